Source: an optimization exercise on an open RTL-to-GDS flow (aim: small area and a short achievable clock period). Production flows keep margins and buffers that such runs may drop. Where RTL was checked, it was by simulation tests only, not by an equivalence proof against the original. Runs are listed by start time; runs that overlapped did not see each other's results, and the first one shown may already differ from the original design. Some runs may be left out. An edit can pass the tests and still lose a function that they never use. The RTL of runs 6 to 11 was laid out without a check of its function. Power figures rest on the tool's default switching activity, not on a simulated workload.

==> flow/design.v <==
module dff(d,clk,q);
    input d,clk;
    output q;
    reg q;
    always @ (posedge clk)
    begin
    q<=d;
    end
endmodule 
module pipo(d, clk, q);
input [7:0]d;
input clk;
output [7:0]q;
    dff uua(d[7], clk, q[7]);
    dff uub(d[6], clk, q[6]);
    dff uuc(d[5], clk, q[5]);
    dff uud(d[4], clk, q[4]);
    dff uue(d[3], clk, q[3]);
    dff uuf(d[2], clk, q[2]);
    dff uug(d[1], clk, q[1]);
    dff uuh(d[0], clk, q[0]);
endmodule
module regfile(clk, en_write, en_read, reg_write_addr,  reg_read_addr1, reg_read_addr2, reg_write_data, reg_read_data1, reg_read_data2 );
input clk;
input en_write;
input en_read;
input [3:0] reg_write_addr;
input [3:0] reg_read_addr1;
input [3:0] reg_read_addr2;
input [7:0] reg_write_data;
reg [7:0] Registers[15:0];
reg [7:0] out_val1;
reg [7:0] out_val2;
output [7:0] reg_read_data1;
output [7:0] reg_read_data2;
	always @(posedge clk)
	begin
      		if (en_write)
       		begin
			Registers[reg_write_addr] <= reg_write_data;
       		end
	end
   	always @(negedge clk)
	begin
		if(en_read)
		begin
		out_val1 <= Registers[reg_read_addr1];
		out_val2 <= Registers[reg_read_addr2];
		end
	end   
assign reg_read_data1 = en_write ? 8'b0 : out_val1;
assign reg_read_data2 = en_write ? 8'b0 : out_val2;
endmodule
module SIMD_CU(d,d1,d2,en_write, 
		en_read, reg_write_addr1,
		reg_write_addr2,reg_write_addr3, 
		reg_read_addr1,reg_read_addr2,reg_read_addr3,reg_read_addr4,reg_read_addr5, reg_read_addr6,  
		clk, 
		reg_read_data1, reg_read_data2, reg_read_data3, reg_read_data4,reg_read_data5,reg_read_data6);
	input clk,en_write, en_read;
	input [3:0] reg_write_addr1;
	input [3:0] reg_write_addr2;
	input [3:0] reg_write_addr3;
	input [3:0] reg_read_addr1;
	input [3:0] reg_read_addr2;
	input [3:0] reg_read_addr3;
	input [3:0] reg_read_addr4;
	input [3:0] reg_read_addr5;
	input [3:0] reg_read_addr6;
	input [7:0] d,d1,d2;
	wire [7:0] q,q1,q2;
	output[7:0] reg_read_data1;
	output[7:0] reg_read_data2;
	output[7:0] reg_read_data3;
	output[7:0] reg_read_data4;
	output[7:0] reg_read_data5;
	output[7:0] reg_read_data6;
	pipo p1(d, clk, q);
	pipo p2(d1, clk, q1);
	pipo p3(d2, clk, q2);
	regfile PEM1(clk, en_write, en_read, reg_write_addr1,  reg_read_addr1, reg_read_addr2, q, reg_read_data1, reg_read_data2 );
	regfile PEM2(clk, en_write, en_read, reg_write_addr2,  reg_read_addr3, reg_read_addr4, q1, reg_read_data3, reg_read_data4 );
	regfile PEM3(clk, en_write, en_read, reg_write_addr3,  reg_read_addr5, reg_read_addr6, q2, reg_read_data5, reg_read_data6 );
endmodule
==> flow/run.sh <==
#!/bin/bash
# synth_recipe.tcl (not shown) runs the flow's synth.tcl, then flattens the netlist and writes it again
# the make line also repeats each setting of config.mk as NAME=value (left out here)
make -C /OpenROAD-flow-scripts/flow DESIGN_CONFIG=/design/flow/config.mk WORK_HOME=/design/flow/orfs CLKGATE_MAP_FILE= SYNTH_SCRIPT=/design/flow/synth_recipe.tcl finish
==> flow/config.mk <==
export PLATFORM = sky130hd
export DESIGN_NAME = SIMD_CU
export DESIGN_NICKNAME = SIMD_CU
export VERILOG_FILES = /design/flow/design.v
export SDC_FILE = /design/flow/constraint.sdc
export NUM_CORES = 4
export LEC_CHECK = 0
export CAP_MARGIN = 20
export CORE_MARGIN = 2
export CORE_UTILIZATION = 40
export SETUP_SLACK_MARGIN = 1.5
export SLEW_MARGIN = 20
==> flow/constraint.sdc <==
create_clock -name core_clock -period 5.2 [get_ports {clk}]
set_input_delay 1.0400 -clock core_clock [delete_from_list [all_inputs] [get_ports {clk}]]
set_output_delay 1.0400 -clock core_clock [all_outputs]
set_load 0.01 [all_outputs]
==> flow_summary.yaml, run 1 <==
drt:
  via_per_inst: 5.56
  detail_route.first_pass.iterations: 5
  wire_per_inst_um: 26.1
  drt-total-wl_um: 52600
  detail_route.iter0.violations: 1050
  drc: 0
  antenna_violating_nets_post_route: 0
  vias: 11224
critical_path:
  critical-path-max-stage-delay_ps: 390
  worstSetupPathType: "reg -> out"
  cp_num_cells: 2
  cp_max_fo: 1
  worst_path_max_delay_cell: "sky130_fd_sc_hd__edfxtp_1"
  crit_path_cell_trace: "nor2b_4 -> buf_6"
  worstSetupEndpointType: "primary output"
  regToRegEndpoint: "PEM3.out_val1[0]"
  worstPathArrival_ps: 3970
  timing.critical_path.required_ps: 4160
  setup.reg_to_reg.worst_slack_ps: 1010
  critical_path.endpoint: "reg_read_data5[7]"
  critPathTopFamily: "flip-flops"
  reg2reg_from: "PEM3.Registers[2][0]"
  cp.buffers_inverters: 1
  startpoint_type: "flip-flop"
  worst-r2r-cell-count: 4
  timing.critical_path.from: "PEM3.out_val1[7]"
clocking:
  cts_hold_repair.buffers: 0
  clkSlewWorstSetupHoldPaths_ps: 60
  clk_path_buf_depth: 3
  tritoncts: "done"
  tritoncts_num_sinks: 456
  clk-insertion-delay-late_ps: 620
  cts-buffers-inserted: 49
  h-tree-depth: 2
  root_buffer_selected_by_cts: "sky130_fd_sc_hd__clkbuf_16"
final_layout:
  post-route-cell-area_sq_um: 26500
  mostFrequentLayoutCells: "sky130_fd_sc_hd__edfxtp_1, sky130_fd_sc_hd__mux4_2, sky130_fd_sc_hd__buf_4"
  layout.core_utilization: 0.528
  syn2layout_area_growth_pct: 30.0
  most_common_library_cell_in_the_layout_ignoring_fill_and_taps: "sky130_fd_sc_hd__edfxtp_1"
  finalNetCount: 1367
  ant_cells: 0
  num-fill-cells: 3892
  fraction_of_final_layout_cells_with_drive_strength_greater_than_1: 0.486
run_status:
  run_status: "finished clean"
synthesis:
  synth_cell_type_count: 25
  synth_area_leaders: "sky130_fd_sc_hd__edfxtp_1, sky130_fd_sc_hd__mux4_2, sky130_fd_sc_hd__mux4_1, sky130_fd_sc_hd__a22oi_1, sky130_fd_sc_hd__dfxtp_1"
  mappedNetlistArea_sq_um: 20400
  postSynthAreaPerCell_sq_um: 20.1
  ys.warnings.count: 2
  post_synth_inst_count: 1011
  yosys_register_bits: 456
  synthDominantAreaCellType: "sky130_fd_sc_hd__edfxtp_1"
  yosysSeqAreaShare: 0.661
  mappedNetlistNets: 1074
  synth.top_cell.area_share: 0.637
sta:
  setup_total_negative_slack_ps: 0
  skew_ps: 49.6
  worst_slew_slack_as_a_fraction_of_its_limit: 0.190
  postLayoutSetupSlackWorst_ps: 194
  finalMaxSlewViolations: 0
  hold_viol_final: 0
  setup_repair_after_global_routing_missed_its_margin: "true"
  setup_viol: 0
  worst_slew_pin_slew_ps: 1210
global_routing:
  tot_gr_track_use: 0.204
  first_global_vias: 11969
  grt_max_degree: 46
  grt_antenna_before_repair: 0
  first_pass_grt_wire_length_um: 78400
  grt_overflow: 0
placed_design:
  io_buffer_count: 110
  pre_cts_slack_ps: -277
  gp_routability_congestion: 0.842
  detailed_place.area_sq_um: 22900
  detailedPlacementHpwl_um: 33300
die:
  die_w_um: 230
  vertical_extent_of_the_die_um: 230
  ios: 111
  std_cell_rows: 82
  fp.dieArea_sq_um: 52700
  start_util: 0.406
  placeableCoreArea_sq_um: 50200
pwr:
  leakage_nw: 9.14
  max-vdd-ir-drop_uv: 218
  pwr_density_cell_nw_per_um2: 323
worst_hold_path:
  hp-class: "reg -> reg"
run:
  drv_cap: 0
-- worst min path at each step --
| stage | start | end | slack, ps | cells past startpoint |
|---|---|---|---|---|
| global route | p3.uua.q | PEM3.Registers[12][7] | 750 | 0 |
| finish | p3.uua.q | PEM3.Registers[8][7] | 700 | 0 |
| floorplan | p1.uuh.q | PEM1.Registers[0][0] | 580 | 0 |
| CTS | p2.uua.q | PEM2.Registers[8][7] | 700 | 0 |
| detailed placement | p2.uua.q | PEM2.Registers[5][7] | 700 | 0 |
| global placement | p3.uua.q | PEM3.Registers[5][7] | 670 | 0 |
-- Yosys cell counts --
master and number:
sky130_fd_sc_hd__buf_6 18, sky130_fd_sc_hd__mux4_1 78, sky130_fd_sc_hd__mux4_4 6, sky130_fd_sc_hd__nor2b_1 54
sky130_fd_sc_hd__mux4_2 108, sky130_fd_sc_hd__inv_1 1, sky130_fd_sc_hd__nor2_1 29, sky130_fd_sc_hd__a22oi_1 96
sky130_fd_sc_hd__or3b_2 1, sky130_fd_sc_hd__dfxtp_1 24, sky130_fd_sc_hd__nor4b_1 2, sky130_fd_sc_hd__nand3_1 3
sky130_fd_sc_hd__edfxtp_1 432, sky130_fd_sc_hd__buf_4 6, sky130_fd_sc_hd__nand2_1 56, sky130_fd_sc_hd__nor4_1 4
sky130_fd_sc_hd__nand3b_1 4, sky130_fd_sc_hd__buf_2 15, sky130_fd_sc_hd__clkdlybuf4s25_2 18, sky130_fd_sc_hd__nor3_1 20
sky130_fd_sc_hd__and2_1 6, sky130_fd_sc_hd__buf_1 3, sky130_fd_sc_hd__clkbuf_1 13, sky130_fd_sc_hd__nand2b_1 8
sky130_fd_sc_hd__and2b_1 6
-- worst reg2reg max path: cells and delay by family (launching register included) --
kind	cells	cell delay [ps]
AOI/OAI and AO/OA	1	170
buffers and inverters	1	140
and+or+nand+nor	1	40
DFF	1	400
muxes	1	610
-- report_power, final --
part	leakage, nW	internal (mW)	total (mW)	switching (mW)
Sequential	4.15	4.09	4.15	0.0612
Combinational	3.95	0.471	0.857	0.386
Clock	1.04	2.04	3.56	1.52
Total	9.14	6.59	8.56	1.97
-- registers in the layout (all words and copies together), names as in the netlist, 8 cells and up --
signal / count
PEM2.out_val2: 8
PEM2.out_val1: 8
PEM1.out_val1: 8
PEM3.out_val2: 8
PEM2.Registers: 128
PEM3.out_val1: 8
PEM3.Registers: 128
PEM1.out_val2: 8
PEM1.Registers: 128
-- cell type report --
class                           instances  area (sq um)  share of cell area
Multi-Input combinational cell        481          7000               0.264
Tap cell                              672           841              0.0318
Sequential cell                       456         13500               0.508
Clock inverter                         69           327              0.0123
Timing Repair Buffer                  268          3420               0.129
Clock buffer                           71          1430              0.0541
-- routing by layer --
| metal | share of wire | GRT usage | vias to the layer above |
|---|---|---|---|
| li1 | - | - | 4873 |
| met1 | 0.39 | 0.256 | 5865 |
| met2 | 0.51 | 0.353 | 360 |
| met3 | 0.053 | 0.0295 | 126 |
| met4 | 0.041 | 0.0903 | 0 |
| met5 | 0 | 0 | - |
-- per-stage QoR --
stage	instances	power (mW)	hold WS (ps)
5_1_grt	2017	8.84	750
2_1_floorplan	1011	4.67	580
3_3_place_gp	1812	4.95	669
6_report	2017	8.56	699
4_1_cts	2007	8.61	701
3_5_place_dp	1812	4.96	696
-- repair_timing --
item / in CTS / in global routing
setup buffers: 37 / 10
setup endpoints to repair: 144 / 96
pin swaps: 27 / 20
gates cloned: 19 / 0
resized for setup: 459 / 30
-- kinds of logic (layout without fill, tap and decap cells) --
family | after synthesis | after routing | share of synthesized area
buffers and inverters | 74 | 408 | 0.0278
AOI/OAI and AO/OA | 96 | 96 | 0.0354
muxes | 192 | 192 | 0.228
and+or+nand+nor | 193 | 193 | 0.0484
DFF | 456 | 456 | 0.661
==> run 2: changes to the inputs <==
--- a/flow/design.v
+++ b/flow/design.v
@@ -6,21 +6,15 @@
     begin
     q<=d;
     end
-endmodule 
+endmodule
 module pipo(d, clk, q);
-input [7:0]d;
+input [7:0] d;
 input clk;
-output [7:0]q;
-    dff uua(d[7], clk, q[7]);
-    dff uub(d[6], clk, q[6]);
-    dff uuc(d[5], clk, q[5]);
-    dff uud(d[4], clk, q[4]);
-    dff uue(d[3], clk, q[3]);
-    dff uuf(d[2], clk, q[2]);
-    dff uug(d[1], clk, q[1]);
-    dff uuh(d[0], clk, q[0]);
+output reg [7:0] q;
+always @(posedge clk) q <= d;
 endmodule
-module regfile(clk, en_write, en_read, reg_write_addr,  reg_read_addr1, reg_read_addr2, reg_write_data, reg_read_data1, reg_read_data2 );
+module regfile(clk, en_write, en_read, reg_write_addr, reg_read_addr1, reg_read_addr2,
+               reg_write_data, reg_read_data1, reg_read_data2);
 input clk;
 input en_write;
 input en_read;
@@ -28,28 +22,36 @@
 input [3:0] reg_read_addr1;
 input [3:0] reg_read_addr2;
 input [7:0] reg_write_data;
-reg [7:0] Registers[15:0];
-reg [7:0] out_val1;
-reg [7:0] out_val2;
 output [7:0] reg_read_data1;
 output [7:0] reg_read_data2;
-	always @(posedge clk)
-	begin
-      		if (en_write)
-       		begin
-			Registers[reg_write_addr] <= reg_write_data;
-       		end
-	end
-   	always @(negedge clk)
-	begin
-		if(en_read)
-		begin
-		out_val1 <= Registers[reg_read_addr1];
-		out_val2 <= Registers[reg_read_addr2];
-		end
-	end   
-assign reg_read_data1 = en_write ? 8'b0 : out_val1;
-assign reg_read_data2 = en_write ? 8'b0 : out_val2;
+reg [7:0] Registers [0:15];
+reg [7:0] hold1, hold2;
+genvar i;
+generate
+  for (i = 0; i < 16; i = i + 1) begin : row
+    always @(posedge clk)
+      if (en_write && reg_write_addr == i)
+        Registers[i] <= reg_write_data;
+  end
+endgenerate
+wire [15:0] sel1 = {16{en_read}} & (16'b1 << reg_read_addr1);
+wire [15:0] sel2 = {16{en_read}} & (16'b1 << reg_read_addr2);
+reg [7:0] r1, r2;
+integer k;
+always @* begin
+  r1 = {8{~en_read}} & hold1;
+  r2 = {8{~en_read}} & hold2;
+  for (k = 0; k < 16; k = k + 1) begin
+    r1 = r1 | ({8{sel1[k]}} & Registers[k]);
+    r2 = r2 | ({8{sel2[k]}} & Registers[k]);
+  end
+end
+always @(posedge clk) begin
+  hold1 <= r1;
+  hold2 <= r2;
+end
+assign reg_read_data1 = {8{~en_write}} & r1;
+assign reg_read_data2 = {8{~en_write}} & r2;
 endmodule
 module SIMD_CU(d,d1,d2,en_write, 
 		en_read, reg_write_addr1,
==> run 2 against run 1 <==
Clock skew is 20 ps lower. Power is 6.3% higher. Critical path depth is 8 higher. Combinational power is 31% higher. Flip-flop and latch count stayed put. Non-clock buffer count is 182 higher.
==> flow_summary.yaml, run 2 <==
run_status:
  run_status: "finished clean"
synthesis:
  mappedNetlistArea_sq_um: 21100
  post_synth_inst_count: 1720
  synth-adder-area-share: 0
  synth_enable_flop_cells: 384
  synthDominantAreaCellType: "sky130_fd_sc_hd__edfxtp_1"
  ys.warnings.count: 3
  postSynthAreaPerCell_sq_um: 12.3
  yosysSeqAreaShare: 0.615
  ys_top_cells_by_count: "sky130_fd_sc_hd__edfxtp_1, sky130_fd_sc_hd__nand3_1, sky130_fd_sc_hd__nand2_1, sky130_fd_sc_hd__nor2_1, sky130_fd_sc_hd__dfxtp_1"
  synth_simple_gate_area_frac: 0.183
  synth_area_leaders: "sky130_fd_sc_hd__edfxtp_1, sky130_fd_sc_hd__dfxtp_1, sky130_fd_sc_hd__nand3_1, sky130_fd_sc_hd__mux2i_1, sky130_fd_sc_hd__nand4_1"
  yosys_register_bits: 456
  synth_compound_area_frac: 0.128
  synthFlopType: "sky130_fd_sc_hd__edfxtp_1"
  synth.top_cell.area_share: 0.547
  post_synthesis_xor_xnor_area_fraction: 0
  mappedNetlistNets: 1783
  post_synth_mux_area_share: 0.0442
  synth_top_family_by_area: "simple AND/OR/NAND/NOR gates"
  most_common_cell_in_the_netlist: "sky130_fd_sc_hd__edfxtp_1"
  ys_async_sr_fraction: 0
  synth_cell_type_count: 74
final_layout:
  num-fill-cells: 4368
  multi_input_area_sq_um: 8870
  ant_cells: 0
  layout.core_utilization: 0.552
  layout.area.seq_sq_um: 13000
  syn2layout_area_growth_pct: 37.0
  finalNetCount: 2150
  mostFrequentLayoutCells: "sky130_fd_sc_hd__edfxtp_1, sky130_fd_sc_hd__buf_4, sky130_fd_sc_hd__nand3_1"
  most_common_library_cell_in_the_layout_ignoring_fill_and_taps: "sky130_fd_sc_hd__edfxtp_1"
  reg_top3: "PEM1.Registers (128), PEM2.Registers (128), PEM3.Registers (128)"
  fraction_of_final_layout_cells_with_drive_strength_greater_than_1: 0.364
  post-route-cell-area_sq_um: 28900
sta:
  worst_slew_pin_slew_ps: 1040
  period_share: 0.744
  skew_ps: 29.7
  setup_total_negative_slack_ps: 0
  finalMaxSlewViolations: 0
  min_period_ps: 3870
  setup_viol: 0
  worst_slew_slack_as_a_fraction_of_its_limit: 0.306
  hold_viol_final: 0
  setup_repair_after_global_routing_missed_its_margin: "true"
  max_freq_mhz: 258
drt:
  detail_route.iter0.violations: 2578
  drt-total-wl_um: 90600
  vias: 18849
  drc: 0
  antenna_violating_nets_post_route: 0
  wire_per_inst_um: 32.2
  via_per_inst: 6.69
  detail_route.first_pass.iterations: 6
pwr:
  power_switching_share: 0.244
  max-vdd-ir-drop_uv: 267
  combinationalPowerShare: 0.123
  power_report.internal_total_mw: 6.88
  power.total_mw: 9.10
  seq_power_share: 0.451
  power.share.clock: 0.426
  pwr_density_cell_nw_per_um2: 315
  net-switching-power_mw: 2.22
  leakage_nw: 10.5
run:
  drv_cap: 0
clocking:
  clk-insertion-delay-late_ps: 610
  tritoncts_num_sinks: 456
  tritoncts: "done"
  root_buffer_selected_by_cts: "sky130_fd_sc_hd__clkbuf_16"
  cts-buffers-inserted: 52
  clk_path_buf_depth: 3
  clkSlewWorstSetupHoldPaths_ps: 60
  h-tree-depth: 2
  cts_hold_repair.buffers: 0
critical_path:
  startpoint_type: "primary input"
  crit_path_cell_trace: "buf_16 -> buf_16 -> buf_8 -> and3b_2 -> buf_6 -> nand3_2 -> nand2_2 -> or4_4 -> and2_4 -> buf_6"
  cp.buffers_inverters: 5
  worstSetupEndpointType: "primary output"
  cp_max_fo: 8
  worstSetupPathType: "in -> out"
  worstPathArrival_ps: 2830
  timing.critical_path.required_ps: 4160
  cp_num_cells: 10
  critical-path-max-stage-delay_ps: 540
  worst_path_max_delay_cell: "sky130_fd_sc_hd__or4_4"
  worst-r2r-cell-count: 4
  critPathTopFamily: "simple AND/OR/NAND/NOR gates"
die:
  vertical_extent_of_the_die_um: 234
  fp.dieArea_sq_um: 54600
  start_util: 0.403
  die_w_um: 234
  ios: 111
  std_cell_rows: 84
  placeableCoreArea_sq_um: 52300
placed_design:
  detailed_place.area_sq_um: 24100
  detailedPlacementHpwl_um: 57600
  io_buffer_count: 110
  gp_routability_congestion: 1.01
global_routing:
  grt_antenna_before_repair: 2
  first_global_vias: 18294
  first_pass_grt_wire_length_um: 128000
  grt_max_degree: 46
  grt_overflow: 0
  tot_gr_track_use: 0.328
worst_hold_path:
  hold-path-cell-count: 2
  hp-class: "reg -> reg"
## run 2: cell count changes after synthesis, moves of 48 or more
cell                       change
sky130_fd_sc_hd__and3_1       +49
sky130_fd_sc_hd__clkbuf_1     +56
sky130_fd_sc_hd__dfxtp_1      +48
sky130_fd_sc_hd__edfxtp_1     -48
sky130_fd_sc_hd__mux4_1       -78
sky130_fd_sc_hd__mux4_2      -104
sky130_fd_sc_hd__nand3_1     +199
sky130_fd_sc_hd__nand4_1      +66
## run 2: worst paths after layout
kind,end,from,slack [ps]
worst max-delay path,reg_read_data5[7],en_read,1330
worst min-delay path,PEM3.hold1[5],PEM3.hold1[5],470
worst max register to register,PEM2.hold2[1],PEM2.Registers[1][1],3430
worst min register to register,PEM3.hold1[5],PEM3.hold1[5],470
## run 2: worst reg2reg max path, stage by stage (launching register included)
cell	delay, ps
sky130_fd_sc_hd__edfxtp_1	440
sky130_fd_sc_hd__mux4_2	490
sky130_fd_sc_hd__and2_0	210
sky130_fd_sc_hd__a2111oi_4	360
sky130_fd_sc_hd__nand4_1	130
## run 2: metal layers
| metal | global-route usage | wire length (um) |
|---|---|---|
| met2 | 0.478 | 38800 |
| met4 | 0.153 | 4910 |
| met3 | 0.0919 | 11500 |
| met5 | 0 | 13 |
| met1 | 0.451 | 35400 |
## run 2: kinds of logic (layout without fill, tap and decap cells)
| logic type | after synthesis | count (layout) |
|---|---|---|
| muxes | 84 | 84 |
| and+or+nand+nor | 692 | 692 |
| AOI/OAI and AO/OA | 343 | 343 |
| buffers and inverters | 145 | 554 |
| DFF | 456 | 456 |
## run 2: through the flow
| stage | worst slack, ps | hold slack (ps) | std cells |
|---|---|---|---|
| 2_1_floorplan | 1550 | 436 | 1720 |
| 3_3_place_gp | 119 | 445 | 2585 |
| 3_5_place_dp | 128 | 452 | 2585 |
| 4_1_cts | 1350 | 471 | 2792 |
| 5_1_grt | 1300 | 486 | 2817 |
| 6_report | 1330 | 468 | 2817 |
## run 2: area by class of cell
| type | instances | area share |
|---|---|---|
| Sequential cell | 456 | 0.449 |
| Multi-Input combinational cell | 1119 | 0.307 |
| Timing Repair Buffer | 450 | 0.151 |
| Clock buffer | 62 | 0.0478 |
| Tap cell | 688 | 0.0298 |
| Clock inverter | 34 | 0.0141 |
| Inverter | 8 | 0.00126 |
## run 2: power groups by stage
stage	logic [mW]	registers [mW]	clock network, mW
2_1_floorplan	0.417	4.16	0
3_3_place_gp	0.828	4.18	0
3_5_place_dp	0.831	4.18	0
4_1_cts	1.02	4.11	3.91
5_1_grt	1.15	4.12	4.06
6_report	1.12	4.11	3.88
## run 2: timing repair
item	in CTS	in global routing
gates resized for setup	635	122
pin swaps	93	57
buffers inserted	93	23
gates cloned	18	2
endpoints found under the setup margin	48	46
==> run 3: changes to the inputs <==
--- a/flow/design.v
+++ b/flow/design.v
@@ -26,32 +26,102 @@
 output [7:0] reg_read_data2;
 reg [7:0] Registers [0:15];
 reg [7:0] hold1, hold2;
+wire [15:0] wsel, nwsel;
+wdec wd (.en(en_write), .a(reg_write_addr), .sel(wsel), .nsel(nwsel));
 genvar i;
 generate
   for (i = 0; i < 16; i = i + 1) begin : row
+    wire [7:0] nxt;
+    genvar b;
+    for (b = 0; b < 8; b = b + 1) begin : wb
+      wbit w (.q(Registers[i][b]), .d(reg_write_data[b]), .s(wsel[i]), .ns(nwsel[i]), .nxt(nxt[b]));
+    end
     always @(posedge clk)
-      if (en_write && reg_write_addr == i)
-        Registers[i] <= reg_write_data;
+      Registers[i] <= nxt;
   end
 endgenerate
-wire [15:0] sel1 = {16{en_read}} & (16'b1 << reg_read_addr1);
-wire [15:0] sel2 = {16{en_read}} & (16'b1 << reg_read_addr2);
-reg [7:0] r1, r2;
-integer k;
-always @* begin
-  r1 = {8{~en_read}} & hold1;
-  r2 = {8{~en_read}} & hold2;
-  for (k = 0; k < 16; k = k + 1) begin
-    r1 = r1 | ({8{sel1[k]}} & Registers[k]);
-    r2 = r2 | ({8{sel2[k]}} & Registers[k]);
+wire [15:0] sel1, sel2;
+wire selh1, selh2;
+rdec rd1 (.en(en_read), .a(reg_read_addr1), .sel(sel1), .selh(selh1));
+rdec rd2 (.en(en_read), .a(reg_read_addr2), .sel(sel2), .selh(selh2));
+wire [7:0] r1, r2;
+generate
+  for (i = 0; i < 8; i = i + 1) begin : rb
+    wire [15:0] col;
+    genvar j;
+    for (j = 0; j < 16; j = j + 1) begin : c
+      assign col[j] = Registers[j][i];
+    end
+    rsel rs1 (.sel(sel1), .selh(selh1), .m(col), .h(hold1[i]), .we(en_write), .r(r1[i]), .o(reg_read_data1[i]));
+    rsel rs2 (.sel(sel2), .selh(selh2), .m(col), .h(hold2[i]), .we(en_write), .r(r2[i]), .o(reg_read_data2[i]));
   end
-end
+endgenerate
 always @(posedge clk) begin
   hold1 <= r1;
   hold2 <= r2;
 end
-assign reg_read_data1 = {8{~en_write}} & r1;
-assign reg_read_data2 = {8{~en_write}} & r2;
+endmodule
+module wdec(en, a, sel, nsel);
+input en;
+input [3:0] a;
+output [15:0] sel, nsel;
+assign sel = {16{en}} & (16'b1 << a);
+assign nsel = ~sel;
+endmodule
+module wbit(q, d, s, ns, nxt);
+input q, d, s, ns;
+output nxt;
+assign nxt = (ns & q) | (s & d);
+endmodule
+module rdec(en, a, sel, selh);
+input en;
+input [3:0] a;
+output [15:0] sel;
+output selh;
+assign sel = {16{en}} & (16'b1 << a);
+assign selh = ~en;
+endmodule
+module rsel(sel, selh, m, h, we, r, o);
+input [15:0] sel, m;
+input selh, h, we;
+output r, o;
+wire [5:0] x;
+aoi222 g0 (sel[0],  m[0],  sel[1],  m[1],  sel[2],  m[2],  x[0]);
+aoi222 g1 (sel[3],  m[3],  sel[4],  m[4],  sel[5],  m[5],  x[1]);
+aoi222 g2 (sel[6],  m[6],  sel[7],  m[7],  sel[8],  m[8],  x[2]);
+aoi222 g3 (sel[9],  m[9],  sel[10], m[10], sel[11], m[11], x[3]);
+aoi222 g4 (sel[12], m[12], sel[13], m[13], sel[14], m[14], x[4]);
+aoi22  g5 (sel[15], m[15], selh,    h,                     x[5]);
+wire n0, n1;
+and3g  g6 (x[0], x[1], x[2], n0);
+and3g  g7 (x[3], x[4], x[5], n1);
+nand2g g8 (n0, n1, r);
+aoi21  g9 (n0, n1, we, o);
+endmodule
+module aoi222(a1, a2, b1, b2, c1, c2, y);
+input a1, a2, b1, b2, c1, c2;
+output y;
+assign y = ~((a1 & a2) | (b1 & b2) | (c1 & c2));
+endmodule
+module aoi22(a1, a2, b1, b2, y);
+input a1, a2, b1, b2;
+output y;
+assign y = ~((a1 & a2) | (b1 & b2));
+endmodule
+module aoi21(a1, a2, b1, y);
+input a1, a2, b1;
+output y;
+assign y = ~((a1 & a2) | b1);
+endmodule
+module and3g(a, b, c, y);
+input a, b, c;
+output y;
+assign y = a & b & c;
+endmodule
+module nand2g(a, b, y);
+input a, b;
+output y;
+assign y = ~(a & b);
 endmodule
 module SIMD_CU(d,d1,d2,en_write, 
 		en_read, reg_write_addr1,
--- a/flow/config.mk
+++ b/flow/config.mk
@@ -10,3 +10,4 @@
 export CORE_UTILIZATION = 40
 export SETUP_SLACK_MARGIN = 1.5
 export SLEW_MARGIN = 20
+export SYNTH_HIERARCHICAL = 1
==> run 3 against run 2 <==
First-iteration DRC count increased by 25%. Largest power group unchanged. Design area decreased by 20%. Count of clock-buffer cells in the layout increased by 4. Final cell count down 10%.
==> flow_summary.yaml, run 3 <==
drt:
  antenna_violating_nets_post_route: 0
  drt-total-wl_um: 68400
  detail_route.iter0.violations: 3231
  wire_per_inst_um: 27.0
  detail_route.first_pass.iterations: 12
  vias: 17404
  drc: 0
  via_per_inst: 6.89
pwr:
  leakage_nw: 8.62
  max-vdd-ir-drop_uv: 270
  pwr_density_cell_nw_per_um2: 440
  power.total_mw: 10.2
synthesis:
  mappedNetlistArea_sq_um: 18200
  ys.warnings.count: 10
  post_synthesis_xor_xnor_area_fraction: 0
  mappedNetlistNets: 1671
  synth_cell_type_count: 21
  ys_top_cells_by_count: "sky130_fd_sc_hd__dfxtp_1, sky130_fd_sc_hd__a22o_1, sky130_fd_sc_hd__a222oi_1, sky130_fd_sc_hd__nor2_1, sky130_fd_sc_hd__and3_1"
  yosys_register_bits: 456
  most_common_cell_in_the_netlist: "sky130_fd_sc_hd__dfxtp_1"
  post_synth_mux_area_share: 0
  post_synth_inst_count: 1608
  synth_area_leaders: "sky130_fd_sc_hd__dfxtp_1, sky130_fd_sc_hd__a22o_1, sky130_fd_sc_hd__a222oi_1, sky130_fd_sc_hd__a22oi_2, sky130_fd_sc_hd__and3_1"
  synth.top_cell.area_share: 0.502
  synth_top_family_by_area: "compound AO/OA/AOI/OAI gates"
  synth-adder-area-share: 0
  synth_compound_area_frac: 0.373
  synth_simple_gate_area_frac: 0.121
  ys_async_sr_fraction: 0
  synth_enable_flop_cells: 0
  yosysSeqAreaShare: 0.502
  synthDominantAreaCellType: "sky130_fd_sc_hd__dfxtp_1"
  postSynthAreaPerCell_sq_um: 11.3
  synthFlopType: "sky130_fd_sc_hd__dfxtp_1"
global_routing:
  first_pass_grt_wire_length_um: 103000
  grt_max_degree: 44
  tot_gr_track_use: 0.282
  grt_antenna_before_repair: 2
  first_global_vias: 16285
  grt_overflow: 0
run:
  drv_cap: 0
clocking:
  tritoncts: "done"
  h-tree-depth: 2
  clkSlewWorstSetupHoldPaths_ps: 60
  cts-buffers-inserted: 50
  cts_hold_repair.buffers: 0
  root_buffer_selected_by_cts: "sky130_fd_sc_hd__clkbuf_16"
  clk-insertion-delay-late_ps: 590
  clk_path_buf_depth: 3
  tritoncts_num_sinks: 456
final_layout:
  finalNetCount: 1948
  mostFrequentLayoutCells: "sky130_fd_sc_hd__dfxtp_1, sky130_fd_sc_hd__a22o_1, sky130_fd_sc_hd__a222oi_1"
  num-fill-cells: 4068
  multi_input_area_sq_um: 9540
  fraction_of_final_layout_cells_with_drive_strength_greater_than_1: 0.261
  syn2layout_area_growth_pct: 27.7
  layout.area.seq_sq_um: 9130
  reg_top3: "PEM1.Registers (128), PEM2.Registers (128), PEM3.Registers (128)"
  most_common_library_cell_in_the_layout_ignoring_fill_and_taps: "sky130_fd_sc_hd__dfxtp_1"
die:
  std_cell_rows: 78
  placeableCoreArea_sq_um: 45100
  ios: 111
  fp.dieArea_sq_um: 47100
  vertical_extent_of_the_die_um: 217
  die_w_um: 217
  start_util: 0.403
worst_hold_path:
  hp-class: "reg -> reg"
  min_delay_worst_endpoint: "PEM1.Registers[4][4]"
  timing.hold.worst.start: "PEM1.Registers[4][4]"
  hold-path-cell-count: 1
critical_path:
  setup.reg_to_reg.worst_slack_ps: 3740
  reg2reg_from: "PEM3.Registers[3][7]"
  worst-r2r-cell-count: 3
  regToRegEndpoint: "PEM3.hold1[7]"
  timing.critical_path.required_ps: 4160
  timing.critical_path.from: "en_read"
  worstSetupPathType: "in -> out"
  startpoint_type: "primary input"
  worstSetupEndpointType: "primary output"
  cp_max_fo: 6
  worstPathArrival_ps: 3020
placed_design:
  gp_routability_congestion: 0.950
  detailedPlacementHpwl_um: 47600
  io_buffer_count: 110
sta:
  worst_slew_slack_as_a_fraction_of_its_limit: 0.320
  hold_viol_final: 0
  max_freq_mhz: 246
  setup_viol: 0
  worst_slew_pin_slew_ps: 1020
  skew_ps: 21.9
  period_share: 0.781
  min_period_ps: 4060
  setup_repair_after_global_routing_missed_its_margin: "true"
  finalMaxSlewViolations: 0
  setup_total_negative_slack_ps: 0
run_status:
  run_status: "finished clean"
## run 3: repair_timing
action                                  CTS  global route
resized for setup                       402            49
pin swaps                               175            84
cloned                                    1             0
buffers inserted                         46            14
endpoints found under the setup margin   48            48
## run 3: worst max path at each step
stage | endpoint | slack (ps) | cells after the start
CTS | reg_read_data3[3] | 1200 | 10
global route | reg_read_data4[7] | 1140 | 11
detailed placement | reg_read_data5[1] | 280 | 8
floorplan | reg_read_data1[0] | 1880 | 5
global placement | reg_read_data5[4] | 290 | 8
finish | reg_read_data3[3] | 1140 | 10
## run 3: kinds of logic after synthesis
logic type      count (synthesis)
compound gates                720
buf+inv                        12
flops                         456
simple gates                  420
## run 3: layer usage
layer / vias to the layer above / part of all wire / GRT usage
met1: 8653 / 0.42 / 0.396
met4: 2 / 0.038 / 0.0979
met5: - / 0.00016 / 0
li1: 7545 / - / -
met2: 1034 / 0.45 / 0.436
met3: 170 / 0.092 / 0.0499
## run 3: layout make-up
type                       count  share of cell area
antenna                        1            0.000108
clock buffer                  66              0.0623
clock inverter                27              0.0155
inverter                       6            0.000970
multi-input combinational   1140               0.411
sequential                   456               0.393
tap                          600              0.0323
timing repair buffer         231              0.0845
## run 3: stage by stage
stage / worst slack, ps / utilization / cells / instance area [sq um] / hold slack, ps
final: 1140 / 0.515 / 2527 / 23200 / 507
after global routing: 1140 / 0.515 / 2526 / 23200 / 521
after CTS: 1200 / 0.509 / 2512 / 22900 / 506
after detailed placement: 283 / 0.454 / 2372 / 20500 / 489
after global placement: 289 / 0.454 / 2372 / 20500 / 483
after floorplan: 1880 / - / 1608 / 18200 / 470
## run 3: report_power, final
group | internal [mW] | switching, mW
Clock | 2.36 | 1.50
Sequential | 4.25 | 0.687
Combinational | 0.825 | 0.593
## run 3: Yosys stat by module, one instance, submodules excluded, a selection
| module | flops+latches | times used | cells |
|---|---|---|---|
| aoi222 | 0 | 240 | 1 |
| regfile | 144 | 3 | 144 |
| pipo | 8 | 3 | 8 |
| rdec | 0 | 6 | 24 |
| nand2g | 0 | 48 | 1 |
| aoi22 | 0 | 48 | 1 |
| wbit | 0 | 384 | 1 |
| aoi21 | 0 | 48 | 1 |
| and3g | 0 | 96 | 1 |
## run 3: critical path, stage by stage
cell	delay, ps
sky130_fd_sc_hd__buf_12	120
sky130_fd_sc_hd__buf_12	150
sky130_fd_sc_hd__buf_8	120
sky130_fd_sc_hd__or3b_4	290
sky130_fd_sc_hd__nor2_4	40
sky130_fd_sc_hd__buf_6	130
sky130_fd_sc_hd__a222oi_1	560
sky130_fd_sc_hd__and3_4	310
sky130_fd_sc_hd__a21oi_2	70
sky130_fd_sc_hd__buf_2	180
==> run 4: changes to the inputs <==
==> flow/design.v (replaced) <==
module dff(d,clk,q);
    input d,clk;
    output q;
    reg q;
    always @ (posedge clk)
    begin
    q<=d;
    end
endmodule
module pipo(d, clk, q);
input [7:0] d;
input clk;
output reg [7:0] q;
always @(posedge clk) q <= d;
endmodule
module regfile(clk, en_write, en_read, reg_write_addr, reg_read_addr1, reg_read_addr2,
               reg_write_data, reg_read_data1, reg_read_data2);
input clk;
input en_write;
input en_read;
input [3:0] reg_write_addr;
input [3:0] reg_read_addr1;
input [3:0] reg_read_addr2;
input [7:0] reg_write_data;
output [7:0] reg_read_data1;
output [7:0] reg_read_data2;
reg [7:0] Registers [0:15];
reg [7:0] hold1, hold2;
wire [15:0] wsel, nwsel;
wdec wd (.en(en_write), .a(reg_write_addr), .sel(wsel), .nsel(nwsel));
genvar i, j;
generate
  for (i = 0; i < 16; i = i + 1) begin : row
    wire [7:0] nxt;
    for (j = 0; j < 8; j = j + 1) begin : wb
      g_a22o w (.a1(nwsel[i]), .a2(Registers[i][j]), .b1(wsel[i]), .b2(reg_write_data[j]), .y(nxt[j]));
    end
    always @(posedge clk)
      Registers[i] <= nxt;
  end
endgenerate
wire [15:0] sel1, sel2;
wire selh1, selh2;
rdec rd1 (.en(en_read), .a(reg_read_addr1), .sel(sel1), .selh(selh1));
rdec rd2 (.en(en_read), .a(reg_read_addr2), .sel(sel2), .selh(selh2));
wire wen;
g_inv iw (.a(en_write), .y(wen));
wire [7:0] r1, r2;
generate
  for (i = 0; i < 8; i = i + 1) begin : rb
    wire [15:0] col;
    for (j = 0; j < 16; j = j + 1) begin : c
      assign col[j] = Registers[j][i];
    end
    rsel rs1 (.sel(sel1), .selh(selh1), .m(col), .h(hold1[i]), .wen(wen), .r(r1[i]), .o(reg_read_data1[i]));
    rsel rs2 (.sel(sel2), .selh(selh2), .m(col), .h(hold2[i]), .wen(wen), .r(r2[i]), .o(reg_read_data2[i]));
  end
endgenerate
always @(posedge clk) begin
  hold1 <= r1;
  hold2 <= r2;
end
endmodule
module wdec(en, a, sel, nsel);
input en;
input [3:0] a;
output [15:0] sel, nsel;
wire [3:0] lo_n, hi_n;
predec p (.en(en), .a(a), .lo_n(lo_n), .hi_n(hi_n));
genvar k;
generate
  for (k = 0; k < 16; k = k + 1) begin : d
    g_nor2 s (.a(lo_n[k % 4]), .b(hi_n[k / 4]), .y(sel[k]));
    g_or2  n (.a(lo_n[k % 4]), .b(hi_n[k / 4]), .y(nsel[k]));
  end
endgenerate
endmodule
module rdec(en, a, sel, selh);
input en;
input [3:0] a;
output [15:0] sel;
output selh;
wire [3:0] lo_n, hi_n;
predec p (.en(en), .a(a), .lo_n(lo_n), .hi_n(hi_n));
genvar k;
generate
  for (k = 0; k < 16; k = k + 1) begin : d
    g_nor2 s (.a(lo_n[k % 4]), .b(hi_n[k / 4]), .y(sel[k]));
  end
endgenerate
g_inv ih (.a(en), .y(selh));
endmodule
module predec(en, a, lo_n, hi_n);
input en;
input [3:0] a;
output [3:0] lo_n, hi_n;
wire [3:0] an;
g_inv i0 (.a(a[0]), .y(an[0]));
g_inv i1 (.a(a[1]), .y(an[1]));
g_inv i2 (.a(a[2]), .y(an[2]));
g_inv i3 (.a(a[3]), .y(an[3]));
g_nand2 l0 (.a(an[1]), .b(an[0]), .y(lo_n[0]));
g_nand2 l1 (.a(an[1]), .b(a[0]),  .y(lo_n[1]));
g_nand2 l2 (.a(a[1]),  .b(an[0]), .y(lo_n[2]));
g_nand2 l3 (.a(a[1]),  .b(a[0]),  .y(lo_n[3]));
g_nand3 h0 (.a(en), .b(an[3]), .c(an[2]), .y(hi_n[0]));
g_nand3 h1 (.a(en), .b(an[3]), .c(a[2]),  .y(hi_n[1]));
g_nand3 h2 (.a(en), .b(a[3]),  .c(an[2]), .y(hi_n[2]));
g_nand3 h3 (.a(en), .b(a[3]),  .c(a[2]),  .y(hi_n[3]));
endmodule
module rsel(sel, selh, m, h, wen, r, o);
input [15:0] sel, m;
input selh, h, wen;
output r, o;
wire [7:0] x;
genvar k;
generate
  for (k = 0; k < 8; k = k + 1) begin : t
    g_a22oi g (.a1(sel[2*k]), .a2(m[2*k]), .b1(sel[2*k+1]), .b2(m[2*k+1]), .y(x[k]));
  end
endgenerate
wire y0, y1, hp;
g_nand4 n0 (.a(x[0]), .b(x[1]), .c(x[2]), .d(x[3]), .y(y0));
g_nand4 n1 (.a(x[4]), .b(x[5]), .c(x[6]), .d(x[7]), .y(y1));
g_and2  hh (.a(selh), .b(h), .y(hp));
g_or3   rr (.a(y0), .b(y1), .c(hp), .y(r));
g_o31a  oo (.a1(y0), .a2(y1), .a3(hp), .b1(wen), .y(o));
endmodule
module g_inv(a, y);
input a; output y;
assign y = ~a;
endmodule
module g_nand2(a, b, y);
input a, b; output y;
assign y = ~(a & b);
endmodule
module g_nand3(a, b, c, y);
input a, b, c; output y;
assign y = ~(a & b & c);
endmodule
module g_nand4(a, b, c, d, y);
input a, b, c, d; output y;
assign y = ~(a & b & c & d);
endmodule
module g_nor2(a, b, y);
input a, b; output y;
assign y = ~(a | b);
endmodule
module g_or2(a, b, y);
input a, b; output y;
assign y = a | b;
endmodule
module g_or3(a, b, c, y);
input a, b, c; output y;
assign y = a | b | c;
endmodule
module g_and2(a, b, y);
input a, b; output y;
assign y = a & b;
endmodule
module g_a22o(a1, a2, b1, b2, y);
input a1, a2, b1, b2; output y;
assign y = (a1 & a2) | (b1 & b2);
endmodule
module g_a22oi(a1, a2, b1, b2, y);
input a1, a2, b1, b2; output y;
assign y = ~((a1 & a2) | (b1 & b2));
endmodule
module g_o31a(a1, a2, a3, b1, y);
input a1, a2, a3, b1; output y;
assign y = (a1 | a2 | a3) & b1;
endmodule
module SIMD_CU(d,d1,d2,en_write, 
		en_read, reg_write_addr1,
		reg_write_addr2,reg_write_addr3, 
		reg_read_addr1,reg_read_addr2,reg_read_addr3,reg_read_addr4,reg_read_addr5, reg_read_addr6,  
		clk, 
		reg_read_data1, reg_read_data2, reg_read_data3, reg_read_data4,reg_read_data5,reg_read_data6);
	input clk,en_write, en_read;
	input [3:0] reg_write_addr1;
	input [3:0] reg_write_addr2;
	input [3:0] reg_write_addr3;
	input [3:0] reg_read_addr1;
	input [3:0] reg_read_addr2;
	input [3:0] reg_read_addr3;
	input [3:0] reg_read_addr4;
	input [3:0] reg_read_addr5;
	input [3:0] reg_read_addr6;
	input [7:0] d,d1,d2;
	wire [7:0] q,q1,q2;
	output[7:0] reg_read_data1;
	output[7:0] reg_read_data2;
	output[7:0] reg_read_data3;
	output[7:0] reg_read_data4;
	output[7:0] reg_read_data5;
	output[7:0] reg_read_data6;
	pipo p1(d, clk, q);
	pipo p2(d1, clk, q1);
	pipo p3(d2, clk, q2);
	regfile PEM1(clk, en_write, en_read, reg_write_addr1,  reg_read_addr1, reg_read_addr2, q, reg_read_data1, reg_read_data2 );
	regfile PEM2(clk, en_write, en_read, reg_write_addr2,  reg_read_addr3, reg_read_addr4, q1, reg_read_data3, reg_read_data4 );
	regfile PEM3(clk, en_write, en_read, reg_write_addr3,  reg_read_addr5, reg_read_addr6, q2, reg_read_data5, reg_read_data6 );
endmodule
==> run 4 against run 3 <==
Largest cell class unchanged. Sequential share of layout area down 3.8 points. Design area up 11%. Via count grew 1.1%. Clock skew down 13 ps.
==> flow_summary.yaml, run 4 <==
global_routing:
  grt_antenna_before_repair: 4
  grt_max_degree: 17
  first_pass_grt_wire_length_um: 110000
  tot_gr_track_use: 0.274
  grt_overflow: 0
  first_global_vias: 17145
clocking:
  clkSlewWorstSetupHoldPaths_ps: 60
  h-tree-depth: 2
  clk-insertion-delay-late_ps: 590
  clk_path_buf_depth: 3
  cts_hold_repair.buffers: 0
  tritoncts_num_sinks: 456
  cts-buffers-inserted: 50
  tritoncts: "done"
  root_buffer_selected_by_cts: "sky130_fd_sc_hd__clkbuf_16"
critical_path:
  startpoint_type: "primary input"
  timing.critical_path.required_ps: 4160
  critical-path-max-stage-delay_ps: 340
  crit_path_cell_trace: "buf_12 -> buf_16 -> buf_12 -> nand3_4 -> nor2_4 -> buf_12 -> a22oi_2 -> nand4_1 -> o31a_1 -> buf_2"
  worstPathArrival_ps: 2710
  cp_max_fo: 8
  critPathTopFamily: "buffers and inverters"
  cp.buffers_inverters: 5
  worst_path_max_delay_cell: "sky130_fd_sc_hd__o31a_1"
  worstSetupEndpointType: "primary output"
  worstSetupPathType: "in -> out"
  critical_path.most_common_cell: "sky130_fd_sc_hd__buf_12"
pwr:
  leakage_nw: 9.03
  pwr_density_cell_nw_per_um2: 397
  max-vdd-ir-drop_uv: 258
die:
  std_cell_rows: 82
  fp.dieArea_sq_um: 52400
  start_util: 0.404
  placeableCoreArea_sq_um: 50100
  die_w_um: 229
  ios: 111
  vertical_extent_of_the_die_um: 229
placed_design:
  io_buffer_count: 110
  detailedPlacementHpwl_um: 51600
  gp_routability_congestion: 0.963
sta:
  setup_viol: 0
  finalMaxSlewViolations: 0
  min_period_ps: 3750
  setup_total_negative_slack_ps: 0
  skew_ps: 9.21
  worst_slew_slack_as_a_fraction_of_its_limit: 0.235
  period_share: 0.720
  max_freq_mhz: 267
  hold_viol_final: 0
  holdWs_ps: 544
  setup_repair_after_global_routing_missed_its_margin: "true"
  worst_slew_pin_slew_ps: 1150
drt:
  antenna_violating_nets_post_route: 0
  drc: 0
  wire_per_inst_um: 26.9
  via_per_inst: 6.41
  vias: 17599
  detail_route.iter0.violations: 1588
  detail_route.first_pass.iterations: 5
  drt-total-wl_um: 73900
synthesis:
  ys_top_cells_by_count: "sky130_fd_sc_hd__dfxtp_1, sky130_fd_sc_hd__a22o_1, sky130_fd_sc_hd__a22oi_2, sky130_fd_sc_hd__nor2_1, sky130_fd_sc_hd__nand4_1"
  yosys_register_bits: 456
  synth_area_leaders: "sky130_fd_sc_hd__dfxtp_1, sky130_fd_sc_hd__a22oi_2, sky130_fd_sc_hd__a22o_1, sky130_fd_sc_hd__nand4_1, sky130_fd_sc_hd__nor2_1"
  yosysSeqAreaShare: 0.451
  ys_async_sr_fraction: 0
  synth_cell_type_count: 12
  post_synth_inst_count: 1773
  synth_enable_flop_cells: 0
  synth.top_cell.area_share: 0.451
  postSynthAreaPerCell_sq_um: 11.4
  synthDominantAreaCellType: "sky130_fd_sc_hd__dfxtp_1"
  mappedNetlistArea_sq_um: 20200
  ys.warnings.count: 10
  most_common_cell_in_the_netlist: "sky130_fd_sc_hd__dfxtp_1"
  synthFlopType: "sky130_fd_sc_hd__dfxtp_1"
  mappedNetlistNets: 1836
final_layout:
  syn2layout_area_growth_pct: 26.8
  mostFrequentLayoutCells: "sky130_fd_sc_hd__dfxtp_1, sky130_fd_sc_hd__a22oi_2, sky130_fd_sc_hd__a22o_1"
  finalNetCount: 2098
  fraction_of_final_layout_cells_with_drive_strength_greater_than_1: 0.375
  reg_top3: "PEM1.Registers (128), PEM2.Registers (128), PEM3.Registers (128)"
  most_common_library_cell_in_the_layout_ignoring_fill_and_taps: "sky130_fd_sc_hd__dfxtp_1"
worst_hold_path:
  hp-class: "reg -> reg"
run_status:
  run_status: "finished clean"
run:
  drv_cap: 0
[run 4: cell types whose count changed after synthesis, moves of 48 or more]
cell / previous run / this run
sky130_fd_sc_hd__a22oi_2: 48 / 384
sky130_fd_sc_hd__a222oi_1: 240 / 0
sky130_fd_sc_hd__and3_1: 96 / 0
sky130_fd_sc_hd__nand4_1: 0 / 96
sky130_fd_sc_hd__nand2_1: 93 / 36
sky130_fd_sc_hd__a21oi_2: 48 / 0
sky130_fd_sc_hd__and2_1: 0 / 48
sky130_fd_sc_hd__o31a_1: 0 / 48
sky130_fd_sc_hd__or2_1: 0 / 48
sky130_fd_sc_hd__or3_1: 0 / 48
[run 4: timing repair]
| action | in CTS | in global routing |
|---|---|---|
| endpoints found under the setup margin | 48 | 45 |
| pin swaps | 237 | 86 |
| cloned | 3 | 0 |
| buffers inserted | 46 | 15 |
| gates resized for setup | 523 | 44 |
[run 4: worst register-to-register path, cell delays in order, from the launching register on]
cell	delay, ps
sky130_fd_sc_hd__dfxtp_1	350
sky130_fd_sc_hd__a22oi_2	230
sky130_fd_sc_hd__nand4_1	250
sky130_fd_sc_hd__buf_4	210
sky130_fd_sc_hd__or3_1	360
[run 4: layer usage]
metal,GRT usage,wire length [um],share of wire,vias to the layer above
met4,0.121,3520,0.048,6
met3,0.0463,4370,0.059,215
met2,0.446,34300,0.46,720
met5,0,48,0.00065,-
met1,0.357,31700,0.43,8812
li1,-,-,-,7846
[run 4: layout make-up]
cell class / count / area, sq um
Fill cell: 4473 / 24400
Timing Repair Buffer: 210 / 1970
Sequential cell: 456 / 9130
Clock buffer: 72 / 1500
Antenna cell: 1 / 2.50
Inverter: 45 / 180
Clock inverter: 19 / 169
Multi-Input combinational cell: 1272 / 11900
Tap cell: 672 / 841
[run 4: logic make-up (layout without fill, tap and decap cells)]
logic type      count (synthesis)  in the layout  synth area share
compound gates                816            816             0.424
buf+inv                        45            346           0.00834
flops                         456            456             0.451
other cells                     0              1                 0
simple gates                  456            456             0.116
[run 4: path summary, 6_finish.rpt]
| kind | endpoint | slack (ps) | startpoint | cells after the start |
|---|---|---|---|---|
| setup reg to reg | PEM2.hold1[4] | 3680 | PEM2.Registers[10][4] | 4 |
| hold / removal | PEM2.hold2[6] | 540 | PEM2.hold2[6] | 2 |
| setup / recovery | reg_read_data4[2] | 1450 | en_read | 10 |
| hold reg to reg | PEM2.hold2[6] | 540 | PEM2.hold2[6] | 2 |
[run 4: modules after synthesis (local to each module, per instance), excerpt]
| module | cells | times used | area, sq um | flip-flops and latches |
|---|---|---|---|---|
| regfile | 144 | 3 | 2880 | 144 |
| g_inv | 1 | 45 | 3.75 | 0 |
| g_or3 | 1 | 48 | 6.26 | 0 |
| g_nand4 | 1 | 96 | 6.26 | 0 |
| g_a22oi | 1 | 384 | 12.5 | 0 |
| g_nor2 | 1 | 144 | 3.75 | 0 |
| pipo | 8 | 3 | 160 | 8 |
| g_nand2 | 1 | 36 | 3.75 | 0 |
| g_or2 | 1 | 48 | 6.26 | 0 |
[run 4: per-stage QoR]
step,cell area (sq um),cells,power [mW],worst slack [ps],utilization
after global routing,25700,2746,10.6,1410,0.513
after floorplan,20200,1773,5.89,1960,-
after CTS,25500,2731,10.2,1450,0.510
after detailed placement,22500,2591,6.56,243,0.449
after global placement,22500,2591,6.52,263,0.449
final,25700,2747,10.2,1450,0.513
[run 4: where the power goes]
part	switching [mW]	leakage [nW]	internal [mW]
clock	1.50	0.815	2.10
combinational	0.580	4.40	0.851
sequential	0.912	3.81	4.25
total	2.99	9.03	7.20
==> run 5: changes to the inputs <==
==> flow/design.v: back to that of run 3 <==
--- a/flow/config.mk
+++ b/flow/config.mk
@@ -8,6 +8,7 @@
 export CAP_MARGIN = 20
 export CORE_MARGIN = 2
 export CORE_UTILIZATION = 40
+export CTS_BUF_LIST = sky130_fd_sc_hd__clkbuf_4 sky130_fd_sc_hd__clkbuf_8
 export SETUP_SLACK_MARGIN = 1.5
 export SLEW_MARGIN = 20
 export SYNTH_HIERARCHICAL = 1
==> run 5 against run 4 <==
Power is 2.9% lower. First-iteration DRC count is 120% higher. Die area is 10% lower. Largest cell class unchanged. Largest power group unchanged.
==> flow_summary.yaml, run 5 <==
run_status:
  run_status: "finished clean"
drt:
  wire_per_inst_um: 27.1
  antenna_violating_nets_post_route: 0
  drt-total-wl_um: 69600
  drc: 0
  detail_route.first_pass.iterations: 9
  vias: 17631
  via_per_inst: 6.87
  detail_route.iter0.violations: 3523
die:
  std_cell_rows: 78
  die_w_um: 217
  vertical_extent_of_the_die_um: 217
  placeableCoreArea_sq_um: 45100
  start_util: 0.403
  ios: 111
  fp.dieArea_sq_um: 47100
synthesis:
  synth_enable_flop_cells: 0
  mappedNetlistArea_sq_um: 18200
  yosys_register_bits: 456
  post_synth_inst_count: 1608
  yosysSeqAreaShare: 0.502
  synth_area_leaders: "sky130_fd_sc_hd__dfxtp_1, sky130_fd_sc_hd__a22o_1, sky130_fd_sc_hd__a222oi_1, sky130_fd_sc_hd__a22oi_2, sky130_fd_sc_hd__and3_1"
  ys_top_cells_by_count: "sky130_fd_sc_hd__dfxtp_1, sky130_fd_sc_hd__a22o_1, sky130_fd_sc_hd__a222oi_1, sky130_fd_sc_hd__nor2_1, sky130_fd_sc_hd__and3_1"
  most_common_cell_in_the_netlist: "sky130_fd_sc_hd__dfxtp_1"
  synth_cell_type_count: 21
  postSynthAreaPerCell_sq_um: 11.3
  mappedNetlistNets: 1671
  ys_async_sr_fraction: 0
  ys.warnings.count: 10
  synth.top_cell.area_share: 0.502
  synthDominantAreaCellType: "sky130_fd_sc_hd__dfxtp_1"
  synthFlopType: "sky130_fd_sc_hd__dfxtp_1"
final_layout:
  num-fill-cells: 4091
  reg_top3: "PEM1.Registers (128), PEM2.Registers (128), PEM3.Registers (128)"
  layout.core_utilization: 0.513
  mostFrequentLayoutCells: "sky130_fd_sc_hd__dfxtp_1, sky130_fd_sc_hd__a22o_1, sky130_fd_sc_hd__a222oi_1"
  finalNetCount: 1967
  fraction_of_final_layout_cells_with_drive_strength_greater_than_1: 0.286
  most_common_library_cell_in_the_layout_ignoring_fill_and_taps: "sky130_fd_sc_hd__dfxtp_1"
  syn2layout_area_growth_pct: 27.2
global_routing:
  grt_antenna_before_repair: 3
  grt_overflow: 0
  first_global_vias: 16676
  first_pass_grt_wire_length_um: 105000
  tot_gr_track_use: 0.287
  grt_max_degree: 44
clocking:
  clk_path_buf_depth: 3
  cts_hold_repair.buffers: 0
  clkSlewWorstSetupHoldPaths_ps: 60
  tritoncts_num_sinks: 456
  tritoncts: "done"
  h-tree-depth: 3
  clk-insertion-delay-late_ps: 650
  root_buffer_selected_by_cts: "sky130_fd_sc_hd__clkbuf_8"
  cts-buffers-inserted: 79
critical_path:
  worstSetupEndpointType: "primary output"
  setup.reg_to_reg.worst_slack_ps: 3760
  worstSetupPathType: "in -> out"
  startpoint_type: "primary input"
  cp_max_fo: 8
  timing.critical_path.required_ps: 4160
  worstPathArrival_ps: 2950
run:
  drv_cap: 0
sta:
  min_period_ps: 3990
  skew_ps: 23.3
  holdWs_ps: 504
  hold_viol_final: 0
  max_freq_mhz: 250
  postLayoutSetupSlackWorst_ps: 1210
  setup_repair_after_global_routing_missed_its_margin: "true"
  period_share: 0.768
  worst_slew_pin_slew_ps: 1050
  finalMaxSlewViolations: 0
  worst_slew_slack_as_a_fraction_of_its_limit: 0.299
  setup_total_negative_slack_ps: 0
  setup_viol: 0
pwr:
  leakage_nw: 8.63
  power_switching_share: 0.282
  max-vdd-ir-drop_uv: 251
  pwr_density_cell_nw_per_um2: 428
  seq_power_share: 0.500
  power_report.internal_total_mw: 7.10
  power.total_mw: 9.89
  combinationalPowerShare: 0.145
  power.share.clock: 0.356
  net-switching-power_mw: 2.79
placed_design:
  detailedPlacementHpwl_um: 47600
  pre_cts_slack_ps: 283
  io_buffer_count: 110
  gp_routability_congestion: 0.950
worst_hold_path:
  hp-class: "reg -> reg"
-- run 5: worst max-delay path: stages --
cell                       delay (ps)
sky130_fd_sc_hd__buf_12           130
sky130_fd_sc_hd__buf_12           150
sky130_fd_sc_hd__or3b_4           270
sky130_fd_sc_hd__buf_12           120
sky130_fd_sc_hd__nor2_4            40
sky130_fd_sc_hd__buf_6            130
sky130_fd_sc_hd__a222oi_1         530
sky130_fd_sc_hd__and3_4           330
sky130_fd_sc_hd__a21oi_2           60
sky130_fd_sc_hd__buf_2            140
-- run 5: final timing paths --
path | start | to | cells past startpoint
worst min register to register | PEM1.Registers[10][6] | PEM1.Registers[10][6] | 1
worst min-delay path | PEM1.Registers[10][6] | PEM1.Registers[10][6] | 1
worst max-delay path | en_read | reg_read_data4[6] | 10
worst max register to register | PEM2.Registers[9][6] | PEM2.hold1[6] | 4
-- run 5: through the flow --
| stage | instance area, sq um | instances |
|---|---|---|
| 2_1_floorplan | 18200 | 1608 |
| 3_3_place_gp | 20500 | 2372 |
| 3_5_place_dp | 20500 | 2372 |
| 4_1_cts | 22900 | 2553 |
| 5_1_grt | 23100 | 2564 |
| 6_report | 23100 | 2565 |
-- run 5: repair_timing --
item / CTS / global route
pin swaps: 168 / 91
gates cloned: 2 / 1
buffers inserted: 38 / 10
endpoints found under the setup margin: 48 / 48
resized for setup: 441 / 41
-- run 5: cell type report --
type | count | area [sq um] | share of cell area
Inverter | 6 | 22.5 | 0.000974
Antenna cell | 1 | 2.50 | 0.000108
Tap cell | 600 | 751 | 0.0325
Multi-Input combinational cell | 1140 | 9600 | 0.415
Sequential cell | 456 | 9130 | 0.395
Clock buffer | 125 | 1570 | 0.0679
Timing Repair Buffer | 221 | 1900 | 0.0822
Clock inverter | 16 | 143 | 0.00617
-- run 5: per-module statistics from Yosys, one instance, submodules excluded, excerpt --
module | times used | cells | cell area (sq um) | flip-flops and latches
regfile | 3 | 144 | 2880 | 144
wdec | 3 | 48 | 244 | 0
pipo | 3 | 8 | 160 | 8
rdec | 6 | 24 | 124 | 0
aoi22 | 48 | 1 | 12.5 | 0
aoi222 | 240 | 1 | 10.0 | 0
aoi21 | 48 | 1 | 8.76 | 0
wbit | 384 | 1 | 8.76 | 0
and3g | 96 | 1 | 6.26 | 0
nand2g | 48 | 1 | 3.75 | 0
-- run 5: layer usage --
layer	track usage	wire, um	vias up	share of wire
li1	-	-	7594	-
met1	0.394	29400	8745	0.42
met2	0.439	31000	1093	0.45
met3	0.0609	6370	197	0.092
met4	0.117	2790	2	0.040
met5	0	10	-	0.00014
-- run 5: logic make-up (layout without fill, tap and decap cells) --
kind of cell,count (synthesis),after routing,synth area share
and+or+nand+nor,420,420,0.121
other,0,1,0
DFF,456,456,0.502
AOI/OAI and AO/OA,720,720,0.373
buffers and inverters,12,368,0.00289
-- run 5: power by group through the flow --
| stage | Sequential (mW) | Clock, mW | Combinational, mW |
|---|---|---|---|
| floorplan | 4.74 | 0 | 0.953 |
| CTS | 4.91 | 3.56 | 1.39 |
| global placement | 4.95 | 0 | 1.32 |
| detailed placement | 4.97 | 0 | 1.35 |
| global route | 5.01 | 3.73 | 1.53 |
| finish | 4.94 | 3.52 | 1.43 |
==> run 6: changes to the inputs <==
==> flow/design.v (replaced) <==
module dff(d,clk,q);
    input d,clk;
    output q;
    reg q;
    always @ (posedge clk)
    begin
    q<=d;
    end
endmodule
module pipo(d, clk, q);
input [7:0] d;
input clk;
output reg [7:0] q;
always @(posedge clk) q <= d;
endmodule
module regfile(clk, en_write, en_read, reg_write_addr, reg_read_addr1, reg_read_addr2,
               reg_write_data, reg_read_data1, reg_read_data2);
input clk;
input en_write;
input en_read;
input [3:0] reg_write_addr;
input [3:0] reg_read_addr1;
input [3:0] reg_read_addr2;
input [7:0] reg_write_data;
output [7:0] reg_read_data1;
output [7:0] reg_read_data2;
reg [7:0] Registers [0:15];
reg [7:0] hold1_n, hold2_n;    
wire [15:0] wsel, nwsel;
wdec wd (.en(en_write), .a(reg_write_addr), .sel(wsel), .nsel(nwsel));
genvar i, j;
generate
  for (i = 0; i < 16; i = i + 1) begin : row
    wire [7:0] nxt;
    for (j = 0; j < 8; j = j + 1) begin : wb
      g_a22o w (.a1(nwsel[i]), .a2(Registers[i][j]), .b1(wsel[i]), .b2(reg_write_data[j]), .y(nxt[j]));
    end
    always @(posedge clk)
      Registers[i] <= nxt;
  end
endgenerate
wire [15:0] sel1, sel2;
wire selh1, selh2;
rdec rd1 (.en(en_read), .a(reg_read_addr1), .sel(sel1), .selh(selh1));
rdec rd2 (.en(en_read), .a(reg_read_addr2), .sel(sel2), .selh(selh2));
wire [7:0] r1n, r2n;
generate
  for (i = 0; i < 8; i = i + 1) begin : rb
    wire [15:0] col;
    for (j = 0; j < 16; j = j + 1) begin : c
      assign col[j] = Registers[j][i];
    end
    rsel rs1 (.sel(sel1), .selh(selh1), .m(col), .hn(hold1_n[i]), .we(en_write), .rn(r1n[i]), .o(reg_read_data1[i]));
    rsel rs2 (.sel(sel2), .selh(selh2), .m(col), .hn(hold2_n[i]), .we(en_write), .rn(r2n[i]), .o(reg_read_data2[i]));
  end
endgenerate
always @(posedge clk) begin
  hold1_n <= r1n;
  hold2_n <= r2n;
end
endmodule
module wdec(en, a, sel, nsel);
input en;
input [3:0] a;
output [15:0] sel, nsel;
wire [3:0] lo_n, hi_n;
predec p (.en(en), .a(a), .lo_n(lo_n), .hi_n(hi_n));
genvar k;
generate
  for (k = 0; k < 16; k = k + 1) begin : d
    g_nor2 s (.a(lo_n[k % 4]), .b(hi_n[k / 4]), .y(sel[k]));
    g_or2  n (.a(lo_n[k % 4]), .b(hi_n[k / 4]), .y(nsel[k]));
  end
endgenerate
endmodule
module rdec(en, a, sel, selh);
input en;
input [3:0] a;
output [15:0] sel;
output selh;
wire [3:0] lo_n, hi_n;
predec p (.en(en), .a(a), .lo_n(lo_n), .hi_n(hi_n));
genvar k;
generate
  for (k = 0; k < 16; k = k + 1) begin : d
    g_nor2 s (.a(lo_n[k % 4]), .b(hi_n[k / 4]), .y(sel[k]));
  end
endgenerate
g_inv ih (.a(en), .y(selh));
endmodule
module predec(en, a, lo_n, hi_n);
input en;
input [3:0] a;
output [3:0] lo_n, hi_n;
wire [3:0] an;
g_inv i0 (.a(a[0]), .y(an[0]));
g_inv i1 (.a(a[1]), .y(an[1]));
g_inv i2 (.a(a[2]), .y(an[2]));
g_inv i3 (.a(a[3]), .y(an[3]));
g_nand2 l0 (.a(an[1]), .b(an[0]), .y(lo_n[0]));
g_nand2 l1 (.a(an[1]), .b(a[0]),  .y(lo_n[1]));
g_nand2 l2 (.a(a[1]),  .b(an[0]), .y(lo_n[2]));
g_nand2 l3 (.a(a[1]),  .b(a[0]),  .y(lo_n[3]));
g_nand3 h0 (.a(en), .b(an[3]), .c(an[2]), .y(hi_n[0]));
g_nand3 h1 (.a(en), .b(an[3]), .c(a[2]),  .y(hi_n[1]));
g_nand3 h2 (.a(en), .b(a[3]),  .c(an[2]), .y(hi_n[2]));
g_nand3 h3 (.a(en), .b(a[3]),  .c(a[2]),  .y(hi_n[3]));
endmodule
module rsel(sel, selh, m, hn, we, rn, o);
input [15:0] sel, m;
input selh, hn, we;
output rn, o;
wire y0, y1, hp;
g_or8  p0 (.s(sel[7:0]),  .m(m[7:0]),  .y(y0));
g_or8  p1 (.s(sel[15:8]), .m(m[15:8]), .y(y1));
g_and2b hh (.a_n(hn), .b(selh), .y(hp));
g_nor3 rr (.a(y0), .b(y1), .c(hp), .y(rn));
g_nor2 oo (.a(we), .b(rn), .y(o));
endmodule
module g_or8(s, m, y);
input [7:0] s, m;
output y;
assign y = |(s & m);
endmodule
module g_inv(a, y);
input a; output y;
assign y = ~a;
endmodule
module g_nand2(a, b, y);
input a, b; output y;
assign y = ~(a & b);
endmodule
module g_nand3(a, b, c, y);
input a, b, c; output y;
assign y = ~(a & b & c);
endmodule
module g_nand4(a, b, c, d, y);
input a, b, c, d; output y;
assign y = ~(a & b & c & d);
endmodule
module g_nor2(a, b, y);
input a, b; output y;
assign y = ~(a | b);
endmodule
module g_or2(a, b, y);
input a, b; output y;
assign y = a | b;
endmodule
module g_nor3(a, b, c, y);
input a, b, c; output y;
assign y = ~(a | b | c);
endmodule
module g_and2b(a_n, b, y);
input a_n, b; output y;
assign y = ~a_n & b;
endmodule
module g_a22o(a1, a2, b1, b2, y);
input a1, a2, b1, b2; output y;
assign y = (a1 & a2) | (b1 & b2);
endmodule
module g_a22oi(a1, a2, b1, b2, y);
input a1, a2, b1, b2; output y;
assign y = ~((a1 & a2) | (b1 & b2));
endmodule
module SIMD_CU(d,d1,d2,en_write, 
		en_read, reg_write_addr1,
		reg_write_addr2,reg_write_addr3, 
		reg_read_addr1,reg_read_addr2,reg_read_addr3,reg_read_addr4,reg_read_addr5, reg_read_addr6,  
		clk, 
		reg_read_data1, reg_read_data2, reg_read_data3, reg_read_data4,reg_read_data5,reg_read_data6);
	input clk,en_write, en_read;
	input [3:0] reg_write_addr1;
	input [3:0] reg_write_addr2;
	input [3:0] reg_write_addr3;
	input [3:0] reg_read_addr1;
	input [3:0] reg_read_addr2;
	input [3:0] reg_read_addr3;
	input [3:0] reg_read_addr4;
	input [3:0] reg_read_addr5;
	input [3:0] reg_read_addr6;
	input [7:0] d,d1,d2;
	wire [7:0] q,q1,q2;
	output[7:0] reg_read_data1;
	output[7:0] reg_read_data2;
	output[7:0] reg_read_data3;
	output[7:0] reg_read_data4;
	output[7:0] reg_read_data5;
	output[7:0] reg_read_data6;
	pipo p1(d, clk, q);
	pipo p2(d1, clk, q1);
	pipo p3(d2, clk, q2);
	regfile PEM1(clk, en_write, en_read, reg_write_addr1,  reg_read_addr1, reg_read_addr2, q, reg_read_data1, reg_read_data2 );
	regfile PEM2(clk, en_write, en_read, reg_write_addr2,  reg_read_addr3, reg_read_addr4, q1, reg_read_data3, reg_read_data4 );
	regfile PEM3(clk, en_write, en_read, reg_write_addr3,  reg_read_addr5, reg_read_addr6, q2, reg_read_data5, reg_read_data6 );
endmodule
--- a/flow/config.mk
+++ b/flow/config.mk
@@ -8,7 +8,6 @@
 export CAP_MARGIN = 20
 export CORE_MARGIN = 2
 export CORE_UTILIZATION = 40
-export CTS_BUF_LIST = sky130_fd_sc_hd__clkbuf_4 sky130_fd_sc_hd__clkbuf_8
-export SETUP_SLACK_MARGIN = 1.5
+export SETUP_SLACK_MARGIN = 0
 export SLEW_MARGIN = 20
 export SYNTH_HIERARCHICAL = 1
==> run 6 against run 5 <==
Still clean on timing, DRC and antenna. Clock power increased by 4%. Sequential share of layout area increased by 1.7 points. Via count decreased by 5.7%. Worst hold slack improved by 5.4 ps. Routed wire length decreased by 4.3%. Sequential power increased by 2%. Final cell count increased by 0.51%. Register-to-register slack improved by 30 ps. Synthesized area increased by 2.4%. Critical path depth decreased by 1. Die area increased by 2.4%. Critical endpoint is now reg_read_data3[4]. Largest power group unchanged.
==> flow_summary.yaml, run 6 <==
synthesis:
  post_synthesis_xor_xnor_area_fraction: 0
  synthFlopType: "sky130_fd_sc_hd__dfxtp_1"
  mappedNetlistNets: 1833
  synth_compound_area_frac: 0.336
  yosysSeqAreaShare: 0.491
  synth-adder-area-share: 0
  postSynthAreaPerCell_sq_um: 10.5
  post_synth_mux_area_share: 0
  yosys_register_bits: 456
  post_synth_inst_count: 1770
  synth.top_cell.area_share: 0.491
  ys_async_sr_fraction: 0
  synth_area_leaders: "sky130_fd_sc_hd__dfxtp_1, sky130_fd_sc_hd__a22o_1, sky130_fd_sc_hd__a22oi_1, sky130_fd_sc_hd__nor2_1, sky130_fd_sc_hd__nor2b_4"
  synth_enable_flop_cells: 0
  mappedNetlistArea_sq_um: 18600
  most_common_cell_in_the_netlist: "sky130_fd_sc_hd__dfxtp_1"
  ys_top_cells_by_count: "sky130_fd_sc_hd__dfxtp_1, sky130_fd_sc_hd__a22o_1, sky130_fd_sc_hd__a22oi_1, sky130_fd_sc_hd__nor2_1, sky130_fd_sc_hd__nand4_1"
  synth_top_family_by_area: "compound AO/OA/AOI/OAI gates"
  synthDominantAreaCellType: "sky130_fd_sc_hd__dfxtp_1"
  ys.warnings.count: 10
  synth_simple_gate_area_frac: 0.165
  synth_cell_type_count: 11
clocking:
  clkSlewWorstSetupHoldPaths_ps: 60
  tritoncts: "done"
  root_buffer_selected_by_cts: "sky130_fd_sc_hd__clkbuf_16"
  cts-buffers-inserted: 49
  clk-insertion-delay-late_ps: 610
  h-tree-depth: 2
  post_cts_resized: 0
  tritoncts_num_sinks: 456
  cts_hold_repair.buffers: 0
  clk_path_buf_depth: 3
  cts_setup_buffers: 0
sta:
  setup_total_negative_slack_ps: 0
  period_share: 0.923
  setup_viol: 0
  holdWs_ps: 510
  skew_ps: 26.4
  worst_slew_pin_slew_ps: 1150
  finalMaxSlewViolations: 0
  worst_slew_slack_as_a_fraction_of_its_limit: 0.231
  min_period_ps: 4800
  setup_repair_after_global_routing_missed_its_margin: "false"
  hold_viol_final: 0
  max_freq_mhz: 208
drt:
  wire_per_inst_um: 25.8
  via_per_inst: 6.45
  antenna_violating_nets_post_route: 0
  detail_route.iter0.violations: 1787
  drc: 0
  drt-total-wl_um: 66500
  vias: 16626
  detail_route.first_pass.iterations: 8
die:
  placeableCoreArea_sq_um: 46300
  start_util: 0.402
  vertical_extent_of_the_die_um: 220
  fp.dieArea_sq_um: 48300
  std_cell_rows: 79
  die_w_um: 220
  ios: 111
global_routing:
  grt_use_met2: 0.433
  tot_gr_track_use: 0.271
  grt_max_degree: 42
  grt_overflow: 0
  grt_antenna_before_repair: 1
  first_pass_grt_wire_length_um: 99000
  groute.layer.met1.usage: 0.371
  global_route.usage.met3: 0.0431
  top_usage_layer: "met2"
  first_global_vias: 15791
placed_design:
  placedCellCount: 2490
  detailedPlacementHpwl_um: 47700
  gp_routability_congestion: 0.956
  io_buffer_count: 110
critical_path:
  startpoint_type: "primary input"
  worstSetupEndpointType: "primary output"
  cp_max_fo: 30
  worstSetupPathType: "in -> out"
  timing.critical_path.from: "en_read"
  reg2reg_from: "p1.q[0]"
  timing.critical_path.required_ps: 4160
  worstPathArrival_ps: 3760
pwr:
  power.total_mw: 9.97
  leakage_nw: 8.12
  max-vdd-ir-drop_uv: 276
  pwr_density_cell_nw_per_um2: 450
final_layout:
  num-fill-cells: 4272
  reg_top3: "PEM1.Registers (128), PEM2.Registers (128), PEM3.Registers (128)"
  final-instance-count-excl-fill: 2578
  most_common_library_cell_in_the_layout_ignoring_fill_and_taps: "sky130_fd_sc_hd__dfxtp_1"
  syn2layout_area_growth_pct: 19.2
  layout.area.seq_sq_um: 9130
  multi_input_area_sq_um: 9320
  finalNetCount: 1997
  layout.core_utilization: 0.480
  mostFrequentLayoutCells: "sky130_fd_sc_hd__dfxtp_1, sky130_fd_sc_hd__a22oi_1, sky130_fd_sc_hd__a22o_1"
  fraction_of_final_layout_cells_with_drive_strength_greater_than_1: 0.0914
run:
  drv_cap: 0
run_status:
  run_status: "finished clean"
worst_hold_path:
  timing.hold.worst.start: "PEM2.Registers[10][0]"
  hp-class: "reg -> reg"
[run 6: changes by cell type in the layout (fill, tap and decap cells not counted), sizes merged, moves of 42 or more]
cell | before | now
or2 | 0 | 48
buf | 164 | 4
nor2b | 6 | 48
a21oi | 48 | 0
clkdlybuf4s50 | 36 | 109
and3 | 99 | 0
nand4 | 0 | 96
a22oi | 48 | 384
clkbuf | 130 | 68
a222oi | 240 | 0
nand2 | 93 | 36
nor2 | 111 | 192
[run 6: cell families after synthesis]
logic type,count (synthesis)
buffers and inverters,42
flip-flops,456
AO/OA/AOI/OAI,768
AND/OR/NAND/NOR,504
[run 6: final timing paths]
check	to	slack, ps	cells past startpoint
setup / recovery	reg_read_data3[4]	400	9
hold / removal	PEM2.Registers[10][0]	510	1
setup reg to reg	PEM1.Registers[3][0]	3790	1
hold reg to reg	PEM2.Registers[10][0]	510	1
[run 6: area by class of cell]
class                           count  share of cell area
Antenna cell                        1            0.000113
Clock buffer                       68              0.0639
Clock inverter                     19              0.0118
Inverter                           42             0.00711
Multi-Input combinational cell   1272               0.420
Sequential cell                   456               0.412
Tap cell                          607              0.0342
Timing Repair Buffer              113              0.0510
[run 6: power by group]
| group | total (mW) | internal (mW) | leakage [nW] | switching [mW] |
|---|---|---|---|---|
| Sequential | 5.03 | 4.25 | 3.81 | 0.776 |
| Combinational | 1.30 | 0.789 | 3.49 | 0.512 |
| Clock | 3.65 | 2.19 | 0.820 | 1.45 |
[run 6: modules after synthesis, one instance, submodules excluded, excerpt]
module,flip-flops and latches,cells,copies in the design
regfile,144,144,3
pipo,8,8,3
g_or8,0,5,96
g_and2b,0,1,48
g_nor2,0,1,192
g_inv,0,1,42
[run 6: critical path: stages]
cell and delay [ps]:
sky130_fd_sc_hd__clkdlybuf4s50_1 510, sky130_fd_sc_hd__buf_12 220, sky130_fd_sc_hd__nand3_1 190, sky130_fd_sc_hd__nor2_1 480, sky130_fd_sc_hd__a22oi_1 210, sky130_fd_sc_hd__nand4_1 190
sky130_fd_sc_hd__nor3_2 70, sky130_fd_sc_hd__nor2_1 240, sky130_fd_sc_hd__clkdlybuf4s50_1 610
[run 6: per-layer routing]
layer / vias up / share of wire / wire (um)
met1: 8167 / 0.45 / 29700
met3: 157 / 0.064 / 4250
met4: 0 / 0.035 / 2330
met5: - / 0 / 0
met2: 790 / 0.45 / 30200
li1: 7512 / - / -
[run 6: through the flow]
stage	setup WS, ps	instance area (sq um)
floorplan	2130	18600
detailed placement	465	20500
finish	403	22200
CTS	466	22200
global placement	485	20500
global route	251	22200
==> run 7: changes to the inputs <==
--- a/flow/config.mk
+++ b/flow/config.mk
@@ -8,6 +8,6 @@
 export CAP_MARGIN = 20
 export CORE_MARGIN = 2
 export CORE_UTILIZATION = 40
-export SETUP_SLACK_MARGIN = 0
+export SETUP_SLACK_MARGIN = 1
 export SLEW_MARGIN = 20
 export SYNTH_HIERARCHICAL = 1
==> run 7 against run 6 <==
Count of clock-buffer cells in the layout did not move. Highest routed layer unchanged. Synthesized area did not move. Largest cell class unchanged. Final cell count up 0.50%. Sequential power is essentially flat.
==> flow_summary.yaml, run 7 <==
worst_hold_path:
  hold-path-cell-count: 1
  min_delay_worst_endpoint: "PEM2.Registers[10][0]"
  timing.hold.worst.start: "PEM2.Registers[10][0]"
  hp-class: "reg -> reg"
synthesis:
  ys_top_cells_by_count: "sky130_fd_sc_hd__dfxtp_1, sky130_fd_sc_hd__a22o_1, sky130_fd_sc_hd__a22oi_1, sky130_fd_sc_hd__nor2_1, sky130_fd_sc_hd__nand4_1"
  ys.warnings.count: 10
  synthDominantAreaCellType: "sky130_fd_sc_hd__dfxtp_1"
  mappedNetlistArea_sq_um: 18600
  yosysSeqAreaShare: 0.491
  synth.top_cell.area_share: 0.491
  synth_enable_flop_cells: 0
  synth_area_leaders: "sky130_fd_sc_hd__dfxtp_1, sky130_fd_sc_hd__a22o_1, sky130_fd_sc_hd__a22oi_1, sky130_fd_sc_hd__nor2_1, sky130_fd_sc_hd__nor2b_4"
  post_synth_inst_count: 1770
  synthFlopType: "sky130_fd_sc_hd__dfxtp_1"
  most_common_cell_in_the_netlist: "sky130_fd_sc_hd__dfxtp_1"
  postSynthAreaPerCell_sq_um: 10.5
  synth_cell_type_count: 11
  mappedNetlistNets: 1833
  yosys_register_bits: 456
  ys_async_sr_fraction: 0
global_routing:
  tot_gr_track_use: 0.278
  first_global_vias: 16288
  grt_antenna_before_repair: 1
  first_pass_grt_wire_length_um: 102000
  grt_overflow: 0
  grt_max_degree: 42
drt:
  drc: 0
  antenna_violating_nets_post_route: 0
  detail_route.first_pass.iterations: 7
  drt-total-wl_um: 68200
  detail_route.iter0.violations: 1518
  wire_per_inst_um: 26.3
  via_per_inst: 6.48
  vias: 16782
pwr:
  power_report.internal_total_mw: 7.27
  leakage_nw: 8.60
  power_switching_share: 0.280
  combinationalPowerShare: 0.140
  seq_power_share: 0.499
  power.total_mw: 10.1
  max-vdd-ir-drop_uv: 276
  power.share.clock: 0.361
  pwr_density_cell_nw_per_um2: 428
  net-switching-power_mw: 2.83
critical_path:
  regToRegEndpoint: "PEM1.hold1_n[5]"
  worstSetupPathType: "in -> out"
  reg2reg_from: "PEM1.Registers[5][5]"
  worst-r2r-cell-count: 11
  worstSetupEndpointType: "primary output"
  timing.critical_path.required_ps: 4160
  crit_path_cell_trace: "buf_4 -> bufbuf_16 -> nand3_4 -> nor2_4 -> a22oi_1 -> nand4_1 -> nor3_2 -> nor2_1 -> clkdlybuf4s50_1"
  cp_max_fo: 8
  worstPathArrival_ps: 3140
  worst_path_max_delay_cell: "sky130_fd_sc_hd__clkdlybuf4s50_1"
  setup.reg_to_reg.worst_slack_ps: 3170
  timing.critical_path.from: "en_read"
  startpoint_type: "primary input"
  critical-path-max-stage-delay_ps: 520
clocking:
  cts-buffers-inserted: 49
  h-tree-depth: 2
  clkSlewWorstSetupHoldPaths_ps: 60
  tritoncts: "done"
  clk_path_buf_depth: 3
  cts_hold_repair.buffers: 0
  root_buffer_selected_by_cts: "sky130_fd_sc_hd__clkbuf_16"
  tritoncts_num_sinks: 456
  clk-insertion-delay-late_ps: 610
sta:
  period_share: 0.803
  worst_slew_pin_slew_ps: 1130
  holdWs_ps: 511
  min_period_ps: 4180
  max_freq_mhz: 239
  postLayoutSetupSlackWorst_ps: 1020
  setup_viol: 0
  skew_ps: 27.3
  worst_slew_slack_as_a_fraction_of_its_limit: 0.244
  hold_viol_final: 0
  setup_repair_after_global_routing_missed_its_margin: "true"
  setup_total_negative_slack_ps: 0
  finalMaxSlewViolations: 0
final_layout:
  reg_top3: "PEM1.Registers (128), PEM2.Registers (128), PEM3.Registers (128)"
  syn2layout_area_growth_pct: 26.8
  finalNetCount: 2010
  mostFrequentLayoutCells: "sky130_fd_sc_hd__dfxtp_1, sky130_fd_sc_hd__a22o_1, sky130_fd_sc_hd__a22oi_1"
  post-route-cell-area_sq_um: 23600
  most_common_library_cell_in_the_layout_ignoring_fill_and_taps: "sky130_fd_sc_hd__dfxtp_1"
  layout.core_utilization: 0.510
  fraction_of_final_layout_cells_with_drive_strength_greater_than_1: 0.195
  final-instance-count-excl-fill: 2591
placed_design:
  detailed_place.area_sq_um: 20500
  gp_routability_congestion: 0.956
  detailedPlacementHpwl_um: 47700
  pre_cts_slack_ps: 465
  io_buffer_count: 110
  placedCellCount: 2490
die:
  placeableCoreArea_sq_um: 46300
  fp.dieArea_sq_um: 48300
  std_cell_rows: 79
  die_w_um: 220
  vertical_extent_of_the_die_um: 220
  ios: 111
  start_util: 0.402
run_status:
  run_status: "finished clean"
run:
  drv_cap: 0
[run 7: cell families after synthesis]
logic type / count (synthesis) / synth area share
AOI/OAI and AO/OA: 768 / 0.336
and+or+nand+nor: 504 / 0.165
DFF: 456 / 0.491
buffers and inverters: 42 / 0.00847
[run 7: area by class of cell]
class,instances,area (sq um)
antenna,1,2.50
clock buffer,68,1420
clock inverter,19,263
fill,4113,22700
inverter,42,158
multi-input combinational,1272,10600
sequential,456,9130
tap,607,759
timing repair buffer,126,1240
[run 7: worst max-delay path by stage]
stage / cells past startpoint / endpoint
2_1_floorplan: 7 / reg_read_data1[0]
3_3_place_gp: 9 / reg_read_data5[4]
3_5_place_dp: 9 / reg_read_data3[4]
4_1_cts: 9 / reg_read_data6[7]
5_1_grt: 9 / reg_read_data6[2]
6_report: 9 / reg_read_data1[6]
[run 7: per-module statistics from Yosys (local to each module, per instance), a selection]
module,flip-flops and latches,area (sq um),copies in the design,cells inside
g_and2b,0,13.8,48,1
pipo,8,160,3,8
g_a22o,0,8.76,384,1
g_inv,0,3.75,42,1
g_nor3,0,10.0,48,1
g_or8,0,36.3,96,5
g_nand2,0,3.75,36,1
regfile,144,2880,3,144
g_nor2,0,3.75,192,1
g_or2,0,6.26,48,1
g_nand3,0,5.00,36,1
[run 7: power by group through the flow]
stage	registers, mW	clock network, mW	logic [mW]
floorplan	4.77	0	0.934
global placement	5.07	0	1.26
detailed placement	5.07	0	1.29
CTS	5.02	3.69	1.40
global route	5.12	3.84	1.52
finish	5.04	3.65	1.41
[run 7: critical path: cells and delay by family]
| family | cells | cell delay [ps] |
|---|---|---|
| AO/OA/AOI/OAI | 1 | 270 |
| buffers and inverters | 3 | 1000 |
| AND/OR/NAND/NOR | 5 | 790 |
[run 7: metal layers]
metal | track usage | vias to the layer above | share of wire | wire length (um)
met3 | 0.0455 | 175 | 0.063 | 4280
met2 | 0.445 | 776 | 0.46 | 31300
met4 | 0.116 | 0 | 0.042 | 2840
li1 | - | 7556 | - | -
met1 | 0.372 | 8275 | 0.44 | 29800
met5 | 0 | - | 0 | 0
[run 7: repair_timing]
item                                    4_1_cts  5_1_grt
buffers inserted                             11        0
resized for setup                           342       53
pin swaps                                    48       38
gates cloned                                  2        0
endpoints found under the setup margin       48       44
==> run 8: changes to the inputs <==
--- a/flow/config.mk
+++ b/flow/config.mk
@@ -8,6 +8,6 @@
 export CAP_MARGIN = 20
 export CORE_MARGIN = 2
 export CORE_UTILIZATION = 40
-export SETUP_SLACK_MARGIN = 1
+export SETUP_SLACK_MARGIN = 2.5
 export SLEW_MARGIN = 20
 export SYNTH_HIERARCHICAL = 1
==> run 8 against run 7 <==
Flip-flop and latch count unchanged. Via count up 1.3%. Synthesized area unchanged. Combinational power up 7%. Power up 1.9%. Non-clock buffer count up 63. Die area unchanged. Sequential share of layout area down 2.3 points. Clock skew down 15 ps. Register-to-register slack better by 400 ps. Largest cell class unchanged.
==> flow_summary.yaml, run 8 <==
run_status:
  run_status: "finished clean"
final_layout:
  mostFrequentLayoutCells: "sky130_fd_sc_hd__dfxtp_1, sky130_fd_sc_hd__a22o_1, sky130_fd_sc_hd__a22oi_2"
  finalNetCount: 2073
  most_common_library_cell_in_the_layout_ignoring_fill_and_taps: "sky130_fd_sc_hd__dfxtp_1"
  syn2layout_area_growth_pct: 34.7
  fraction_of_final_layout_cells_with_drive_strength_greater_than_1: 0.363
  reg_top3: "PEM1.Registers (128), PEM2.Registers (128), PEM3.Registers (128)"
synthesis:
  synth_area_leaders: "sky130_fd_sc_hd__dfxtp_1, sky130_fd_sc_hd__a22o_1, sky130_fd_sc_hd__a22oi_1, sky130_fd_sc_hd__nor2_1, sky130_fd_sc_hd__nor2b_4"
  ys_top_cells_by_count: "sky130_fd_sc_hd__dfxtp_1, sky130_fd_sc_hd__a22o_1, sky130_fd_sc_hd__a22oi_1, sky130_fd_sc_hd__nor2_1, sky130_fd_sc_hd__nand4_1"
  yosys_register_bits: 456
  yosysSeqAreaShare: 0.491
  postSynthAreaPerCell_sq_um: 10.5
  synth_enable_flop_cells: 0
  mappedNetlistNets: 1833
  post_synth_inst_count: 1770
  synthFlopType: "sky130_fd_sc_hd__dfxtp_1"
  most_common_cell_in_the_netlist: "sky130_fd_sc_hd__dfxtp_1"
  mappedNetlistArea_sq_um: 18600
  synthDominantAreaCellType: "sky130_fd_sc_hd__dfxtp_1"
  ys_async_sr_fraction: 0
  ys.warnings.count: 10
  synth.top_cell.area_share: 0.491
  synth_cell_type_count: 11
sta:
  finalMaxSlewViolations: 0
  max_freq_mhz: 266
  setup_viol: 0
  setup_total_negative_slack_ps: 0
  setup_repair_after_global_routing_missed_its_margin: "true"
  period_share: 0.722
  skew_ps: 12.2
  hold_viol_final: 0
  postLayoutSetupSlackWorst_ps: 1450
  min_period_ps: 3750
  worst_slew_pin_slew_ps: 1060
  worst_slew_slack_as_a_fraction_of_its_limit: 0.289
global_routing:
  tot_gr_track_use: 0.290
  grt_antenna_before_repair: 4
  first_global_vias: 16497
  first_pass_grt_wire_length_um: 106000
  grt_overflow: 0
  grt_max_degree: 61
worst_hold_path:
  timing.hold.worst.start: "PEM1.Registers[14][6]"
  hp-class: "reg -> reg"
  hold-path-cell-count: 1
  min_delay_worst_endpoint: "PEM1.Registers[14][6]"
clocking:
  clkSlewWorstSetupHoldPaths_ps: 60
  root_buffer_selected_by_cts: "sky130_fd_sc_hd__clkbuf_16"
  clk-insertion-delay-late_ps: 600
  h-tree-depth: 2
  tritoncts: "done"
  clk_path_buf_depth: 3
  tritoncts_num_sinks: 456
  cts-buffers-inserted: 49
pwr:
  pwr_density_cell_nw_per_um2: 411
  max-vdd-ir-drop_uv: 281
  leakage_nw: 8.90
  power.total_mw: 10.3
placed_design:
  detailedPlacementHpwl_um: 50200
  gp_routability_congestion: 0.982
  io_buffer_count: 110
  pre_cts_slack_ps: 631
drt:
  wire_per_inst_um: 26.7
  detail_route.first_pass.iterations: 5
  via_per_inst: 6.40
  drc: 0
  detail_route.iter0.violations: 1383
  vias: 16992
  drt-total-wl_um: 71000
  antenna_violating_nets_post_route: 0
die:
  die_w_um: 220
  vertical_extent_of_the_die_um: 220
  fp.dieArea_sq_um: 48300
  ios: 111
  start_util: 0.402
  placeableCoreArea_sq_um: 46300
  std_cell_rows: 79
critical_path:
  timing.critical_path.from: "en_read"
  worstSetupEndpointType: "primary output"
  worst-r2r-cell-count: 8
  cp.buffers_inverters: 4
  regToRegEndpoint: "PEM1.hold1_n[7]"
  worstSetupPathType: "in -> out"
  worstPathArrival_ps: 2710
  critical-path-max-stage-delay_ps: 270
  critPathTopFamily: "simple AND/OR/NAND/NOR gates"
  reg2reg_from: "PEM1.Registers[2][7]"
  setup.reg_to_reg.worst_slack_ps: 3570
  crit_path_cell_trace: "buf_12 -> buf_16 -> buf_8 -> nand3_4 -> nor2_4 -> a22oi_2 -> nand4_1 -> nor3_2 -> nor2_2 -> buf_2"
  startpoint_type: "primary input"
  worst_path_max_delay_cell: "sky130_fd_sc_hd__nor3_2"
  timing.critical_path.required_ps: 4160
  cp_max_fo: 8
run:
  drv_cap: 0
-- run 8: modules after synthesis, one instance, submodules excluded, excerpt --
module,flip-flops and latches,cells inside
g_a22o,0,1
g_and2b,0,1
g_inv,0,1
g_nand2,0,1
g_nand3,0,1
g_nor2,0,1
g_nor3,0,1
g_or2,0,1
g_or8,0,5
pipo,8,8
regfile,144,144
-- run 8: worst max-delay path by stage --
stage,to,slack [ps],cells after the start
2_1_floorplan,reg_read_data1[0],2240,7
3_3_place_gp,reg_read_data5[0],680,9
3_5_place_dp,reg_read_data5[4],630,9
4_1_cts,reg_read_data4[6],1450,10
5_1_grt,reg_read_data4[0],1410,10
6_report,reg_read_data4[6],1450,10
-- run 8: cell type report --
class | instances | area (sq um)
sequential | 456 | 9130
inverter | 42 | 158
multi-input combinational | 1272 | 11700
tap | 607 | 759
fill | 4057 | 21200
timing repair buffer | 189 | 1610
antenna | 2 | 5.00
clock buffer | 70 | 1430
clock inverter | 18 | 254
-- run 8: power by group --
part / switching, mW / total (mW) / internal, mW
clock network: 1.49 / 3.66 / 2.16
logic: 0.640 / 1.51 / 0.874
registers: 0.881 / 5.13 / 4.25
total: 3.01 / 10.3 / 7.29
-- run 8: per-stage QoR --
| step | util | instances | area, sq um | hold WS (ps) |
|---|---|---|---|---|
| 2_1_floorplan | - | 1770 | 19900 | 473 |
| 3_3_place_gp | 0.470 | 2488 | 21700 | 486 |
| 3_5_place_dp | 0.470 | 2488 | 21700 | 492 |
| 4_1_cts | 0.532 | 2639 | 24600 | 507 |
| 5_1_grt | 0.542 | 2654 | 25100 | 530 |
| 6_report | 0.542 | 2656 | 25100 | 513 |
-- run 8: routing by layer --
metal | vias to the layer above | wire length (um) | track usage
met5 | - | 26 | 0
met1 | 8425 | 30000 | 0.375
met4 | 4 | 3310 | 0.127
li1 | 7688 | - | -
met2 | 664 | 33600 | 0.479
met3 | 211 | 4080 | 0.0446
-- run 8: logic make-up (layout without fill, tap and decap cells) --
kind of cell           after synthesis  in the layout  share of synthesized area
AO/OA/AOI/OAI                      768            768                      0.336
buffers and inverters               42            319                    0.00847
other                                0              2                          0
flip-flops                         456            456                      0.491
AND/OR/NAND/NOR                    504            504                      0.165
-- run 8: repair_timing --
item                       CTS  global route
cloned                       2             0
setup endpoints to repair  160            48
buffers inserted            61            15
resized for setup          492            70
pin swaps                  243           179
hold buffers                 0             0
==> run 9: changes to the inputs <==
==> flow/flow/run.sh (new file) <==
#!/bin/bash
# Standard synthesis, then every combinational cell that synthesis gave a
# drive strength above 1 is set back to strength 1 (same function and pins;
# flip-flops are left as they are), then the standard layout from there.
# Each tool's output goes to a log file of its own in this folder.
set -euo pipefail
R=orfs/results/sky130hd/SIMD_CU/base
bash standard.sh synth > synth.log 2>&1
python3 flow/downsize.py "$FLOW_HOME/platforms/sky130hd/lib/sky130_fd_sc_hd__tt_025C_1v80.lib" \
  $R/1_2_yosys.v > downsize.log 2>&1
rm -f $R/1_synth.odb $R/1_synth.sdc
bash standard.sh finish > layout.log 2>&1
==> flow/flow/downsize.py (new file) <==
# Set every combinational cell in a synthesized netlist to drive strength 1.
# usage: downsize.py LIBERTY NETLIST (the netlist is rewritten in place)
import re, sys, collections
lib, net = sys.argv[1], sys.argv[2]
cells = set(re.findall(r'cell\s*\(\s*"?(sky130_fd_sc_hd__\w+?)"?\s*\)', open(lib).read()))
keep = ('df', 'edf', 'sdf', 'dl', 'clk', 'conb', 'tap', 'fill', 'decap')
changed = collections.Counter()
def swap(m):
    name, base, size = m.group(0), m.group(1), m.group(2)
    if base.startswith(keep) or size == '1':
        return name
    new = 'sky130_fd_sc_hd__%s_1' % base
    if new not in cells:
        return name
    changed[name + ' -> ' + new] += 1
    return new
text = open(net).read()
text = re.sub(r'(?<=^  )sky130_fd_sc_hd__(\w+?)_(\d+)(?= )', swap, text, flags=re.M)
open(net, 'w').write(text)
for k, n in sorted(changed.items()):
    print(n, k)
==> flow/standard.sh (new file) <==
#!/bin/bash
# synth_recipe.tcl (not shown) runs the flow's synth.tcl, then flattens the netlist and writes it again
# the make line also repeats each setting of config.mk as NAME=value (left out here)
make -C /OpenROAD-flow-scripts/flow DESIGN_CONFIG=/design/flow/config.mk WORK_HOME=/design/flow/orfs CLKGATE_MAP_FILE= SYNTH_SCRIPT=/design/flow/synth_recipe.tcl "${@:-finish}"
--- a/flow/config.mk
+++ b/flow/config.mk
@@ -8,6 +8,6 @@
 export CAP_MARGIN = 20
 export CORE_MARGIN = 2
 export CORE_UTILIZATION = 40
-export SETUP_SLACK_MARGIN = 2.5
+export SETUP_SLACK_MARGIN = 1.5
 export SLEW_MARGIN = 20
 export SYNTH_HIERARCHICAL = 1
removed: flow/run.sh
==> run 9 against run 8 <==
Routed wire length about the same. First-iteration DRC count up 31%. Via count up 0.34%. Still clean on timing, DRC and antenna. Critical path depth down 1. Largest cell class unchanged. Power down 3.5%.
==> flow_summary.yaml, run 9 <==
worst_hold_path:
  min_delay_worst_endpoint: "PEM2.Registers[5][0]"
  hold-path-cell-count: 1
  timing.hold.worst.start: "PEM2.Registers[5][0]"
  hp-class: "reg -> reg"
global_routing:
  tot_gr_track_use: 0.295
  first_global_vias: 16665
  grt_antenna_before_repair: 7
  first_pass_grt_wire_length_um: 105000
  grt_max_degree: 61
  grt_overflow: 0
die:
  placeableCoreArea_sq_um: 44300
  start_util: 0.406
  vertical_extent_of_the_die_um: 216
  ios: 111
  std_cell_rows: 77
  die_w_um: 216
  fp.dieArea_sq_um: 46700
critical_path:
  timing.critical_path.required_ps: 4160
  worst-r2r-cell-count: 1
  worstSetupPathType: "in -> out"
  regToRegEndpoint: "PEM1.Registers[9][6]"
  cp_max_fo: 8
  worstPathArrival_ps: 2760
  worstSetupEndpointType: "primary output"
  reg2reg_from: "p1.q[6]"
  setup.reg_to_reg.worst_slack_ps: 3790
  startpoint_type: "primary input"
drt:
  drt-total-wl_um: 71000
  via_per_inst: 6.54
  wire_per_inst_um: 27.2
  detail_route.iter0.violations: 1809
  vias: 17050
  antenna_violating_nets_post_route: 0
  detail_route.first_pass.iterations: 7
  drc: 0
final_layout:
  finalNetCount: 2037
  layout.area.seq_sq_um: 9130
  most_common_library_cell_in_the_layout_ignoring_fill_and_taps: "sky130_fd_sc_hd__dfxtp_1"
  reg_top3: "PEM1.Registers (128), PEM2.Registers (128), PEM3.Registers (128)"
  syn2layout_area_growth_pct: 32.3
  multi_input_area_sq_um: 10900
  mostFrequentLayoutCells: "sky130_fd_sc_hd__dfxtp_1, sky130_fd_sc_hd__a22o_1, sky130_fd_sc_hd__a22oi_1"
  fraction_of_final_layout_cells_with_drive_strength_greater_than_1: 0.273
  num-fill-cells: 3964
sta:
  hold_viol_final: 0
  worst_slew_slack_as_a_fraction_of_its_limit: 0.235
  finalMaxSlewViolations: 0
  setup_total_negative_slack_ps: 0
  setup_repair_after_global_routing_missed_its_margin: "true"
  skew_ps: 31.3
  period_share: 0.731
  setup_viol: 0
  min_period_ps: 3800
  worst_slew_pin_slew_ps: 1150
  max_freq_mhz: 263
pwr:
  leakage_nw: 8.36
  max-vdd-ir-drop_uv: 305
  power.total_mw: 9.94
  pwr_density_cell_nw_per_um2: 417
run_status:
  run_status: "finished clean"
placed_design:
  gp_routability_congestion: 1.02
  detailedPlacementHpwl_um: 48100
  io_buffer_count: 110
clocking:
  tritoncts: "done"
  clk_path_buf_depth: 3
  tritoncts_num_sinks: 456
  clkSlewWorstSetupHoldPaths_ps: 60
  root_buffer_selected_by_cts: "sky130_fd_sc_hd__clkbuf_16"
  clk-insertion-delay-late_ps: 620
  h-tree-depth: 2
  cts-buffers-inserted: 47
synthesis:
  mappedNetlistNets: 1833
  postSynthAreaPerCell_sq_um: 10.2
  mappedNetlistArea_sq_um: 18000
  post_synth_inst_count: 1770
  ys.warnings.count: 10
run:
  drv_cap: 0
-- run 9: cell type report --
cell class                 instances  area share
clock inverter                    19     0.00919
timing repair buffer             155      0.0535
inverter                          42     0.00662
clock buffer                      68      0.0573
tap                              592      0.0311
antenna                            5    0.000525
sequential                       456       0.383
multi-input combinational       1272       0.459
-- run 9: power by group --
group,total (mW),switching [mW],internal [mW]
combinational,1.38,0.605,0.780
sequential,5.07,0.824,4.25
clock,3.48,1.50,1.99
total,9.94,2.92,7.01
-- run 9: critical path, stage by stage --
cell and delay [ps]:
sky130_fd_sc_hd__clkdlybuf4s15_2 270, sky130_fd_sc_hd__inv_2 90, sky130_fd_sc_hd__nand2_4 140, sky130_fd_sc_hd__nor2_4 90, sky130_fd_sc_hd__a22oi_1 280, sky130_fd_sc_hd__nand4_1 330, sky130_fd_sc_hd__nor3_2 280, sky130_fd_sc_hd__nor2_1 60
sky130_fd_sc_hd__buf_2 170
-- run 9: through the flow --
stage               setup slack (ps)  hold WS [ps]  cells  area [sq um]  utilization
global placement                 386           487   2474         19900        0.448
finish                          1400           509   2609         23800        0.537
detailed placement               458           494   2474         19900        0.448
floorplan                       2140           473   1770         18000            -
global route                    1400           536   2604         23800        0.537
CTS                             1470           510   2580         23500        0.529
-- run 9: repair_timing --
action / CTS / global route
hold buffers: 0 / 0
gates cloned: 2 / 0
buffers inserted: 17 / 24
gates resized for setup: 673 / 131
pin swaps: 176 / 129
setup endpoints to repair: 48 / 48
-- run 9: how the worst max path moves through the flow --
stage	from	endpoint	slack, ps
2_1_floorplan	reg_read_addr1[2]	reg_read_data1[0]	2140
3_3_place_gp	en_read	reg_read_data5[1]	390
3_5_place_dp	en_read	reg_read_data5[6]	460
4_1_cts	reg_read_addr1[0]	reg_read_data1[2]	1470
5_1_grt	reg_read_addr5[1]	reg_read_data5[1]	1400
6_report	reg_read_addr5[1]	reg_read_data5[1]	1400
-- run 9: metal layers --
| layer | global-route usage | vias to the layer above | part of all wire |
|---|---|---|---|
| met3 | 0.0612 | 251 | 0.083 |
| met5 | 0 | - | 0.00014 |
| met1 | 0.385 | 8271 | 0.42 |
| met4 | 0.157 | 2 | 0.058 |
| met2 | 0.459 | 897 | 0.44 |
| li1 | - | 7629 | - |
==> run 10: changes to the inputs <==
--- a/flow/design.v
+++ b/flow/design.v
@@ -25,7 +25,7 @@
 output [7:0] reg_read_data1;
 output [7:0] reg_read_data2;
 reg [7:0] Registers [0:15];
-reg [7:0] hold1_n, hold2_n;    
+reg [7:0] hold1, hold2;
 wire [15:0] wsel, nwsel;
 wdec wd (.en(en_write), .a(reg_write_addr), .sel(wsel), .nsel(nwsel));
 genvar i, j;
@@ -40,23 +40,24 @@
   end
 endgenerate
 wire [15:0] sel1, sel2;
-wire selh1, selh2;
-rdec rd1 (.en(en_read), .a(reg_read_addr1), .sel(sel1), .selh(selh1));
-rdec rd2 (.en(en_read), .a(reg_read_addr2), .sel(sel2), .selh(selh2));
-wire [7:0] r1n, r2n;
+rdec rd1 (.a(reg_read_addr1), .sel(sel1));
+rdec rd2 (.a(reg_read_addr2), .sel(sel2));
+wire en_read_n;
+g_inv ie (.a(en_read), .y(en_read_n));
+wire [7:0] r1, r2;
 generate
   for (i = 0; i < 8; i = i + 1) begin : rb
     wire [15:0] col;
     for (j = 0; j < 16; j = j + 1) begin : c
       assign col[j] = Registers[j][i];
     end
-    rsel rs1 (.sel(sel1), .selh(selh1), .m(col), .hn(hold1_n[i]), .we(en_write), .rn(r1n[i]), .o(reg_read_data1[i]));
-    rsel rs2 (.sel(sel2), .selh(selh2), .m(col), .hn(hold2_n[i]), .we(en_write), .rn(r2n[i]), .o(reg_read_data2[i]));
+    rsel rs1 (.sel(sel1), .m(col), .en(en_read), .en_n(en_read_n), .h(hold1[i]), .we(en_write), .r(r1[i]), .o(reg_read_data1[i]));
+    rsel rs2 (.sel(sel2), .m(col), .en(en_read), .en_n(en_read_n), .h(hold2[i]), .we(en_write), .r(r2[i]), .o(reg_read_data2[i]));
   end
 endgenerate
 always @(posedge clk) begin
-  hold1_n <= r1n;
-  hold2_n <= r2n;
+  hold1 <= r1;
+  hold2 <= r2;
 end
 endmodule
 module wdec(en, a, sel, nsel);
@@ -64,32 +65,30 @@
 input [3:0] a;
 output [15:0] sel, nsel;
 wire [3:0] lo_n, hi_n;
-predec p (.en(en), .a(a), .lo_n(lo_n), .hi_n(hi_n));
+predec p (.a(a), .lo_n(lo_n), .hi_n(hi_n));
 genvar k;
 generate
   for (k = 0; k < 16; k = k + 1) begin : d
-    g_nor2 s (.a(lo_n[k % 4]), .b(hi_n[k / 4]), .y(sel[k]));
-    g_or2  n (.a(lo_n[k % 4]), .b(hi_n[k / 4]), .y(nsel[k]));
+    wire s;
+    g_nor2 s0 (.a(lo_n[k % 4]), .b(hi_n[k / 4]), .y(s));
+    g_and2 s1 (.a(s), .b(en), .y(sel[k]));
+    g_nand2 n (.a(s), .b(en), .y(nsel[k]));
   end
 endgenerate
 endmodule
-module rdec(en, a, sel, selh);
-input en;
+module rdec(a, sel);
 input [3:0] a;
 output [15:0] sel;
-output selh;
 wire [3:0] lo_n, hi_n;
-predec p (.en(en), .a(a), .lo_n(lo_n), .hi_n(hi_n));
+predec p (.a(a), .lo_n(lo_n), .hi_n(hi_n));
 genvar k;
 generate
   for (k = 0; k < 16; k = k + 1) begin : d
     g_nor2 s (.a(lo_n[k % 4]), .b(hi_n[k / 4]), .y(sel[k]));
   end
 endgenerate
-g_inv ih (.a(en), .y(selh));
 endmodule
-module predec(en, a, lo_n, hi_n);
-input en;
+module predec(a, lo_n, hi_n);
 input [3:0] a;
 output [3:0] lo_n, hi_n;
 wire [3:0] an;
@@ -101,21 +100,21 @@
 g_nand2 l1 (.a(an[1]), .b(a[0]),  .y(lo_n[1]));
 g_nand2 l2 (.a(a[1]),  .b(an[0]), .y(lo_n[2]));
 g_nand2 l3 (.a(a[1]),  .b(a[0]),  .y(lo_n[3]));
-g_nand3 h0 (.a(en), .b(an[3]), .c(an[2]), .y(hi_n[0]));
-g_nand3 h1 (.a(en), .b(an[3]), .c(a[2]),  .y(hi_n[1]));
-g_nand3 h2 (.a(en), .b(a[3]),  .c(an[2]), .y(hi_n[2]));
-g_nand3 h3 (.a(en), .b(a[3]),  .c(a[2]),  .y(hi_n[3]));
+g_nand2 h0 (.a(an[3]), .b(an[2]), .y(hi_n[0]));
+g_nand2 h1 (.a(an[3]), .b(a[2]),  .y(hi_n[1]));
+g_nand2 h2 (.a(a[3]),  .b(an[2]), .y(hi_n[2]));
+g_nand2 h3 (.a(a[3]),  .b(a[2]),  .y(hi_n[3]));
 endmodule
-module rsel(sel, selh, m, hn, we, rn, o);
+module rsel(sel, m, en, en_n, h, we, r, o);
 input [15:0] sel, m;
-input selh, hn, we;
-output rn, o;
-wire y0, y1, hp;
-g_or8  p0 (.s(sel[7:0]),  .m(m[7:0]),  .y(y0));
-g_or8  p1 (.s(sel[15:8]), .m(m[15:8]), .y(y1));
-g_and2b hh (.a_n(hn), .b(selh), .y(hp));
-g_nor3 rr (.a(y0), .b(y1), .c(hp), .y(rn));
-g_nor2 oo (.a(we), .b(rn), .y(o));
+input en, en_n, h, we;
+output r, o;
+wire y0, y1, rn;
+g_or8    p0 (.s(sel[7:0]),  .m(m[7:0]),  .y(y0));
+g_or8    p1 (.s(sel[15:8]), .m(m[15:8]), .y(y1));
+g_a222oi f  (.a1(en), .a2(y0), .b1(en), .b2(y1), .c1(en_n), .c2(h), .y(rn));
+g_nor2   oo (.a(we), .b(rn), .y(o));
+g_inv    ir (.a(rn), .y(r));
 endmodule
 module g_or8(s, m, y);
 input [7:0] s, m;
@@ -130,37 +129,21 @@
 input a, b; output y;
 assign y = ~(a & b);
 endmodule
-module g_nand3(a, b, c, y);
-input a, b, c; output y;
-assign y = ~(a & b & c);
-endmodule
-module g_nand4(a, b, c, d, y);
-input a, b, c, d; output y;
-assign y = ~(a & b & c & d);
+module g_and2(a, b, y);
+input a, b; output y;
+assign y = a & b;
 endmodule
 module g_nor2(a, b, y);
 input a, b; output y;
 assign y = ~(a | b);
 endmodule
-module g_or2(a, b, y);
-input a, b; output y;
-assign y = a | b;
-endmodule
-module g_nor3(a, b, c, y);
-input a, b, c; output y;
-assign y = ~(a | b | c);
-endmodule
-module g_and2b(a_n, b, y);
-input a_n, b; output y;
-assign y = ~a_n & b;
-endmodule
 module g_a22o(a1, a2, b1, b2, y);
 input a1, a2, b1, b2; output y;
 assign y = (a1 & a2) | (b1 & b2);
 endmodule
-module g_a22oi(a1, a2, b1, b2, y);
-input a1, a2, b1, b2; output y;
-assign y = ~((a1 & a2) | (b1 & b2));
+module g_a222oi(a1, a2, b1, b2, c1, c2, y);
+input a1, a2, b1, b2, c1, c2; output y;
+assign y = ~((a1 & a2) | (b1 & b2) | (c1 & c2));
 endmodule
 module SIMD_CU(d,d1,d2,en_write, 
 		en_read, reg_write_addr1,
==> run 10 against run 9 <==
Global-route usage is 0.33 points lower. Setup slack better by 43 ps. Non-clock buffer count is 19 higher. Combinational power is about 20% higher. Die area is 1.3% higher. Power is 4.3% higher. Routed wire length is 0.37% higher. Design area is 1.3% higher. Critical path type unchanged. Critical endpoint is now reg_read_data1[5]. Largest cell class unchanged. Highest routed layer is now met4.
==> flow_summary.yaml, run 10 <==
run_status:
  run_status: "finished clean"
clocking:
  clk-insertion-delay-late_ps: 620
  root_buffer_selected_by_cts: "sky130_fd_sc_hd__clkbuf_16"
  cts_hold_repair.buffers: 0
  cts-buffers-inserted: 49
  clk_path_buf_depth: 3
  clkSlewWorstSetupHoldPaths_ps: 60
  h-tree-depth: 2
  tritoncts: "done"
  tritoncts_num_sinks: 456
worst_hold_path:
  hold-path-cell-count: 2
  timing.hold.worst.start: "PEM2.hold1[6]"
  hp-class: "reg -> reg"
synthesis:
  yosys_register_bits: 456
  post_synth_inst_count: 1815
  ys.warnings.count: 10
  synthDominantAreaCellType: "sky130_fd_sc_hd__dfxtp_1"
  mappedNetlistNets: 1878
  postSynthAreaPerCell_sq_um: 10.1
  synth_area_leaders: "sky130_fd_sc_hd__dfxtp_1, sky130_fd_sc_hd__a22o_1, sky130_fd_sc_hd__a22oi_1, sky130_fd_sc_hd__nor2_1, sky130_fd_sc_hd__nand4_1"
  mappedNetlistArea_sq_um: 18300
  synthFlopType: "sky130_fd_sc_hd__dfxtp_1"
  most_common_cell_in_the_netlist: "sky130_fd_sc_hd__dfxtp_1"
  yosysSeqAreaShare: 0.500
  synth_cell_type_count: 9
  synth_enable_flop_cells: 0
  synth.top_cell.area_share: 0.500
  ys_top_cells_by_count: "sky130_fd_sc_hd__dfxtp_1, sky130_fd_sc_hd__a22o_1, sky130_fd_sc_hd__a22oi_1, sky130_fd_sc_hd__nor2_1, sky130_fd_sc_hd__nand2_1"
  ys_async_sr_fraction: 0
final_layout:
  syn2layout_area_growth_pct: 32.2
  reg_top3: "PEM1.Registers (128), PEM2.Registers (128), PEM3.Registers (128)"
  ant_cells: 0
  fraction_of_final_layout_cells_with_drive_strength_greater_than_1: 0.267
  num-fill-cells: 4012
  finalNetCount: 2103
  post-route-cell-area_sq_um: 24100
  most_common_library_cell_in_the_layout_ignoring_fill_and_taps: "sky130_fd_sc_hd__dfxtp_1"
  mostFrequentLayoutCells: "sky130_fd_sc_hd__dfxtp_1, sky130_fd_sc_hd__a22o_1, sky130_fd_sc_hd__a22oi_1"
critical_path:
  cp_max_fo: 8
  startpoint_type: "primary input"
  timing.critical_path.from: "reg_read_addr1[1]"
  reg2reg_from: "PEM1.Registers[8][2]"
  worstPathArrival_ps: 2720
  setup.reg_to_reg.worst_slack_ps: 2800
  critical_path.endpoint: "reg_read_data1[5]"
  worst-r2r-cell-count: 14
  worstSetupPathType: "in -> out"
  timing.critical_path.required_ps: 4160
  regToRegEndpoint: "PEM1.hold1[2]"
  worstSetupEndpointType: "primary output"
sta:
  max_freq_mhz: 266
  worst_slew_pin_slew_ps: 1120
  postLayoutSetupSlackWorst_ps: 1440
  setup_viol: 0
  skew_ps: 32.9
  worst_slew_slack_as_a_fraction_of_its_limit: 0.250
  finalMaxSlewViolations: 0
  min_period_ps: 3760
  hold_viol_final: 0
  setup_total_negative_slack_ps: 0
  period_share: 0.723
  setup_repair_after_global_routing_missed_its_margin: "true"
placed_design:
  pre_cts_slack_ps: 452
  gp_routability_congestion: 0.993
  detailed_place.area_sq_um: 20100
  io_buffer_count: 110
  detailedPlacementHpwl_um: 48900
global_routing:
  grt_antenna_before_repair: 0
  grt_overflow: 0
  first_global_vias: 16855
  grt_max_degree: 82
  tot_gr_track_use: 0.291
  first_pass_grt_wire_length_um: 106000
die:
  ios: 111
  placeableCoreArea_sq_um: 45200
  start_util: 0.404
  std_cell_rows: 78
  die_w_um: 218
  fp.dieArea_sq_um: 47400
  vertical_extent_of_the_die_um: 218
pwr:
  pwr_density_cell_nw_per_um2: 430
  max-vdd-ir-drop_uv: 254
  leakage_nw: 8.96
  power.total_mw: 10.4
drt:
  via_per_inst: 6.53
  vias: 17497
  drc: 0
  detail_route.first_pass.iterations: 10
  drt-total-wl_um: 71300
  wire_per_inst_um: 26.6
  antenna_violating_nets_post_route: 0
  detail_route.iter0.violations: 2192
run:
  drv_cap: 0
==> run 10: metrics by stage <==
stage                     cells   util  hold slack [ps]
final                      2678  0.534              483
after global routing       2678  0.534              507
after global placement     2529  0.446              459
after CTS                  2666  0.513              484
after floorplan            1815      -              442
after detailed placement   2529  0.446              464
==> run 10: per-module statistics from Yosys (local to each module, per instance), a selection <==
module	cell area (sq um)	times used	flops+latches
g_a222oi	10.0	48	0
g_a22o	8.76	384	0
g_and2	6.26	48	0
g_inv	3.75	87	0
g_nand2	3.75	120	0
g_nor2	3.75	192	0
g_or8	36.3	96	0
pipo	160	3	8
regfile	2880	3	144
==> run 10: report_power, final <==
group          switching (mW)  internal, mW  leakage, nW
clock network            1.50          2.14        0.829
logic                   0.721         0.924         4.32
registers               0.835          4.24         3.81
==> run 10: worst min-delay path by stage <==
stage / end / slack, ps
floorplan: PEM1.hold1[0] / 440
finish: PEM2.hold1[6] / 480
global placement: PEM1.hold2[0] / 460
global route: PEM3.hold1[5] / 510
detailed placement: PEM1.hold1[1] / 460
CTS: PEM1.hold2[0] / 480
==> run 10: final cells by class <==
type | instances | area (sq um) | area share
inverter | 87 | 420 | 0.0174
tap | 600 | 751 | 0.0311
clock buffer | 68 | 1410 | 0.0583
multi-input combinational | 1272 | 10700 | 0.445
clock inverter | 21 | 263 | 0.0109
sequential | 456 | 9130 | 0.378
timing repair buffer | 174 | 1420 | 0.0589
==> run 10: logic make-up (layout without fill, tap and decap cells) <==
logic type / Yosys count / after routing / synth area share
AOI/OAI and AO/OA: 816 / 816 / 0.368
DFF: 456 / 456 / 0.500
and+or+nand+nor: 456 / 456 / 0.114
buffers and inverters: 87 / 350 / 0.0179
==> run 10: worst max-delay path: stages <==
cell                       delay (ps)
sky130_fd_sc_hd__buf_6            120
sky130_fd_sc_hd__inv_4             70
sky130_fd_sc_hd__nand2_8          100
sky130_fd_sc_hd__nor2_4            80
sky130_fd_sc_hd__a22oi_2          220
sky130_fd_sc_hd__nand4_1          200
sky130_fd_sc_hd__a222oi_1         430
sky130_fd_sc_hd__buf_4            200
sky130_fd_sc_hd__nor2_1            50
sky130_fd_sc_hd__buf_2            180
==> run 10: routing by layer <==
layer | up-vias | global-route usage | share of wire
met5 | - | 0 | 0
met4 | 0 | 0.134 | 0.051
met3 | 240 | 0.0431 | 0.067
met2 | 829 | 0.465 | 0.45
met1 | 8572 | 0.389 | 0.43
li1 | 7856 | - | -
==> run 10: timing repair <==
action,4_1_cts,5_1_grt
endpoints found under the setup margin,48,48
setup buffers,48,12
pin swaps,158,116
resized for setup,658,198
==> run 11: changes to the inputs <==
==> flow/flow/run.sh (replaced) <==
#!/bin/bash
# Standard synthesis, then every combinational cell that synthesis gave a
# drive strength above 1 is set back to strength 1 (same function and pins;
# flip-flops are left as they are), then the standard layout from there.
# Clock tree: larger sink clusters and no dummy loads.
# Each tool's output goes to a log file of its own in this folder.
set -euo pipefail
R=orfs/results/sky130hd/SIMD_CU/base
bash standard.sh synth > synth.log 2>&1
python3 flow/downsize.py "$FLOW_HOME/platforms/sky130hd/lib/sky130_fd_sc_hd__tt_025C_1v80.lib" \
  $R/1_2_yosys.v > downsize.log 2>&1
rm -f $R/1_synth.odb $R/1_synth.sdc
bash standard.sh finish \
  CTS_ARGS="-sink_clustering_enable -repair_clock_nets -dont_use_dummy_load -sink_clustering_size 24 -sink_clustering_max_diameter 80" \
  > layout.log 2>&1
==> run 11 against run 10 <==
Global-route usage shrank 0.52 points. Count of clock-buffer cells in the layout is 38 lower. Non-clock buffer count rose by 15.
==> flow_summary.yaml, run 11 <==
synthesis:
  mappedNetlistNets: 1878
  most_common_cell_in_the_netlist: "sky130_fd_sc_hd__dfxtp_1"
  synth_enable_flop_cells: 0
  yosysSeqAreaShare: 0.500
  yosys_register_bits: 456
  synthFlopType: "sky130_fd_sc_hd__dfxtp_1"
  mappedNetlistArea_sq_um: 18300
  ys.warnings.count: 10
  synth.top_cell.area_share: 0.500
  ys_async_sr_fraction: 0
  synthDominantAreaCellType: "sky130_fd_sc_hd__dfxtp_1"
  ys_top_cells_by_count: "sky130_fd_sc_hd__dfxtp_1, sky130_fd_sc_hd__a22o_1, sky130_fd_sc_hd__a22oi_1, sky130_fd_sc_hd__nor2_1, sky130_fd_sc_hd__nand2_1"
  postSynthAreaPerCell_sq_um: 10.1
  synth_cell_type_count: 9
  synth_area_leaders: "sky130_fd_sc_hd__dfxtp_1, sky130_fd_sc_hd__a22o_1, sky130_fd_sc_hd__a22oi_1, sky130_fd_sc_hd__nor2_1, sky130_fd_sc_hd__nand4_1"
  post_synth_inst_count: 1815
run_status:
  run_status: "finished clean"
placed_design:
  detailed_place.area_sq_um: 20100
  gp_routability_congestion: 0.993
  io_buffer_count: 110
  detailedPlacementHpwl_um: 48900
pwr:
  leakage_nw: 8.56
  max-vdd-ir-drop_uv: 277
  pwr_density_cell_nw_per_um2: 384
  power.total_mw: 8.93
sta:
  period_share: 0.716
  setup_repair_after_global_routing_missed_its_margin: "true"
  setup_total_negative_slack_ps: 0
  hold_viol_final: 0
  min_period_ps: 3720
  holdWs_ps: 482
  setup_viol: 0
  finalMaxSlewViolations: 0
  worst_slew_pin_slew_ps: 1140
  skew_ps: 47.8
  max_freq_mhz: 269
  worst_slew_slack_as_a_fraction_of_its_limit: 0.238
drt:
  detail_route.first_pass.iterations: 11
  antenna_violating_nets_post_route: 0
  wire_per_inst_um: 26.7
  drc: 0
  via_per_inst: 6.62
  detail_route.iter0.violations: 2195
  drt-total-wl_um: 70400
  vias: 17448
die:
  vertical_extent_of_the_die_um: 218
  fp.dieArea_sq_um: 47400
  ios: 111
  die_w_um: 218
  std_cell_rows: 78
  placeableCoreArea_sq_um: 45200
  start_util: 0.404
critical_path:
  timing.critical_path.required_ps: 4160
  worst_path_max_delay_cell: "sky130_fd_sc_hd__a222oi_1"
  worstSetupPathType: "in -> out"
  cp.buffers_inverters: 4
  cp_num_cells: 10
  crit_path_cell_trace: "buf_6 -> inv_4 -> nand2_8 -> nor2_4 -> buf_4 -> a22oi_2 -> nand4_1 -> a222oi_1 -> nor2_1 -> buf_2"
  cp_max_fo: 8
  worstSetupEndpointType: "primary output"
  startpoint_type: "primary input"
  worstPathArrival_ps: 2680
  critPathTopFamily: "compound AO/OA/AOI/OAI gates"
  worst-r2r-cell-count: 16
  critical-path-max-stage-delay_ps: 470
clocking:
  clkSlewWorstSetupHoldPaths_ps: 50
  h-tree-depth: 1
  root_buffer_selected_by_cts: "sky130_fd_sc_hd__clkbuf_16"
  tritoncts_num_sinks: 456
  tritoncts: "done"
  cts-buffers-inserted: 30
  cts_hold_repair.buffers: 0
  clk-insertion-delay-late_ps: 610
  clk_path_buf_depth: 3
worst_hold_path:
  hold-path-cell-count: 2
  hp-class: "reg -> reg"
global_routing:
  grt_antenna_before_repair: 0
  grt_max_degree: 82
  tot_gr_track_use: 0.286
  grt_overflow: 0
  first_pass_grt_wire_length_um: 104000
  first_global_vias: 16662
final_layout:
  layout.area.seq_sq_um: 9130
  post-route-cell-area_sq_um: 23200
  syn2layout_area_growth_pct: 27.3
  fraction_of_final_layout_cells_with_drive_strength_greater_than_1: 0.250
  multi_input_area_sq_um: 10600
  num-fill-cells: 4120
  most_common_library_cell_in_the_layout_ignoring_fill_and_taps: "sky130_fd_sc_hd__dfxtp_1"
  finalNetCount: 2099
  ant_cells: 0
  reg_top3: "PEM1.Registers (128), PEM2.Registers (128), PEM3.Registers (128)"
  mostFrequentLayoutCells: "sky130_fd_sc_hd__dfxtp_1, sky130_fd_sc_hd__a22o_1, sky130_fd_sc_hd__a22oi_1"
run:
  drv_cap: 0
## run 11: timing repair
item	in CTS	in global routing
endpoints found under the hold margin	0	0
resized for setup	658	181
pin swaps	156	108
setup endpoints to repair	48	47
setup buffers	61	14
## run 11: where the power goes
group / leakage, nW / switching [mW] / internal (mW)
Combinational: 4.38 / 0.722 / 0.950
Sequential: 3.81 / 0.827 / 4.24
Clock: 0.370 / 1.18 / 1.01
Total: 8.56 / 2.73 / 6.20
## run 11: layer usage
| layer | vias to the layer above | GRT usage | share of wire |
|---|---|---|---|
| li1 | 7809 | - | - |
| met1 | 8571 | 0.384 | 0.42 |
| met2 | 859 | 0.465 | 0.46 |
| met3 | 209 | 0.0378 | 0.070 |
| met4 | 0 | 0.117 | 0.048 |
| met5 | - | 0 | 0 |
## run 11: Yosys stat by module, one instance, submodules excluded, a selection
module | flip-flops and latches | times used | cell area [sq um] | cells
regfile | 144 | 3 | 2880 | 144
pipo | 8 | 3 | 160 | 8
g_or8 | 0 | 96 | 36.3 | 5
g_a222oi | 0 | 48 | 10.0 | 1
g_a22o | 0 | 384 | 8.76 | 1
g_and2 | 0 | 48 | 6.26 | 1
g_inv | 0 | 87 | 3.75 | 1
g_nand2 | 0 | 120 | 3.75 | 1
g_nor2 | 0 | 192 | 3.75 | 1
## run 11: worst reg2reg max path, stage by stage, from the launching register on
cell                       delay, ps
sky130_fd_sc_hd__dfxtp_1         350
sky130_fd_sc_hd__a22oi_2         260
sky130_fd_sc_hd__nand4_1         170
sky130_fd_sc_hd__a222oi_1        470
sky130_fd_sc_hd__buf_4           180
sky130_fd_sc_hd__buf_4            90
sky130_fd_sc_hd__buf_4            90
sky130_fd_sc_hd__buf_4            90
sky130_fd_sc_hd__buf_4            90
sky130_fd_sc_hd__buf_4            90
sky130_fd_sc_hd__buf_4            90
sky130_fd_sc_hd__buf_4            90
sky130_fd_sc_hd__buf_4           100
sky130_fd_sc_hd__buf_4            90
sky130_fd_sc_hd__buf_4            90
sky130_fd_sc_hd__buf_4            90
sky130_fd_sc_hd__inv_1            30
## run 11: worst paths after layout
check        slack (ps)           endpoint                 start
max                1480  reg_read_data2[0]     reg_read_addr2[0]
min                 480      PEM3.hold2[5]         PEM3.hold2[5]
max reg2reg        2680      PEM3.hold1[3]  PEM3.Registers[3][3]
min reg2reg         480      PEM3.hold2[5]         PEM3.hold2[5]
## run 11: cells by family (layout without fill, tap and decap cells)
kind of cell,after synthesis,count (layout),synth area share
buffers and inverters,87,306,0.0179
flip-flops,456,456,0.500
AO/OA/AOI/OAI,816,816,0.368
AND/OR/NAND/NOR,456,456,0.114
## run 11: final cells by class
type,count,area share
inverters,87,0.0180
clock buffers,30,0.0323
flip-flops and latches,456,0.393
multi-input cells,1272,0.458
repair buffers,189,0.0670
well taps,600,0.0323
## run 11: per-stage QoR
| stage | utilization | worst slack, ps | instances |
|---|---|---|---|
| 6_report | 0.514 | 1480 | 2634 |
| 5_1_grt | 0.514 | 1410 | 2634 |
| 3_5_place_dp | 0.446 | 452 | 2529 |
| 4_1_cts | 0.495 | 1490 | 2620 |
| 3_3_place_gp | 0.446 | 411 | 2529 |
| 2_1_floorplan | - | 2110 | 1815 |
==> run 12: changes to the inputs <==
--- a/flow/design.v
+++ b/flow/design.v
@@ -109,12 +109,13 @@
 input [15:0] sel, m;
 input en, en_n, h, we;
 output r, o;
-wire y0, y1, rn;
-g_or8    p0 (.s(sel[7:0]),  .m(m[7:0]),  .y(y0));
-g_or8    p1 (.s(sel[15:8]), .m(m[15:8]), .y(y1));
-g_a222oi f  (.a1(en), .a2(y0), .b1(en), .b2(y1), .c1(en_n), .c2(h), .y(rn));
-g_nor2   oo (.a(we), .b(rn), .y(o));
-g_inv    ir (.a(rn), .y(r));
+wire y0, y1, a, b;
+g_or8   p0 (.s(sel[7:0]),  .m(m[7:0]),  .y(y0));
+g_or8   p1 (.s(sel[15:8]), .m(m[15:8]), .y(y1));
+g_o21ai na (.a1(y0), .a2(y1), .b1(en), .y(a));    
+g_nand2 nb (.a(en_n), .b(h), .y(b));              
+g_a21oi oo (.a1(a), .a2(b), .b1(we), .y(o));
+g_nand2 rr (.a(a), .b(b), .y(r));
 endmodule
 module g_or8(s, m, y);
 input [7:0] s, m;
@@ -141,9 +142,13 @@
 input a1, a2, b1, b2; output y;
 assign y = (a1 & a2) | (b1 & b2);
 endmodule
-module g_a222oi(a1, a2, b1, b2, c1, c2, y);
-input a1, a2, b1, b2, c1, c2; output y;
-assign y = ~((a1 & a2) | (b1 & b2) | (c1 & c2));
+module g_o21ai(a1, a2, b1, y);
+input a1, a2, b1; output y;
+assign y = ~((a1 | a2) & b1);
+endmodule
+module g_a21oi(a1, a2, b1, y);
+input a1, a2, b1; output y;
+assign y = ~((a1 & a2) | b1);
 endmodule
 module SIMD_CU(d,d1,d2,en_write, 
 		en_read, reg_write_addr1,
==> flow/flow/run.sh (replaced) <==
#!/bin/bash
# Standard synthesis, then every combinational cell that synthesis gave a
# drive strength above 1 is set back to strength 1 (same function and pins;
# flip-flops are left as they are), then the standard layout from there.
# Each tool's output goes to a log file of its own in this folder.
set -euo pipefail
R=orfs/results/sky130hd/SIMD_CU/base
bash standard.sh synth > synth.log 2>&1
python3 flow/downsize.py "$FLOW_HOME/platforms/sky130hd/lib/sky130_fd_sc_hd__tt_025C_1v80.lib" \
  $R/1_2_yosys.v > downsize.log 2>&1
rm -f $R/1_synth.odb $R/1_synth.sdc
bash standard.sh finish > layout.log 2>&1
==> run 12 against run 11 <==
Final cell count up 4.0%. Maximum frequency down 3.4%. Count of clock-buffer cells in the layout up 38. Largest power group unchanged. Synthesized cell count up 2.6%. Die area unchanged. Setup slack worse by 130 ps. Synthesized area unchanged. Still clean. Clock skew down 30 ps. First-iteration DRC count down 7.2%. Combinational power down 11%.
==> flow_summary.yaml, run 12 <==
synthesis:
  ys_top_cells_by_count: "sky130_fd_sc_hd__dfxtp_1, sky130_fd_sc_hd__a22o_1, sky130_fd_sc_hd__a22oi_1, sky130_fd_sc_hd__nand2_1, sky130_fd_sc_hd__nor2_1"
  synth_cell_type_count: 10
  yosysSeqAreaShare: 0.495
  yosys_register_bits: 456
  summed_standard_cell_area_reported_by_yosys_sq_um: 18400
  synthDominantAreaCellType: "sky130_fd_sc_hd__dfxtp_1"
  postSynthAreaPerCell_sq_um: 9.80
  ys.warnings.count: 10
  synth_enable_flop_cells: 0
  post_synth_inst_count: 1863
  mappedNetlistArea_sq_um: 18300
  synthFlopType: "sky130_fd_sc_hd__dfxtp_1"
  synth.top_cell.area_share: 0.495
  most_common_cell_in_the_netlist: "sky130_fd_sc_hd__dfxtp_1"
  ys_async_sr_fraction: 0
  mappedNetlistNets: 1926
  synth_area_leaders: "sky130_fd_sc_hd__dfxtp_1, sky130_fd_sc_hd__a22o_1, sky130_fd_sc_hd__a22oi_1, sky130_fd_sc_hd__nand2_1, sky130_fd_sc_hd__nand4_1"
drt:
  wire_per_inst_um: 25.2
  drt-total-wl_um: 68900
  antenna_violating_nets_post_route: 0
  detail_route.first_pass.iterations: 8
  detail_route.iter0.violations: 2036
  drc: 0
  via_per_inst: 6.50
  vias: 17800
sta:
  worst_slew_slack_as_a_fraction_of_its_limit: 0.270
  min_period_ps: 3850
  finalMaxSlewViolations: 0
  skew_ps: 18.0
  worst_slew_pin_slew_ps: 1090
  max_freq_mhz: 260
  hold_viol_final: 0
  setup_total_negative_slack_ps: 0
  setup_repair_after_global_routing_missed_its_margin: "true"
  setup_viol: 0
  holdWs_ps: 435
  period_share: 0.741
pwr:
  pwr_density_cell_nw_per_um2: 422
  leakage_nw: 9.00
  max-vdd-ir-drop_uv: 296
  power.total_mw: 10.0
critical_path:
  worstSetupEndpointType: "primary output"
  regToRegEndpoint: "PEM3.hold1[6]"
  timing.critical_path.from: "reg_read_addr3[1]"
  critical-path-max-stage-delay_ps: 520
  worstPathArrival_ps: 2810
  critical_path.endpoint: "reg_read_data3[3]"
  startpoint_type: "primary input"
  worst_path_max_delay_cell: "sky130_fd_sc_hd__clkdlybuf4s50_1"
  timing.critical_path.required_ps: 4160
  setup.reg_to_reg.worst_slack_ps: 3690
  crit_path_cell_trace: "buf_2 -> inv_2 -> nand2_4 -> nor2_4 -> a22oi_1 -> nand4_1 -> o21ai_2 -> a21oi_2 -> clkdlybuf4s50_1"
  cp_max_fo: 8
  reg2reg_from: "PEM3.Registers[5][6]"
  worst-r2r-cell-count: 6
  worstSetupPathType: "in -> out"
global_routing:
  grt_antenna_before_repair: 0
  grt_max_degree: 47
  global_route.usage.met3: 0.0483
  tot_gr_track_use: 0.282
  first_global_vias: 16754
  first_pass_grt_wire_length_um: 103000
  top_usage_layer: "met2"
  grt_overflow: 0
  groute.layer.met1.usage: 0.398
  grt_use_met2: 0.429
final_layout:
  most_common_library_cell_in_the_layout_ignoring_fill_and_taps: "sky130_fd_sc_hd__dfxtp_1"
  mostFrequentLayoutCells: "sky130_fd_sc_hd__dfxtp_1, sky130_fd_sc_hd__a22o_1, sky130_fd_sc_hd__a22oi_1"
  num-fill-cells: 3999
  ant_cells: 0
  reg_top3: "PEM1.Registers (128), PEM2.Registers (128), PEM3.Registers (128)"
  syn2layout_area_growth_pct: 30.1
  fraction_of_final_layout_cells_with_drive_strength_greater_than_1: 0.235
  final-instance-count-excl-fill: 2740
  finalNetCount: 2166
clocking:
  tritoncts: "done"
  root_buffer_selected_by_cts: "sky130_fd_sc_hd__clkbuf_16"
  cts-buffers-inserted: 49
  h-tree-depth: 2
  tritoncts_num_sinks: 456
  clk_path_buf_depth: 3
  cts_hold_repair.buffers: 0
  clk-insertion-delay-late_ps: 600
  clkSlewWorstSetupHoldPaths_ps: 60
placed_design:
  placedCellCount: 2586
  detailedPlacementHpwl_um: 48000
  io_buffer_count: 110
  gp_routability_congestion: 0.987
worst_hold_path:
  hp-class: "reg -> reg"
die:
  die_w_um: 218
  vertical_extent_of_the_die_um: 218
  std_cell_rows: 78
  placeableCoreArea_sq_um: 45200
  fp.dieArea_sq_um: 47400
  ios: 111
  start_util: 0.404
run_status:
  run_status: "finished clean"
run:
  drv_cap: 0
## run 12: cell count changes after synthesis
| cell | before | now |
|---|---|---|
| sky130_fd_sc_hd__inv_1 | 87 | 39 |
| sky130_fd_sc_hd__nand2_1 | 120 | 216 |
| sky130_fd_sc_hd__a222oi_1 | 48 | 0 |
| sky130_fd_sc_hd__nor2_1 | 192 | 144 |
| sky130_fd_sc_hd__a21oi_2 | 0 | 48 |
| sky130_fd_sc_hd__o21ai_1 | 0 | 48 |
## run 12: final cells by class
class                      instances  area, sq um  area share
tap                              600          751      0.0316
clock inverter                    20          176     0.00743
multi-input combinational       1368        10600       0.444
sequential                       456         9130       0.384
timing repair buffer             189         1530      0.0646
clock buffer                      68         1460      0.0615
inverter                          39          151     0.00637
## run 12: logic make-up after synthesis
group / Yosys count / synth area share
AOI/OAI and AO/OA: 864 / 0.375
buffers and inverters: 39 / 0.00794
and+or+nand+nor: 504 / 0.122
DFF: 456 / 0.495
## run 12: worst min-delay path by stage
| stage | startpoint | to | slack [ps] | depth (start not counted) |
|---|---|---|---|---|
| 6_report | PEM1.hold2[1] | PEM1.hold2[1] | 440 | 2 |
| 2_1_floorplan | PEM1.hold1[0] | PEM1.hold1[0] | 410 | 2 |
| 5_1_grt | PEM3.hold2[3] | PEM3.hold2[3] | 460 | 2 |
| 3_5_place_dp | PEM1.hold2[7] | PEM1.hold2[7] | 420 | 2 |
| 3_3_place_gp | PEM2.hold1[6] | PEM2.hold1[6] | 420 | 2 |
| 4_1_cts | PEM3.hold1[3] | PEM3.hold1[3] | 440 | 2 |
## run 12: modules after synthesis (local to each module, per instance), excerpt
| module | flops+latches | cells | copies in the design |
|---|---|---|---|
| g_a22o | 0 | 1 | 384 |
| pipo | 8 | 8 | 3 |
| regfile | 144 | 144 | 3 |
| g_inv | 0 | 1 | 39 |
| g_a21oi | 0 | 1 | 48 |
| g_and2 | 0 | 1 | 48 |
| g_or8 | 0 | 5 | 96 |
| g_nand2 | 0 | 1 | 216 |
| g_nor2 | 0 | 1 | 144 |
## run 12: repair_timing
item	4_1_cts	5_1_grt
setup endpoints to repair	48	44
gates resized for setup	573	90
pin swaps	127	92
buffers inserted	52	14
## run 12: per-layer routing
| metal | routed length [um] | vias up | part of all wire |
|---|---|---|---|
| met5 | 0 | - | 0 |
| met4 | 2570 | 0 | 0.037 |
| met3 | 5450 | 164 | 0.079 |
| met2 | 30400 | 929 | 0.44 |
| met1 | 30500 | 8718 | 0.44 |
| li1 | - | 7989 | - |
## run 12: worst max-delay path: cells and delay by family
kind                   cells  cell delay, ps
AO/OA/AOI/OAI              3             570
buffers and inverters      3             790
AND/OR/NAND/NOR            3             410
## run 12: through the flow
stage / util / instance area, sq um / setup slack [ps]
after CTS: 0.521 / 23600 / 1320
after global placement: 0.447 / 20200 / 567
after floorplan: - / 18300 / 2120
final: 0.526 / 23800 / 1350
after global routing: 0.526 / 23800 / 1270
after detailed placement: 0.447 / 20200 / 588
## run 12: power breakdown
part	total [mW]	internal [mW]	switching (mW)
combinational	1.48	0.801	0.681
sequential	5.01	4.24	0.766
clock	3.55	2.06	1.49
total	10.0	7.10	2.94
==> run 13: changes to the inputs <==
==> flow/flow/run.sh (replaced) <==
#!/bin/bash
# Standard synthesis, then every combinational cell that synthesis gave a
# drive strength above 1 is set back to strength 1 (same function and pins;
# flip-flops are left as they are), then the standard layout from there.
# Clock tree: larger sink clusters and no dummy loads.
# Port buffers: buf_2 (the resizer sizes them from there).
# Each tool's output goes to a log file of its own in this folder.
set -euo pipefail
R=orfs/results/sky130hd/SIMD_CU/base
bash standard.sh synth > synth.log 2>&1
python3 flow/downsize.py "$FLOW_HOME/platforms/sky130hd/lib/sky130_fd_sc_hd__tt_025C_1v80.lib" \
  $R/1_2_yosys.v > downsize.log 2>&1
rm -f $R/1_synth.odb $R/1_synth.sdc
bash standard.sh finish \
  CTS_ARGS="-sink_clustering_enable -repair_clock_nets -dont_use_dummy_load -sink_clustering_size 24 -sink_clustering_max_diameter 80" \
  BUFFER_PORTS_ARGS="-buffer_cell sky130_fd_sc_hd__buf_2" \
  > layout.log 2>&1
--- a/flow/config.mk
+++ b/flow/config.mk
@@ -8,6 +8,6 @@
 export CAP_MARGIN = 20
 export CORE_MARGIN = 2
 export CORE_UTILIZATION = 40
-export SETUP_SLACK_MARGIN = 1.5
+export SETUP_SLACK_MARGIN = 2.0
 export SLEW_MARGIN = 20
 export SYNTH_HIERARCHICAL = 1
==> run 13 against run 12 <==
Still clean. Power down 13%. Die area did not move. Count of clock-buffer cells in the layout down 40. Clock power is 41% lower. Final cell count shrank 3.9%. Clock skew is 40 ps higher. Flip-flop and latch count did not move. Register-to-register slack improved by 60 ps. Design area fell by 1.1%. Sequential share of layout area is 0.43 points higher. Routed wire length down 0.78%. Sequential power is essentially flat. Largest cell class unchanged. Largest power group unchanged.
==> flow_summary.yaml, run 13 <==
pwr:
  power_switching_share: 0.308
  power_report.internal_total_mw: 6.01
  net-switching-power_mw: 2.68
  power.share.clock: 0.241
  leakage_nw: 8.35
  seq_power_share: 0.581
  pwr_density_cell_nw_per_um2: 370
  combinationalPowerShare: 0.178
  max-vdd-ir-drop_uv: 292
drt:
  drt-total-wl_um: 68400
  antenna_violating_nets_post_route: 0
  detail_route.first_pass.iterations: 5
  via_per_inst: 6.60
  wire_per_inst_um: 26.0
  drc: 0
  vias: 17376
  detail_route.iter0.violations: 1876
synthesis:
  post_synth_inst_count: 1863
  synth_cell_type_count: 10
  yosysSeqAreaShare: 0.495
  yosys_register_bits: 456
  summed_standard_cell_area_reported_by_yosys_sq_um: 18400
  mappedNetlistNets: 1926
  synth_area_leaders: "sky130_fd_sc_hd__dfxtp_1, sky130_fd_sc_hd__a22o_1, sky130_fd_sc_hd__a22oi_1, sky130_fd_sc_hd__nand2_1, sky130_fd_sc_hd__nand4_1"
  most_common_cell_in_the_netlist: "sky130_fd_sc_hd__dfxtp_1"
  postSynthAreaPerCell_sq_um: 9.80
  ys_async_sr_fraction: 0
  synth_enable_flop_cells: 0
  mappedNetlistArea_sq_um: 18300
  ys.warnings.count: 10
  synth.top_cell.area_share: 0.495
  synthFlopType: "sky130_fd_sc_hd__dfxtp_1"
  ys_top_cells_by_count: "sky130_fd_sc_hd__dfxtp_1, sky130_fd_sc_hd__a22o_1, sky130_fd_sc_hd__a22oi_1, sky130_fd_sc_hd__nand2_1, sky130_fd_sc_hd__nor2_1"
  synthDominantAreaCellType: "sky130_fd_sc_hd__dfxtp_1"
die:
  start_util: 0.404
  fp.dieArea_sq_um: 47400
  placeableCoreArea_sq_um: 45200
  std_cell_rows: 78
  ios: 111
  vertical_extent_of_the_die_um: 218
  die_w_um: 218
critical_path:
  worst_path_max_delay_cell: "sky130_fd_sc_hd__o21ai_2"
  cp_max_fo: 7
  critical-path-max-stage-delay_ps: 240
  worstSetupEndpointType: "primary output"
  crit_path_cell_trace: "buf_12 -> inv_8 -> nand2_8 -> nor2_4 -> buf_4 -> a22oi_2 -> nand4_1 -> o21ai_2 -> a21oi_1 -> buf_2"
  critPathTopFamily: "compound AO/OA/AOI/OAI gates"
  worstPathArrival_ps: 2470
  timing.critical_path.required_ps: 4160
  startpoint_type: "primary input"
  cp.buffers_inverters: 4
  worstSetupPathType: "in -> out"
clocking:
  tritoncts: "done"
  clkSlewWorstSetupHoldPaths_ps: 50
  root_buffer_selected_by_cts: "sky130_fd_sc_hd__clkbuf_16"
  clk-insertion-delay-late_ps: 600
  tritoncts_num_sinks: 456
  cts-buffers-inserted: 28
  h-tree-depth: 1
  cts_hold_repair.buffers: 0
  clk_path_buf_depth: 3
sta:
  setup_viol: 0
  holdWs_ps: 437
  finalMaxSlewViolations: 0
  setup_repair_after_global_routing_missed_its_margin: "true"
  worst_slew_slack_as_a_fraction_of_its_limit: 0.298
  max_freq_mhz: 285
  hold_viol_final: 0
  period_share: 0.674
  setup_total_negative_slack_ps: 0
  worst_slew_pin_slew_ps: 1050
  skew_ps: 57.6
  min_period_ps: 3510
final_layout:
  syn2layout_area_growth_pct: 28.7
  ant_cells: 0
  num-fill-cells: 3963
  most_common_library_cell_in_the_layout_ignoring_fill_and_taps: "sky130_fd_sc_hd__dfxtp_1"
  fraction_of_final_layout_cells_with_drive_strength_greater_than_1: 0.274
  layout.area.seq_sq_um: 9130
  reg_top3: "PEM1.Registers (128), PEM2.Registers (128), PEM3.Registers (128)"
  finalNetCount: 2098
  multi_input_area_sq_um: 11400
  mostFrequentLayoutCells: "sky130_fd_sc_hd__dfxtp_1, sky130_fd_sc_hd__a22o_1, sky130_fd_sc_hd__a22oi_1"
global_routing:
  grt_antenna_before_repair: 0
  tot_gr_track_use: 0.278
  grt_max_degree: 84
  grt_overflow: 0
  first_pass_grt_wire_length_um: 102000
  first_global_vias: 16238
run:
  drv_cap: 0
placed_design:
  detailedPlacementHpwl_um: 47900
  gp_routability_congestion: 1.02
  io_buffer_count: 110
run_status:
  run_status: "finished clean"
worst_hold_path:
  hp-class: "reg -> reg"
run 13: worst register-to-register path, cell delays in order, from the launching register on:
cell	delay [ps]
sky130_fd_sc_hd__dfxtp_1	360
sky130_fd_sc_hd__a22oi_2	260
sky130_fd_sc_hd__nand4_1	250
sky130_fd_sc_hd__o21ai_2	230
sky130_fd_sc_hd__buf_4	130
sky130_fd_sc_hd__buf_4	90
sky130_fd_sc_hd__nand2_1	40
run 13: final timing paths:
kind	depth (start not counted)	slack, ps	endpoint	start
worst max-delay path	10	1690	reg_read_data6[6]	reg_read_addr6[1]
worst min-delay path	2	440	PEM1.hold1[4]	PEM1.hold1[4]
worst max register to register	6	3750	PEM1.hold1[6]	PEM1.Registers[2][6]
worst min register to register	2	440	PEM1.hold1[4]	PEM1.hold1[4]
run 13: final cells by class:
type / count / area share
Inverter: 39 / 0.0143
Clock buffer: 28 / 0.0298
Timing Repair Buffer: 142 / 0.0495
Tap cell: 600 / 0.0320
Sequential cell: 456 / 0.389
Multi-Input combinational cell: 1368 / 0.486
run 13: modules after synthesis (local to each module, per instance), a selection:
module,area [sq um],cells,flops+latches,copies in the design
g_and2,6.26,1,0,48
g_or8,36.3,5,0,96
g_nand2,3.75,1,0,216
regfile,2880,144,144,3
g_a22o,8.76,1,0,384
pipo,160,8,8,3
g_o21ai,5.00,1,0,48
run 13: timing repair:
item                                    in CTS  in global routing
pin swaps                                  252                108
buffers inserted                            14                 14
endpoints found under the setup margin      48                 48
resized for setup                          674                 61
run 13: logic make-up after synthesis:
kind of cell / Yosys count / synth area share
DFF: 456 / 0.495
buffers and inverters: 39 / 0.00794
and+or+nand+nor: 504 / 0.122
AOI/OAI and AO/OA: 864 / 0.375
run 13: per-stage QoR:
step	power [mW]	area, sq um	cells	util	setup slack (ps)
floorplan	5.63	18300	1863	-	2120
finish	8.69	23500	2633	0.520	1690
global route	9.03	23500	2633	0.520	1670
global placement	6.21	19600	2577	0.433	1330
CTS	8.61	23100	2619	0.511	1780
detailed placement	6.24	19600	2577	0.433	1330
run 13: power by group through the flow:
| stage | logic [mW] | clock network (mW) | registers [mW] |
|---|---|---|---|
| 2_1_floorplan | 0.923 | 0 | 4.71 |
| 3_3_place_gp | 1.21 | 0 | 5.01 |
| 3_5_place_dp | 1.24 | 0 | 5.00 |
| 4_1_cts | 1.49 | 2.13 | 5.00 |
| 5_1_grt | 1.66 | 2.25 | 5.12 |
| 6_report | 1.55 | 2.10 | 5.04 |
run 13: per-layer routing:
layer  track usage  wire (um)
met2         0.425      30100
met4        0.0916       2570
met3        0.0427       5140
met5             0          0
met1         0.400      30600
==> run 14: changes to the inputs <==
--- a/flow/config.mk
+++ b/flow/config.mk
@@ -8,6 +8,6 @@
 export CAP_MARGIN = 20
 export CORE_MARGIN = 2
 export CORE_UTILIZATION = 40
-export SETUP_SLACK_MARGIN = 2.0
+export SETUP_SLACK_MARGIN = 1.5
 export SLEW_MARGIN = 20
 export SYNTH_HIERARCHICAL = 1
==> run 14 against run 13 <==
Synthesized area is the same. First-iteration DRC count grew 2.1%. Die area did not move. Critical endpoint is now reg_read_data3[2]. Worst hold slack worse by 2.1 ps. Clock skew is 0.70 ps higher. Largest power group unchanged. Power down 3.4%. Flip-flop and latch count did not move. Final cell count is 1.1% lower. Sequential power down 1%.
==> flow_summary.yaml, run 14 <==
run_status:
  run_status: "finished clean"
synthesis:
  post_synth_inst_count: 1863
  synth_cell_type_count: 10
  ys_async_sr_fraction: 0
  synth.top_cell.area_share: 0.495
  ys.warnings.count: 10
  synth_enable_flop_cells: 0
  yosysSeqAreaShare: 0.495
  synthDominantAreaCellType: "sky130_fd_sc_hd__dfxtp_1"
  synthFlopType: "sky130_fd_sc_hd__dfxtp_1"
  most_common_cell_in_the_netlist: "sky130_fd_sc_hd__dfxtp_1"
  summed_standard_cell_area_reported_by_yosys_sq_um: 18400
  postSynthAreaPerCell_sq_um: 9.80
  mappedNetlistNets: 1926
  ys_top_cells_by_count: "sky130_fd_sc_hd__dfxtp_1, sky130_fd_sc_hd__a22o_1, sky130_fd_sc_hd__a22oi_1, sky130_fd_sc_hd__nand2_1, sky130_fd_sc_hd__nor2_1"
  synth_area_leaders: "sky130_fd_sc_hd__dfxtp_1, sky130_fd_sc_hd__a22o_1, sky130_fd_sc_hd__a22oi_1, sky130_fd_sc_hd__nand2_1, sky130_fd_sc_hd__nand4_1"
  mappedNetlistArea_sq_um: 18300
  yosys_register_bits: 456
final_layout:
  finalNetCount: 2070
  post-route-cell-area_sq_um: 21200
  multi_input_area_sq_um: 9860
  ant_cells: 0
  most_common_library_cell_in_the_layout_ignoring_fill_and_taps: "sky130_fd_sc_hd__dfxtp_1"
  reg_top3: "PEM1.Registers (128), PEM2.Registers (128), PEM3.Registers (128)"
  fraction_of_final_layout_cells_with_drive_strength_greater_than_1: 0.158
  layout.area.seq_sq_um: 9130
  syn2layout_area_growth_pct: 16.0
  num-fill-cells: 4253
  mostFrequentLayoutCells: "sky130_fd_sc_hd__dfxtp_1, sky130_fd_sc_hd__a22o_1, sky130_fd_sc_hd__a22oi_1"
global_routing:
  grt_overflow: 0
  grt_max_degree: 84
  grt_antenna_before_repair: 0
  tot_gr_track_use: 0.268
  first_global_vias: 15573
  first_pass_grt_wire_length_um: 98500
die:
  vertical_extent_of_the_die_um: 218
  die_w_um: 218
  ios: 111
  fp.dieArea_sq_um: 47400
  placeableCoreArea_sq_um: 45200
  std_cell_rows: 78
  start_util: 0.404
critical_path:
  critical-path-max-stage-delay_ps: 280
  startpoint_type: "primary input"
  critical_path.most_common_cell: "sky130_fd_sc_hd__buf_2"
  cp_max_fo: 8
  worst_path_max_delay_cell: "sky130_fd_sc_hd__a22oi_1"
  worstPathArrival_ps: 2660
  crit_path_cell_trace: "buf_2 -> inv_1 -> nand2_2 -> nor2_4 -> a22oi_1 -> nand4_1 -> o21ai_1 -> a21oi_1 -> buf_2"
  worstSetupEndpointType: "primary output"
  critPathTopFamily: "compound AO/OA/AOI/OAI gates"
  cp.buffers_inverters: 3
  timing.critical_path.required_ps: 4160
  setup.reg_to_reg.worst_slack_ps: 3800
  worstSetupPathType: "in -> out"
clocking:
  clk-insertion-delay-late_ps: 600
  tritoncts_num_sinks: 456
  cts-buffers-inserted: 28
  root_buffer_selected_by_cts: "sky130_fd_sc_hd__clkbuf_16"
  clkSlewWorstSetupHoldPaths_ps: 50
  clk_path_buf_depth: 3
  tritoncts: "done"
  h-tree-depth: 1
pwr:
  leakage_nw: 7.95
  pwr_density_cell_nw_per_um2: 396
  max-vdd-ir-drop_uv: 292
  power.total_mw: 8.39
sta:
  setup_repair_after_global_routing_missed_its_margin: "true"
  min_period_ps: 3700
  finalMaxSlewViolations: 0
  worst_slew_slack_as_a_fraction_of_its_limit: 0.290
  skew_ps: 58.3
  max_freq_mhz: 270
  setup_viol: 0
  period_share: 0.712
  worst_slew_pin_slew_ps: 1060
  hold_viol_final: 0
  holdWs_ps: 435
  setup_total_negative_slack_ps: 0
placed_design:
  detailed_place.area_sq_um: 19600
  detailedPlacementHpwl_um: 47900
  gp_routability_congestion: 1.02
  io_buffer_count: 110
run:
  drv_cap: 0
drt:
  detail_route.first_pass.iterations: 6
  wire_per_inst_um: 25.5
  vias: 17021
  via_per_inst: 6.53
  drc: 0
  drt-total-wl_um: 66300
  detail_route.iter0.violations: 1916
  antenna_violating_nets_post_route: 0
worst_hold_path:
  hp-class: "reg -> reg"
==> run 14: logic make-up after synthesis <==
group,synth area share
buf+inv,0.00794
simple gates,0.122
compound gates,0.375
flops,0.495
==> run 14: where the power goes <==
part / internal (mW) / switching [mW]
Clock: 0.950 / 1.14
Sequential: 4.23 / 0.732
Combinational: 0.710 / 0.625
==> run 14: final cells by class <==
type / instances / area share
repair buffers: 114 / 0.0277
inverters: 39 / 0.00692
clock buffers: 28 / 0.0331
flip-flops and latches: 456 / 0.431
well taps: 600 / 0.0355
multi-input cells: 1368 / 0.466
==> run 14: metal layers <==
layer  track usage  up-vias  share of wire
li1              -     7732              -
met2         0.405      872           0.43
met4        0.0829        0          0.038
met3        0.0382      144          0.075
met5             0        -              0
met1         0.394     8273           0.45
==> run 14: path summary, 6_finish.rpt <==
path                startpoint                   end  cells past startpoint
min              PEM1.hold1[2]         PEM1.hold1[2]                      2
min reg2reg      PEM1.hold1[2]         PEM1.hold1[2]                      2
max reg2reg            p1.q[3]  PEM1.Registers[5][3]                      1
max          reg_read_addr3[3]     reg_read_data3[2]                      9
==> run 14: through the flow <==
step / util / worst slack, ps / instances
after floorplan: - / 2120 / 1863
after global placement: 0.433 / 1330 / 2577
after detailed placement: 0.433 / 1330 / 2577
after CTS: 0.454 / 1420 / 2605
after global routing: 0.468 / 1420 / 2605
final: 0.468 / 1500 / 2605
==> run 14: per-module statistics from Yosys, one instance, submodules excluded, excerpt <==
module | cells | cell area [sq um] | flops+latches | times used
g_nor2 | 1 | 3.75 | 0 | 144
g_inv | 1 | 3.75 | 0 | 39
g_and2 | 1 | 6.26 | 0 | 48
regfile | 144 | 2880 | 144 | 3
g_a22o | 1 | 8.76 | 0 | 384
g_nand2 | 1 | 3.75 | 0 | 216
g_o21ai | 1 | 5.00 | 0 | 48
g_a21oi | 1 | 8.76 | 0 | 48
g_or8 | 5 | 36.3 | 0 | 96
pipo | 8 | 160 | 8 | 3
==> run 14: tightest hold or removal path, cell delays in order (launching register included) <==
cell and delay (ps):
sky130_fd_sc_hd__dfxtp_1 300, sky130_fd_sc_hd__nand2_1 60, sky130_fd_sc_hd__nand2_1 50
==> run 14: timing repair <==
action	CTS	global route
resized for setup	81	171
buffers inserted	0	0
setup endpoints to repair	48	48
hold buffers	0	0
pin swaps	1	13
==> run 15: changes to the inputs <==
--- a/flow/design.v
+++ b/flow/design.v
@@ -64,15 +64,24 @@
 input en;
 input [3:0] a;
 output [15:0] sel, nsel;
-wire [3:0] lo_n, hi_n;
-predec p (.a(a), .lo_n(lo_n), .hi_n(hi_n));
+wire [3:0] an, lo, hi;
+g_inv i0 (.a(a[0]), .y(an[0]));
+g_inv i1 (.a(a[1]), .y(an[1]));
+g_inv i2 (.a(a[2]), .y(an[2]));
+g_inv i3 (.a(a[3]), .y(an[3]));
+g_nor2 l0 (.a(a[1]),  .b(a[0]),  .y(lo[0]));
+g_nor2 l1 (.a(a[1]),  .b(an[0]), .y(lo[1]));
+g_nor2 l2 (.a(an[1]), .b(a[0]),  .y(lo[2]));
+g_nor2 l3 (.a(an[1]), .b(an[0]), .y(lo[3]));
+g_nor2 h0 (.a(a[3]),  .b(a[2]),  .y(hi[0]));
+g_nor2 h1 (.a(a[3]),  .b(an[2]), .y(hi[1]));
+g_nor2 h2 (.a(an[3]), .b(a[2]),  .y(hi[2]));
+g_nor2 h3 (.a(an[3]), .b(an[2]), .y(hi[3]));
 genvar k;
 generate
   for (k = 0; k < 16; k = k + 1) begin : d
-    wire s;
-    g_nor2 s0 (.a(lo_n[k % 4]), .b(hi_n[k / 4]), .y(s));
-    g_and2 s1 (.a(s), .b(en), .y(sel[k]));
-    g_nand2 n (.a(s), .b(en), .y(nsel[k]));
+    g_nand3 n (.a(en), .b(lo[k % 4]), .c(hi[k / 4]), .y(nsel[k]));
+    g_inv   s (.a(nsel[k]), .y(sel[k]));
   end
 endgenerate
 endmodule
@@ -130,9 +139,9 @@
 input a, b; output y;
 assign y = ~(a & b);
 endmodule
-module g_and2(a, b, y);
-input a, b; output y;
-assign y = a & b;
+module g_nand3(a, b, c, y);
+input a, b, c; output y;
+assign y = ~(a & b & c);
 endmodule
 module g_nor2(a, b, y);
 input a, b; output y;
==> run 15 against run 14 <==
Still clean. Die area shrank 1.3%. Worst hold slack gained 3.5 ps. Flip-flop and latch count stayed put. Sequential share of layout area is 0.79 points higher. Sequential power barely moved. Final cell count is 2.0% lower. Clock skew fell by 8.6 ps. Design area is 1.8% lower. Combinational power about the same. Highest routed layer unchanged.
==> flow_summary.yaml, run 15 <==
die:
  fp.dieArea_sq_um: 46700
  placeableCoreArea_sq_um: 44300
  vertical_extent_of_the_die_um: 216
  start_util: 0.406
  ios: 111
  std_cell_rows: 77
  die_w_um: 216
global_routing:
  first_global_vias: 15864
  grt_antenna_before_repair: 3
  top_usage_layer: "met2"
  global_route.usage.met3: 0.0401
  grt_use_met2: 0.424
  tot_gr_track_use: 0.272
  grt_max_degree: 80
  grt_overflow: 0
  groute.layer.met1.usage: 0.384
  first_pass_grt_wire_length_um: 99100
sta:
  setup_total_negative_slack_ps: 0
  period_share: 0.713
  worst_slew_pin_slew_ps: 1050
  min_period_ps: 3710
  max_freq_mhz: 270
  worst_slew_slack_as_a_fraction_of_its_limit: 0.300
  postLayoutSetupSlackWorst_ps: 1490
  setup_viol: 0
  hold_viol_final: 0
  setup_repair_after_global_routing_missed_its_margin: "true"
  finalMaxSlewViolations: 0
  skew_ps: 49.7
clocking:
  cts_hold_repair.buffers: 0
  tritoncts_num_sinks: 456
  clk-insertion-delay-late_ps: 590
  h-tree-depth: 1
  clkSlewWorstSetupHoldPaths_ps: 60
  clk_path_buf_depth: 3
  root_buffer_selected_by_cts: "sky130_fd_sc_hd__clkbuf_16"
  tritoncts: "done"
  cts-buffers-inserted: 27
final_layout:
  mostFrequentLayoutCells: "sky130_fd_sc_hd__dfxtp_1, sky130_fd_sc_hd__a22o_1, sky130_fd_sc_hd__a22oi_1"
  finalNetCount: 2022
  layout.core_utilization: 0.469
  fraction_of_final_layout_cells_with_drive_strength_greater_than_1: 0.160
  most_common_library_cell_in_the_layout_ignoring_fill_and_taps: "sky130_fd_sc_hd__dfxtp_1"
  reg_top3: "PEM1.Registers (128), PEM2.Registers (128), PEM3.Registers (128)"
  final-instance-count-excl-fill: 2553
  syn2layout_area_growth_pct: 15.4
critical_path:
  worstSetupEndpointType: "primary output"
  timing.critical_path.required_ps: 4160
  regToRegEndpoint: "PEM1.hold1[1]"
  worst-r2r-cell-count: 4
  cp_max_fo: 8
  reg2reg_from: "PEM1.Registers[10][1]"
  timing.critical_path.from: "reg_read_addr1[0]"
  worstPathArrival_ps: 2670
  startpoint_type: "primary input"
  worstSetupPathType: "in -> out"
  setup.reg_to_reg.worst_slack_ps: 3820
  critical_path.endpoint: "reg_read_data1[1]"
drt:
  antenna_violating_nets_post_route: 0
  wire_per_inst_um: 25.7
  detail_route.first_pass.iterations: 6
  via_per_inst: 6.57
  detail_route.iter0.violations: 1978
  drc: 0
  drt-total-wl_um: 65700
  vias: 16767
synthesis:
  mappedNetlistArea_sq_um: 18000
  mappedNetlistNets: 1878
  post_synth_inst_count: 1815
  postSynthAreaPerCell_sq_um: 9.92
  ys.warnings.count: 10
placed_design:
  pre_cts_slack_ps: 1380
  gp_routability_congestion: 1.01
  detailedPlacementHpwl_um: 47500
  io_buffer_count: 110
  placedCellCount: 2519
run:
  drv_cap: 0
pwr:
  pwr_density_cell_nw_per_um2: 401
  max-vdd-ir-drop_uv: 246
  leakage_nw: 8.15
  power.total_mw: 8.34
worst_hold_path:
  hp-class: "reg -> reg"
  timing.hold.worst.start: "PEM3.hold2[2]"
run_status:
  run_status: "finished clean"
-- run 15: cell count changes in the layout (fill, tap and decap cells not counted), moves of 9 or more --
cell                      change
sky130_fd_sc_hd__nor2_2      +18
sky130_fd_sc_hd__nor2_4      -18
sky130_fd_sc_hd__nor2_1      -24
sky130_fd_sc_hd__nand2_1     -61
sky130_fd_sc_hd__and2_1      -48
sky130_fd_sc_hd__nand2_4      -9
sky130_fd_sc_hd__inv_1       +47
sky130_fd_sc_hd__nand3_1     +48
-- run 15: per-stage QoR --
stage	instance area [sq um]	hold WS, ps
after global routing	20800	462
after floorplan	18000	410
final	20800	439
after global placement	19300	418
after detailed placement	19300	424
after CTS	20200	441
-- run 15: routing by layer --
layer	part of all wire	wire (um)
met1	0.44	28900
met2	0.45	29400
met3	0.072	4700
met4	0.040	2630
met5	0	0
-- run 15: worst max-delay path: stages --
cell and delay, ps:
sky130_fd_sc_hd__buf_2 120, sky130_fd_sc_hd__inv_1 70, sky130_fd_sc_hd__nand2_2 170, sky130_fd_sc_hd__nor2_4 90, sky130_fd_sc_hd__a22oi_1 310, sky130_fd_sc_hd__nand4_1 270, sky130_fd_sc_hd__o21ai_2 290, sky130_fd_sc_hd__a21oi_1 110
sky130_fd_sc_hd__buf_2 190
-- run 15: layout make-up --
| cell class | instances | area [sq um] |
|---|---|---|
| fill | 4242 | 23500 |
| multi-input combinational | 1272 | 9300 |
| sequential | 456 | 9130 |
| tap | 592 | 741 |
| clock buffer | 27 | 676 |
| timing repair buffer | 115 | 593 |
| inverter | 87 | 334 |
| antenna | 4 | 10.0 |
-- run 15: worst min path at each step --
stage / endpoint / slack [ps] / depth (start not counted)
after floorplan: PEM1.hold1[0] / 410 / 2
after global placement: PEM1.hold2[1] / 420 / 2
after detailed placement: PEM2.hold2[0] / 420 / 2
after CTS: PEM1.hold2[5] / 440 / 2
after global routing: PEM3.hold1[1] / 460 / 2
final: PEM3.hold2[2] / 440 / 2
-- run 15: report_power, final --
part	internal, mW	switching (mW)
clock network	0.919	1.15
logic	0.705	0.608
registers	4.23	0.718
-- run 15: what timing repair did --
item,4_1_cts,5_1_grt
setup buffers,0,3
endpoints found under the setup margin,44,48
pin swaps,0,13
gates resized for setup,66,156
==> run 16: changes to the inputs <==
--- a/flow/config.mk
+++ b/flow/config.mk
@@ -7,7 +7,7 @@
 export LEC_CHECK = 0
 export CAP_MARGIN = 20
 export CORE_MARGIN = 2
-export CORE_UTILIZATION = 40
+export CORE_UTILIZATION = 60
 export SETUP_SLACK_MARGIN = 1.5
 export SLEW_MARGIN = 20
 export SYNTH_HIERARCHICAL = 1
==> run 16 against run 15 <==
Still clean on timing, DRC and antenna. Routed wire length shrank 3.4%. Register-to-register slack lost 20 ps. Die area shrank 33%. Maximum frequency shrank 0.77%. Non-clock buffer count is the same. Critical path type unchanged. Largest cell class unchanged.
==> flow_summary.yaml, run 16 <==
clocking:
  clkSlewWorstSetupHoldPaths_ps: 60
  h-tree-depth: 1
  cts_hold_repair.buffers: 0
  tritoncts_num_sinks: 456
  tritoncts: "done"
  cts-buffers-inserted: 25
  clk-insertion-delay-late_ps: 580
  root_buffer_selected_by_cts: "sky130_fd_sc_hd__clkbuf_16"
  clk_path_buf_depth: 3
placed_design:
  placedCellCount: 2319
  detailedPlacementHpwl_um: 45300
  io_buffer_count: 110
  detailed_place.area_sq_um: 19100
  gp_routability_congestion: 1.04
critical_path:
  startpoint_type: "primary input"
  setup.reg_to_reg.worst_slack_ps: 3800
  worstSetupEndpointType: "primary output"
  worstSetupPathType: "in -> out"
  worstPathArrival_ps: 2700
  timing.critical_path.required_ps: 4160
  cp_max_fo: 8
sta:
  setup_repair_after_global_routing_missed_its_margin: "true"
  setup_total_negative_slack_ps: 0
  max_freq_mhz: 268
  setup_viol: 0
  worst_slew_pin_slew_ps: 1060
  worst_slew_slack_as_a_fraction_of_its_limit: 0.293
  finalMaxSlewViolations: 0
  min_period_ps: 3740
  period_share: 0.719
  hold_viol_final: 0
  skew_ps: 46.7
global_routing:
  tot_gr_track_use: 0.392
  grt_max_degree: 63
  grt_overflow: 0
  first_global_vias: 15810
  first_pass_grt_wire_length_um: 94600
  grt_antenna_before_repair: 1
final_layout:
  reg_top3: "PEM1.Registers (128), PEM2.Registers (128), PEM3.Registers (128)"
  mostFrequentLayoutCells: "sky130_fd_sc_hd__dfxtp_1, sky130_fd_sc_hd__a22o_1, sky130_fd_sc_hd__a22oi_1"
  final-instance-count-excl-fill: 2345
  syn2layout_area_growth_pct: 13.7
  num-fill-cells: 2307
  most_common_library_cell_in_the_layout_ignoring_fill_and_taps: "sky130_fd_sc_hd__dfxtp_1"
  post-route-cell-area_sq_um: 20500
  fraction_of_final_layout_cells_with_drive_strength_greater_than_1: 0.149
  finalNetCount: 2020
  ant_cells: 0
pwr:
  leakage_nw: 8.13
  power.total_mw: 8.25
  pwr_density_cell_nw_per_um2: 403
  max-vdd-ir-drop_uv: 360
drt:
  detail_route.iter0.violations: 2840
  wire_per_inst_um: 27.1
  antenna_violating_nets_post_route: 0
  vias: 17369
  drc: 0
  detail_route.first_pass.iterations: 7
  drt-total-wl_um: 63500
  via_per_inst: 7.41
synthesis:
  mappedNetlistNets: 1878
  ys.warnings.count: 10
  post_synth_inst_count: 1815
  postSynthAreaPerCell_sq_um: 9.92
  mappedNetlistArea_sq_um: 18000
run_status:
  run_status: "finished clean"
die:
  placeableCoreArea_sq_um: 29600
  ios: 111
  vertical_extent_of_the_die_um: 177
  fp.dieArea_sq_um: 31400
  die_w_um: 177
  std_cell_rows: 63
  start_util: 0.608
run:
  drv_cap: 0
worst_hold_path:
  hp-class: "reg -> reg"
run 16: cell type report:
class                      count  area, sq um  share of cell area
sequential                   456         9130               0.446
multi-input combinational   1272         9320               0.455
clock buffer                  25          626              0.0305
timing repair buffer         115          593              0.0290
inverter                      87          327              0.0159
tap                          390          488              0.0238
run 16: routing by layer:
| metal | vias up | wire length (um) | global-route usage |
|---|---|---|---|
| met2 | 1219 | 27200 | 0.581 |
| met4 | 0 | 2580 | 0.134 |
| met1 | 8379 | 26200 | 0.564 |
| li1 | 7592 | - | - |
| met3 | 179 | 7440 | 0.0840 |
| met5 | - | 0 | 0 |
run 16: report_power, final:
part / total [mW] / switching (mW) / internal, mW
clock: 1.96 / 1.11 / 0.855
combinational: 1.33 / 0.627 / 0.702
sequential: 4.95 / 0.720 / 4.23
total: 8.25 / 2.45 / 5.79
run 16: final timing paths:
check,endpoint,start,cells past startpoint
max,reg_read_data3[7],reg_read_addr3[0],9
min,PEM3.hold1[2],PEM3.hold1[2],2
max reg2reg,PEM2.hold2[7],PEM2.Registers[10][7],4
min reg2reg,PEM3.hold1[2],PEM3.hold1[2],2
run 16: worst max-delay path: stages:
cell and delay, ps:
sky130_fd_sc_hd__buf_2 120, sky130_fd_sc_hd__inv_1 60, sky130_fd_sc_hd__nand2_1 240, sky130_fd_sc_hd__nor2_2 150
sky130_fd_sc_hd__a22oi_1 330, sky130_fd_sc_hd__nand4_1 220, sky130_fd_sc_hd__o21ai_2 260, sky130_fd_sc_hd__a21oi_1 100
sky130_fd_sc_hd__buf_2 180
run 16: timing repair:
item                                    CTS  global route
cloned                                    0             0
setup buffers                             0             1
pin swaps                                 0             2
endpoints found under the setup margin   43            47
hold endpoints to repair                  0             0
resized for setup                        59           164
run 16: stage by stage:
| step | hold WS (ps) | utilization | setup WS, ps |
|---|---|---|---|
| floorplan | 410 | - | 2120 |
| global placement | 418 | 0.644 | 1330 |
| detailed placement | 424 | 0.644 | 1280 |
| CTS | 443 | 0.671 | 1500 |
| global route | 452 | 0.691 | 1460 |
| finish | 441 | 0.691 | 1460 |
==> run 17: changes to the inputs <==
--- a/flow/flow/run.sh
+++ b/flow/flow/run.sh
@@ -12,6 +12,6 @@
   $R/1_2_yosys.v > downsize.log 2>&1
 rm -f $R/1_synth.odb $R/1_synth.sdc
 bash standard.sh finish \
-  CTS_ARGS="-sink_clustering_enable -repair_clock_nets -dont_use_dummy_load -sink_clustering_size 24 -sink_clustering_max_diameter 80" \
+  CTS_ARGS="-sink_clustering_enable -repair_clock_nets -dont_use_dummy_load -sink_clustering_size 16 -sink_clustering_max_diameter 60 -buf_list sky130_fd_sc_hd__clkbuf_8" \
   BUFFER_PORTS_ARGS="-buffer_cell sky130_fd_sc_hd__buf_2" \
   > layout.log 2>&1
--- a/flow/config.mk
+++ b/flow/config.mk
@@ -7,7 +7,7 @@
 export LEC_CHECK = 0
 export CAP_MARGIN = 20
 export CORE_MARGIN = 2
-export CORE_UTILIZATION = 60
-export SETUP_SLACK_MARGIN = 1.5
+export CORE_UTILIZATION = 40
+export SETUP_SLACK_MARGIN = 1.7
 export SLEW_MARGIN = 20
 export SYNTH_HIERARCHICAL = 1
==> run 17 against run 16 <==
Critical path depth did not move. Clock skew rose by 7.0 ps. Utilization fell by 18 points. First-iteration DRC count fell by 39%. Clock power fell by 6%. Via count fell by 1.6%. Largest cell class unchanged.
==> flow_summary.yaml, run 17 <==
placed_design:
  io_buffer_count: 110
  placedCellCount: 2519
  detailedPlacementHpwl_um: 47500
  gp_routability_congestion: 1.01
  detailed_place.area_sq_um: 19300
  pre_cts_slack_ps: 1380
sta:
  postLayoutSetupSlackWorst_ps: 1650
  max_freq_mhz: 282
  min_period_ps: 3550
  skew_ps: 53.8
  worst_slew_slack_as_a_fraction_of_its_limit: 0.278
  setup_total_negative_slack_ps: 0
  period_share: 0.683
  finalMaxSlewViolations: 0
  holdWs_ps: 442
  setup_repair_after_global_routing_missed_its_margin: "true"
  setup_viol: 0
  hold_viol_final: 0
  worst_slew_pin_slew_ps: 1080
final_layout:
  mostFrequentLayoutCells: "sky130_fd_sc_hd__dfxtp_1, sky130_fd_sc_hd__a22o_1, sky130_fd_sc_hd__a22oi_1"
  fraction_of_final_layout_cells_with_drive_strength_greater_than_1: 0.282
  final-instance-count-excl-fill: 2587
  reg_top3: "PEM1.Registers (128), PEM2.Registers (128), PEM3.Registers (128)"
  most_common_library_cell_in_the_layout_ignoring_fill_and_taps: "sky130_fd_sc_hd__dfxtp_1"
  post-route-cell-area_sq_um: 22700
  finalNetCount: 2057
  layout.core_utilization: 0.512
  syn2layout_area_growth_pct: 25.9
synthesis:
  mappedNetlistArea_sq_um: 18000
  ys.warnings.count: 10
  mappedNetlistNets: 1878
  postSynthAreaPerCell_sq_um: 9.92
  post_synth_inst_count: 1815
global_routing:
  first_global_vias: 16430
  first_pass_grt_wire_length_um: 102000
  global_route.usage.met3: 0.0495
  grt_use_met2: 0.436
  grt_max_degree: 80
  grt_antenna_before_repair: 2
  tot_gr_track_use: 0.281
  groute.layer.met1.usage: 0.385
  grt_overflow: 0
  top_usage_layer: "met2"
worst_hold_path:
  hp-class: "reg -> reg"
  min_delay_worst_endpoint: "PEM1.hold1[6]"
  timing.hold.worst.start: "PEM1.hold1[6]"
  hold-path-cell-count: 2
clocking:
  cts_hold_repair.buffers: 0
  clk_path_buf_depth: 3
  clk-insertion-delay-late_ps: 650
  tritoncts: "done"
  root_buffer_selected_by_cts: "sky130_fd_sc_hd__clkbuf_8"
  clkSlewWorstSetupHoldPaths_ps: 90
  h-tree-depth: 2
  tritoncts_num_sinks: 456
  cts-buffers-inserted: 39
critical_path:
  cp_max_fo: 8
  worstSetupEndpointType: "primary output"
  cp.buffers_inverters: 3
  crit_path_cell_trace: "buf_4 -> inv_2 -> nand2_4 -> nor2_4 -> a22oi_1 -> nand4_1 -> o21ai_2 -> a21oi_1 -> buf_2"
  reg2reg_from: "PEM3.Registers[5][3]"
  setup.reg_to_reg.worst_slack_ps: 3750
  worstSetupPathType: "in -> out"
  cp_num_cells: 9
  regToRegEndpoint: "PEM3.hold2[3]"
  worst_path_max_delay_cell: "sky130_fd_sc_hd__a22oi_1"
  critical-path-max-stage-delay_ps: 270
  startpoint_type: "primary input"
  critPathTopFamily: "compound AO/OA/AOI/OAI gates"
  worstPathArrival_ps: 2510
  worst-r2r-cell-count: 5
  timing.critical_path.required_ps: 4160
run:
  drv_cap: 0
die:
  fp.dieArea_sq_um: 46700
  placeableCoreArea_sq_um: 44300
  die_w_um: 216
  std_cell_rows: 77
  ios: 111
  vertical_extent_of_the_die_um: 216
  start_util: 0.406
drt:
  antenna_violating_nets_post_route: 0
  detail_route.first_pass.iterations: 6
  drc: 0
  vias: 17086
  wire_per_inst_um: 26.3
  via_per_inst: 6.60
  detail_route.iter0.violations: 1746
  drt-total-wl_um: 67900
run_status:
  run_status: "finished clean"
pwr:
  combinationalPowerShare: 0.180
  power_switching_share: 0.318
  power_report.internal_total_mw: 5.72
  seq_power_share: 0.601
  pwr_density_cell_nw_per_um2: 369
  leakage_nw: 8.48
  max-vdd-ir-drop_uv: 214
  power.share.clock: 0.219
  power.total_mw: 8.37
  net-switching-power_mw: 2.66
run 17: cell count changes in the layout (fill, tap and decap cells not counted), moves of 21 or more:
cell                        before  now
sky130_fd_sc_hd__buf_2         108   84
sky130_fd_sc_hd__nand2_4         0   21
sky130_fd_sc_hd__o21ai_1        35    2
sky130_fd_sc_hd__nand2_2        37    1
sky130_fd_sc_hd__a22oi_2         6  153
sky130_fd_sc_hd__o21ai_2        13   46
sky130_fd_sc_hd__clkbuf_16      25    0
sky130_fd_sc_hd__a22oi_1       378  231
sky130_fd_sc_hd__nand2_8         0   26
sky130_fd_sc_hd__inv_1          87   60
sky130_fd_sc_hd__nor2_4         70   96
sky130_fd_sc_hd__nor2_2         26    0
sky130_fd_sc_hd__clkbuf_8        0   39
run 17: tightest hold or removal path, cell delays in order (launching register included):
cell	delay, ps
sky130_fd_sc_hd__dfxtp_1	310
sky130_fd_sc_hd__nand2_1	50
sky130_fd_sc_hd__nand2_1	50
run 17: how the worst max path moves through the flow:
| stage | end | startpoint | slack [ps] |
|---|---|---|---|
| 6_report | reg_read_data2[1] | reg_read_addr2[3] | 1650 |
| 5_1_grt | reg_read_data2[1] | reg_read_addr2[3] | 1610 |
| 4_1_cts | reg_read_data2[0] | reg_read_addr2[3] | 1670 |
| 3_5_place_dp | reg_read_data6[5] | reg_read_addr6[1] | 1380 |
| 3_3_place_gp | reg_read_data6[5] | reg_read_addr6[2] | 1370 |
| 2_1_floorplan | reg_read_data1[0] | reg_read_addr1[2] | 2120 |
run 17: power groups by stage:
stage | Combinational (mW) | Clock (mW) | Sequential (mW)
after global routing | 1.62 | 1.98 | 5.12
after detailed placement | 1.23 | 0 | 4.99
after CTS | 1.37 | 1.87 | 4.95
after floorplan | 0.917 | 0 | 4.71
final | 1.51 | 1.84 | 5.03
after global placement | 1.19 | 0 | 4.99
run 17: area by class of cell:
class                           instances  area (sq um)
Multi-Input combinational cell       1272         10900
Inverter                               87           408
Tap cell                              592           741
Fill cell                            4059         21600
Timing Repair Buffer                  138          1010
Antenna cell                            3          7.51
Clock buffer                           39           537
Sequential cell                       456          9130
run 17: timing repair:
item | CTS | global route
endpoints found under the setup margin | 48 | 48
hold endpoints to repair | 0 | 0
resized for setup | 400 | 255
pin swaps | 85 | 175
buffers inserted | 11 | 15
run 17: per-layer routing:
| layer | vias up | wire length (um) |
|---|---|---|
| met5 | - | 0 |
| met3 | 201 | 5400 |
| met1 | 8373 | 28900 |
| met4 | 0 | 3000 |
| li1 | 7659 | - |
| met2 | 853 | 30700 |
==> run 18: changes to the inputs <==
--- a/flow/config.mk
+++ b/flow/config.mk
@@ -8,6 +8,6 @@
 export CAP_MARGIN = 20
 export CORE_MARGIN = 2
 export CORE_UTILIZATION = 40
-export SETUP_SLACK_MARGIN = 1.7
+export SETUP_SLACK_MARGIN = 1.3
 export SLEW_MARGIN = 20
 export SYNTH_HIERARCHICAL = 1
==> run 18 against run 17 <==
Still clean. Clock power barely moved. Combinational power is 17% lower. Setup slack got worse by 290 ps. Die area unchanged. Routed wire length decreased by 3.2%. Critical endpoint is now reg_read_data5[7]. Largest cell class is now flip-flops and latches. Largest power group unchanged.
==> flow_summary.yaml, run 18 <==
worst_hold_path:
  hold-path-cell-count: 2
  min_delay_worst_endpoint: "PEM1.hold1[6]"
  hp-class: "reg -> reg"
  timing.hold.worst.start: "PEM1.hold1[6]"
die:
  vertical_extent_of_the_die_um: 216
  ios: 111
  fp.dieArea_sq_um: 46700
  std_cell_rows: 77
  placeableCoreArea_sq_um: 44300
  start_util: 0.406
  die_w_um: 216
critical_path:
  reg2reg_from: "PEM3.Registers[2][3]"
  cp.buffers_inverters: 3
  critPathTopFamily: "simple AND/OR/NAND/NOR gates"
  timing.critical_path.required_ps: 4160
  worstSetupPathType: "in -> out"
  regToRegEndpoint: "PEM3.hold2[3]"
  critical_path.most_common_cell: "sky130_fd_sc_hd__buf_2"
  critical-path-max-stage-delay_ps: 530
  worstPathArrival_ps: 2810
  startpoint_type: "primary input"
  crit_path_cell_trace: "buf_2 -> inv_1 -> nand2_1 -> nor2_1 -> a22oi_1 -> nand4_1 -> o21ai_1 -> a21oi_1 -> buf_2"
  worst-r2r-cell-count: 4
  setup.reg_to_reg.worst_slack_ps: 3760
  worstSetupEndpointType: "primary output"
  worst_path_max_delay_cell: "sky130_fd_sc_hd__nor2_1"
  cp_max_fo: 8
final_layout:
  most_common_library_cell_in_the_layout_ignoring_fill_and_taps: "sky130_fd_sc_hd__dfxtp_1"
  mostFrequentLayoutCells: "sky130_fd_sc_hd__dfxtp_1, sky130_fd_sc_hd__a22oi_1, sky130_fd_sc_hd__a22o_1"
  multi_input_area_sq_um: 8670
  reg_top3: "PEM1.Registers (128), PEM2.Registers (128), PEM3.Registers (128)"
  syn2layout_area_growth_pct: 10.9
  fraction_of_final_layout_cells_with_drive_strength_greater_than_1: 0.0997
  num-fill-cells: 4318
  layout.area.seq_sq_um: 9130
  final-instance-count-excl-fill: 2561
  finalNetCount: 2031
  layout.core_utilization: 0.451
global_routing:
  grt_antenna_before_repair: 3
  grt_overflow: 0
  tot_gr_track_use: 0.275
  grt_max_degree: 80
  first_pass_grt_wire_length_um: 99400
  first_global_vias: 15972
drt:
  via_per_inst: 6.58
  drc: 0
  antenna_violating_nets_post_route: 0
  drt-total-wl_um: 65700
  detail_route.first_pass.iterations: 8
  wire_per_inst_um: 25.7
  vias: 16839
  detail_route.iter0.violations: 1880
pwr:
  max-vdd-ir-drop_uv: 215
  pwr_density_cell_nw_per_um2: 401
  leakage_nw: 8.04
synthesis:
  postSynthAreaPerCell_sq_um: 9.92
  mappedNetlistArea_sq_um: 18000
  ys.warnings.count: 10
  post_synth_inst_count: 1815
  mappedNetlistNets: 1878
sta:
  finalMaxSlewViolations: 0
  period_share: 0.740
  hold_viol_final: 0
  min_period_ps: 3850
  worst_slew_slack_as_a_fraction_of_its_limit: 0.301
  worst_slew_pin_slew_ps: 1050
  setup_repair_after_global_routing_missed_its_margin: "true"
  postLayoutSetupSlackWorst_ps: 1350
  setup_total_negative_slack_ps: 0
  setup_viol: 0
  max_freq_mhz: 260
  skew_ps: 62.3
  holdWs_ps: 441
placed_design:
  detailedPlacementHpwl_um: 47500
  gp_routability_congestion: 1.01
  pre_cts_slack_ps: 1380
  io_buffer_count: 110
  placedCellCount: 2519
clocking:
  tritoncts: "done"
  tritoncts_num_sinks: 456
  clkSlewWorstSetupHoldPaths_ps: 80
  h-tree-depth: 2
  cts-buffers-inserted: 39
  clk-insertion-delay-late_ps: 660
  root_buffer_selected_by_cts: "sky130_fd_sc_hd__clkbuf_8"
  clk_path_buf_depth: 3
run_status:
  run_status: "finished clean"
run:
  drv_cap: 0
run 18: how the worst max path moves through the flow:
stage	from	end	slack (ps)	depth (start not counted)
2_1_floorplan	reg_read_addr1[2]	reg_read_data1[0]	2120	7
3_3_place_gp	reg_read_addr6[2]	reg_read_data6[5]	1370	9
3_5_place_dp	reg_read_addr6[1]	reg_read_data6[5]	1380	9
4_1_cts	reg_read_addr6[1]	reg_read_data6[5]	1380	9
5_1_grt	reg_read_addr3[2]	reg_read_data3[4]	1280	9
6_report	reg_read_addr5[3]	reg_read_data5[7]	1350	9
run 18: power breakdown:
part	internal, mW	total [mW]	switching, mW
Clock	0.673	1.82	1.15
Combinational	0.682	1.25	0.568
Sequential	4.23	4.94	0.710
run 18: layout make-up:
type	count	share of cell area
inverter	87	0.0163
tap	592	0.0371
sequential	456	0.457
antenna	3	0.000376
timing repair buffer	112	0.0284
clock buffer	39	0.0269
multi-input combinational	1272	0.434
run 18: what timing repair did:
item | 4_1_cts | 5_1_grt
endpoints found under the setup margin | 0 | 34
endpoints found under the hold margin | 0 | 0
setup buffers | 0 | 0
gates resized for setup | 0 | 45
hold buffers | 0 | 0
run 18: metrics by stage:
stage	power, mW	area (sq um)
floorplan	5.63	18000
global placement	6.19	19300
detailed placement	6.21	19300
CTS	8.02	19900
global route	8.37	20000
finish	8.02	20000
run 18: routing by layer:
layer	GRT usage	routed length, um
met5	0	0
met4	0.116	2700
met3	0.0466	5080
met2	0.424	29100
met1	0.381	28800
run 18: tightest hold or removal path, cell delays in order, from the launching register on:
cell and delay [ps]:
sky130_fd_sc_hd__dfxtp_1 310, sky130_fd_sc_hd__nand2_1 50, sky130_fd_sc_hd__nand2_1 50
==> run 19: changes to the inputs <==
--- a/flow/config.mk
+++ b/flow/config.mk
@@ -8,6 +8,6 @@
 export CAP_MARGIN = 20
 export CORE_MARGIN = 2
 export CORE_UTILIZATION = 40
-export SETUP_SLACK_MARGIN = 1.3
+export SETUP_SLACK_MARGIN = 1.5
 export SLEW_MARGIN = 20
 export SYNTH_HIERARCHICAL = 1
==> run 19 against run 18 <==
Synthesized area is the same. Critical endpoint is now reg_read_data6[3]. Final cell count rose by 0.23%. Design area up 3.4%. Largest cell class is now multi-input gates. Synthesized cell count is the same. Utilization increased by 1.5 points. Clock skew decreased by 1.4 ps.
==> flow_summary.yaml, run 19 <==
run_status:
  run_status: "finished clean"
global_routing:
  grt_max_degree: 80
  grt_antenna_before_repair: 3
  first_global_vias: 15999
  grt_overflow: 0
  tot_gr_track_use: 0.275
  first_pass_grt_wire_length_um: 99600
die:
  placeableCoreArea_sq_um: 44300
  start_util: 0.406
  fp.dieArea_sq_um: 46700
  std_cell_rows: 77
  ios: 111
  die_w_um: 216
  vertical_extent_of_the_die_um: 216
final_layout:
  finalNetCount: 2036
  fraction_of_final_layout_cells_with_drive_strength_greater_than_1: 0.166
  reg_top3: "PEM1.Registers (128), PEM2.Registers (128), PEM3.Registers (128)"
  layout.area.seq_sq_um: 9130
  layout.core_utilization: 0.466
  num-fill-cells: 4282
  multi_input_area_sq_um: 9310
  mostFrequentLayoutCells: "sky130_fd_sc_hd__dfxtp_1, sky130_fd_sc_hd__a22o_1, sky130_fd_sc_hd__a22oi_1"
  most_common_library_cell_in_the_layout_ignoring_fill_and_taps: "sky130_fd_sc_hd__dfxtp_1"
  syn2layout_area_growth_pct: 14.7
sta:
  skew_ps: 60.9
  setup_viol: 0
  holdWs_ps: 440
  setup_total_negative_slack_ps: 0
  max_freq_mhz: 268
  hold_viol_final: 0
  period_share: 0.717
  min_period_ps: 3730
  worst_slew_slack_as_a_fraction_of_its_limit: 0.299
  setup_repair_after_global_routing_missed_its_margin: "true"
  worst_slew_pin_slew_ps: 1050
  finalMaxSlewViolations: 0
pwr:
  max-vdd-ir-drop_uv: 208
  pwr_density_cell_nw_per_um2: 391
  leakage_nw: 8.11
critical_path:
  worstPathArrival_ps: 2690
  startpoint_type: "primary input"
  cp_max_fo: 8
  worstSetupPathType: "in -> out"
  timing.critical_path.required_ps: 4160
  worstSetupEndpointType: "primary output"
placed_design:
  io_buffer_count: 110
  detailedPlacementHpwl_um: 47500
  gp_routability_congestion: 1.01
drt:
  vias: 16848
  antenna_violating_nets_post_route: 0
  drt-total-wl_um: 66000
  detail_route.first_pass.iterations: 7
  via_per_inst: 6.56
  detail_route.iter0.violations: 1890
  drc: 0
  wire_per_inst_um: 25.7
synthesis:
  mappedNetlistNets: 1878
  mappedNetlistArea_sq_um: 18000
  postSynthAreaPerCell_sq_um: 9.92
  post_synth_inst_count: 1815
  ys.warnings.count: 10
run:
  drv_cap: 0
clocking:
  tritoncts: "done"
  cts_hold_repair.buffers: 0
  root_buffer_selected_by_cts: "sky130_fd_sc_hd__clkbuf_8"
  clk-insertion-delay-late_ps: 660
  tritoncts_num_sinks: 456
  clkSlewWorstSetupHoldPaths_ps: 80
  cts-buffers-inserted: 39
  clk_path_buf_depth: 3
  h-tree-depth: 2
worst_hold_path:
  hp-class: "reg -> reg"
## run 19: stage by stage
| step | std cells | instance area (sq um) | worst slack [ps] | total power [mW] |
|---|---|---|---|---|
| floorplan | 1815 | 18000 | 2120 | 5.63 |
| CTS | 2558 | 20000 | 1470 | 8.03 |
| finish | 2567 | 20700 | 1470 | 8.09 |
| detailed placement | 2519 | 19300 | 1380 | 6.21 |
| global placement | 2519 | 19300 | 1370 | 6.19 |
| global route | 2564 | 20700 | 1400 | 8.44 |
## run 19: repair_timing
| item | in CTS | in global routing |
|---|---|---|
| buffers inserted | 0 | 5 |
| endpoints found under the hold margin | 0 | 0 |
| setup endpoints to repair | 44 | 48 |
| pin swaps | 0 | 13 |
| gates resized for setup | 61 | 161 |
## run 19: layout make-up
cell class,count,area share
Antenna cell,4,0.000484
Timing Repair Buffer,117,0.0294
Tap cell,592,0.0358
Multi-Input combinational cell,1272,0.450
Inverter,87,0.0162
Sequential cell,456,0.442
Clock buffer,39,0.0260
## run 19: final timing paths
| path | start | to | slack, ps | cells past startpoint |
|---|---|---|---|---|
| hold reg to reg | PEM1.hold1[6] | PEM1.hold1[6] | 440 | 2 |
| setup reg to reg | PEM3.Registers[2][3] | PEM3.hold1[3] | 3720 | 5 |
| hold / removal | PEM1.hold1[6] | PEM1.hold1[6] | 440 | 2 |
| setup / recovery | reg_read_addr6[1] | reg_read_data6[3] | 1470 | 9 |
## run 19: critical path, stage by stage
cell and delay (ps):
sky130_fd_sc_hd__buf_2 100, sky130_fd_sc_hd__inv_1 50, sky130_fd_sc_hd__nand2_1 190, sky130_fd_sc_hd__nor2_2 140, sky130_fd_sc_hd__a22oi_1 300, sky130_fd_sc_hd__nand4_1 230
sky130_fd_sc_hd__o21ai_1 320, sky130_fd_sc_hd__a21oi_1 110, sky130_fd_sc_hd__buf_2 190
## run 19: power breakdown
part	total, mW	leakage, nW	switching [mW]	internal [mW]
logic	1.32	4.01	0.608	0.707
clock network	1.82	0.280	1.15	0.673
registers	4.95	3.81	0.721	4.23
total	8.09	8.11	2.48	5.61
## run 19: routing by layer
| layer | GRT usage | routed length (um) | up-vias | part of all wire |
|---|---|---|---|---|
| met5 | 0 | 0 | - | 0 |
| met4 | 0.114 | 2690 | 0 | 0.041 |
| met3 | 0.0462 | 4690 | 172 | 0.071 |
| met2 | 0.426 | 29500 | 811 | 0.45 |
| met1 | 0.381 | 29100 | 8271 | 0.44 |
| li1 | - | - | 7594 | - |
==> run 20: changes to the inputs <==
--- a/flow/config.mk
+++ b/flow/config.mk
@@ -8,6 +8,7 @@
 export CAP_MARGIN = 20
 export CORE_MARGIN = 2
 export CORE_UTILIZATION = 40
+export PLACE_DENSITY = 0.8
 export SETUP_SLACK_MARGIN = 1.5
 export SLEW_MARGIN = 20
 export SYNTH_HIERARCHICAL = 1
==> run 20 against run 19 <==
Still clean. Design area fell by 0.65%. Setup slack improved by 7.2 ps. Combinational power barely moved. Critical path type unchanged. Largest cell class unchanged. Largest power group unchanged. Highest routed layer unchanged.
==> flow_summary.yaml, run 20 <==
placed_design:
  gp_routability_congestion: 1.03
  io_buffer_count: 110
  detailedPlacementHpwl_um: 44200
  pre_cts_slack_ps: 1330
global_routing:
  tot_gr_track_use: 0.254
  grt_overflow: 0
  first_pass_grt_wire_length_um: 94100
  grt_antenna_before_repair: 0
  first_global_vias: 16073
  grt_max_degree: 50
sta:
  max_freq_mhz: 269
  worst_slew_pin_slew_ps: 1060
  setup_repair_after_global_routing_missed_its_margin: "true"
  worst_slew_slack_as_a_fraction_of_its_limit: 0.295
  hold_viol_final: 0
  skew_ps: 87.4
  period_share: 0.716
  postLayoutSetupSlackWorst_ps: 1480
  setup_viol: 0
  min_period_ps: 3720
  setup_total_negative_slack_ps: 0
  finalMaxSlewViolations: 0
critical_path:
  worstPathArrival_ps: 2680
  critical-path-max-stage-delay_ps: 360
  startpoint_type: "primary input"
  critPathTopFamily: "compound AO/OA/AOI/OAI gates"
  cp.buffers_inverters: 3
  critical_path.most_common_cell: "sky130_fd_sc_hd__buf_2"
  worstSetupEndpointType: "primary output"
  worstSetupPathType: "in -> out"
  timing.critical_path.required_ps: 4160
  cp_max_fo: 8
  worst_path_max_delay_cell: "sky130_fd_sc_hd__a22oi_1"
  crit_path_cell_trace: "buf_2 -> inv_1 -> nand2_1 -> nor2_2 -> a22oi_1 -> nand4_1 -> o21ai_1 -> a21oi_1 -> buf_2"
die:
  placeableCoreArea_sq_um: 44300
  fp.dieArea_sq_um: 46700
  start_util: 0.406
  ios: 111
  std_cell_rows: 77
  die_w_um: 216
  vertical_extent_of_the_die_um: 216
final_layout:
  mostFrequentLayoutCells: "sky130_fd_sc_hd__dfxtp_1, sky130_fd_sc_hd__a22o_1, sky130_fd_sc_hd__a22oi_1"
  most_common_library_cell_in_the_layout_ignoring_fill_and_taps: "sky130_fd_sc_hd__dfxtp_1"
  layout.core_utilization: 0.463
  reg_top3: "PEM1.Registers (128), PEM2.Registers (128), PEM3.Registers (128)"
  syn2layout_area_growth_pct: 14.0
  num-fill-cells: 4174
  fraction_of_final_layout_cells_with_drive_strength_greater_than_1: 0.145
  finalNetCount: 2033
clocking:
  root_buffer_selected_by_cts: "sky130_fd_sc_hd__clkbuf_8"
  tritoncts_num_sinks: 456
  clk_path_buf_depth: 3
  cts-buffers-inserted: 38
  cts_hold_repair.buffers: 0
  clk-insertion-delay-late_ps: 660
  clkSlewWorstSetupHoldPaths_ps: 70
  h-tree-depth: 2
  tritoncts: "done"
worst_hold_path:
  hp-class: "reg -> reg"
pwr:
  leakage_nw: 8.09
  max-vdd-ir-drop_uv: 235
  pwr_density_cell_nw_per_um2: 391
synthesis:
  mappedNetlistArea_sq_um: 18000
  post_synth_inst_count: 1815
  ys.warnings.count: 10
  mappedNetlistNets: 1878
  postSynthAreaPerCell_sq_um: 9.92
run:
  drv_cap: 0
drt:
  drc: 0
  vias: 17258
  drt-total-wl_um: 62200
  via_per_inst: 6.74
  wire_per_inst_um: 24.3
  detail_route.first_pass.iterations: 7
  antenna_violating_nets_post_route: 0
  detail_route.iter0.violations: 2311
run_status:
  run_status: "finished clean"
## run 20: worst min-delay path: stages, from the launching register on
cell and delay, ps:
sky130_fd_sc_hd__dfxtp_1 310, sky130_fd_sc_hd__nand2_1 60, sky130_fd_sc_hd__nand2_1 50
## run 20: cell type report
class | instances | area, sq um | area share
Inverter | 87 | 327 | 0.0159
Timing Repair Buffer | 115 | 618 | 0.0301
Sequential cell | 456 | 9130 | 0.445
Tap cell | 592 | 741 | 0.0361
Antenna cell | 1 | 2.50 | 0.000122
Clock buffer | 38 | 523 | 0.0255
Multi-Input combinational cell | 1272 | 9190 | 0.448
## run 20: repair_timing
item                                    4_1_cts  5_1_grt
cloned                                        0        0
endpoints found under the setup margin       38       48
gates resized for setup                      46      144
buffers inserted                              0        3
pin swaps                                     0        5
## run 20: through the flow
stage               area (sq um)  power, mW  hold slack [ps]  std cells
finish                     20500       8.04              440       2561
global route               20500       8.35              455       2560
CTS                        20000       7.96              443       2557
detailed placement         19300       6.19              424       2519
global placement           19300       6.12              417       2519
floorplan                  18000       5.63              410       1815
## run 20: final timing paths
check	startpoint	to	slack (ps)	cells after the start
worst max-delay path	reg_read_addr5[1]	reg_read_data5[2]	1480	9
worst min-delay path	PEM1.hold1[2]	PEM1.hold1[2]	440	2
worst max register to register	PEM3.Registers[0][5]	PEM3.hold1[5]	3820	4
worst min register to register	PEM1.hold1[2]	PEM1.hold1[2]	440	2
## run 20: report_power, final
| part | switching (mW) | total [mW] | internal (mW) |
|---|---|---|---|
| Combinational | 0.599 | 1.30 | 0.698 |
| Sequential | 0.707 | 4.94 | 4.23 |
| Clock | 1.14 | 1.80 | 0.656 |
| Total | 2.45 | 8.04 | 5.59 |
## run 20: metal layers
layer,share of wire,vias up,GRT usage
li1,-,7602,-
met1,0.41,8250,0.345
met2,0.44,1165,0.392
met3,0.10,241,0.0441
met4,0.050,0,0.119
met5,0,-,0
==> run 21: changes to the inputs <==
--- a/flow/config.mk
+++ b/flow/config.mk
@@ -7,7 +7,7 @@
 export LEC_CHECK = 0
 export CAP_MARGIN = 20
 export CORE_MARGIN = 2
-export CORE_UTILIZATION = 40
+export CORE_UTILIZATION = 55
 export PLACE_DENSITY = 0.8
 export SETUP_SLACK_MARGIN = 1.5
 export SLEW_MARGIN = 20
==> run 21 against run 20 <==
Sequential share of layout area up 0.47 points. Flip-flop and latch count is the same. Maximum frequency decreased by 1.6%. Clock power shrank 3%. Die area decreased by 27%. Power down 0.42%. Register-to-register slack got worse by 90 ps. Sequential power hardly changed. Synthesized cell count is the same. Clock skew is 31 ps lower. Count of clock-buffer cells in the layout is 1 lower. Synthesized area stayed put.
==> flow_summary.yaml, run 21 <==
pwr:
  max-vdd-ir-drop_uv: 315
  power.share.clock: 0.218
  power.total_mw: 8.00
  power_switching_share: 0.304
  combinationalPowerShare: 0.165
  pwr_density_cell_nw_per_um2: 394
  leakage_nw: 8.09
  seq_power_share: 0.618
  power_report.internal_total_mw: 5.57
  net-switching-power_mw: 2.43
sta:
  setup_repair_after_global_routing_missed_its_margin: "true"
  hold_viol_final: 0
  setup_viol: 0
  skew_ps: 56.2
  worst_slew_slack_as_a_fraction_of_its_limit: 0.282
  worst_slew_pin_slew_ps: 1080
  setup_total_negative_slack_ps: 0
  finalMaxSlewViolations: 0
  period_share: 0.727
  max_freq_mhz: 265
  min_period_ps: 3780
drt:
  wire_per_inst_um: 26.4
  drt-total-wl_um: 63500
  antenna_violating_nets_post_route: 0
  drc: 0
  detail_route.iter0.violations: 2056
  vias: 17105
  detail_route.first_pass.iterations: 6
  via_per_inst: 7.11
global_routing:
  groute.layer.met1.usage: 0.524
  grt_antenna_before_repair: 1
  grt_overflow: 0
  tot_gr_track_use: 0.360
  grt_use_met2: 0.540
  first_pass_grt_wire_length_um: 93900
  top_usage_layer: "met2"
  grt_max_degree: 60
  global_route.usage.met3: 0.0676
  first_global_vias: 15541
final_layout:
  fraction_of_final_layout_cells_with_drive_strength_greater_than_1: 0.149
  mostFrequentLayoutCells: "sky130_fd_sc_hd__dfxtp_1, sky130_fd_sc_hd__a22o_1, sky130_fd_sc_hd__a22oi_1"
  most_common_library_cell_in_the_layout_ignoring_fill_and_taps: "sky130_fd_sc_hd__dfxtp_1"
  reg_top3: "PEM1.Registers (128), PEM2.Registers (128), PEM3.Registers (128)"
  finalNetCount: 2029
  syn2layout_area_growth_pct: 12.8
  ant_cells: 0
die:
  placeableCoreArea_sq_um: 32400
  ios: 111
  die_w_um: 185
  fp.dieArea_sq_um: 34200
  vertical_extent_of_the_die_um: 185
  std_cell_rows: 66
  start_util: 0.556
critical_path:
  critical-path-max-stage-delay_ps: 350
  startpoint_type: "primary input"
  timing.critical_path.required_ps: 4160
  setup.reg_to_reg.worst_slack_ps: 3730
  cp_max_fo: 8
  worstSetupEndpointType: "primary output"
  critical_path.most_common_cell: "sky130_fd_sc_hd__buf_2"
  crit_path_cell_trace: "buf_2 -> inv_1 -> nand2_2 -> nor2_2 -> a22oi_1 -> nand4_1 -> o21ai_2 -> a21oi_1 -> buf_2"
  cp.buffers_inverters: 3
  worst-r2r-cell-count: 4
  cp_num_cells: 9
  worstSetupPathType: "in -> out"
  critPathTopFamily: "compound AO/OA/AOI/OAI gates"
  worst_path_max_delay_cell: "sky130_fd_sc_hd__a22oi_1"
  worstPathArrival_ps: 2740
clocking:
  clk_path_buf_depth: 3
  root_buffer_selected_by_cts: "sky130_fd_sc_hd__clkbuf_8"
  clk-insertion-delay-late_ps: 620
  h-tree-depth: 2
  cts-buffers-inserted: 37
  clkSlewWorstSetupHoldPaths_ps: 60
  tritoncts_num_sinks: 456
  tritoncts: "done"
synthesis:
  post_synth_inst_count: 1815
  mappedNetlistNets: 1878
  postSynthAreaPerCell_sq_um: 9.92
  ys.warnings.count: 10
  mappedNetlistArea_sq_um: 18000
placed_design:
  detailedPlacementHpwl_um: 46000
  gp_routability_congestion: 1.03
  io_buffer_count: 110
run_status:
  run_status: "finished clean"
worst_hold_path:
  hp-class: "reg -> reg"
  hold-path-cell-count: 2
run:
  drv_cap: 0
==> run 21: layer usage <==
metal,vias to the layer above,wire (um)
li1,7593,-
met1,8327,28100
met2,1038,27100
met3,145,6210
met4,2,2060
met5,-,14
==> run 21: cell type report <==
class                      count  area (sq um)
sequential                   456          9130
timing repair buffer         112           587
fill                        2717         12100
multi-input combinational   1272          9210
tap                          442           553
clock buffer                  37           509
inverter                      87           327
==> run 21: power groups by stage <==
| stage | logic (mW) | registers (mW) | clock network [mW] |
|---|---|---|---|
| 5_1_grt | 1.42 | 5.02 | 1.88 |
| 3_3_place_gp | 1.19 | 4.97 | 0 |
| 6_report | 1.32 | 4.94 | 1.74 |
| 2_1_floorplan | 0.917 | 4.71 | 0 |
| 3_5_place_dp | 1.23 | 4.98 | 0 |
| 4_1_cts | 1.24 | 4.91 | 1.76 |
==> run 21: final timing paths <==
check	from	endpoint
min	PEM1.hold1[4]	PEM1.hold1[4]
min reg2reg	PEM1.hold1[4]	PEM1.hold1[4]
max	reg_read_addr1[1]	reg_read_data1[4]
max reg2reg	PEM1.Registers[5][4]	PEM1.hold1[4]
==> run 21: what timing repair did <==
item	4_1_cts	5_1_grt
pin swaps	0	7
setup endpoints to repair	28	46
cloned	0	0
hold buffers	0	0
buffers inserted	0	0
resized for setup	44	154
==> run 21: worst reg2reg max path: cells and delay by family, from the launching register on <==
family / cells / cell delay, ps
flip-flops: 1 / 360
AO/OA/AOI/OAI: 2 / 580
AND/OR/NAND/NOR: 2 / 410
==> run 21: stage by stage <==
step	hold slack [ps]	worst slack (ps)	util	area, sq um	std cells
after detailed placement	424	1350	0.591	19100	2369
after CTS	444	1470	0.611	19800	2406
after global routing	463	1370	0.628	20300	2406
after global placement	418	1360	0.591	19100	2369
after floorplan	410	2120	-	18000	1815
final	441	1420	0.628	20300	2406
==> run 22: changes to the inputs <==
--- a/flow/config.mk
+++ b/flow/config.mk
@@ -7,8 +7,8 @@
 export LEC_CHECK = 0
 export CAP_MARGIN = 20
 export CORE_MARGIN = 2
-export CORE_UTILIZATION = 55
-export PLACE_DENSITY = 0.8
+export CORE_UTILIZATION = 40
 export SETUP_SLACK_MARGIN = 1.5
 export SLEW_MARGIN = 20
 export SYNTH_HIERARCHICAL = 1
+export TNS_END_PERCENT = 5
==> run 22 against run 21 <==
Clock power up 5%. Synthesized area unchanged. Worst hold slack worse by 1.3 ps. Flip-flop and latch count unchanged. Global-route usage down 8.4 points. Critical endpoint is now reg_read_data2[2]. Critical path type unchanged.
==> flow_summary.yaml, run 22 <==
run_status:
  run_status: "finished clean"
critical_path:
  worst_path_max_delay_cell: "sky130_fd_sc_hd__nor2_1"
  cp.buffers_inverters: 2
  reg2reg_from: "PEM3.Registers[2][4]"
  crit_path_cell_trace: "buf_2 -> nand2_1 -> nor2_1 -> a22oi_1 -> nand4_1 -> o21ai_1 -> a21oi_1 -> buf_2"
  worstSetupPathType: "in -> out"
  critical_path.most_common_cell: "sky130_fd_sc_hd__buf_2"
  worstSetupEndpointType: "primary output"
  critPathTopFamily: "simple AND/OR/NAND/NOR gates"
  timing.critical_path.required_ps: 4160
  worstPathArrival_ps: 2700
  critical-path-max-stage-delay_ps: 520
  startpoint_type: "primary input"
  setup.reg_to_reg.worst_slack_ps: 3770
  timing.critical_path.from: "reg_read_addr2[3]"
  cp_max_fo: 8
clocking:
  clkSlewWorstSetupHoldPaths_ps: 70
  tritoncts_num_sinks: 456
  root_buffer_selected_by_cts: "sky130_fd_sc_hd__clkbuf_8"
  clk_path_buf_depth: 3
  cts_hold_repair.buffers: 0
  h-tree-depth: 2
  cts-buffers-inserted: 39
  clk-insertion-delay-late_ps: 650
  tritoncts: "done"
drt:
  drc: 0
  via_per_inst: 6.57
  wire_per_inst_um: 25.7
  detail_route.first_pass.iterations: 8
  antenna_violating_nets_post_route: 0
  drt-total-wl_um: 65900
  detail_route.iter0.violations: 2095
  vias: 16859
sta:
  holdWs_ps: 440
  finalMaxSlewViolations: 0
  min_period_ps: 3740
  worst_slew_pin_slew_ps: 1030
  max_freq_mhz: 268
  setup_total_negative_slack_ps: 0
  setup_viol: 0
  worst_slew_slack_as_a_fraction_of_its_limit: 0.312
  skew_ps: 59.7
  postLayoutSetupSlackWorst_ps: 1460
  setup_repair_after_global_routing_missed_its_margin: "true"
  hold_viol_final: 0
  period_share: 0.719
pwr:
  leakage_nw: 8.06
  max-vdd-ir-drop_uv: 208
  power.total_mw: 8.05
  pwr_density_cell_nw_per_um2: 397
final_layout:
  reg_top3: "PEM1.Registers (128), PEM2.Registers (128), PEM3.Registers (128)"
  post-route-cell-area_sq_um: 20300
  fraction_of_final_layout_cells_with_drive_strength_greater_than_1: 0.140
  syn2layout_area_growth_pct: 12.6
  layout.core_utilization: 0.457
  most_common_library_cell_in_the_layout_ignoring_fill_and_taps: "sky130_fd_sc_hd__dfxtp_1"
  finalNetCount: 2034
  mostFrequentLayoutCells: "sky130_fd_sc_hd__dfxtp_1, sky130_fd_sc_hd__a22o_1, sky130_fd_sc_hd__a22oi_1"
  final-instance-count-excl-fill: 2565
synthesis:
  ys.warnings.count: 10
  mappedNetlistArea_sq_um: 18000
  mappedNetlistNets: 1878
  post_synth_inst_count: 1815
  postSynthAreaPerCell_sq_um: 9.92
placed_design:
  detailedPlacementHpwl_um: 47500
  gp_routability_congestion: 1.01
  io_buffer_count: 110
  pre_cts_slack_ps: 1380
  detailed_place.area_sq_um: 19300
  placedCellCount: 2519
global_routing:
  first_global_vias: 15956
  first_pass_grt_wire_length_um: 99600
  tot_gr_track_use: 0.276
  grt_overflow: 0
  grt_max_degree: 80
  grt_antenna_before_repair: 3
worst_hold_path:
  hp-class: "reg -> reg"
  timing.hold.worst.start: "PEM3.hold2[1]"
die:
  fp.dieArea_sq_um: 46700
  placeableCoreArea_sq_um: 44300
  std_cell_rows: 77
  vertical_extent_of_the_die_um: 216
  start_util: 0.406
  ios: 111
  die_w_um: 216
run:
  drv_cap: 0
-- run 22: cell count changes in the layout (fill, tap and decap cells not counted), sizes merged --
cell and change:
inv -2, clkbuf +2, buf +3, diode +4, clkinvlp +2
-- run 22: routing by layer --
layer	wire length (um)	vias up	track usage
li1	-	7590	-
met4	2780	0	0.116
met3	5220	187	0.0453
met1	28600	8262	0.383
met2	29300	820	0.424
met5	0	-	0
-- run 22: worst reg2reg max path, delay by kind of cell (launching register included) --
kind	cells	cell delay, ps
DFF	1	350
and+or+nand+nor	2	350
AOI/OAI and AO/OA	2	570
-- run 22: timing repair --
item,CTS,global route
resized for setup,32,98
buffers inserted,0,3
setup endpoints to repair,44,48
pin swaps,0,3
-- run 22: final timing paths --
check                      endpoint  depth (start not counted)
setup / recovery  reg_read_data2[2]                          8
hold / removal        PEM3.hold2[1]                          2
setup reg to reg      PEM3.hold2[4]                          4
hold reg to reg       PEM3.hold2[1]                          2
-- run 22: layout make-up --
class                      instances  area [sq um]
multi-input combinational       1272          8930
tap                              592           741
inverter                          87           334
fill                            4304         24000
timing repair buffer             115           593
antenna                            4          10.0
clock buffer                      39           537
sequential                       456          9130
-- run 22: report_power, final --
group	internal (mW)	switching [mW]
Clock	0.673	1.14
Combinational	0.694	0.587
Sequential	4.23	0.715
==> run 23: changes to the inputs <==
--- a/flow/design.v
+++ b/flow/design.v
@@ -42,8 +42,11 @@
 wire [15:0] sel1, sel2;
 rdec rd1 (.a(reg_read_addr1), .sel(sel1));
 rdec rd2 (.a(reg_read_addr2), .sel(sel2));
-wire en_read_n;
+wire en_read_n, en_write_n, enw, hw;
 g_inv ie (.a(en_read), .y(en_read_n));
+g_inv iw (.a(en_write), .y(en_write_n));
+g_and2 gw (.a(en_read), .b(en_write_n), .y(enw));
+g_nor2 gh (.a(en_read), .b(en_write), .y(hw));
 wire [7:0] r1, r2;
 generate
   for (i = 0; i < 8; i = i + 1) begin : rb
@@ -51,8 +54,8 @@
     for (j = 0; j < 16; j = j + 1) begin : c
       assign col[j] = Registers[j][i];
     end
-    rsel rs1 (.sel(sel1), .m(col), .en(en_read), .en_n(en_read_n), .h(hold1[i]), .we(en_write), .r(r1[i]), .o(reg_read_data1[i]));
-    rsel rs2 (.sel(sel2), .m(col), .en(en_read), .en_n(en_read_n), .h(hold2[i]), .we(en_write), .r(r2[i]), .o(reg_read_data2[i]));
+    rsel rs1 (.sel(sel1), .m(col), .en(en_read), .en_n(en_read_n), .enw(enw), .hw(hw), .h(hold1[i]), .r(r1[i]), .o(reg_read_data1[i]));
+    rsel rs2 (.sel(sel2), .m(col), .en(en_read), .en_n(en_read_n), .enw(enw), .hw(hw), .h(hold2[i]), .r(r2[i]), .o(reg_read_data2[i]));
   end
 endgenerate
 always @(posedge clk) begin
@@ -114,17 +117,19 @@
 g_nand2 h2 (.a(a[3]),  .b(an[2]), .y(hi_n[2]));
 g_nand2 h3 (.a(a[3]),  .b(a[2]),  .y(hi_n[3]));
 endmodule
-module rsel(sel, m, en, en_n, h, we, r, o);
+module rsel(sel, m, en, en_n, enw, hw, h, r, o);
 input [15:0] sel, m;
-input en, en_n, h, we;
+input en, en_n, enw, hw, h;
 output r, o;
-wire y0, y1, a, b;
+wire y0, y1, a, b, c, d;
 g_or8   p0 (.s(sel[7:0]),  .m(m[7:0]),  .y(y0));
 g_or8   p1 (.s(sel[15:8]), .m(m[15:8]), .y(y1));
-g_o21ai na (.a1(y0), .a2(y1), .b1(en), .y(a));    
-g_nand2 nb (.a(en_n), .b(h), .y(b));              
-g_a21oi oo (.a1(a), .a2(b), .b1(we), .y(o));
-g_nand2 rr (.a(a), .b(b), .y(r));
+g_o21ai na (.a1(y0), .a2(y1), .b1(enw), .y(a));
+g_nand2 nb (.a(hw), .b(h), .y(b));
+g_nand2 oo (.a(a), .b(b), .y(o));
+g_o21ai nc (.a1(y0), .a2(y1), .b1(en), .y(c));
+g_nand2 nd (.a(en_n), .b(h), .y(d));
+g_nand2 rr (.a(c), .b(d), .y(r));
 endmodule
 module g_or8(s, m, y);
 input [7:0] s, m;
@@ -155,9 +160,9 @@
 input a1, a2, b1; output y;
 assign y = ~((a1 | a2) & b1);
 endmodule
-module g_a21oi(a1, a2, b1, y);
-input a1, a2, b1; output y;
-assign y = ~((a1 & a2) | b1);
+module g_and2(a, b, y);
+input a, b; output y;
+assign y = a & b;
 endmodule
 module SIMD_CU(d,d1,d2,en_write, 
 		en_read, reg_write_addr1,
--- a/flow/config.mk
+++ b/flow/config.mk
@@ -8,6 +8,7 @@
 export CAP_MARGIN = 20
 export CORE_MARGIN = 2
 export CORE_UTILIZATION = 40
+export PLACE_DENSITY = 0.8
 export SETUP_SLACK_MARGIN = 1.5
 export SLEW_MARGIN = 20
 export SYNTH_HIERARCHICAL = 1
==> run 23 against run 22 <==
Clock power barely moved. Synthesized cell count rose by 5.8%. Design area is 0.72% higher. Routed wire length is 1.6% lower. Maximum frequency increased by 0.34%.
==> flow_summary.yaml, run 23 <==
run_status:
  run_status: "finished clean"
sta:
  holdWs_ps: 442
  hold_viol_final: 0
  setup_viol: 0
  worst_slew_slack_as_a_fraction_of_its_limit: 0.297
  period_share: 0.716
  skew_ps: 60.5
  worst_slew_pin_slew_ps: 1050
  setup_repair_after_global_routing_missed_its_margin: "true"
  setup_total_negative_slack_ps: 0
  min_period_ps: 3730
  max_freq_mhz: 268
  finalMaxSlewViolations: 0
  postLayoutSetupSlackWorst_ps: 1470
synthesis:
  synthFlopType: "sky130_fd_sc_hd__dfxtp_1"
  mappedNetlistNets: 1983
  postSynthAreaPerCell_sq_um: 9.59
  most_common_cell_in_the_netlist: "sky130_fd_sc_hd__dfxtp_1"
  synth_enable_flop_cells: 0
  mappedNetlistArea_sq_um: 18400
  ys_top_cells_by_count: "sky130_fd_sc_hd__dfxtp_1, sky130_fd_sc_hd__a22o_1, sky130_fd_sc_hd__a22oi_1, sky130_fd_sc_hd__nand2_1, sky130_fd_sc_hd__nor2_1"
  synth_cell_type_count: 10
  post_synth_inst_count: 1920
  yosysSeqAreaShare: 0.496
  synthDominantAreaCellType: "sky130_fd_sc_hd__dfxtp_1"
  ys.warnings.count: 10
  yosys_register_bits: 456
  synth_area_leaders: "sky130_fd_sc_hd__dfxtp_1, sky130_fd_sc_hd__a22o_1, sky130_fd_sc_hd__a22oi_1, sky130_fd_sc_hd__nand2_1, sky130_fd_sc_hd__nand4_1"
  ys_async_sr_fraction: 0
  synth.top_cell.area_share: 0.496
global_routing:
  grt_overflow: 0
  grt_use_met2: 0.403
  first_global_vias: 16633
  tot_gr_track_use: 0.263
  groute.layer.met1.usage: 0.365
  first_pass_grt_wire_length_um: 98100
  global_route.usage.met3: 0.0413
  grt_max_degree: 29
  top_usage_layer: "met2"
  grt_antenna_before_repair: 0
final_layout:
  most_common_library_cell_in_the_layout_ignoring_fill_and_taps: "sky130_fd_sc_hd__dfxtp_1"
  num-fill-cells: 4362
  mostFrequentLayoutCells: "sky130_fd_sc_hd__dfxtp_1, sky130_fd_sc_hd__a22oi_1, sky130_fd_sc_hd__a22o_1"
  fraction_of_final_layout_cells_with_drive_strength_greater_than_1: 0.0993
  ant_cells: 0
  layout.area.seq_sq_um: 9130
  syn2layout_area_growth_pct: 10.9
  multi_input_area_sq_um: 9080
  final-instance-count-excl-fill: 2674
  reg_top3: "PEM1.Registers (128), PEM2.Registers (128), PEM3.Registers (128)"
  finalNetCount: 2139
critical_path:
  timing.critical_path.from: "reg_read_addr4[3]"
  startpoint_type: "primary input"
  cp.buffers_inverters: 3
  worstSetupEndpointType: "primary output"
  setup.reg_to_reg.worst_slack_ps: 3840
  worstSetupPathType: "in -> out"
  worst-r2r-cell-count: 1
  timing.critical_path.required_ps: 4160
  critical-path-max-stage-delay_ps: 540
  critPathTopFamily: "simple AND/OR/NAND/NOR gates"
  worst_path_max_delay_cell: "sky130_fd_sc_hd__nor2_1"
  reg2reg_from: "p1.q[0]"
  worstPathArrival_ps: 2690
  regToRegEndpoint: "PEM1.Registers[15][0]"
  crit_path_cell_trace: "buf_2 -> inv_1 -> nand2_1 -> nor2_1 -> a22oi_1 -> nand4_1 -> o21ai_1 -> nand2_1 -> buf_2"
  cp_max_fo: 8
clocking:
  cts_hold_repair.buffers: 0
  cts-buffers-inserted: 39
  h-tree-depth: 2
  tritoncts: "done"
  tritoncts_num_sinks: 456
  clkSlewWorstSetupHoldPaths_ps: 100
  root_buffer_selected_by_cts: "sky130_fd_sc_hd__clkbuf_8"
  clk_path_buf_depth: 3
  clk-insertion-delay-late_ps: 620
  cts_setup_buffers: 0
  post_cts_resized: 1
drt:
  via_per_inst: 6.65
  detail_route.first_pass.iterations: 7
  drc: 0
  detail_route.iter0.violations: 2440
  drt-total-wl_um: 64800
  antenna_violating_nets_post_route: 0
  vias: 17788
  wire_per_inst_um: 24.2
die:
  std_cell_rows: 78
  vertical_extent_of_the_die_um: 219
  placeableCoreArea_sq_um: 45400
  ios: 111
  die_w_um: 219
  fp.dieArea_sq_um: 47800
  start_util: 0.406
placed_design:
  pre_cts_slack_ps: 1340
  placedCellCount: 2635
  gp_routability_congestion: 1.04
  io_buffer_count: 110
  detailedPlacementHpwl_um: 46800
worst_hold_path:
  min_delay_worst_endpoint: "PEM2.hold1[6]"
  hold-path-cell-count: 2
  hp-class: "reg -> reg"
  timing.hold.worst.start: "PEM2.hold1[6]"
pwr:
  pwr_density_cell_nw_per_um2: 396
  max-vdd-ir-drop_uv: 215
  leakage_nw: 8.40
  power.total_mw: 8.08
run:
  drv_cap: 0
[run 23: per-layer routing]
| metal | part of all wire | routed length [um] |
|---|---|---|
| met3 | 0.10 | 6640 |
| met4 | 0.046 | 2990 |
| met5 | 0 | 0 |
| met2 | 0.44 | 28500 |
| met1 | 0.41 | 26700 |
[run 23: worst max-delay path by stage]
stage,endpoint,slack [ps],cells past startpoint
after floorplan,reg_read_data1[0],2220,7
after global placement,reg_read_data2[5],1390,5
after detailed placement,reg_read_data6[3],1340,6
after CTS,reg_read_data2[5],1350,5
after global routing,reg_read_data1[1],1440,8
final,reg_read_data4[1],1470,9
[run 23: logic make-up after synthesis]
logic type,after synthesis,share of synthesized area
and+or+nand+nor,510,0.121
AOI/OAI and AO/OA,864,0.365
DFF,456,0.496
buffers and inverters,90,0.0183
[run 23: through the flow]
stage	util	instance area, sq um
final	0.450	20400
after global routing	0.450	20400
after CTS	0.447	20300
after detailed placement	0.435	19800
after global placement	0.435	19800
after floorplan	-	18400
[run 23: tightest hold or removal path, stage by stage (launching register included)]
cell and delay [ps]:
sky130_fd_sc_hd__dfxtp_1 320, sky130_fd_sc_hd__nand2_1 50, sky130_fd_sc_hd__nand2_1 40
[run 23: where the power goes]
part	switching (mW)	total (mW)	internal, mW
Clock	1.15	1.82	0.673
Combinational	0.617	1.31	0.696
Sequential	0.715	4.95	4.23
Total	2.48	8.08	5.60
[run 23: layout make-up]
cell class | count | share of cell area
clock buffer | 39 | 0.0263
inverter | 90 | 0.0165
multi-input combinational | 1374 | 0.444
sequential | 456 | 0.447
tap | 600 | 0.0368
timing repair buffer | 115 | 0.0289
[run 23: per-module statistics from Yosys (local to each module, per instance), a selection]
module | area, sq um | cells
pipo | 160 | 8
g_nand2 | 3.75 | 1
g_nor2 | 3.75 | 1
g_nand3 | 5.00 | 1
g_o21ai | 5.00 | 1
g_a22o | 8.76 | 1
regfile | 2880 | 144
g_or8 | 36.3 | 5
g_and2 | 6.26 | 1
g_inv | 3.75 | 1
==> run 24: changes to the inputs <==
--- a/flow/config.mk
+++ b/flow/config.mk
@@ -8,7 +8,6 @@
 export CAP_MARGIN = 20
 export CORE_MARGIN = 2
 export CORE_UTILIZATION = 40
-export PLACE_DENSITY = 0.8
 export SETUP_SLACK_MARGIN = 1.5
 export SLEW_MARGIN = 20
 export SYNTH_HIERARCHICAL = 1
==> run 24 against run 23 <==
Die area is the same. Synthesized cell count is the same. Flip-flop and latch count is the same. Global-route usage grew 0.82 points. Final cell count is essentially flat. Setup slack gained 9.7 ps. Clock power grew 3%.
==> flow_summary.yaml, run 24 <==
run_status:
  run_status: "finished clean"
pwr:
  leakage_nw: 8.41
  power.total_mw: 8.13
  max-vdd-ir-drop_uv: 211
  pwr_density_cell_nw_per_um2: 396
placed_design:
  placedCellCount: 2634
  detailed_place.area_sq_um: 19700
  detailedPlacementHpwl_um: 47400
  gp_routability_congestion: 0.984
  pre_cts_slack_ps: 1350
  io_buffer_count: 110
clocking:
  root_buffer_selected_by_cts: "sky130_fd_sc_hd__clkbuf_8"
  cts_setup_buffers: 0
  clk-insertion-delay-late_ps: 630
  cts-buffers-inserted: 41
  clk_path_buf_depth: 3
  clkSlewWorstSetupHoldPaths_ps: 60
  h-tree-depth: 2
  tritoncts: "done"
  cts_hold_repair.buffers: 0
  tritoncts_num_sinks: 456
drt:
  vias: 17416
  drc: 0
  wire_per_inst_um: 24.6
  drt-total-wl_um: 66000
  antenna_violating_nets_post_route: 0
  detail_route.iter0.violations: 2436
  via_per_inst: 6.51
  detail_route.first_pass.iterations: 8
synthesis:
  synth.top_cell.area_share: 0.496
  ys.warnings.count: 10
  synth_compound_area_frac: 0.365
  yosysSeqAreaShare: 0.496
  postSynthAreaPerCell_sq_um: 9.59
  synthDominantAreaCellType: "sky130_fd_sc_hd__dfxtp_1"
  synth_enable_flop_cells: 0
  most_common_cell_in_the_netlist: "sky130_fd_sc_hd__dfxtp_1"
  synthFlopType: "sky130_fd_sc_hd__dfxtp_1"
  synth_area_leaders: "sky130_fd_sc_hd__dfxtp_1, sky130_fd_sc_hd__a22o_1, sky130_fd_sc_hd__a22oi_1, sky130_fd_sc_hd__nand2_1, sky130_fd_sc_hd__nand4_1"
  post_synth_mux_area_share: 0
  synth_cell_type_count: 10
  mappedNetlistArea_sq_um: 18400
  post_synth_inst_count: 1920
  ys_async_sr_fraction: 0
  synth_simple_gate_area_frac: 0.121
  mappedNetlistNets: 1983
  ys_top_cells_by_count: "sky130_fd_sc_hd__dfxtp_1, sky130_fd_sc_hd__a22o_1, sky130_fd_sc_hd__a22oi_1, sky130_fd_sc_hd__nand2_1, sky130_fd_sc_hd__nor2_1"
  synth-adder-area-share: 0
  yosys_register_bits: 456
  synth_top_family_by_area: "compound AO/OA/AOI/OAI gates"
  post_synthesis_xor_xnor_area_fraction: 0
sta:
  postLayoutSetupSlackWorst_ps: 1480
  skew_ps: 54.4
  finalMaxSlewViolations: 0
  setup_total_negative_slack_ps: 0
  period_share: 0.715
  setup_repair_after_global_routing_missed_its_margin: "true"
  worst_slew_pin_slew_ps: 1090
  max_freq_mhz: 269
  setup_viol: 0
  hold_viol_final: 0
  min_period_ps: 3720
  worst_slew_slack_as_a_fraction_of_its_limit: 0.270
die:
  start_util: 0.406
  fp.dieArea_sq_um: 47800
  placeableCoreArea_sq_um: 45400
  ios: 111
  vertical_extent_of_the_die_um: 219
  std_cell_rows: 78
  die_w_um: 219
critical_path:
  worst_path_max_delay_cell: "sky130_fd_sc_hd__nor2_1"
  worstSetupPathType: "in -> out"
  timing.critical_path.required_ps: 4160
  cp_max_fo: 8
  worstSetupEndpointType: "primary output"
  crit_path_cell_trace: "buf_2 -> inv_1 -> nand2_1 -> nor2_1 -> a22oi_1 -> nand4_1 -> o21ai_1 -> nand2_1 -> buf_2"
  worstPathArrival_ps: 2680
  critical-path-max-stage-delay_ps: 490
  startpoint_type: "primary input"
final_layout:
  syn2layout_area_growth_pct: 11.5
  num-fill-cells: 4380
  finalNetCount: 2141
  fraction_of_final_layout_cells_with_drive_strength_greater_than_1: 0.116
  reg_top3: "PEM1.Registers (128), PEM2.Registers (128), PEM3.Registers (128)"
  mostFrequentLayoutCells: "sky130_fd_sc_hd__dfxtp_1, sky130_fd_sc_hd__a22oi_1, sky130_fd_sc_hd__a22o_1"
  final-instance-count-excl-fill: 2676
  post-route-cell-area_sq_um: 20500
  most_common_library_cell_in_the_layout_ignoring_fill_and_taps: "sky130_fd_sc_hd__dfxtp_1"
  ant_cells: 0
run:
  drv_cap: 0
global_routing:
  grt_max_degree: 33
  tot_gr_track_use: 0.271
  first_pass_grt_wire_length_um: 99800
  grt_antenna_before_repair: 0
  first_global_vias: 16203
  grt_overflow: 0
worst_hold_path:
  hp-class: "reg -> reg"
[run 24: cell counts after synthesis]
Identical to the previous run, type by type.
[run 24: routing by layer]
metal	global-route usage	wire, um
met1	0.383	29000
met2	0.417	29200
met3	0.0448	5640
met4	0.0964	2060
met5	0	0
[run 24: worst paths after layout]
| kind | startpoint | to | slack [ps] | cells past startpoint |
|---|---|---|---|---|
| max | reg_read_addr1[0] | reg_read_data1[6] | 1480 | 9 |
| min | PEM3.hold1[7] | PEM3.hold1[7] | 440 | 2 |
| max reg2reg | p3.q[6] | PEM3.Registers[14][6] | 3820 | 1 |
| min reg2reg | PEM3.hold1[7] | PEM3.hold1[7] | 440 | 2 |
[run 24: kinds of logic (layout without fill, tap and decap cells)]
| kind of cell | after synthesis | after routing |
|---|---|---|
| simple gates | 510 | 510 |
| buf+inv | 90 | 246 |
| compound gates | 864 | 864 |
| flops | 456 | 456 |
[run 24: layout make-up]
type                            instances  area (sq um)  share of cell area
Clock buffer                           41           564              0.0275
Inverter                               90           338              0.0164
Sequential cell                       456          9130               0.444
Timing Repair Buffer                  115           593              0.0289
Multi-Input combinational cell       1374          9160               0.446
Tap cell                              600           751              0.0366
[run 24: timing repair]
action                                  CTS  global route
resized for setup                         3            84
endpoints found under the setup margin   47            48
gates cloned                              0             0
pin swaps                                 0             1
[run 24: through the flow]
step	hold WS, ps	utilization
floorplan	415	-
global placement	424	0.435
detailed placement	429	0.435
CTS	439	0.448
global route	450	0.453
finish	439	0.453
[run 24: Yosys stat by module, one instance, submodules excluded, excerpt]
module   times used  area, sq um  flops+latches
regfile           3         2880            144
g_or8            96         36.3              0
g_inv            90         3.75              0
g_nor2          123         3.75              0
g_and2            3         6.26              0
g_a22o          384         8.76              0
g_nand3          48         5.00              0
g_o21ai          96         5.00              0
g_nand2         240         3.75              0
pipo              3          160              8
[run 24: critical path: cells and delay by family]
kind            cells  cell delay, ps
simple gates        4            1010
buf+inv             3             320
compound gates      2             300
[run 24: power by group]
group	leakage, nW	switching, mW	internal, mW
Sequential	3.81	0.716	4.24
Combinational	4.30	0.608	0.697
Clock	0.295	1.17	0.706
==> run 25: changes to the inputs <==
--- a/flow/config.mk
+++ b/flow/config.mk
@@ -11,4 +11,3 @@
 export SETUP_SLACK_MARGIN = 1.5
 export SLEW_MARGIN = 20
 export SYNTH_HIERARCHICAL = 1
-export TNS_END_PERCENT = 5
==> run 25 against run 24 <==
Setup slack improved by 34 ps. Routed wire length barely moved. Critical path depth did not move. Clock skew rose by 4.7 ps. Largest cell class unchanged.
==> flow_summary.yaml, run 25 <==
run_status:
  run_status: "finished clean"
critical_path:
  timing.critical_path.required_ps: 4160
  startpoint_type: "primary input"
  reg2reg_from: "p1.q[1]"
  cp_max_fo: 8
  worst-r2r-cell-count: 1
  worstSetupPathType: "in -> out"
  worstPathArrival_ps: 2640
  setup.reg_to_reg.worst_slack_ps: 3820
  worstSetupEndpointType: "primary output"
  regToRegEndpoint: "PEM1.Registers[15][1]"
clocking:
  h-tree-depth: 2
  cts-buffers-inserted: 41
  clkSlewWorstSetupHoldPaths_ps: 80
  root_buffer_selected_by_cts: "sky130_fd_sc_hd__clkbuf_8"
  tritoncts_num_sinks: 456
  cts_setup_buffers: 0
  cts_hold_repair.buffers: 0
  tritoncts: "done"
  clk_path_buf_depth: 3
  clk-insertion-delay-late_ps: 640
sta:
  hold_viol_final: 0
  postLayoutSetupSlackWorst_ps: 1520
  min_period_ps: 3680
  setup_repair_after_global_routing_missed_its_margin: "true"
  finalMaxSlewViolations: 0
  worst_slew_pin_slew_ps: 1070
  skew_ps: 59.1
  worst_slew_slack_as_a_fraction_of_its_limit: 0.285
  period_share: 0.708
  setup_total_negative_slack_ps: 0
  max_freq_mhz: 272
  setup_viol: 0
global_routing:
  grt_overflow: 0
  tot_gr_track_use: 0.272
  first_global_vias: 16229
  first_pass_grt_wire_length_um: 99800
  grt_max_degree: 33
  grt_antenna_before_repair: 0
pwr:
  leakage_nw: 8.40
  net-switching-power_mw: 2.51
  max-vdd-ir-drop_uv: 210
  combinationalPowerShare: 0.161
  power_report.internal_total_mw: 5.64
  pwr_density_cell_nw_per_um2: 396
  power.total_mw: 8.15
  power.share.clock: 0.231
  power_switching_share: 0.308
  seq_power_share: 0.608
synthesis:
  synth_area_leaders: "sky130_fd_sc_hd__dfxtp_1, sky130_fd_sc_hd__a22o_1, sky130_fd_sc_hd__a22oi_1, sky130_fd_sc_hd__nand2_1, sky130_fd_sc_hd__nand4_1"
  yosys_register_bits: 456
  synthFlopType: "sky130_fd_sc_hd__dfxtp_1"
  ys_top_cells_by_count: "sky130_fd_sc_hd__dfxtp_1, sky130_fd_sc_hd__a22o_1, sky130_fd_sc_hd__a22oi_1, sky130_fd_sc_hd__nand2_1, sky130_fd_sc_hd__nor2_1"
  synth_cell_type_count: 10
  ys.warnings.count: 10
  synth.top_cell.area_share: 0.496
  post_synth_inst_count: 1920
  mappedNetlistArea_sq_um: 18400
  postSynthAreaPerCell_sq_um: 9.59
  mappedNetlistNets: 1983
  synthDominantAreaCellType: "sky130_fd_sc_hd__dfxtp_1"
  yosysSeqAreaShare: 0.496
  most_common_cell_in_the_netlist: "sky130_fd_sc_hd__dfxtp_1"
  ys_async_sr_fraction: 0
  synth_enable_flop_cells: 0
final_layout:
  mostFrequentLayoutCells: "sky130_fd_sc_hd__dfxtp_1, sky130_fd_sc_hd__a22o_1, sky130_fd_sc_hd__a22oi_1"
  fraction_of_final_layout_cells_with_drive_strength_greater_than_1: 0.125
  final-instance-count-excl-fill: 2675
  post-route-cell-area_sq_um: 20600
  most_common_library_cell_in_the_layout_ignoring_fill_and_taps: "sky130_fd_sc_hd__dfxtp_1"
  syn2layout_area_growth_pct: 11.8
  finalNetCount: 2140
  ant_cells: 0
  reg_top3: "PEM1.Registers (128), PEM2.Registers (128), PEM3.Registers (128)"
placed_design:
  io_buffer_count: 110
  pre_cts_slack_ps: 1350
  placedCellCount: 2634
  gp_routability_congestion: 0.984
  detailedPlacementHpwl_um: 47400
  detailed_place.area_sq_um: 19700
drt:
  detail_route.iter0.violations: 2456
  detail_route.first_pass.iterations: 8
  via_per_inst: 6.54
  drc: 0
  drt-total-wl_um: 66000
  wire_per_inst_um: 24.7
  antenna_violating_nets_post_route: 0
  vias: 17486
worst_hold_path:
  hp-class: "reg -> reg"
  hold-path-cell-count: 2
  min_delay_worst_endpoint: "PEM1.hold1[5]"
  timing.hold.worst.start: "PEM1.hold1[5]"
die:
  vertical_extent_of_the_die_um: 219
  die_w_um: 219
  ios: 111
  std_cell_rows: 78
  placeableCoreArea_sq_um: 45400
  fp.dieArea_sq_um: 47800
  start_util: 0.406
run:
  drv_cap: 0
run 25: cell count changes in the layout (fill, tap and decap cells not counted), moves of 3 or more:
cell,change
sky130_fd_sc_hd__a22oi_1,-3
sky130_fd_sc_hd__nand2_2,+3
sky130_fd_sc_hd__a22oi_2,+3
sky130_fd_sc_hd__nor2_1,-13
sky130_fd_sc_hd__nand2_1,-3
sky130_fd_sc_hd__nor2_2,+12
run 25: layout make-up:
class	count	area [sq um]
Inverter	90	338
Clock buffer	41	564
Timing Repair Buffer	114	586
Fill cell	4390	24800
Multi-Input combinational cell	1374	9230
Sequential cell	456	9130
Tap cell	600	751
run 25: metal layers:
metal / track usage / vias to the layer above / wire (um)
li1: - / 7917 / -
met1: 0.382 / 8489 / 28700
met2: 0.417 / 928 / 29100
met3: 0.0459 / 152 / 5950
met4: 0.0980 / 0 / 2190
met5: 0 / - / 0
run 25: repair_timing:
action                                  CTS  global route
gates resized for setup                   7           101
pin swaps                                 0             2
endpoints found under the setup margin   47            48
run 25: power groups by stage:
| stage | combinational [mW] | sequential (mW) | clock [mW] |
|---|---|---|---|
| after floorplan | 0.947 | 4.73 | 0 |
| after CTS | 1.27 | 4.93 | 1.92 |
| final | 1.31 | 4.95 | 1.88 |
| after global routing | 1.42 | 5.04 | 2.04 |
| after global placement | 1.24 | 4.99 | 0 |
| after detailed placement | 1.27 | 5.00 | 0 |
run 25: worst max-delay path by stage:
stage / start / endpoint / slack [ps] / cells past startpoint
after floorplan: reg_read_addr1[2] / reg_read_data1[0] / 2220 / 7
after global placement: reg_read_addr3[2] / reg_read_data3[1] / 1380 / 9
after detailed placement: en_read / reg_read_data5[1] / 1350 / 6
after CTS: reg_read_addr4[1] / reg_read_data4[6] / 1510 / 8
after global routing: reg_read_addr3[2] / reg_read_data3[7] / 1470 / 9
final: reg_read_addr3[2] / reg_read_data3[6] / 1520 / 9
run 25: cells by family after synthesis:
kind of cell	Yosys count	synth area share
AOI/OAI and AO/OA	864	0.365
and+or+nand+nor	510	0.121
DFF	456	0.496
buffers and inverters	90	0.0183
run 25: modules after synthesis, one instance, submodules excluded, a selection:
module	cell area, sq um	flops+latches
g_a22o	8.76	0
g_and2	6.26	0
g_inv	3.75	0
g_nand2	3.75	0
g_nand3	5.00	0
g_nor2	3.75	0
g_o21ai	5.00	0
g_or8	36.3	0
pipo	160	8
regfile	2880	144
run 25: per-stage QoR:
step / hold slack, ps / util
after floorplan: 415 / -
after global placement: 424 / 0.435
after detailed placement: 429 / 0.435
after CTS: 439 / 0.448
after global routing: 450 / 0.454
final: 441 / 0.454
run 25: critical path, stage by stage:
cell	delay, ps
sky130_fd_sc_hd__buf_2	120
sky130_fd_sc_hd__inv_1	60
sky130_fd_sc_hd__nand2_1	200
sky130_fd_sc_hd__nor2_2	150
sky130_fd_sc_hd__a22oi_1	370
sky130_fd_sc_hd__nand4_1	290
sky130_fd_sc_hd__o21ai_1	190
sky130_fd_sc_hd__nand2_1	80
sky130_fd_sc_hd__buf_2	140
==> run 26: changes to the inputs <==
--- a/flow/config.mk
+++ b/flow/config.mk
@@ -8,6 +8,7 @@
 export CAP_MARGIN = 20
 export CORE_MARGIN = 2
 export CORE_UTILIZATION = 40
-export SETUP_SLACK_MARGIN = 1.5
+export SETUP_SLACK_MARGIN = 1.7
 export SLEW_MARGIN = 20
 export SYNTH_HIERARCHICAL = 1
+export TNS_END_PERCENT = 5
==> run 26 against run 25 <==
Largest cell class unchanged. Utilization increased by 2.9 points. Register-to-register slack got worse by 40 ps. Count of clock-buffer cells in the layout stayed put. Still clean on timing, DRC and antenna. Non-clock buffer count up 22. Worst hold slack worse by 1.7 ps. Largest power group unchanged. Clock power is essentially flat.
==> flow_summary.yaml, run 26 <==
synthesis:
  ys_async_sr_fraction: 0
  synthFlopType: "sky130_fd_sc_hd__dfxtp_1"
  synth.top_cell.area_share: 0.496
  mappedNetlistArea_sq_um: 18400
  post_synth_inst_count: 1920
  synth_cell_type_count: 10
  yosys_register_bits: 456
  synth_enable_flop_cells: 0
  mappedNetlistNets: 1983
  synth_area_leaders: "sky130_fd_sc_hd__dfxtp_1, sky130_fd_sc_hd__a22o_1, sky130_fd_sc_hd__a22oi_1, sky130_fd_sc_hd__nand2_1, sky130_fd_sc_hd__nand4_1"
  ys.warnings.count: 10
  postSynthAreaPerCell_sq_um: 9.59
  most_common_cell_in_the_netlist: "sky130_fd_sc_hd__dfxtp_1"
  synthDominantAreaCellType: "sky130_fd_sc_hd__dfxtp_1"
  yosysSeqAreaShare: 0.496
  ys_top_cells_by_count: "sky130_fd_sc_hd__dfxtp_1, sky130_fd_sc_hd__a22o_1, sky130_fd_sc_hd__a22oi_1, sky130_fd_sc_hd__nand2_1, sky130_fd_sc_hd__nor2_1"
final_layout:
  num-fill-cells: 4252
  most_common_library_cell_in_the_layout_ignoring_fill_and_taps: "sky130_fd_sc_hd__dfxtp_1"
  finalNetCount: 2162
  mostFrequentLayoutCells: "sky130_fd_sc_hd__dfxtp_1, sky130_fd_sc_hd__a22o_1, sky130_fd_sc_hd__a22oi_1"
  layout.area.seq_sq_um: 9130
  syn2layout_area_growth_pct: 19.1
  reg_top3: "PEM1.Registers (128), PEM2.Registers (128), PEM3.Registers (128)"
  multi_input_area_sq_um: 10400
  fraction_of_final_layout_cells_with_drive_strength_greater_than_1: 0.203
die:
  die_w_um: 219
  placeableCoreArea_sq_um: 45400
  ios: 111
  vertical_extent_of_the_die_um: 219
  start_util: 0.406
  std_cell_rows: 78
  fp.dieArea_sq_um: 47800
sta:
  min_period_ps: 3550
  hold_viol_final: 0
  worst_slew_slack_as_a_fraction_of_its_limit: 0.259
  setup_viol: 0
  skew_ps: 61.1
  period_share: 0.683
  max_freq_mhz: 282
  setup_repair_after_global_routing_missed_its_margin: "true"
  worst_slew_pin_slew_ps: 1110
  finalMaxSlewViolations: 0
  setup_total_negative_slack_ps: 0
  postLayoutSetupSlackWorst_ps: 1650
critical_path:
  timing.critical_path.required_ps: 4160
  worst_path_max_delay_cell: "sky130_fd_sc_hd__a22oi_1"
  worstSetupPathType: "in -> out"
  worstPathArrival_ps: 2510
  critical-path-max-stage-delay_ps: 270
  startpoint_type: "primary input"
  crit_path_cell_trace: "clkbuf_4 -> inv_2 -> nand2_4 -> nor2_4 -> a22oi_1 -> nand4_1 -> o21ai_1 -> nand2_1 -> buf_2"
  worstSetupEndpointType: "primary output"
  cp_max_fo: 8
drt:
  antenna_violating_nets_post_route: 0
  drc: 0
  via_per_inst: 6.52
  drt-total-wl_um: 67400
  detail_route.first_pass.iterations: 6
  detail_route.iter0.violations: 2229
  wire_per_inst_um: 25.0
  vias: 17593
global_routing:
  grt_overflow: 0
  tot_gr_track_use: 0.272
  first_global_vias: 16308
  grt_max_degree: 33
  grt_antenna_before_repair: 0
  first_pass_grt_wire_length_um: 100000
clocking:
  h-tree-depth: 2
  clk_path_buf_depth: 3
  tritoncts_num_sinks: 456
  cts_hold_repair.buffers: 0
  tritoncts: "done"
  clkSlewWorstSetupHoldPaths_ps: 60
  root_buffer_selected_by_cts: "sky130_fd_sc_hd__clkbuf_8"
  cts-buffers-inserted: 41
  clk-insertion-delay-late_ps: 640
worst_hold_path:
  hp-class: "reg -> reg"
pwr:
  net-switching-power_mw: 2.61
  power_report.internal_total_mw: 5.70
  power.share.clock: 0.227
  leakage_nw: 8.75
  max-vdd-ir-drop_uv: 209
  power_switching_share: 0.314
  seq_power_share: 0.601
  combinationalPowerShare: 0.173
  pwr_density_cell_nw_per_um2: 379
placed_design:
  io_buffer_count: 110
  detailedPlacementHpwl_um: 47400
  pre_cts_slack_ps: 1350
  gp_routability_congestion: 0.984
run:
  drv_cap: 0
run_status:
  run_status: "finished clean"
-- run 26: cell counts after synthesis --
Identical to the previous run, type by type.
-- run 26: through the flow --
stage                     utilization  hold slack (ps)  std cells  cell area [sq um]  total power [mW]
after floorplan                     -              415       1920              18400              5.67
final                           0.483              439       2698              21900              8.31
after global routing            0.483              450       2697              21900              8.67
after global placement          0.435              424       2634              19700              6.23
after detailed placement        0.435              429       2634              19700              6.27
after CTS                       0.454              439       2677              20600              8.14
-- run 26: cell type report --
class                           instances  area share
Tap cell                              600      0.0342
Clock buffer                           41      0.0257
Multi-Input combinational cell       1374       0.472
Antenna cell                            1    0.000114
Sequential cell                       456       0.416
Inverter                               90      0.0154
Timing Repair Buffer                  136      0.0358
-- run 26: power groups by stage --
stage / sequential, mW / clock [mW] / combinational [mW]
floorplan: 4.73 / 0 / 0.947
global placement: 4.99 / 0 / 1.24
detailed placement: 5.00 / 0 / 1.27
CTS: 4.93 / 1.92 / 1.29
global route: 5.08 / 2.04 / 1.55
finish: 4.99 / 1.88 / 1.44
-- run 26: critical path, delay by kind of cell --
kind | cells | cell delay (ps)
buffers and inverters | 3 | 380
AO/OA/AOI/OAI | 2 | 470
AND/OR/NAND/NOR | 4 | 610
-- run 26: logic make-up (layout without fill, tap and decap cells) --
group                  count (synthesis)  count (layout)  synth area share
buffers and inverters                 90             267            0.0183
other                                  0               1                 0
AO/OA/AOI/OAI                        864             864             0.365
AND/OR/NAND/NOR                      510             510             0.121
flip-flops                           456             456             0.496
-- run 26: timing repair --
| action | 4_1_cts | 5_1_grt |
|---|---|---|
| resized for setup | 108 | 281 |
| endpoints found under the setup margin | 48 | 48 |
| pin swaps | 6 | 108 |
| setup buffers | 2 | 20 |
-- run 26: path summary, 6_finish.rpt --
check | start | end | slack [ps] | cells after the start
setup / recovery | reg_read_addr2[0] | reg_read_data2[6] | 1650 | 9
hold / removal | PEM3.hold1[7] | PEM3.hold1[7] | 440 | 2
setup reg to reg | p3.q[6] | PEM3.Registers[14][6] | 3780 | 1
hold reg to reg | PEM3.hold1[7] | PEM3.hold1[7] | 440 | 2
-- run 26: per-module statistics from Yosys (local to each module, per instance), excerpt --
module	cell area, sq um	flip-flops and latches	copies in the design	cells
regfile	2880	144	3	144
pipo	160	8	3	8
g_or8	36.3	0	96	5
g_a22o	8.76	0	384	1
g_and2	6.26	0	3	1
g_nand3	5.00	0	48	1
g_o21ai	5.00	0	96	1
g_inv	3.75	0	90	1
g_nand2	3.75	0	240	1
g_nor2	3.75	0	123	1
-- run 26: metal layers --
metal,GRT usage,share of wire
met5,0,0
met4,0.0980,0.036
met3,0.0455,0.085
met2,0.420,0.44
met1,0.382,0.44

==> what the ideal ports hide <==
In the flow no input, the clock included, has a driving cell. The finished layouts below were timed again as built, in two steps.
Step 1: set_driving_cell puts a clkbuf_16 on clk and a buf_2 on each other input, an assumption about the parent block.
Step 2, shift: input delay + t, output delay - t, t = (earliest + latest rising clock arrival at the registers) / 2. This alone moves slack from input paths to output paths.
a / b / c = ideal ports / drivers / drivers and shift; a / b = the first two.
run	shift t [ns]	setup slack, ns	clock arrival spread, ns
run 2	0.655	1.330 / 1.177 / 1.177	0.035 / 0.035
run 3	0.637	1.140 / 1.093 / 1.093	0.023 / 0.022
run 4	0.642	1.454 / 1.408 / 1.408	0.015 / 0.014
run 5	0.692	1.206 / 1.159 / 1.159	0.028 / 0.029
run 6	0.651	0.403 / 0.381 / 0.381	0.027 / 0.027
run 7	0.646	1.024 / 1.001 / 1.001	0.031 / 0.030
run 8	0.654	1.446 / 1.395 / 1.395	0.013 / 0.014
run 9	0.661	1.400 / 1.362 / 1.362	0.031 / 0.031
run 10	0.657	1.443 / 1.399 / 1.399	0.034 / 0.035
run 11	0.646	1.477 / 1.424 / 1.407	0.058 / 0.058
run 12	0.653	1.348 / 1.323 / 1.323	0.022 / 0.021
run 13	0.623	1.694 / 1.626 / 1.626	0.057 / 0.058
run 14	0.625	1.498 / 1.463 / 1.463	0.060 / 0.061
run 15	0.626	1.492 / 1.428 / 1.428	0.062 / 0.062
run 16	0.606	1.464 / 1.419 / 1.419	0.049 / 0.050
run 17	0.673	1.649 / 1.606 / 1.606	0.055 / 0.055
run 18	0.678	1.354 / 1.327 / 1.327	0.062 / 0.062
run 19	0.675	1.472 / 1.417 / 1.417	0.066 / 0.066
run 20	0.661	1.479 / 1.457 / 1.457	0.100 / 0.101
run 21	0.641	1.420 / 1.399 / 1.399	0.058 / 0.058
run 22	0.675	1.462 / 1.422 / 1.422	0.060 / 0.060
run 23	0.654	1.475 / 1.456 / 1.456	0.095 / 0.096
run 24	0.665	1.484 / 1.465 / 1.465	0.066 / 0.066
run 25	0.665	1.519 / 1.498 / 1.498	0.067 / 0.067
run 26	0.667	1.648 / 1.626 / 1.626	0.067 / 0.067
After both steps every run listed still meets setup and hold. The setup slack of run 2, which loses most, moves by -0.153 ns with the drivers and by -0.153 ns with both steps.
